This design comes from an exercise in tuning for small area on the open sky130 flow, not from production work.
At most, simulation tests tie the RTL to the original design; equivalence was not proved.
The runs stand in the order in which they began. Some may have run side by side, so a run need not build on the results above it, and the first need not be the original design.
The series may have gaps, and a smaller design here may also do less where the tests do not look.
No functional check of the RTL was part of run 16.
Power figures rest on the tool's default switching activity, not on a simulated workload.

==> config.mk <==
export PLATFORM = sky130hd
export DESIGN_NAME = lottery
export DESIGN_NICKNAME = lottery
export VERILOG_FILES = /design/flow/design.v
export SDC_FILE = /design/flow/constraint.sdc
export NUM_CORES = 4
export LEC_CHECK = 0
export CAP_MARGIN = 20
export CORE_MARGIN = 2
export CORE_UTILIZATION = 40
export PLACE_DENSITY = 0.6
export SLEW_MARGIN = 20
==> constraint.sdc <==
create_clock -name core_clock -period 15.0 [get_ports {clk}]
set_input_delay 3.0000 -clock core_clock [delete_from_list [all_inputs] [get_ports {clk}]]
set_output_delay 3.0000 -clock core_clock [all_outputs]
set_load 0.01 [all_outputs]
==> design.v <==
module winning_number(
	input [4:0] W1, W2, W3, W4,  
	output SYSRDY  
);
	reg rdy;
	assign SYSRDY = rdy;
	always @ (W1 or W2 or W3 or W4) begin 
		if(W1 == 0 || W2 == 0 || W3 == 0 || W4 == 0 || W1 == W2 || W1 == W3 || W1 == W4 || W2 == W3 || W2 == W4 || W3 == W4)
			rdy = 0;
		else
			rdy = 1;
	end 
endmodule 
module bet(
	input clk,
	input [4:0] N_in, 
	input reset, scan, SYSRDY,
	output [4:0] B1, B2, B3, B4, 
	output RD_ERR, V, finish,
	output [1:0] number,
	output take,  
	output last   
);
	reg [4:0] b1, b2, b3, b4;
	reg [2:0] line;
	reg err, v, f;
	reg [1:0] n;
	assign B1 = b1;  
	assign B2 = b2;  
	assign B3 = b3;  
	assign B4 = b4;  
	assign RD_ERR = err;  
	assign V = v;  
	assign finish = f;  
	assign number = n;  
	wire rd = scan && SYSRDY && (N_in != 0) && (line != 0);
	assign take = rd && ((n == 0) ||
	                     (n == 1 && N_in != b1) ||
	                     (n == 2 && N_in != b1 && N_in != b2) ||
	                     (n == 3 && N_in != b1 && N_in != b2 && N_in != b3));
	assign last = take && (n == 3) && (line == 1) && !f;
	always @ (posedge clk or negedge reset) begin
		if(!reset) begin  
			err <= 0;
			b1 <= 0;
			b2 <= 0;
			b3 <= 0;
			b4 <= 0;
			line <= 0;
			n <= 0;
			v <= 0;
			f <= 0;
		end
		else if (scan && SYSRDY) begin  
			if(N_in == 0)  
				err <= 1;
			else if(line == 0) begin  
				if(N_in > 6)  
					err <= 1;
				else begin 
					line <= N_in[2:0];  
					n <= 0;  
					err <= 0;  
					v <= 1;  
					b1 <= 0;
					b2 <= 0;
					b3 <= 0;
					b4 <= 0;
				end
			end
			else begin
			if(n == 0) begin  
				b1 <= N_in;
				n <= 1;  
				v <= 0; 
			end
			else if(n == 1) begin  
				if(N_in == b1)  
					err <= 1;
				else begin  
					b2 <= N_in;
					n <= 2;  
					v <= 0; 
					err <= 0;
				end	
			end
			else if(n == 2) begin
				if(N_in == b1 || N_in == b2)  
					err <= 1;
				else begin
					b3 <= N_in;
					n <= 3;
					v <= 0; 
					err <= 0;
				end
			end 
			else begin  
				if(N_in == b1 || N_in == b2 || N_in == b3)  
					err <= 1;
				else begin
					b4 <= N_in;
					n <= 0;  
					line <= line - 1;  
					v <= 0; 
					err <= 0;
					if(line == 1)  
						f <= 1;
				end				
			end
			end
		end
	end 
	endmodule
module check_bet(
	input clk,
	input [4:0] W1, W2, W3, W4, N_in, 
	input take, reset, 
	input [1:0] number, 
	output [9:0] sum,  
	output [9:0] sum_next  
);
reg [2:0] h;  
reg [9:0] s;
assign sum = s;
wire hit = (N_in == W1 || N_in == W2 || N_in == W3 || N_in == W4);  
wire [2:0] h_next = (number == 0) ? {2'b0, hit} : h + {2'b0, hit};
reg [9:0] prize;
always @(*) begin
	case(h_next)
		0: prize = 0;  
		1: prize = 1;  
		2: prize = 5;  
		3: prize = 25;  
		4: prize = 125;  
		default: prize = 0;
	endcase
end
assign sum_next = (take && number == 3) ? s + prize : s;
always @ (posedge clk or negedge reset) begin  
	if(!reset) begin
		h <= 0;
		s <= 0;
	end
	else if(take) begin
		h <= h_next;
		s <= sum_next;
	end
end
endmodule
module cash(
	input clk,
	input [9:0] sum, 
	input reset, V, finish, last,
	output [2:0] Eur100, 
	output [3:0] Eur010, Eur001,
	output winner, not_a_win
);
	reg w, w_;
	reg [2:0] c;
	reg [3:0] d, u;
	reg [9:0] count, count_c, count_d;
	reg [2:0] c_n;
	reg [3:0] d_n, u_n;
	assign Eur100 = c;  
	assign Eur010 = d;  
	assign Eur001 = u;  
	assign winner = w;  
	assign not_a_win = w_;  
	always @(*) begin
		count = sum;
		count_c = count;
		count_d = 0;
		c_n = 0;
		d_n = 0;
		u_n = 0;
		if(count >= 700) begin
			count_c = count - 700;
			c_n = 7;
		end
		else if(count >= 600) begin
			count_c = count - 600;
			c_n = 6;
		end
		else if(count >= 500) begin
			count_c = count - 500;
			c_n = 5;
		end
		else if(count >= 400) begin
			count_c = count - 400;
			c_n = 4;
		end
		else if(count >= 300) begin
			count_c = count - 300;
			c_n = 3;
		end
		else if(count >= 200) begin
			count_c = count - 200;
			c_n = 2;
		end
		else if(count >= 100) begin
			count_c = count - 100;
			c_n = 1;
		end
		else begin
			c_n = 0;
			count_c = count;
		end
		if(count_c >= 90) begin
			count_d = count_c - 90;
			d_n = 9;
		end
		else if(count_c >= 80) begin
			count_d = count_c - 80;
			d_n = 8;
		end
		else if(count_c >= 70) begin
			count_d = count_c - 70;
			d_n = 7;
		end
		else if(count_c >= 60) begin
			count_d = count_c - 60;
			d_n = 6;
		end
		else if(count_c >= 50) begin
			count_d = count_c - 50;
			d_n = 5;
		end
		else if(count_c >= 40) begin
			count_d = count_c - 40;
			d_n = 4;
		end
		else if(count_c >= 30) begin
			count_d = count_c - 30;
			d_n = 3;
		end
		else if(count_c >= 20) begin
			count_d = count_c - 20;
			d_n = 2;
		end
		else if(count_c >= 10) begin
			count_d = count_c - 10;
			d_n = 1;
		end
		else begin
			count_d = count_c;
			d_n = 0;
		end
		u_n = count_d[3:0];
	end
	always @ (posedge clk or negedge reset) begin  
		if(!reset) begin
			c <= 3'b0;
			d <= 4'b0;
			u <= 4'b0;
			w <= 0;
			w_ <= 0;
		end
		else if(last && !finish) begin
			if(V) begin  
				w <= 0;
				w_ <= 0;
			end
			else if(sum == 0) begin  
				w <= 0;	
				w_ <= 1;
				c <= 3'b0;
				d <= 4'b0;
				u <= 4'b0;
			end
			else begin  
				w <= 1;
				w_ <= 0;
				c <= c_n;
				d <= d_n;
				u <= u_n;
			end
		end
	end
endmodule
module lottery(
	input clk,
	input [4:0] W1, W2, W3, W4, N_in, 
	input reset, scan,
	output SYSRDY, winner, not_a_win, RD_ERR, 
	output [2:0] Eur100, 
	output [3:0] Eur010, Eur001
);
	wire V, finish, take, last;
	wire [1:0] number;
	wire [9:0] sum, sum_next;
	wire [4:0] B1, B2, B3, B4;
	winning_number U1 (W1, W2, W3, W4, SYSRDY);
	bet U2 (clk, N_in, reset, scan, SYSRDY, B1, B2, B3, B4, RD_ERR, V, finish, number, take, last);
	check_bet U3 (clk, W1, W2, W3, W4, N_in, take, reset, number, sum, sum_next);
	cash U4 (clk, sum_next, reset, V, finish, last, Eur100, Eur010, Eur001, winner, not_a_win);
	endmodule
==> run.sh <==
#!/bin/bash
# synth_recipe.tcl (not shown) runs the flow's synth.tcl, then flattens the netlist and writes it again
# the make line also repeats each setting of config.mk as NAME=value (left out here)
make -C /OpenROAD-flow-scripts/flow DESIGN_CONFIG=/design/flow/config.mk WORK_HOME=/design/flow/orfs CLKGATE_MAP_FILE= SYNTH_SCRIPT=/design/flow/synth_recipe.tcl finish
==> run_results.csv, run 1 <==
group,metric,value,unit
timing,clock_skew,0.00893,ns
grt,gr-total-overflow,0,
synth,synth_cell_type_count,97,
synth,synth_commonest_cells,"nand2_1, dfrtp_1, xnor2_1, nor2_1, xor2_1",
clocking,clk_transition_reported_paths,0.07,ns
synth,synth_flop_cell,"dfrtp_1",
worst_setup_path,critical_path.max_fanout,13,
routing,top_layer_used,"met4",
worst_setup_path,worst-endpoint-required,15.18,ns
routing,routedWlPerCell,20.0,um
worst_setup_path,setup.worst_path.start_class,"primary input",
placed_design,hpwl,15.1,mm
clocking,postCtsHoldBufs,0,
placed_design,gp_congestion,0.960,
synth,syn_area_per_cell,8.04,um^2
synth,synthCells,791,
timing,relative_slew_margins,0.379,
floorplan,design.die.area,0.0169,mm^2
grt,number_of_antenna_violations_at_the_first_check_in_global_routing,0,
routing,met2RoutedLength,9.09,mm
clocking,numCtsBuffers,5,
synth,synth.most_common_cell,"nand2_1",
worst_setup_path,worstPathArrival,12.19,ns
final_layout,drive_above_1_share,0.0981,
synth,synth.yosys.seq_area_share,0.193,
clocking,tritoncts_num_sinks,49,
floorplan,die_h,130,um
routing,detailroute.wirelength.met3,1.45,mm
worst_setup_path,path_class,"primary input to flop",
worst_setup_path,cp-end-kind,"flop",
timing,final_min_period_over_clock_period,0.800,
synth,number_of_enable_type_register_cells_in_the_synthesized_netlist,0,
timing,finalHoldViolCount,0,
worst_setup_path,crit_path_max_incr_delay,0.82,ns
final_layout,fin_nets,849,
routing,drt_first_iter_violations,545,
final_layout,area_growth,9.03,%
grt,grt_start_max_net_pins,50,
clocking,clock_tree.root_cell,"clkbuf_16",
floorplan,design.portCount,43,
timing,timing.setup.tns,0,ns
grt,first_global_vias,6004,
final_layout,n_fill_cell,1533,
routing,detailroute.via_count,6183,
run,cap_violations,0,
grt,grtUsageTotal,0.238,
placed_design,io_buffer_count,42,
clocking,post_cts_buffers,0,
floorplan,placementRows,46,
clocking,insertion_delay,0.30,ns
synth,netlist_area,0.00636,mm^2
synth,synth.area.top_cells,"dfrtp_1, ha_1, xnor2_1, xor2_1, nand2_1",
timing,setup_repair_after_global_routing_missed_its_margin,"false",
timing,worst_slew_pin_slew,0.926,ns
synth,synth_fp_nets,856,
worst_setup_path,critical-path-slowest-cell,"clkdlybuf4s50_1",
timing,max_clock_freq,83.3,MHz
timing,finalWorstPathRequiredPeriod,12.01,ns
routing,post_drt_via_cell_ratio,6.18,
clocking,cts_tree,"done",
routing,detail_route.wirelength,20.0,mm
final_layout,sequential_cell_area,0.00123,mm^2
clocking,cts_htree_levels,2,
routing,route.antenna.remaining_nets,0,
routing,drt-met1-wl,8.95,mm
grt,grt_first_pass_wirelength,32.1,mm
synth,yosysTopAreaCell,"dfrtp_1",
clocking,postCtsResizedCells,0,
synth,postSynthRegisterBits,49,
outcome,outcome,"complete, no violations",
floorplan,core,0.0157,mm^2
routing,drtPass1Iterations,5,
final_layout,combined_area_of_the_multi_input_logic_cells,0.00470,mm^2
worst_setup_path,cpMostUsedCell,"ha_1",
synth,netlist.area_leader.share,0.193,
timing,final-max-slew-violation-count,0,
timing,timing.final.setup_violations,0,
floorplan,die_width,130,um
routing,drc_errors,0,
final_layout,n_antenna_cell,0,
clocking,clockBufferDepth,2,
synth,postSynth.asyncResetShare,1.00,
synth,yosys_warns,4,
floorplan,initial_utilization,0.405,
worst_hold_path,hold_path_class,"flop to flop",
==> logic make-up (layout without fill, tap and decap cells) <==
group | Yosys count | count (layout) | share of synthesized area
AND/OR/NAND/NOR | 279 | 279 | 0.235
XOR/XNOR | 89 | 89 | 0.124
multiplexers | 35 | 35 | 0.0608
buffers and inverters | 93 | 87 | 0.0693
flip-flops | 49 | 49 | 0.193
AO/OA/AOI/OAI | 209 | 209 | 0.246
adder cells (fa/ha/maj) | 37 | 37 | 0.0728
==> per-layer routing <==
metal,vias up,global-route usage
met5,-,0
met4,0,0.0715
met3,48,0.0312
met2,275,0.385
met1,2981,0.333
li1,2879,-
==> through the flow <==
step / area, um^2 / worst slack [ns] / std cells / util / hold WS (ns)
final: 6930 / 2.99 / 1001 / 0.441 / 0.463
after global routing: 6930 / 2.29 / 1001 / 0.441 / 0.493
after CTS: 6930 / 3.03 / 1001 / 0.441 / 0.466
after detailed placement: 6760 / 2.75 / 993 / 0.430 / 0.442
after global placement: 6760 / 2.87 / 993 / 0.430 / 0.441
after floorplan: 6360 / 4.98 / 791 / - / 0.421
==> cells in the final DEF, fill, tap and decap left out, types with 6 or more instances in the layout <==
master / count
a31oi_1: 14
or3_1: 7
nor4_1: 10
inv_1: 30
xor2_1: 39
a211oi_1: 8
or4_1: 7
a21o_1: 12
clkdlybuf4s50_1: 41
nor2_1: 44
mux2i_1: 10
and2_1: 12
dfrtp_1: 49
nand3_1: 37
xnor2_1: 49
o21a_1: 6
nand2_1: 72
nand2b_1: 8
ha_1: 37
and3_1: 8
mux2_2: 22
nor3_1: 31
a21oi_1: 34
o21ai_0: 38
o211ai_1: 9
==> worst paths after layout <==
kind                       cells past startpoint                   start                  end  slack [ns]
max reg2reg                                   26  U2.line[0]$_DFFE_PN0P_  U4.u[3]$_DFFE_PN0P_        6.73
min                                            1        U2.f$_DFFE_PN0P_     U2.f$_DFFE_PN0P_        0.46
max                                           37                 N_in[2]  U4.u[3]$_DFFE_PN0P_        2.99
min reg2reg                                    1        U2.f$_DFFE_PN0P_     U2.f$_DFFE_PN0P_        0.46
max in group asynchronous                      2                   reset  U4.u[0]$_DFFE_PN0P_       11.72
min in group asynchronous                      2                   reset  U3.s[8]$_DFFE_PN0N_        2.81
==> final cells by class <==
| class | instances | area share |
|---|---|---|
| multi-input combinational | 649 | 0.677 |
| clock buffer | 5 | 0.0180 |
| inverter | 33 | 0.0179 |
| tap | 216 | 0.0390 |
| timing repair buffer | 46 | 0.0642 |
| sequential | 49 | 0.177 |
| clock inverter | 3 | 0.00668 |
==> sequential cells by signal, summed over array words and instances (netlist names) <==
signal,cells
U2.v,1
U2.line,3
U2.b2,5
U3.h,3
U2.b3,5
U4.w,1
U2.b1,5
U2.err,1
U2.n,2
U4.u,4
U4.d,4
U2.f,1
U3.s,10
U4.w_,1
U4.c,3
==> critical path, delay by kind of cell <==
family | cells | cell delay (ns)
AO/OA/AOI/OAI | 14 | 3.57
XOR/XNOR | 3 | 0.69
adder cells (fa/ha/maj) | 6 | 1.39
buffers and inverters | 4 | 1.51
multiplexers | 1 | 0.39
AND/OR/NAND/NOR | 9 | 1.59
Power of run 1 is not shown: the default activity estimate is doubtful for this run.
==> inputs of run 2 (changes only) <==
==> design.v (replaced) <==
module lottery(
	input clk,
	input [4:0] W1, W2, W3, W4, N_in,
	input reset, scan,
	output SYSRDY, winner, not_a_win, RD_ERR,
	output [2:0] Eur100,
	output [3:0] Eur010, Eur001
);
	assign RD_ERR = err;
	assign SYSRDY = (W1 != 0) && (W2 != 0) && (W3 != 0) && (W4 != 0) &&
	                (W1 != W2) && (W1 != W3) && (W1 != W4) &&
	                (W2 != W3) && (W2 != W4) && (W3 != W4);
	reg [4:0] b1, b2, b3;    
	reg [2:0] line;          
	reg [1:0] n;             
	reg [1:0] h;             
	reg err, f;              
	reg [2:0] sh;            
	reg [3:0] st, su;        
	wire rd   = scan && SYSRDY && (N_in != 0);
	wire cnt  = rd && (line == 0);                     
	wire dup1 = (N_in == b1);
	wire dup2 = (N_in == b2);
	wire dup3 = (N_in == b3);
	wire dup  = (n[1] | n[0]) & dup1 | n[1] & dup2 | n[1] & n[0] & dup3;
	wire take = rd && (line != 0) && !dup;             
	wire hit  = (N_in == W1) || (N_in == W2) || (N_in == W3) || (N_in == W4);
	wire [2:0] hn = (n == 0) ? {2'b0, hit} : {1'b0, h} + {2'b0, hit};
	wire add  = take && (n == 3) && !f;                
	wire [3:0] ua = (hn == 0) ? 4'd0 : (hn == 1) ? 4'd1 : 4'd5;
	wire [4:0] us = su + ua;
	wire       uc = (us >= 10);
	wire [3:0] un = uc ? us - 10 : us[3:0];
	wire [4:0] ts = st + {hn >= 3, 1'b0} + uc;
	wire       tc = (ts >= 10);
	wire [3:0] tn = tc ? ts - 10 : ts[3:0];
	wire [2:0] hs = sh + hn[2] + tc;
	always @(posedge clk or negedge reset) begin
		if (!reset) begin
			line <= 0;
			n <= 0;
			err <= 0;
			f <= 0;
		end
		else if (scan && SYSRDY) begin
			if (N_in == 0)
				err <= 1;
			else if (line == 0) begin
				if (N_in > 6)
					err <= 1;
				else begin
					line <= N_in[2:0];
					err <= 0;
				end
			end
			else if (dup)
				err <= 1;
			else begin
				n <= n + 1;
				if (n != 0)
					err <= 0;
				if (n == 3) begin
					line <= line - 1;
					if (line == 1)
						f <= 1;
				end
			end
		end
	end
	always @(posedge clk) begin
		if (take) begin
			b1 <= N_in;
			b2 <= b1;
			b3 <= b2;
			h <= hn[1:0];
		end
	end
	always @(posedge clk) begin
		if (cnt && !f) begin
			sh <= 0;
			st <= 0;
			su <= 0;
		end
		else if (add) begin
			sh <= hs;
			st <= tn;
			su <= un;
		end
	end
	wire nz = (sh != 0) || (st != 0) || (su != 0);
	assign winner    = f & nz;
	assign not_a_win = f & !nz;
	assign Eur100 = f ? sh : 3'd0;
	assign Eur010 = f ? st : 4'd0;
	assign Eur001 = f ? su : 4'd0;
endmodule
==> run_results.csv, run 2 <==
group,metric,value,unit
outcome,outcome,"complete, no violations",
worst_hold_path,min_from,"b1[0]$_DFFE_PP_",
worst_setup_path,cpMostUsedCell,"ha_1",
timing,setup_repair_after_global_routing_missed_its_margin,"false",
run,cap_violations,0,
worst_setup_path,cp-end-kind,"flop",
power,peakVddDrop,75.7,uV
synth,syn_area_per_cell,9.40,um^2
timing,hold_slack,0.473,ns
routing,drt_first_iter_violations,50,
timing,final_min_period_over_clock_period,0.629,
synth,postSynthRegisterBits,35,
synth,yosysTopAreaCell,"edfxtp_1",
final_layout,final_common_cell,"clkdlybuf4s50_1",
power,pwr-share-seq,0.390,
placed_design,placement.cell_area,0.00324,mm^2
clocking,post_cts_buffers,0,
timing,max_clock_freq,106,MHz
synth,netlist.area_leader.share,0.177,
routing,routedWlPerCell,14.9,um
synth,postSynth.asyncResetShare,0.200,
synth,number_of_enable_type_register_cells_in_the_synthesized_netlist,17,
worst_setup_path,worstPathArrival,9.62,ns
worst_setup_path,path_class,"primary input to flop",
timing,clock_skew,0.00643,ns
power,sw_frac_of_total,0.351,
clocking,insertion_delay,0.28,ns
clocking,cts_tree,"done",
clocking,numCtsBuffers,5,
worst_setup_path,timing.rr.start,"h[0]$_DFFE_PP_",
placed_design,numPlacedInstances,416,
final_layout,area_growth,15.7,%
power,comb_power_share,0.412,
final_layout,fin_nets,372,
floorplan,design.die.area,0.00789,mm^2
floorplan,core,0.00687,mm^2
grt,grt_start_max_net_pins,18,
power,internal_power,227,uW
routing,route.antenna.remaining_nets,0,
floorplan,design.portCount,43,
grt,grtUsageTotal,0.172,
worst_setup_path,critical-path-slowest-cell,"clkdlybuf4s50_1",
worst_setup_path,timing.critical_path.from,"N_in[0]",
timing,timing.setup.tns,0,ns
power,power.clock.fraction,0.198,
routing,detail_route.wirelength,6.33,mm
final_layout,final_cell_area,0.00333,mm^2
timing,finalWorstPathRequiredPeriod,9.44,ns
placed_design,gp_congestion,0.835,
clocking,clockBufferDepth,2,
timing,timing.final.setup_violations,0,
synth,synth_commonest_cells,"xor2_1, xnor2_1, buf_2, edfxtp_1",
final_layout,instances_no_fill,424,
clocking,clock_tree.root_cell,"clkbuf_8",
power,power-per-cell-area,105,mW/mm^2
routing,drc_errors,0,
floorplan,initial_utilization,0.419,
synth,yosys_warns,1,
final_layout,drive_above_1_share,0.0579,
final_layout,n_antenna_cell,0,
clocking,tritoncts_num_sinks,35,
final_layout,most-common-layout-cells,"clkdlybuf4s50_1, xor2_1, xnor2_1",
timing,final-max-slew-violation-count,0,
floorplan,die_width,88.8,um
synth,netlist_area,0.00288,mm^2
synth,synth.most_common_cell,"xor2_1",
worst_hold_path,hold_path_class,"flop to flop",
synth,synth_fp_nets,351,
floorplan,die_h,88.8,um
routing,drtPass1Iterations,4,
worst_setup_path,crit_path_max_incr_delay,0.86,ns
floorplan,placementRows,30,
routing,detailroute.via_count,2223,
worst_setup_path,worst-endpoint-required,15.18,ns
grt,grt_first_pass_wirelength,10.6,mm
routing,post_drt_via_cell_ratio,5.24,
clocking,cts_htree_levels,2,
clocking,postCtsHoldBufs,0,
timing,finalHoldViolCount,0,
placed_design,io_buffer_count,42,
placed_design,hpwl,4.86,mm
power,switchingPower,123,uW
synth,synthCells,306,
clocking,clk_transition_reported_paths,0.07,ns
grt,gr-total-overflow,0,
power,p_leak,0.00128,uW
clocking,postCtsResizedCells,0,
synth,synth.yosys.seq_area_share,0.315,
timing,relative_slew_margins,0.546,
grt,number_of_antenna_violations_at_the_first_check_in_global_routing,0,
grt,first_global_vias,2176,
synth,synth_cell_type_count,55,
worst_setup_path,setup.worst_path.start_class,"primary input",
worst_setup_path,critical_path.max_fanout,11,
synth,synth_flop_cell,"edfxtp_1",
final_layout,biggestRegsByFlops,"b1 (5), b2 (5), b3 (5)",
timing,worst_slew_pin_slew,0.680,ns
synth,synth.area.top_cells,"edfxtp_1, xor2_1, xnor2_1, dfxtp_1, ha_1",
-- run 2: cell types whose count changed in the layout (fill, tap and decap cells not counted), moves of 20 or more --
cell     previous run  this run
a21oi_1            34         8
mux2_2             22         2
nand3_1            37        15
o21ai_0            38         3
nor2_1             44        14
ha_1               37        15
nand2_1            72         6
dfrtp_1            49         7
-- run 2: path summary, 6_finish.rpt --
| kind | to | slack (ns) | depth (start not counted) |
|---|---|---|---|
| setup / recovery | sh[1]$_SDFFE_PP0P_ | 5.56 | 30 |
| hold / removal | b2[0]$_DFFE_PP_ | 0.47 | 0 |
| setup reg to reg | sh[1]$_SDFFE_PP0P_ | 9.46 | 24 |
| hold reg to reg | b2[0]$_DFFE_PP_ | 0.47 | 0 |
| max in group asynchronous | n[1]$_DFFE_PN0P_ | 11.76 | 1 |
| min in group asynchronous | line[0]$_DFFE_PN0P_ | 2.98 | 1 |
-- run 2: final cells by class --
type / count / area [um^2]
Sequential cell: 35 / 906
Fill cell: 651 / 3540
Multi-Input combinational cell: 227 / 1730
Clock inverter: 1 / 5.00
Clock buffer: 7 / 86.3
Tap cell: 96 / 120
Inverter: 16 / 60.1
Timing Repair Buffer: 42 / 420
-- run 2: worst max-delay path: cells and delay by family --
family                     cells  cell delay, ns
AOI/OAI and AO/OA              4            0.86
and+or+nand+nor                8            1.48
adders and majority gates     10            2.53
buffers and inverters          5            1.16
xor gates and xnor gates       3            0.60
-- run 2: cells by family after synthesis --
family,Yosys count,share of synthesized area
AOI/OAI and AO/OA,44,0.115
xor gates and xnor gates,71,0.216
adders and majority gates,17,0.0792
buffers and inverters,44,0.0831
DFF,35,0.315
muxes,3,0.0113
and+or+nand+nor,92,0.181
-- run 2: routing by layer --
layer	track usage	share of wire	up-vias
met2	0.270	0.47	54
met1	0.247	0.49	1062
met3	0.0280	0.041	4
met5	0	0	-
li1	-	-	1103
met4	0.0468	0.0081	0
-- run 2: power groups by stage --
stage,registers [uW],clock network [uW],logic (uW)
global placement,138,0,142
detailed placement,139,0,144
CTS,137,71.6,145
global route,139,76.0,163
finish,137,69.5,144
floorplan,136,0,115
-- run 2: metrics by stage --
stage / power [uW] / worst slack [ns] / utilization
global placement: 280 / 5.40 / 0.471
CTS: 353 / 5.56 / 0.485
floorplan: 252 / 6.50 / -
finish: 350 / 5.56 / 0.485
detailed placement: 283 / 5.28 / 0.471
global route: 378 / 4.95 / 0.485
==> inputs of run 3 (changes only) <==
==> flow/run.sh (new file) <==
#!/bin/bash
# The standard layout, with the smallest buffer on every input and output port.
set -euo pipefail
bash standard.sh BUFFER_PORTS_ARGS="-buffer_cell sky130_fd_sc_hd__buf_1" finish > make_finish.log 2>&1
==> standard.sh (new file) <==
#!/bin/bash
# synth_recipe.tcl (not shown) runs the flow's synth.tcl, then flattens the netlist and writes it again
# the make line also repeats each setting of config.mk as NAME=value (left out here)
make -C /OpenROAD-flow-scripts/flow DESIGN_CONFIG=/design/flow/config.mk WORK_HOME=/design/flow/orfs CLKGATE_MAP_FILE= SYNTH_SCRIPT=/design/flow/synth_recipe.tcl "${@:-finish}"
--- a/config.mk
+++ b/config.mk
@@ -5,6 +5,7 @@
 export SDC_FILE = /design/flow/constraint.sdc
 export NUM_CORES = 4
 export LEC_CHECK = 0
+export ABC_AREA = 1
 export CAP_MARGIN = 20
 export CORE_MARGIN = 2
 export CORE_UTILIZATION = 40
removed: run.sh
==> run_results.csv, run 3 <==
group,metric,value,unit
final_layout,biggestRegsByFlops,"b1 (5), b2 (5), b3 (5)",
clocking,cts_htree_levels,2,
power,p_leak,0.00186,uW
timing,finalHoldViolCount,0,
routing,post_drt_via_cell_ratio,4.86,
clocking,post_cts_buffers,0,
timing,final_min_period_over_clock_period,0.547,
final_layout,n_antenna_cell,0,
power,design_power_total,488,uW
routing,drc_errors,0,
synth,synth.area.top_cells,"nand2_1, edfxtp_1, inv_1, dfxtp_1, nor2_1",
power,internal_power,277,uW
routing,detailroute.via_count,2967,
synth,synth_flop_cell,"edfxtp_1",
final_layout,final_cell_area,0.00344,mm^2
floorplan,design.die.area,0.00863,mm^2
final_layout,sequential_cell_area,906,um^2
timing,timing.setup.tns,0,ns
worst_setup_path,critical-path-slowest-cell,"fa_1",
worst_hold_path,min_delay_path_depth,0,
final_layout,area_growth,8.94,%
synth,postSynth.asyncResetShare,0.200,
synth,synth_cell_type_count,41,
clocking,tritoncts_num_sinks,35,
worst_setup_path,critical_path.max_fanout,11,
power,power.clock.fraction,0.179,
routing,drtPass1Iterations,5,
timing,clock_skew,0.0101,ns
timing,setup_repair_after_global_routing_missed_its_margin,"false",
timing,relative_slew_margins,0.542,
synth,yosysTopAreaCell,"nand2_1",
timing,worst_slew_pin_slew,0.686,ns
timing,final-max-slew-violation-count,0,
worst_setup_path,crit_path_max_incr_delay,0.40,ns
routing,drt_first_iter_violations,164,
worst_hold_path,hold_path_class,"flop to flop",
synth,synthCells,476,
worst_setup_path,path_buf_inv,5,
placed_design,numPlacedInstances,603,
routing,detail_route.wirelength,7.50,mm
power,power-per-cell-area,142,mW/mm^2
synth,synth_commonest_cells,"nand2_1, inv_1, nor2_1, nand3_1",
power,comb_power_share,0.545,
floorplan,placementRows,32,
final_layout,fin_nets,553,
worst_setup_path,setup.worst_path.start_class,"primary input",
synth,synth.yosys.seq_area_share,0.287,
clocking,postCtsHoldBufs,0,
worst_setup_path,cp-end-kind,"flop",
placed_design,gp_congestion,0.926,
floorplan,initial_utilization,0.411,
worst_setup_path,path_class,"primary input to flop",
placed_design,placement.cell_area,0.00333,mm^2
worst_setup_path,cpMostUsedCell,"ha_1",
final_layout,most-common-layout-cells,"nand2_1, inv_1, nor2_1",
synth,synth_fp_nets,521,
grt,grt_first_pass_wirelength,12.9,mm
power,sw_frac_of_total,0.432,
synth,syn_area_per_cell,6.64,um^2
synth,netlist.area_leader.share,0.172,
final_layout,final_common_cell,"nand2_1",
synth,number_of_enable_type_register_cells_in_the_synthesized_netlist,17,
timing,finalWorstPathRequiredPeriod,8.20,ns
routing,routedWlPerCell,12.3,um
worst_setup_path,worstPathArrival,8.43,ns
worst_setup_path,cp_num_cells,33,
floorplan,die_width,92.9,um
clocking,clock_tree.root_cell,"clkbuf_8",
final_layout,drive_above_1_share,0.0550,
clocking,clockBufferDepth,2,
timing,max_clock_freq,122,MHz
grt,gr-total-overflow,0,
placed_design,io_buffer_count,42,
final_layout,instances_no_fill,611,
grt,number_of_antenna_violations_at_the_first_check_in_global_routing,0,
power,switchingPower,211,uW
floorplan,die_h,92.9,um
worst_setup_path,cpLargestDelayFamily,"adder cells",
floorplan,core,0.00769,mm^2
timing,timing.final.setup_violations,0,
synth,netlist_area,0.00316,mm^2
final_layout,n_fill_cell,836,
final_layout,combined_area_of_the_multi_input_logic_cells,0.00183,mm^2
clocking,cts_tree,"done",
clocking,numCtsBuffers,5,
worst_setup_path,worst-r2r-cell-count,26,
clocking,insertion_delay,0.29,ns
clocking,clk_transition_reported_paths,0.08,ns
power,peakVddDrop,62.9,uV
grt,first_global_vias,2781,
timing,hold_slack,0.456,ns
outcome,outcome,"complete, no violations",
run,cap_violations,0,
clocking,postCtsResizedCells,0,
power,pwr-share-seq,0.277,
floorplan,design.portCount,43,
synth,postSynthRegisterBits,35,
synth,yosys_warns,1,
grt,grtUsageTotal,0.184,
synth,synth.most_common_cell,"nand2_1",
routing,route.antenna.remaining_nets,0,
worst_setup_path,worst-endpoint-required,15.22,ns
grt,grt_start_max_net_pins,20,
placed_design,hpwl,5.96,mm
[run 3: cell types whose count changed in the layout (fill, tap and decap cells not counted), sizes merged, moves of 16 or more]
cell           before  now
clkdlybuf4s50      42    0
buf                 0   42
xor2               37   14
nor2               15   62
inv                16   84
o21ai               3   19
xnor2              34   12
nand2               6  146
[run 3: path summary, 6_finish.rpt]
kind | slack (ns) | from | endpoint
max | 6.80 | N_in[0] | sh[2]$_SDFFE_PP0P_
min | 0.46 | b1[3]$_DFFE_PP_ | b2[3]$_DFFE_PP_
max reg2reg | 10.26 | h[0]$_DFFE_PP_ | sh[2]$_SDFFE_PP0P_
min reg2reg | 0.46 | b1[3]$_DFFE_PP_ | b2[3]$_DFFE_PP_
max in group asynchronous | 12.05 | reset | n[1]$_DFFE_PN0P_
min in group asynchronous | 2.63 | reset | line[2]$_DFFE_PN0P_
[run 3: per-layer routing]
metal | routed length (um) | track usage
met2 | 3220 | 0.290
met4 | 92 | 0.0441
met5 | 0 | 0
met1 | 3830 | 0.266
met3 | 359 | 0.0260
[run 3: through the flow]
stage | setup WS, ns | util
6_report | 6.80 | 0.448
5_1_grt | 6.17 | 0.448
4_1_cts | 6.79 | 0.448
3_5_place_dp | 6.52 | 0.433
3_3_place_gp | 6.81 | 0.433
2_1_floorplan | 7.38 | -
[run 3: area by class of cell]
| class | count | share of cell area |
|---|---|---|
| multi-input cells | 341 | 0.530 |
| flip-flops and latches | 35 | 0.263 |
| inverters | 83 | 0.0904 |
| repair buffers | 42 | 0.0458 |
| well taps | 102 | 0.0371 |
| clock buffers | 5 | 0.0200 |
| clock inverters | 3 | 0.0134 |
[run 3: power by group through the flow]
stage / clock [uW] / combinational (uW) / sequential (uW)
5_1_grt: 93.7 / 308 / 137
6_report: 87.1 / 266 / 135
3_5_place_dp: 0 / 262 / 137
3_3_place_gp: 0 / 256 / 137
2_1_floorplan: 0 / 211 / 134
4_1_cts: 89.8 / 265 / 135
[run 3: cell families (layout without fill, tap and decap cells)]
logic type / after synthesis / count (layout) / share of synthesized area
AND/OR/NAND/NOR: 257 / 257 / 0.354
buffers and inverters: 100 / 133 / 0.136
AO/OA/AOI/OAI: 40 / 40 / 0.0764
flip-flops: 35 / 35 / 0.287
XOR/XNOR: 26 / 26 / 0.0720
adder cells (fa/ha/maj): 17 / 17 / 0.0720
multiplexers: 1 / 1 / 0.00317
[run 3: worst register-to-register path: stages (launching register included)]
cell and delay [ns]:
edfxtp_1 0.38, ha_1 0.21, ha_1 0.27, nand2_1 0.10, nand4_1 0.11, ha_1 0.21, ha_1 0.20, xor2_1 0.20
inv_1 0.08, ha_1 0.21, o21ai_0 0.07, nand2_1 0.07, nand2_1 0.14, ha_1 0.20, inv_1 0.06, fa_1 0.40
xnor2_1 0.18, inv_1 0.08, ha_1 0.19, o21ai_0 0.11, nand2_1 0.11, nand2_1 0.11, fa_1 0.38, ha_1 0.20
xor2_1 0.13, nand4_1 0.11, a21oi_1 0.16
==> inputs of run 4 (changes only) <==
==> run.sh (new file) <==
#!/bin/bash
# synth_recipe.tcl (not shown) runs the flow's synth.tcl, then flattens the netlist and writes it again
# the make line also repeats each setting of config.mk as NAME=value (left out here)
make -C /OpenROAD-flow-scripts/flow DESIGN_CONFIG=/design/flow/config.mk WORK_HOME=/design/flow/orfs CLKGATE_MAP_FILE= SYNTH_SCRIPT=/design/flow/synth_recipe.tcl finish
removed: flow/run.sh
removed: standard.sh
==> run_results.csv, run 4 <==
group,metric,value,unit
synth,synth_commonest_cells,"nand2_1, inv_1, nor2_1, nand3_1",
grt,grt_start_max_net_pins,20,
timing,clock_skew,0.00375,ns
final_layout,final_cell_area,0.00368,mm^2
clocking,clk_transition_reported_paths,0.08,ns
synth,synth.most_common_cell,"nand2_1",
final_layout,final_common_cell,"nand2_1",
synth,synth_simple_gate_area_frac,0.354,
synth,number_of_enable_type_register_cells_in_the_synthesized_netlist,17,
placed_design,gp_congestion,0.929,
power,design_power_total,478,uW
timing,final_min_period_over_clock_period,0.566,
placed_design,placement.cell_area,0.00359,mm^2
final_layout,instances_no_fill,611,
floorplan,design.die.area,0.00863,mm^2
final_layout,area_growth,16.4,%
clocking,postCtsHoldBufs,0,
floorplan,initial_utilization,0.411,
synth,synth-adder-area-share,0.0720,
timing,finalHoldViolCount,0,
final_layout,n_antenna_cell,0,
synth,compound_cell_area_share_of_the_yosys_netlist,0.0764,
final_layout,fin_nets,553,
floorplan,placementRows,32,
synth,yosysTopAreaCell,"nand2_1",
placed_design,numPlacedInstances,603,
power,power-per-cell-area,130,mW/mm^2
synth,synth_cell_type_count,41,
grt,grtUsageTotal,0.196,
clocking,clockBufferDepth,2,
timing,setup_repair_after_global_routing_missed_its_margin,"false",
clocking,insertion_delay,0.29,ns
worst_setup_path,worstPathArrival,8.72,ns
worst_setup_path,critical-path-slowest-cell,"clkdlybuf4s50_1",
clocking,tritoncts_num_sinks,35,
final_layout,biggestRegsByFlops,"b1 (5), b2 (5), b3 (5)",
synth,synth.area.top_cells,"nand2_1, edfxtp_1, inv_1, dfxtp_1, nor2_1",
synth,synth_flop_cell,"edfxtp_1",
synth,synth_xor_xnor_area_share,0.0720,
clocking,cts_tree,"done",
power,p_leak,0.00197,uW
worst_setup_path,path_class,"primary input to flop",
grt,grt_first_pass_wirelength,13.5,mm
routing,routedWlPerCell,12.9,um
synth,netlist_area,0.00316,mm^2
placed_design,io_buffer_count,42,
worst_setup_path,cpMostUsedCell,"ha_1",
worst_hold_path,hold_path_class,"flop to flop",
synth,multiplexer_share_of_the_synthesized_area,0.00317,
timing,relative_slew_margins,0.537,
final_layout,finalCoreUtilization,0.479,
synth,netlist.area_leader.share,0.172,
floorplan,core,0.00769,mm^2
timing,max_clock_freq,118,MHz
synth,synth_fp_nets,521,
timing,timing.setup.tns,0,ns
grt,first_global_vias,2839,
routing,detail_route.wirelength,7.86,mm
clocking,postCtsResizedCells,0,
routing,post_drt_via_cell_ratio,4.92,
synth,postSynthRegisterBits,35,
synth,synthCells,476,
clocking,post_cts_buffers,0,
placed_design,hpwl,6.15,mm
worst_setup_path,cp-end-kind,"flop",
routing,drc_errors,0,
clocking,clock_tree.root_cell,"clkbuf_8",
timing,worst_slew_pin_slew,0.693,ns
synth,yosys_warns,1,
floorplan,design.portCount,43,
routing,route.antenna.remaining_nets,0,
routing,drtPass1Iterations,5,
synth,postSynth.asyncResetShare,0.200,
grt,gr-total-overflow,0,
worst_setup_path,critical_path.max_fanout,11,
clocking,numCtsBuffers,5,
routing,drt_first_iter_violations,185,
worst_setup_path,setup.worst_path.start_class,"primary input",
worst_setup_path,worst-endpoint-required,15.23,ns
final_layout,drive_above_1_share,0.0530,
outcome,outcome,"complete, no violations",
timing,timing.final.setup_violations,0,
run,cap_violations,0,
worst_setup_path,crit_path_max_incr_delay,0.70,ns
final_layout,most-common-layout-cells,"nand2_1, inv_1, nor2_1",
power,peakVddDrop,69.3,uV
timing,finalWorstPathRequiredPeriod,8.49,ns
synth,synth_top_family_by_area,"simple AND/OR/NAND/NOR gates",
floorplan,die_h,92.9,um
grt,number_of_antenna_violations_at_the_first_check_in_global_routing,0,
floorplan,die_width,92.9,um
clocking,cts_htree_levels,2,
timing,final-max-slew-violation-count,0,
routing,detailroute.via_count,3007,
synth,syn_area_per_cell,6.64,um^2
synth,synth.yosys.seq_area_share,0.287,
## run 4: changes by cell type in the layout (fill, tap and decap cells not counted)
cell | before | now
buf_1 | 42 | 0
clkdlybuf4s50_1 | 0 | 42
bufinv_16 | 1 | 0
clkinv_1 | 0 | 1
clkinv_4 | 0 | 1
inv_6 | 1 | 0
## run 4: through the flow
stage / worst slack, ns / hold slack, ns
detailed placement: 6.24 / 0.439
CTS: 6.54 / 0.454
global placement: 6.47 / 0.434
global route: 5.78 / 0.479
finish: 6.51 / 0.457
floorplan: 7.38 / 0.426
## run 4: routing by layer
| layer | vias up | GRT usage | part of all wire |
|---|---|---|---|
| met4 | 0 | 0.0466 | 0.015 |
| met1 | 1343 | 0.287 | 0.51 |
| met5 | - | 0 | 0 |
| met3 | 13 | 0.0334 | 0.063 |
| li1 | 1552 | - | - |
| met2 | 99 | 0.299 | 0.42 |
## run 4: final cells by class
cell class	instances	area, um^2
Clock buffer	5	68.8
Clock inverter	3	20.0
Sequential cell	35	906
Inverter	83	312
Timing Repair Buffer	42	420
Multi-Input combinational cell	341	1830
Tap cell	102	128
Fill cell	790	4010
## run 4: where the power goes
part	switching, uW	internal [uW]	total (uW)
Sequential	12.2	123	135
Combinational	163	109	273
Clock	37.4	32.4	69.8
Total	213	265	478
## run 4: worst max-delay path: cells and delay by family
family	cells	cell delay, ns
buffers and inverters	5	1.15
and+or+nand+nor	11	1.26
AOI/OAI and AO/OA	4	0.46
xor gates and xnor gates	3	0.50
adders and majority gates	10	2.36
## run 4: worst paths after layout
kind	start	end	slack (ns)	cells past startpoint
min reg2reg	b2[0]$_DFFE_PP_	b3[0]$_DFFE_PP_	0.46	0
max reg2reg	h[0]$_DFFE_PP_	sh[2]$_SDFFE_PP0P_	10.29	26
max	N_in[0]	sh[2]$_SDFFE_PP0P_	6.51	33
min in group asynchronous	reset	n[0]$_DFFE_PN0P_	2.99	1
max in group asynchronous	reset	err$_DFFE_PN0P_	11.74	1
min	b2[0]$_DFFE_PP_	b3[0]$_DFFE_PP_	0.46	0
## run 4: cell families after synthesis
kind of cell / after synthesis
compound gates: 40
fa+ha+maj: 17
buf+inv: 100
mux: 1
simple gates: 257
xor+xnor: 26
flops: 35
==> inputs of run 5 (changes only) <==
==> flow/run.sh (new file) <==
#!/bin/bash
# The standard layout, with the smallest buffer on every input and output port.
set -euo pipefail
bash standard.sh BUFFER_PORTS_ARGS="-buffer_cell sky130_fd_sc_hd__buf_1" finish > make_finish.log 2>&1
==> standard.sh (new file) <==
#!/bin/bash
# synth_recipe.tcl (not shown) runs the flow's synth.tcl, then flattens the netlist and writes it again
# the make line also repeats each setting of config.mk as NAME=value (left out here)
make -C /OpenROAD-flow-scripts/flow DESIGN_CONFIG=/design/flow/config.mk WORK_HOME=/design/flow/orfs CLKGATE_MAP_FILE= SYNTH_SCRIPT=/design/flow/synth_recipe.tcl "${@:-finish}"
--- a/config.mk
+++ b/config.mk
@@ -5,7 +5,6 @@
 export SDC_FILE = /design/flow/constraint.sdc
 export NUM_CORES = 4
 export LEC_CHECK = 0
-export ABC_AREA = 1
 export CAP_MARGIN = 20
 export CORE_MARGIN = 2
 export CORE_UTILIZATION = 40
removed: run.sh
==> run_results.csv, run 5 <==
group,metric,value,unit
outcome,outcome,"complete, no violations",
worst_setup_path,worstPathArrival,9.40,ns
grt,global_route.usage.met3,0.0280,
final_layout,final_common_cell,"buf_1",
routing,post_drt_via_cell_ratio,5.31,
placed_design,numPlacedInstances,416,
power,peakVddDrop,60.0,uV
synth,yosysTopAreaCell,"edfxtp_1",
placed_design,hpwl,4.85,mm
grt,busiest_layer,"met2",
worst_setup_path,critical_path.max_fanout,11,
routing,routedWlPerCell,15.1,um
synth,netlist.area_leader.share,0.177,
timing,post-route-worst-setup-slack,5.77,ns
synth,postSynth.asyncResetShare,0.200,
placed_design,io_buffer_count,42,
grt,gr-total-overflow,0,
grt,met2_global_route_usage,0.277,
floorplan,design.die.area,0.00789,mm^2
worst_setup_path,critical-path-slowest-cell,"buf_1",
timing,clock_skew,0.00652,ns
placed_design,preCtsSetupSlack,5.50,ns
clocking,postCtsHoldBufs,0,
timing,worst_slew_pin_slew,0.765,ns
clocking,postCtsResizedCells,0,
worst_hold_path,hold_path_class,"flop to flop",
final_layout,area_growth,6.61,%
worst_setup_path,crit_path_max_incr_delay,0.56,ns
floorplan,core,0.00687,mm^2
synth,netlist_area,0.00288,mm^2
synth,number_of_enable_type_register_cells_in_the_synthesized_netlist,17,
run,cap_violations,0,
timing,setup_repair_after_global_routing_missed_its_margin,"false",
routing,drtPass1Iterations,4,
synth,synth_cell_type_count,55,
synth,synth.area.top_cells,"edfxtp_1, xor2_1, xnor2_1, dfxtp_1, ha_1",
floorplan,placementRows,30,
routing,detail_route.wirelength,6.39,mm
synth,synth_commonest_cells,"xor2_1, xnor2_1, buf_2, edfxtp_1",
final_layout,biggestRegsByFlops,"b1 (5), b2 (5), b3 (5)",
grt,globalRouteMet1Util,0.244,
routing,drt_first_iter_violations,79,
synth,synth_flop_cell,"edfxtp_1",
clocking,insertion_delay,0.28,ns
synth,synthCells,306,
timing,timing.setup.tns,0,ns
synth,synth.most_common_cell,"xor2_1",
clocking,numCtsBuffers,5,
timing,final_min_period_over_clock_period,0.616,
grt,grt_start_max_net_pins,18,
clocking,cts_htree_levels,2,
grt,first_global_vias,2176,
final_layout,n_antenna_cell,0,
clocking,tritoncts_num_sinks,35,
timing,final-max-slew-violation-count,0,
clocking,clock_tree.root_cell,"clkbuf_8",
worst_setup_path,path_class,"primary input to flop",
worst_hold_path,min_delay_path_depth,0,
synth,synth.yosys.seq_area_share,0.315,
final_layout,instances_no_fill,424,
clocking,clk_transition_reported_paths,0.07,ns
final_layout,fin_nets,372,
synth,synth_fp_nets,351,
timing,relative_slew_margins,0.490,
synth,syn_area_per_cell,9.40,um^2
grt,grt_first_pass_wirelength,10.6,mm
power,p_leak,0.00117,uW
floorplan,design.portCount,43,
floorplan,initial_utilization,0.419,
clocking,post_cts_buffers,0,
grt,number_of_antenna_violations_at_the_first_check_in_global_routing,0,
power,power-per-cell-area,113,mW/mm^2
timing,finalHoldViolCount,0,
final_layout,drive_above_1_share,0.0579,
grt,grtUsageTotal,0.174,
worst_setup_path,cpMostUsedCell,"ha_1",
worst_setup_path,setup.worst_path.start_class,"primary input",
timing,max_clock_freq,108,MHz
floorplan,die_width,88.8,um
placed_design,gp_congestion,0.872,
floorplan,die_h,88.8,um
timing,finalWorstPathRequiredPeriod,9.23,ns
final_layout,most-common-layout-cells,"buf_1, xor2_1, xnor2_1",
worst_setup_path,worst-r2r-cell-count,24,
synth,postSynthRegisterBits,35,
clocking,clockBufferDepth,2,
routing,drc_errors,0,
routing,detailroute.via_count,2251,
worst_setup_path,cp-end-kind,"flop",
synth,yosys_warns,1,
clocking,cts_tree,"done",
routing,route.antenna.remaining_nets,0,
worst_setup_path,worst-endpoint-required,15.17,ns
timing,timing.final.setup_violations,0,
==> run 5: report_power, final <==
part	internal (uW)	switching (uW)	total (uW)	leakage [uW]
registers	125	12.1	137	0.000329
logic	58.9	80.0	139	0.000788
clock network	37.0	32.4	69.4	0.0000482
total	221	124	345	0.00117
==> run 5: cells by family (layout without fill, tap and decap cells) <==
family          after synthesis  count (layout)  synth area share
compound gates               44              44             0.115
buf+inv                      44              66            0.0831
mux                           3               3            0.0113
xor+xnor                     71              71             0.216
fa+ha+maj                    17              17            0.0792
simple gates                 92              92             0.181
flops                        35              35             0.315
==> run 5: worst max-delay path: cells and delay by family <==
kind                     cells  cell delay (ns)
AO/OA/AOI/OAI                4             0.88
XOR/XNOR                     3             0.63
adder cells (fa/ha/maj)     10             2.55
buffers and inverters        5             0.88
AND/OR/NAND/NOR              8             1.47
==> run 5: final timing paths <==
check	startpoint	to	slack (ns)
min in group asynchronous	reset	line[1]$_DFFE_PN0P_	2.63
worst min register to register	b2[4]$_DFFE_PP_	b3[4]$_DFFE_PP_	0.47
worst min-delay path	b2[4]$_DFFE_PP_	b3[4]$_DFFE_PP_	0.47
max in group asynchronous	reset	n[1]$_DFFE_PN0P_	12.06
worst max-delay path	N_in[1]	sh[1]$_SDFFE_PP0P_	5.77
worst max register to register	h[0]$_DFFE_PP_	sh[1]$_SDFFE_PP0P_	9.41
==> run 5: layout make-up <==
| cell class | instances | area [um^2] |
|---|---|---|
| Multi-Input combinational cell | 227 | 1730 |
| Clock inverter | 1 | 5.00 |
| Inverter | 16 | 60.1 |
| Sequential cell | 35 | 906 |
| Tap cell | 96 | 120 |
| Clock buffer | 7 | 86.3 |
| Timing Repair Buffer | 42 | 158 |
| Fill cell | 683 | 3800 |
==> run 5: metrics by stage <==
| step | total power, uW | hold WS (ns) | cell area (um^2) | utilization |
|---|---|---|---|---|
| 5_1_grt | 373 | 0.482 | 3070 | 0.446 |
| 3_3_place_gp | 273 | 0.450 | 2980 | 0.433 |
| 4_1_cts | 349 | 0.474 | 3070 | 0.446 |
| 2_1_floorplan | 252 | 0.447 | 2880 | - |
| 6_report | 345 | 0.470 | 3070 | 0.446 |
| 3_5_place_dp | 279 | 0.457 | 2980 | 0.433 |
==> run 5: layer usage <==
layer  up-vias  part of all wire  routed length [um]
li1       1107                 -                   -
met1      1092              0.47                3030
met2        43              0.47                2980
met3         9             0.045                 285
met4         0             0.015                  95
met5         -                 0                   0
==> inputs of run 6 (changes only) <==
--- a/design.v
+++ b/design.v
@@ -18,7 +18,6 @@
 	reg [2:0] sh;            
 	reg [3:0] st, su;        
 	wire rd   = scan && SYSRDY && (N_in != 0);
-	wire cnt  = rd && (line == 0);                     
 	wire dup1 = (N_in == b1);
 	wire dup2 = (N_in == b2);
 	wire dup3 = (N_in == b3);
@@ -27,14 +26,17 @@
 	wire hit  = (N_in == W1) || (N_in == W2) || (N_in == W3) || (N_in == W4);
 	wire [2:0] hn = (n == 0) ? {2'b0, hit} : {1'b0, h} + {2'b0, hit};
 	wire add  = take && (n == 3) && !f;                
-	wire [3:0] ua = (hn == 0) ? 4'd0 : (hn == 1) ? 4'd1 : 4'd5;
-	wire [4:0] us = su + ua;
+	wire p1   = add && (hn == 1);                      
+	wire p5   = add && (hn >= 2);                      
+	wire p20  = add && (hn >= 3);                      
+	wire p100 = add && hn[2];                          
+	wire [4:0] us = su + {1'b0, p5, 1'b0, p5 | p1};
 	wire       uc = (us >= 10);
 	wire [3:0] un = uc ? us - 10 : us[3:0];
-	wire [4:0] ts = st + {hn >= 3, 1'b0} + uc;
+	wire [4:0] ts = st + {p20, 1'b0} + uc;
 	wire       tc = (ts >= 10);
 	wire [3:0] tn = tc ? ts - 10 : ts[3:0];
-	wire [2:0] hs = sh + hn[2] + tc;
+	wire [2:0] hs = sh + p100 + tc;
 	always @(posedge clk or negedge reset) begin
 		if (!reset) begin
 			line <= 0;
@@ -75,13 +77,13 @@
 			h <= hn[1:0];
 		end
 	end
-	always @(posedge clk) begin
-		if (cnt && !f) begin
+	always @(posedge clk or negedge reset) begin
+		if (!reset) begin
 			sh <= 0;
 			st <= 0;
 			su <= 0;
 		end
-		else if (add) begin
+		else begin
 			sh <= hs;
 			st <= tn;
 			su <= un;
==> flow/run.sh (replaced) <==
#!/bin/bash
# The standard synthesis, its combinational logic mapped again for area by ABC
# (flip-flops untouched), then the standard layout with the smallest buffer on
# every input and output port. Each tool's output goes to a log file here.
set -euo pipefail
R=orfs/results/$FLOW_PLATFORM/lottery/base
export LIB=$FLOW_HOME/platforms/$FLOW_PLATFORM/lib/sky130_fd_sc_hd__tt_025C_1v80.lib
bash standard.sh synth > make_synth.log 2>&1
cp $R/1_2_yosys.v standard_synth.v
python3 flow/mkmodels.py $LIB models.v > mkmodels.log 2>&1
export ABC_DONT_USE="$(for c in $(sed -n '/^export DONT_USE_CELLS/,/^$/p' $FLOW_HOME/platforms/$FLOW_PLATFORM/config.mk | grep -o 'sky130_fd_sc_hd__[a-z0-9_]*'); do printf -- '-dont_use %s ' $c; done)"
NETLIST_IN=standard_synth.v NETLIST_OUT=resynth.v yosys -c flow/resynth.tcl > yosys_resynth.log 2>&1
cp resynth.v $R/1_2_yosys.v
rm -f $R/1_synth.odb $R/1_synth.sdc
bash standard.sh BUFFER_PORTS_ARGS="-buffer_cell sky130_fd_sc_hd__buf_1" finish > make_finish.log 2>&1
==> flow/mkmodels.py (new file) <==
# Write Verilog models of the combinational cells of a liberty file: mkmodels.py LIB OUT
import re, sys
txt = open(sys.argv[1]).read()
out = []
for c in re.split(r'\n\s*cell\s*\(', txt)[1:]:
    name = c.split(')')[0].strip().strip('"')
    if re.search(r'\b(ff|latch|statetable)\s*\(', c):
        continue
    pins = re.findall(r'pin\s*\(\s*"?(\w+)"?\s*\)\s*\{(.*?)\n\s{8}\}', c, re.S)
    ins, outs = [], []
    for p, body in pins:
        d = re.search(r'direction\s*:\s*"?(\w+)"?', body)
        if not d:
            continue
        if d.group(1) == 'input':
            ins.append(p)
        elif d.group(1) == 'output':
            f = re.search(r'function\s*:\s*"([^"]*)"', body)
            if not f:
                outs = None
                break
            outs.append((p, f.group(1)))
    if not outs:
        continue
    def conv(f):
        f = f.replace('!', '~').replace('*', '&').replace('+', '|')
        f = re.sub(r'(\w|\))\s+(?=[\w(~])', r'\1 & ', f)
        return f
    out.append('module %s(%s);' % (name, ', '.join(ins + [o for o, _ in outs])))
    for i in ins:
        out.append('  input %s;' % i)
    for o, f in outs:
        out.append('  output %s;' % o)
        out.append('  assign %s = %s;' % (o, conv(f)))
    out.append('endmodule')
open(sys.argv[2], 'w').write('\n'.join(out) + '\n')
==> flow/resynth.abc (new file) <==
strash
&get -n
&deepsyn -T 20
&put
dch -f
amap
topo
==> flow/resynth.tcl (new file) <==
# Re-map the combinational logic of the standard synthesis netlist for area.
# The flip-flops stay as they are (same instances, names and cell types): the
# cell library is read as black boxes, then the combinational cells are replaced
# by their logic functions (models.v), flattened and mapped again by ABC.
yosys read_liberty -lib $::env(LIB)
yosys read_verilog -overwrite models.v
yosys read_verilog $::env(NETLIST_IN)
yosys hierarchy -top $::env(FLOW_TOP)
yosys flatten
yosys techmap
yosys opt -purge
yosys abc -liberty $::env(LIB) {*}$::env(ABC_DONT_USE) -script flow/resynth.abc
yosys opt_clean -purge
yosys hilomap -singleton -hicell sky130_fd_sc_hd__conb_1 HI -locell sky130_fd_sc_hd__conb_1 LO
yosys splitnets
yosys opt_clean -purge
yosys hierarchy -top $::env(FLOW_TOP)
yosys stat -liberty $::env(LIB)
yosys write_verilog -noattr -nohex -nodec $::env(NETLIST_OUT)
==> run_results.csv, run 6 <==
group,metric,value,unit
grt,first_global_vias,2261,
floorplan,die_width,79.2,um
final_layout,biggestRegsByFlops,"b1 (5), b2 (5), b3 (5)",
synth,yosys_warns,1,
timing,setup_repair_after_global_routing_missed_its_margin,"false",
routing,drc_errors,0,
worst_setup_path,cp-end-kind,"flop",
timing,final_min_period_over_clock_period,0.568,
placed_design,hpwl,4.77,mm
final_layout,most-common-layout-cells,"nor2_1, clkinv_1, buf_1",
worst_setup_path,worst-endpoint-required,15.21,ns
timing,timing.final.setup_violations,0,
timing,clock_skew,0.0105,ns
final_layout,area_growth,15.3,%
floorplan,core,0.00547,mm^2
clocking,clockBufferDepth,2,
clocking,numCtsBuffers,5,
routing,post_drt_via_cell_ratio,6.00,
floorplan,design.portCount,43,
worst_hold_path,hold_path_class,"flop to flop",
floorplan,design.die.area,0.00627,mm^2
grt,gr-total-overflow,0,
synth,syn_area_per_cell,8.11,um^2
worst_setup_path,crit_path_max_incr_delay,0.73,ns
routing,routedWlPerCell,15.4,um
timing,max_clock_freq,117,MHz
power,p_leak,0.000869,uW
synth,synthCells,279,
clocking,postCtsResizedCells,0,
clocking,tritoncts_num_sinks,35,
worst_setup_path,timing.rr.end,"sh[2]$_DFF_PN0_",
clocking,clock_tree.root_cell,"clkbuf_8",
synth,netlist_area,0.00226,mm^2
routing,detailroute.via_count,2419,
floorplan,initial_utilization,0.413,
timing,worst_slew_pin_slew,0.909,ns
worst_setup_path,ff_to_ff_setup_slack,10.48,ns
worst_setup_path,setup.worst_path.start_class,"primary input",
worst_hold_path,min_from,"b2[2]$_DFFE_PN_",
final_layout,drive_above_1_share,0.0272,
timing,hold_slack,0.481,ns
worst_setup_path,critical-path-slowest-cell,"a2111oi_0",
worst_setup_path,path_class,"primary input to flop",
worst_hold_path,min_delay_path_depth,0,
worst_setup_path,worst-r2r-cell-count,28,
final_layout,fin_nets,358,
worst_setup_path,worstPathArrival,8.73,ns
placed_design,numPlacedInstances,395,
power,peakVddDrop,44.2,uV
routing,detail_route.wirelength,6.22,mm
clocking,postCtsHoldBufs,0,
clocking,insertion_delay,0.29,ns
final_layout,final_cell_area,0.00261,mm^2
clocking,clk_transition_reported_paths,0.07,ns
timing,relative_slew_margins,0.378,
final_layout,n_antenna_cell,0,
placed_design,placement.cell_area,0.00252,mm^2
worst_setup_path,timing.rr.start,"b3[4]$_DFFE_PN_",
clocking,post_cts_buffers,0,
grt,grt_first_pass_wirelength,10.7,mm
clocking,cts_htree_levels,2,
grt,number_of_antenna_violations_at_the_first_check_in_global_routing,0,
worst_setup_path,critical_path.max_fanout,7,
routing,drtPass1Iterations,5,
run,cap_violations,0,
worst_setup_path,cpMostUsedCell,"nor2_1",
grt,grtUsageTotal,0.215,
synth,synth_fp_nets,307,
outcome,outcome,"complete, no violations",
floorplan,placementRows,27,
power,power-per-cell-area,102,mW/mm^2
final_layout,instances_no_fill,403,
worst_hold_path,holdPathEnd,"b3[2]$_DFFE_PN_",
placed_design,io_buffer_count,42,
grt,grt_start_max_net_pins,19,
timing,finalHoldViolCount,0,
placed_design,gp_congestion,0.980,
floorplan,die_h,79.2,um
timing,finalWorstPathRequiredPeriod,8.52,ns
timing,timing.setup.tns,0,ns
timing,final-max-slew-violation-count,0,
final_layout,final_common_cell,"nor2_1",
routing,route.antenna.remaining_nets,0,
routing,drt_first_iter_violations,237,
clocking,cts_tree,"done",
final_layout,finalCoreUtilization,0.476,
run 6: through the flow:
stage,setup WS [ns],total power [uW]
after floorplan,6.20,177
after detailed placement,6.24,204
after global placement,6.55,203
final,6.48,267
after global routing,5.60,284
after CTS,6.51,268
run 6: worst max-delay path by stage:
stage                      endpoint   from  slack, ns  cells after the start
global placement    sh[2]$_DFF_PN0_  W4[0]       6.55                     30
global route        sh[2]$_DFF_PN0_  W4[0]       5.60                     30
finish              sh[2]$_DFF_PN0_  W4[0]       6.48                     30
floorplan           sh[2]$_DFF_PN0_  W4[2]       6.20                     29
CTS                 sh[2]$_DFF_PN0_  W4[0]       6.51                     30
detailed placement  sh[2]$_DFF_PN0_  W4[0]       6.24                     30
run 6: final cells by class:
cell class	count	area [um^2]
clock buffer	7	76.3
fill	545	2870
sequential	35	961
timing repair buffer	44	174
multi-input combinational	198	1130
clock inverter	1	5.00
inverter	46	173
tap	72	90.1
run 6: where the power goes:
part / total, uW / leakage, uW / internal [uW] / switching, uW
logic: 66.0 / 0.000454 / 23.2 / 42.8
registers: 136 / 0.000373 / 123 / 13.1
clock network: 64.9 / 0.0000422 / 32.5 / 32.4
run 6: per-layer routing:
metal | GRT usage | vias to the layer above | part of all wire
li1 | - | 1175 | -
met1 | 0.293 | 1100 | 0.45
met2 | 0.329 | 118 | 0.45
met3 | 0.0352 | 26 | 0.071
met4 | 0.107 | 0 | 0.030
met5 | 0 | - | 0
run 6: worst max-delay path: cells and delay by family:
kind / cells / cell delay, ns
compound gates: 8 / 2.07
buf+inv: 4 / 0.62
simple gates: 18 / 3.04
==> inputs of run 7 (changes only) <==
--- a/config.mk
+++ b/config.mk
@@ -8,5 +8,7 @@
 export CAP_MARGIN = 20
 export CORE_MARGIN = 2
 export CORE_UTILIZATION = 40
+export CTS_BUF_LIST = sky130_fd_sc_hd__clkbuf_4
+export CTS_CLUSTER_SIZE = 10
 export PLACE_DENSITY = 0.6
 export SLEW_MARGIN = 20
==> run_results.csv, run 7 <==
group,metric,value,unit
outcome,outcome,"complete, no violations",
floorplan,placementRows,27,
routing,drc_errors,0,
timing,max_clock_freq,118,MHz
worst_setup_path,cpMostUsedCell,"nor2_1",
clocking,clk_transition_reported_paths,0.11,ns
routing,detailroute.via_count,2422,
clocking,clockBufferDepth,2,
power,p_leak,0.000863,uW
worst_setup_path,critical-path-slowest-cell,"a2111oi_0",
timing,relative_slew_margins,0.392,
synth,yosys_warns,1,
grt,grtUsageTotal,0.214,
synth,synth_fp_nets,307,
placed_design,gp_congestion,0.980,
worst_setup_path,worst-endpoint-required,15.26,ns
worst_setup_path,worstPathArrival,8.75,ns
grt,grt_start_max_net_pins,19,
timing,finalHoldViolCount,0,
floorplan,initial_utilization,0.413,
clocking,postCtsHoldBufs,0,
worst_setup_path,setup.worst_path.start_class,"primary input",
grt,first_global_vias,2261,
floorplan,die_width,79.2,um
timing,timing.final.setup_violations,0,
final_layout,instances_no_fill,403,
power,power-per-cell-area,98.5,mW/mm^2
worst_setup_path,critical_path.max_fanout,6,
placed_design,placement.cell_area,0.00252,mm^2
final_layout,most-common-layout-cells,"nor2_1, clkinv_1, buf_1",
floorplan,die_h,79.2,um
placed_design,hpwl,4.77,mm
clocking,numCtsBuffers,5,
synth,netlist_area,0.00226,mm^2
placed_design,numPlacedInstances,395,
final_layout,final_common_cell,"nor2_1",
routing,drtPass1Iterations,5,
final_layout,n_antenna_cell,0,
synth,syn_area_per_cell,8.11,um^2
routing,route.antenna.remaining_nets,0,
worst_setup_path,cp-end-kind,"flop",
grt,number_of_antenna_violations_at_the_first_check_in_global_routing,0,
worst_hold_path,hold_path_class,"flop to flop",
floorplan,design.portCount,43,
final_layout,fin_nets,358,
routing,detail_route.wirelength,6.23,mm
timing,finalWorstPathRequiredPeriod,8.49,ns
final_layout,drive_above_1_share,0.0332,
timing,worst_slew_pin_slew,0.890,ns
timing,clock_skew,0.0140,ns
placed_design,io_buffer_count,42,
floorplan,design.die.area,0.00627,mm^2
timing,timing.setup.tns,0,ns
floorplan,core,0.00547,mm^2
final_layout,area_growth,14.2,%
clocking,tritoncts_num_sinks,35,
run,cap_violations,0,
grt,gr-total-overflow,0,
timing,hold_slack,0.486,ns
clocking,post_cts_buffers,0,
clocking,clock_tree.root_cell,"clkbuf_4",
routing,drt_first_iter_violations,197,
final_layout,finalCoreUtilization,0.472,
timing,final_min_period_over_clock_period,0.566,
clocking,insertion_delay,0.34,ns
timing,final-max-slew-violation-count,0,
clocking,cts_tree,"done",
synth,synthCells,279,
final_layout,n_fill_cell,546,
final_layout,biggestRegsByFlops,"b1 (5), b2 (5), b3 (5)",
routing,post_drt_via_cell_ratio,6.01,
worst_setup_path,crit_path_max_incr_delay,0.72,ns
grt,grt_first_pass_wirelength,10.7,mm
final_layout,final_cell_area,0.00258,mm^2
power,peakVddDrop,42.1,uV
clocking,cts_htree_levels,2,
timing,setup_repair_after_global_routing_missed_its_margin,"false",
worst_setup_path,path_class,"primary input to flop",
clocking,postCtsResizedCells,0,
routing,routedWlPerCell,15.5,um
## run 7: cell types whose count changed in the layout (fill, tap and decap cells not counted)
cell	delta
clkbuf_4	+7
clkbuf_1	-2
clkbuf_8	-5
## run 7: cell type report
type                            instances  area, um^2  share of cell area
Sequential cell                        35         961               0.372
Clock inverter                          1        5.00             0.00194
Multi-Input combinational cell        198        1130               0.437
Clock buffer                            7        52.6              0.0203
Inverter                               46         173              0.0668
Tap cell                               72        90.1              0.0349
Timing Repair Buffer                   44         174              0.0673
## run 7: final timing paths
| path | startpoint | to | slack, ns | cells after the start |
|---|---|---|---|---|
| setup / recovery | W1[2] | sh[2]$_DFF_PN0_ | 6.51 | 30 |
| hold / removal | b2[2]$_DFFE_PN_ | b3[2]$_DFFE_PN_ | 0.49 | 0 |
| setup reg to reg | b3[4]$_DFFE_PN_ | sh[2]$_DFF_PN0_ | 10.46 | 28 |
| hold reg to reg | b2[2]$_DFFE_PN_ | b3[2]$_DFFE_PN_ | 0.49 | 0 |
| max in group asynchronous | reset | line[0]$_DFFE_PN0P_ | 12.06 | 1 |
| min in group asynchronous | reset | su[3]$_DFF_PN0_ | 2.60 | 1 |
## run 7: layer usage
layer,track usage,vias up,share of wire
met5,0,-,0
met4,0.102,0,0.033
met3,0.0386,26,0.076
met2,0.329,120,0.44
met1,0.292,1098,0.45
li1,-,1178,-
## run 7: per-stage QoR
step	setup WS (ns)	power [uW]
detailed placement	6.24	204
floorplan	6.20	177
global route	5.66	271
global placement	6.55	203
finish	6.51	255
CTS	6.54	255
## run 7: critical path, delay by kind of cell
| kind | cells | cell delay (ns) |
|---|---|---|
| compound gates | 8 | 2.06 |
| buf+inv | 4 | 0.69 |
| simple gates | 18 | 2.97 |
## run 7: report_power, final
group          switching [uW]  internal [uW]  total [uW]  leakage (uW)
clock                    30.6           21.9        52.5     0.0000361
combinational            42.9           23.2        66.1      0.000454
sequential               13.2            123         136      0.000373
==> inputs of run 8 (changes only) <==
--- a/flow/run.sh
+++ b/flow/run.sh
@@ -12,4 +12,4 @@
 NETLIST_IN=standard_synth.v NETLIST_OUT=resynth.v yosys -c flow/resynth.tcl > yosys_resynth.log 2>&1
 cp resynth.v $R/1_2_yosys.v
 rm -f $R/1_synth.odb $R/1_synth.sdc
-bash standard.sh BUFFER_PORTS_ARGS="-buffer_cell sky130_fd_sc_hd__buf_1" finish > make_finish.log 2>&1
+bash standard.sh BUFFER_PORTS_ARGS="-buffer_cell sky130_fd_sc_hd__buf_1" CTS_ARGS="-sink_clustering_enable -repair_clock_nets -dont_use_dummy_load -buf_list sky130_fd_sc_hd__clkbuf_4 -sink_clustering_size 35 -sink_clustering_max_diameter 500" finish > make_finish.log 2>&1
--- a/config.mk
+++ b/config.mk
@@ -8,7 +8,5 @@
 export CAP_MARGIN = 20
 export CORE_MARGIN = 2
 export CORE_UTILIZATION = 40
-export CTS_BUF_LIST = sky130_fd_sc_hd__clkbuf_4
-export CTS_CLUSTER_SIZE = 10
 export PLACE_DENSITY = 0.6
 export SLEW_MARGIN = 20
==> run_results.csv, run 8 <==
group,metric,value,unit
clocking,tritoncts_num_sinks,35,
final_layout,combined_area_of_the_multi_input_logic_cells,0.00113,mm^2
floorplan,core,0.00547,mm^2
clocking,clockBufferDepth,2,
synth,synthCells,279,
routing,detailroute.via_count,2445,
clocking,post_cts_buffers,0,
run,cap_violations,0,
floorplan,die_h,79.2,um
routing,post_drt_via_cell_ratio,6.11,
final_layout,n_fill_cell,549,
synth,syn_area_per_cell,8.11,um^2
worst_setup_path,worst-endpoint-required,15.24,ns
timing,timing.setup.tns,0,ns
timing,worst_slew_pin_slew,0.883,ns
worst_setup_path,path_class,"primary input to flop",
placed_design,placement.cell_area,0.00252,mm^2
timing,final-max-slew-violation-count,0,
worst_setup_path,cp-end-kind,"flop",
floorplan,initial_utilization,0.413,
timing,finalHoldViolCount,0,
floorplan,design.die.area,0.00627,mm^2
clocking,cts_htree_levels,2,
grt,first_global_vias,2250,
clocking,postCtsResizedCells,0,
timing,finalWorstPathRequiredPeriod,8.47,ns
final_layout,sequential_cell_area,961,um^2
final_layout,biggestRegsByFlops,"b1 (5), b2 (5), b3 (5)",
worst_setup_path,cpMostUsedCell,"nor2_1",
routing,drtPass1Iterations,5,
grt,grt_first_pass_wirelength,10.7,mm
timing,clock_skew,0.0248,ns
routing,route.antenna.remaining_nets,0,
synth,synth_fp_nets,307,
timing,max_clock_freq,118,MHz
final_layout,most-common-layout-cells,"nor2_1, clkinv_1, buf_1",
timing,relative_slew_margins,0.396,
timing,setup_repair_after_global_routing_missed_its_margin,"false",
worst_hold_path,hold_path_class,"flop to flop",
clocking,numCtsBuffers,5,
floorplan,design.portCount,43,
placed_design,gp_congestion,0.980,
routing,routedWlPerCell,15.6,um
clocking,cts_tree,"done",
synth,yosys_warns,1,
clocking,clk_transition_reported_paths,0.10,ns
final_layout,n_antenna_cell,0,
worst_setup_path,critical-path-slowest-cell,"a2111oi_0",
worst_setup_path,crit_path_max_incr_delay,0.71,ns
placed_design,hpwl,4.77,mm
final_layout,drive_above_1_share,0.0244,
final_layout,area_growth,13.3,%
timing,final_min_period_over_clock_period,0.564,
final_layout,final_cell_area,0.00256,mm^2
power,power-per-cell-area,95.9,mW/mm^2
grt,gr-total-overflow,0,
routing,drt_first_iter_violations,201,
clocking,clock_tree.root_cell,"clkbuf_4",
power,p_leak,0.000850,uW
routing,detail_route.wirelength,6.24,mm
clocking,insertion_delay,0.34,ns
worst_setup_path,worstPathArrival,8.71,ns
power,peakVddDrop,42.0,uV
synth,netlist_area,0.00226,mm^2
worst_setup_path,ff_to_ff_setup_slack,10.46,ns
clocking,postCtsHoldBufs,0,
routing,drc_errors,0,
outcome,outcome,"complete, no violations",
grt,grt_start_max_net_pins,19,
floorplan,placementRows,27,
grt,grtUsageTotal,0.214,
final_layout,final_common_cell,"nor2_1",
grt,number_of_antenna_violations_at_the_first_check_in_global_routing,0,
timing,timing.final.setup_violations,0,
placed_design,io_buffer_count,42,
final_layout,fin_nets,358,
worst_setup_path,setup.worst_path.start_class,"primary input",
floorplan,die_width,79.2,um
worst_setup_path,critical_path.max_fanout,7,
run 8: stage by stage:
stage | utilization | setup WS, ns | cells | hold WS (ns) | power [uW]
3_3_place_gp | 0.461 | 6.55 | 395 | 0.452 | 203
3_5_place_dp | 0.461 | 6.24 | 395 | 0.466 | 204
6_report | 0.468 | 6.53 | 400 | 0.480 | 246
2_1_floorplan | - | 6.20 | 279 | 0.445 | 177
4_1_cts | 0.468 | 6.54 | 400 | 0.491 | 247
5_1_grt | 0.468 | 5.63 | 400 | 0.501 | 263
run 8: area by class of cell:
class,instances,area share
inverters,46,0.0674
repair buffers,44,0.0678
flip-flops and latches,35,0.375
well taps,72,0.0351
multi-input cells,198,0.440
clock buffers,5,0.0146
run 8: layer usage:
metal	part of all wire	up-vias	track usage
met2	0.45	125	0.329
met3	0.086	29	0.0386
met5	0	-	0
met4	0.030	0	0.102
met1	0.44	1112	0.293
li1	-	1179	-
run 8: worst max-delay path, delay by kind of cell:
family | cells | cell delay [ns]
simple gates | 18 | 3.02
compound gates | 8 | 2.06
buf+inv | 4 | 0.62
run 8: worst paths after layout:
kind                                 start                   to  cells after the start
setup / recovery                     W4[0]      sh[2]$_DFF_PN0_                     30
hold / removal             b2[2]$_DFFE_PN_      b3[2]$_DFFE_PN_                      0
setup reg to reg           b3[4]$_DFFE_PN_      sh[2]$_DFF_PN0_                     28
hold reg to reg            b2[2]$_DFFE_PN_      b3[2]$_DFFE_PN_                      0
max in group asynchronous            reset  line[0]$_DFFE_PN0P_                      1
min in group asynchronous            reset      su[3]$_DFF_PN0_                      1
run 8: power breakdown:
group	switching (uW)	internal (uW)
logic	42.8	23.2
clock network	28.3	15.7
registers	13.1	123
total	84.2	162
==> inputs of run 9 (changes only) <==
--- a/flow/run.sh
+++ b/flow/run.sh
@@ -12,4 +12,4 @@
 NETLIST_IN=standard_synth.v NETLIST_OUT=resynth.v yosys -c flow/resynth.tcl > yosys_resynth.log 2>&1
 cp resynth.v $R/1_2_yosys.v
 rm -f $R/1_synth.odb $R/1_synth.sdc
-bash standard.sh BUFFER_PORTS_ARGS="-buffer_cell sky130_fd_sc_hd__buf_1" CTS_ARGS="-sink_clustering_enable -repair_clock_nets -dont_use_dummy_load -buf_list sky130_fd_sc_hd__clkbuf_4 -sink_clustering_size 35 -sink_clustering_max_diameter 500" finish > make_finish.log 2>&1
+bash standard.sh BUFFER_PORTS_ARGS="-buffer_cell sky130_fd_sc_hd__buf_1" CTS_ARGS="-sink_clustering_enable -repair_clock_nets -dont_use_dummy_load -buf_list sky130_fd_sc_hd__clkbuf_8 -sink_clustering_size 35 -sink_clustering_max_diameter 500" finish > make_finish.log 2>&1
==> run_results.csv, run 9 <==
group,metric,value,unit
floorplan,design.die.area,0.00627,mm^2
timing,worst_slew_pin_slew,0.916,ns
routing,route.antenna.remaining_nets,0,
placed_design,io_buffer_count,42,
floorplan,core,0.00547,mm^2
clocking,cts_tree,"done",
synth,synth_fp_nets,307,
timing,timing.setup.tns,0,ns
routing,post_drt_via_cell_ratio,6.00,
final_layout,biggestRegsByFlops,"b1 (5), b2 (5), b3 (5)",
timing,finalHoldViolCount,0,
synth,synthCells,279,
worst_setup_path,critical-path-slowest-cell,"a2111oi_0",
timing,post-route-worst-setup-slack,6.45,ns
grt,gr-total-overflow,0,
worst_hold_path,min_delay_path_depth,0,
outcome,outcome,"complete, no violations",
worst_setup_path,path_buf_inv,4,
worst_hold_path,hold_path_class,"flop to flop",
worst_setup_path,critical_path.max_fanout,7,
clocking,clock_tree.root_cell,"clkbuf_8",
final_layout,fin_nets,358,
worst_setup_path,ff_to_ff_setup_slack,10.46,ns
worst_setup_path,worst-r2r-cell-count,28,
grt,first_global_vias,2255,
worst_setup_path,worstPathArrival,8.75,ns
floorplan,die_width,79.2,um
grt,number_of_antenna_violations_at_the_first_check_in_global_routing,0,
timing,final_min_period_over_clock_period,0.570,
timing,timing.final.setup_violations,0,
final_layout,final_common_cell,"nor2_1",
worst_hold_path,holdPathEnd,"b3[2]$_DFFE_PN_",
final_layout,instances_no_fill,400,
clocking,tritoncts_num_sinks,35,
timing,hold_slack,0.477,ns
routing,drt_first_iter_violations,221,
timing,relative_slew_margins,0.373,
clocking,insertion_delay,0.28,ns
worst_setup_path,worst-endpoint-required,15.20,ns
synth,yosys_warns,1,
power,power-per-cell-area,101,mW/mm^2
final_layout,most-common-layout-cells,"nor2_1, clkinv_1, buf_1",
grt,grt_first_pass_wirelength,10.6,mm
routing,detailroute.via_count,2399,
timing,setup_repair_after_global_routing_missed_its_margin,"false",
worst_setup_path,setup.worst_path.start_class,"primary input",
final_layout,drive_above_1_share,0.0244,
clocking,post_cts_buffers,0,
routing,routedWlPerCell,15.6,um
grt,grtUsageTotal,0.214,
clocking,postCtsResizedCells,0,
timing,final-max-slew-violation-count,0,
placed_design,preCtsSetupSlack,6.24,ns
worst_setup_path,timing.rr.start,"b3[4]$_DFFE_PN_",
final_layout,n_antenna_cell,0,
worst_setup_path,cp-end-kind,"flop",
clocking,clk_transition_reported_paths,0.07,ns
clocking,numCtsBuffers,5,
run,cap_violations,0,
routing,drc_errors,0,
routing,detail_route.wirelength,6.23,mm
worst_setup_path,timing.rr.end,"sh[2]$_DFF_PN0_",
grt,grt_start_max_net_pins,19,
worst_setup_path,cpMostUsedCell,"nor2_1",
placed_design,numPlacedInstances,395,
routing,drtPass1Iterations,6,
synth,netlist_area,0.00226,mm^2
worst_setup_path,cpLargestDelayFamily,"simple AND/OR/NAND/NOR gates",
clocking,cts_htree_levels,2,
floorplan,die_h,79.2,um
power,p_leak,0.000863,uW
timing,max_clock_freq,117,MHz
worst_hold_path,min_from,"b2[2]$_DFFE_PN_",
worst_setup_path,crit_path_max_incr_delay,0.74,ns
worst_setup_path,cp_num_cells,30,
final_layout,area_growth,14.7,%
floorplan,design.portCount,43,
floorplan,initial_utilization,0.413,
timing,clock_skew,0.0152,ns
placed_design,hpwl,4.77,mm
worst_setup_path,path_class,"primary input to flop",
floorplan,placementRows,27,
timing,finalWorstPathRequiredPeriod,8.55,ns
placed_design,gp_congestion,0.980,
power,peakVddDrop,44.1,uV
clocking,postCtsHoldBufs,0,
clocking,clockBufferDepth,2,
synth,syn_area_per_cell,8.11,um^2
[run 9: layer usage]
layer,vias up,share of wire,track usage
met4,0,0.031,0.107
met1,1079,0.44,0.293
met2,120,0.45,0.329
li1,1175,-,-
met5,-,0,0
met3,25,0.075,0.0352
[run 9: through the flow]
step / total power, uW / utilization / cell area (um^2)
after detailed placement: 204 / 0.461 / 2520
after global routing: 279 / 0.474 / 2590
final: 262 / 0.474 / 2590
after global placement: 203 / 0.461 / 2520
after floorplan: 177 / - / 2260
after CTS: 263 / 0.474 / 2590
[run 9: worst max-delay path by stage]
stage	slack, ns	from	end
after floorplan	6.20	W4[2]	sh[2]$_DFF_PN0_
after global placement	6.55	W4[0]	sh[2]$_DFF_PN0_
after detailed placement	6.24	W4[0]	sh[2]$_DFF_PN0_
after CTS	6.51	W4[0]	sh[2]$_DFF_PN0_
after global routing	5.58	W4[0]	sh[2]$_DFF_PN0_
final	6.45	W4[0]	sh[2]$_DFF_PN0_
[run 9: layout make-up]
cell class / count / area, um^2
Tap cell: 72 / 90.1
Sequential cell: 35 / 961
Multi-Input combinational cell: 198 / 1130
Fill cell: 544 / 2880
Inverter: 46 / 173
Timing Repair Buffer: 44 / 174
Clock buffer: 5 / 68.8
[run 9: power by group]
part	switching [uW]	internal (uW)	leakage (uW)	total [uW]
registers	13.1	123	0.000373	136
logic	42.7	23.2	0.000454	65.9
clock network	30.1	29.9	0.0000359	59.9
total	85.8	176	0.000863	262
==> inputs of run 10 (changes only) <==
--- a/design.v
+++ b/design.v
@@ -16,7 +16,9 @@
 	reg [1:0] h;             
 	reg err, f;              
 	reg [2:0] sh;            
-	reg [3:0] st, su;        
+	reg [3:0] st;            
+	reg [2:0] sq;            
+	reg sr;                  
 	wire rd   = scan && SYSRDY && (N_in != 0);
 	wire dup1 = (N_in == b1);
 	wire dup2 = (N_in == b2);
@@ -30,9 +32,10 @@
 	wire p5   = add && (hn >= 2);                      
 	wire p20  = add && (hn >= 3);                      
 	wire p100 = add && hn[2];                          
-	wire [4:0] us = su + {1'b0, p5, 1'b0, p5 | p1};
-	wire       uc = (us >= 10);
-	wire [3:0] un = uc ? us - 10 : us[3:0];
+	wire       qw = p1 & sq[2];                        
+	wire [2:0] qn = p1 ? {sq[1] & sq[0], sq[1] ^ sq[0], ~sq[0] & ~sq[2]} : sq;
+	wire       rt = p5 | qw;                           
+	wire       uc = sr & rt;                           
 	wire [4:0] ts = st + {p20, 1'b0} + uc;
 	wire       tc = (ts >= 10);
 	wire [3:0] tn = tc ? ts - 10 : ts[3:0];
@@ -77,19 +80,23 @@
 			h <= hn[1:0];
 		end
 	end
-	always @(posedge clk or negedge reset) begin
-		if (!reset) begin
+	wire clr = rd && (line == 0) && !f;
+	always @(posedge clk) begin
+		if (clr) begin
 			sh <= 0;
 			st <= 0;
-			su <= 0;
+			sq <= 0;
+			sr <= 0;
 		end
 		else begin
 			sh <= hs;
 			st <= tn;
-			su <= un;
+			sq <= qn;
+			sr <= sr ^ rt;
 		end
 	end
-	wire nz = (sh != 0) || (st != 0) || (su != 0);
+	wire [3:0] su = sq + (sr ? 4'd5 : 4'd0);
+	wire nz = (sh != 0) || (st != 0) || (sq != 0) || sr;
 	assign winner    = f & nz;
 	assign not_a_win = f & !nz;
 	assign Eur100 = f ? sh : 3'd0;
==> flow/run.sh (replaced) <==
#!/bin/bash
# The standard synthesis, its combinational logic mapped again for area by ABC
# (flip-flops untouched; four ABC runs with different seeds, the smallest kept),
# then the standard layout with the smallest buffer on every input and output
# port and a small clock tree. Each tool's output goes to a log file here.
set -euo pipefail
R=orfs/results/$FLOW_PLATFORM/lottery/base
export LIB=$FLOW_HOME/platforms/$FLOW_PLATFORM/lib/sky130_fd_sc_hd__tt_025C_1v80.lib
bash standard.sh synth > make_synth.log 2>&1
cp $R/1_2_yosys.v standard_synth.v
python3 flow/mkmodels.py $LIB models.v > mkmodels.log 2>&1
export ABC_DONT_USE="$(for c in $(sed -n '/^export DONT_USE_CELLS/,/^$/p' $FLOW_HOME/platforms/$FLOW_PLATFORM/config.mk | grep -o 'sky130_fd_sc_hd__[a-z0-9_]*'); do printf -- '-dont_use %s ' $c; done)"
for s in 1 2 3 4; do
  printf 'strash\n&get -n\n&deepsyn -T 20 -S %s\n&put\ndch -f\namap\ntopo\n' $s > resynth_$s.abc
  ABC_SCRIPT=resynth_$s.abc NETLIST_IN=standard_synth.v NETLIST_OUT=resynth_$s.v yosys -c flow/resynth.tcl > yosys_resynth_$s.log 2>&1 &
done
wait
best=$(for s in 1 2 3 4; do a=$(grep -o "Chip area for module '.lottery': [0-9.]*" yosys_resynth_$s.log | awk '{print $NF}'); [[ -n "$a" ]] && echo "$a $s"; done | sort -n | head -1 | awk '{print $2}')
echo "kept ABC run $best" > resynth_choice.log
grep "Chip area for module" yosys_resynth_*.log >> resynth_choice.log
cp resynth_$best.v $R/1_2_yosys.v
rm -f $R/1_synth.odb $R/1_synth.sdc
CTS="-sink_clustering_enable -repair_clock_nets -dont_use_dummy_load -buf_list sky130_fd_sc_hd__clkbuf_4 -sink_clustering_size 35 -sink_clustering_max_diameter 500"
bash standard.sh BUFFER_PORTS_ARGS="-buffer_cell sky130_fd_sc_hd__buf_1" CTS_ARGS="$CTS" finish > make_finish.log 2>&1
--- a/flow/resynth.tcl
+++ b/flow/resynth.tcl
@@ -9,7 +9,7 @@
 yosys flatten
 yosys techmap
 yosys opt -purge
-yosys abc -liberty $::env(LIB) {*}$::env(ABC_DONT_USE) -script flow/resynth.abc
+yosys abc -liberty $::env(LIB) {*}$::env(ABC_DONT_USE) -script $::env(ABC_SCRIPT)
 yosys opt_clean -purge
 yosys hilomap -singleton -hicell sky130_fd_sc_hd__conb_1 HI -locell sky130_fd_sc_hd__conb_1 LO
 yosys splitnets
--- a/config.mk
+++ b/config.mk
@@ -5,8 +5,8 @@
 export SDC_FILE = /design/flow/constraint.sdc
 export NUM_CORES = 4
 export LEC_CHECK = 0
-export CAP_MARGIN = 20
+export CAP_MARGIN = 0
 export CORE_MARGIN = 2
 export CORE_UTILIZATION = 40
 export PLACE_DENSITY = 0.6
-export SLEW_MARGIN = 20
+export SLEW_MARGIN = 0
removed: flow/resynth.abc
==> run_results.csv, run 10 <==
group,metric,value,unit
worst_setup_path,path_class,"primary input to output port",
final_layout,fin_nets,360,
timing,post-route-worst-setup-slack,6.68,ns
clocking,tritoncts_num_sinks,35,
floorplan,core,0.00547,mm^2
routing,routedWlPerCell,15.5,um
final_layout,area_growth,13.1,%
worst_setup_path,crit_path_cell_trace,"buf_1 > clkinv_1 > nand2_1 > nor4_1 > or4_1 > or4_1 > a2111oi_0 > buf_1",
clocking,numCtsBuffers,5,
timing,hold_slack,0.469,ns
synth,syn_area_per_cell,7.94,um^2
power,p_leak,0.000805,uW
timing,finalHoldViolCount,0,
routing,route.antenna.remaining_nets,0,
routing,detail_route.wirelength,6.23,mm
timing,timing.setup.tns,0,ns
final_layout,combined_area_of_the_multi_input_logic_cells,0.00117,mm^2
final_layout,final_common_cell,"nor2_1",
floorplan,die_width,78.8,um
timing,relative_slew_margins,0.331,
power,peakVddDrop,62.6,uV
routing,post_drt_via_cell_ratio,6.03,
timing,clock_skew,0.0125,ns
synth,synthCells,282,
final_layout,drive_above_1_share,0.0182,
worst_setup_path,path_buf_inv,3,
routing,drt_first_iter_violations,176,
timing,worst_slew_pin_slew,0.979,ns
clocking,postCtsHoldBufs,0,
final_layout,sequential_cell_area,906,um^2
grt,grt_first_pass_wirelength,10.6,mm
run,cap_violations,0,
floorplan,design.portCount,43,
synth,netlist_area,0.00224,mm^2
worst_hold_path,hold_path_class,"flop to flop",
clocking,clockBufferDepth,2,
synth,synth_fp_nets,310,
worst_setup_path,cpLargestDelayFamily,"simple AND/OR/NAND/NOR gates",
worst_setup_path,worstPathArrival,5.32,ns
outcome,outcome,"complete, no violations",
worst_setup_path,critical-path-slowest-cell,"a2111oi_0",
worst_setup_path,ff_to_ff_setup_slack,11.09,ns
timing,finalWorstPathRequiredPeriod,8.32,ns
timing,final_min_period_over_clock_period,0.554,
power,power-per-cell-area,96.5,mW/mm^2
worst_setup_path,crit_path_max_incr_delay,0.59,ns
floorplan,design.die.area,0.00621,mm^2
worst_hold_path,min_delay_path_depth,2,
grt,grtUsageTotal,0.214,
worst_setup_path,critical_path.max_fanout,7,
final_layout,most-common-layout-cells,"nor2_1, clkinv_1, buf_1",
final_layout,n_fill_cell,592,
routing,detailroute.via_count,2424,
clocking,clk_transition_reported_paths,0.09,ns
timing,timing.final.setup_violations,0,
placed_design,placement.cell_area,0.00249,mm^2
grt,gr-total-overflow,0,
floorplan,initial_utilization,0.409,
timing,max_clock_freq,120,MHz
worst_setup_path,worst-r2r-cell-count,24,
worst_setup_path,worst-endpoint-required,12.00,ns
worst_setup_path,setup.worst_path.start_class,"primary input",
floorplan,placementRows,27,
timing,final-max-slew-violation-count,0,
routing,drtPass1Iterations,6,
grt,first_global_vias,2283,
clocking,insertion_delay,0.33,ns
grt,grt_start_max_net_pins,20,
clocking,cts_tree,"done",
placed_design,hpwl,4.79,mm
placed_design,gp_congestion,0.918,
clocking,cts_htree_levels,2,
final_layout,biggestRegsByFlops,"b1 (5), b2 (5), b3 (5)",
placed_design,preCtsSetupSlack,6.70,ns
clocking,post_cts_buffers,0,
clocking,postCtsResizedCells,0,
placed_design,io_buffer_count,42,
final_layout,n_antenna_cell,0,
synth,yosys_warns,1,
worst_setup_path,cp-end-kind,"output port",
grt,number_of_antenna_violations_at_the_first_check_in_global_routing,0,
floorplan,die_h,78.8,um
final_layout,final_cell_area,0.00253,mm^2
worst_setup_path,cp_num_cells,8,
routing,drc_errors,0,
clocking,clock_tree.root_cell,"clkbuf_4",
timing,setup_repair_after_global_routing_missed_its_margin,"false",
## run 10: changes by cell type in the layout (fill, tap and decap cells not counted), sizes merged, moves of 2 or more
cell    change
dfxtp      +11
o22ai       -5
or3         +2
nor4        +2
a222oi      +3
a21oi       +2
a211oi      +3
or2         +2
a221oi      -2
clkinv      -3
o21ai       -4
dfrtp      -11
nand4       -2
## run 10: stage by stage
step,total power (uW),util,instances
after CTS,247,0.463,402
after floorplan,177,-,282
final,244,0.463,402
after global placement,202,0.456,397
after detailed placement,202,0.456,397
after global routing,262,0.463,402
## run 10: worst paths after layout
kind | startpoint | end
max reg2reg | b3[2]$_DFFE_PN_ | sh[2]$_SDFF_PP0_
min reg2reg | st[2]$_SDFF_PP0_ | st[3]$_SDFF_PP0_
min in group asynchronous | reset | err$_DFFE_PN0P_
max | W2[1] | SYSRDY
min | st[2]$_SDFF_PP0_ | st[3]$_SDFF_PP0_
max in group asynchronous | reset | n[0]$_DFFE_PN0P_
## run 10: cell type report
class,instances,area share
repair buffers,43,0.0652
flip-flops and latches,35,0.358
inverters,43,0.0637
multi-input cells,204,0.463
clock buffers,5,0.0148
well taps,72,0.0356
## run 10: worst reg2reg max path: cells and delay by family, from the launching register on
| kind | cells | cell delay (ns) |
|---|---|---|
| buffers and inverters | 3 | 0.46 |
| AND/OR/NAND/NOR | 12 | 1.83 |
| AO/OA/AOI/OAI | 9 | 1.15 |
| flip-flops | 1 | 0.40 |
## run 10: report_power, final
group          internal [uW]  leakage (uW)  switching (uW)
registers                123      0.000328            13.1
logic                   23.6      0.000454            40.7
clock network           15.7     0.0000230            28.6
## run 10: layer usage
| layer | up-vias | track usage | routed length (um) |
|---|---|---|---|
| met5 | - | 0 | 0 |
| li1 | 1190 | - | - |
| met1 | 1127 | 0.288 | 2910 |
| met4 | 0 | 0.0810 | 106 |
| met3 | 12 | 0.0398 | 375 |
| met2 | 95 | 0.342 | 2830 |
==> inputs of run 11 (changes only) <==
--- a/design.v
+++ b/design.v
@@ -81,18 +81,27 @@
 		end
 	end
 	wire clr = rd && (line == 0) && !f;
+	reg [2:0] shi, sqi;
+	reg [3:0] sti;
+	reg sri;
+	always @(*) begin
+		sh = ~shi;
+		st = ~sti;
+		sq = ~sqi;
+		sr = ~sri;
+	end
 	always @(posedge clk) begin
 		if (clr) begin
-			sh <= 0;
-			st <= 0;
-			sq <= 0;
-			sr <= 0;
+			shi <= 3'b111;
+			sti <= 4'b1111;
+			sqi <= 3'b111;
+			sri <= 1'b1;
 		end
 		else begin
-			sh <= hs;
-			st <= tn;
-			sq <= qn;
-			sr <= sr ^ rt;
+			shi <= ~hs;
+			sti <= ~tn;
+			sqi <= ~qn;
+			sri <= ~(sr ^ rt);
 		end
 	end
 	wire [3:0] su = sq + (sr ? 4'd5 : 4'd0);
--- a/config.mk
+++ b/config.mk
@@ -8,5 +8,6 @@
 export CAP_MARGIN = 0
 export CORE_MARGIN = 2
 export CORE_UTILIZATION = 40
+export GPL_TIMING_DRIVEN = 0
 export PLACE_DENSITY = 0.6
 export SLEW_MARGIN = 0
==> run_results.csv, run 11 <==
group,metric,value,unit
outcome,outcome,"complete, no violations",
placed_design,preCtsSetupSlack,5.81,ns
floorplan,die_h,78.5,um
timing,max_clock_freq,113,MHz
worst_hold_path,hold_path_class,"flop to flop",
routing,drc_errors,0,
grt,met2_global_route_usage,0.344,
synth,yosys_warns,1,
synth,synth_fp_nets,308,
power,power-per-cell-area,102,mW/mm^2
routing,drtPass1Iterations,5,
floorplan,initial_utilization,0.408,
worst_setup_path,timing.critical_path.from,"W2[0]",
clocking,postCtsHoldBufs,0,
placed_design,io_buffer_count,42,
placed_design,gp_congestion,0.950,
routing,post_drt_via_cell_ratio,6.15,
clocking,postCtsResizedCells,0,
timing,setup_repair_after_global_routing_missed_its_margin,"false",
routing,drt_first_iter_violations,211,
synth,netlist_area,0.00222,mm^2
worst_setup_path,worst-r2r-cell-count,20,
final_layout,n_antenna_cell,0,
grt,grtUsageTotal,0.218,
clocking,clock_tree.root_cell,"clkbuf_4",
grt,busiest_layer,"met2",
timing,post-route-worst-setup-slack,6.18,ns
floorplan,design.portCount,43,
clocking,clk_transition_reported_paths,0.11,ns
clocking,tritoncts_num_sinks,35,
clocking,numCtsBuffers,5,
floorplan,placementRows,27,
clocking,cts_htree_levels,2,
grt,globalRouteMet1Util,0.298,
timing,finalHoldViolCount,0,
grt,grt_start_max_net_pins,21,
timing,worst_slew_pin_slew,0.914,ns
timing,clock_skew,0.0363,ns
final_layout,sequential_cell_area,906,um^2
worst_setup_path,worstPathArrival,9.10,ns
final_layout,n_fill_cell,579,
synth,synthCells,280,
worst_setup_path,setup.worst_path.start_class,"primary input",
grt,global_route.usage.met3,0.0391,
final_layout,most-common-layout-cells,"nor2_1, buf_1, clkinv_1",
power,design_power_total,257,uW
grt,grt_first_pass_wirelength,10.9,mm
final_layout,combined_area_of_the_multi_input_logic_cells,0.00116,mm^2
worst_hold_path,min_from,"b2[4]$_DFFE_PN_",
power,peakVddDrop,43.7,uV
worst_setup_path,cp-end-kind,"flop",
grt,first_global_vias,2353,
timing,final-max-slew-violation-count,0,
timing,timing.final.setup_violations,0,
timing,relative_slew_margins,0.375,
routing,detail_route.wirelength,6.37,mm
synth,syn_area_per_cell,7.93,um^2
timing,final_min_period_over_clock_period,0.588,
routing,route.antenna.remaining_nets,0,
power,p_leak,0.000799,uW
final_layout,fin_nets,357,
grt,gr-total-overflow,0,
worst_setup_path,critical_path.max_fanout,20,
worst_setup_path,worst-endpoint-required,15.28,ns
run,cap_violations,0,
routing,routedWlPerCell,16.0,um
routing,detailroute.via_count,2452,
timing,finalWorstPathRequiredPeriod,8.82,ns
worst_setup_path,timing.rr.start,"n[0]$_DFFE_PN0P_",
worst_hold_path,min_delay_path_depth,0,
floorplan,core,0.00544,mm^2
final_layout,drive_above_1_share,0.0183,
timing,timing.setup.tns,0,ns
timing,hold_slack,0.463,ns
floorplan,design.die.area,0.00616,mm^2
floorplan,die_width,78.5,um
final_layout,biggestRegsByFlops,"b1 (5), b2 (5), b3 (5)",
clocking,post_cts_buffers,0,
clocking,cts_tree,"done",
final_layout,area_growth,13.0,%
grt,number_of_antenna_violations_at_the_first_check_in_global_routing,0,
clocking,insertion_delay,0.34,ns
worst_setup_path,path_class,"primary input to flop",
placed_design,hpwl,4.76,mm
clocking,clockBufferDepth,2,
==> run 11: path summary, 6_finish.rpt <==
path	end	slack (ns)
hold reg to reg	b3[4]$_DFFE_PN_	0.46
min in group asynchronous	n[0]$_DFFE_PN0P_	2.54
setup / recovery	shi[2]$_SDFF_PP1_	6.18
max in group asynchronous	line[0]$_DFFE_PN0P_	12.20
setup reg to reg	shi[2]$_SDFF_PP1_	10.47
hold / removal	b3[4]$_DFFE_PN_	0.46
==> run 11: power breakdown <==
part | leakage (uW) | internal [uW] | switching [uW]
logic | 0.000448 | 25.7 | 45.9
registers | 0.000328 | 125 | 16.0
clock network | 0.0000230 | 15.7 | 28.5
total | 0.000799 | 166 | 90.4
==> run 11: final cells by class <==
cell class | instances | area share
timing repair buffer | 42 | 0.0628
sequential | 35 | 0.361
clock buffer | 5 | 0.0150
multi-input combinational | 204 | 0.464
inverter | 41 | 0.0613
tap | 72 | 0.0359
==> run 11: metrics by stage <==
stage	util	cell area [um^2]	instances
after floorplan	-	2220	280
after global placement	0.454	2470	394
after detailed placement	0.454	2470	394
after CTS	0.461	2510	399
after global routing	0.461	2510	399
final	0.461	2510	399
==> run 11: metal layers <==
metal  up-vias  wire (um)
met5         -          0
met4         0        125
met3        14        380
met2        97       2860
met1      1152       3000
li1       1189          -
==> run 11: critical path, stage by stage <==
cell and delay (ns):
buf_1 0.23, clkinv_1 0.24, nand2_1 0.12, nor4_1 0.06
or4_1 0.47, or4_1 0.52, a2111oi_0 0.57, and2_0 0.32
o41ai_1 0.13, nor2_2 0.76, nand2_1 0.22, nor2_1 0.33
nand2_1 0.18, nor2_1 0.16, nand2_1 0.10, nor3_1 0.25
clkinv_1 0.14, o21ai_0 0.24, nand2_1 0.11, o22ai_1 0.22
o32ai_1 0.15, o21ai_0 0.22, or2_0 0.19, a21oi_1 0.08
o21ai_0 0.09
==> inputs of run 12 (changes only) <==
==> flow/run.sh (replaced) <==
#!/bin/bash
# The standard synthesis, its combinational logic mapped again for area by ABC
# (flip-flops untouched; sixteen ABC runs with different seeds, the smallest kept),
# then the standard layout with the smallest buffer on every input and output
# port and a small clock tree. Each tool's output goes to a log file here.
set -euo pipefail
R=orfs/results/$FLOW_PLATFORM/lottery/base
export LIB=$FLOW_HOME/platforms/$FLOW_PLATFORM/lib/sky130_fd_sc_hd__tt_025C_1v80.lib
bash standard.sh synth > make_synth.log 2>&1
cp $R/1_2_yosys.v standard_synth.v
python3 flow/mkmodels.py $LIB models.v > mkmodels.log 2>&1
export ABC_DONT_USE="$(for c in $(sed -n '/^export DONT_USE_CELLS/,/^$/p' $FLOW_HOME/platforms/$FLOW_PLATFORM/config.mk | grep -o 'sky130_fd_sc_hd__[a-z0-9_]*'); do printf -- '-dont_use %s ' $c; done)"
SEEDS="1 2 3 4 5 6 7 8 9 10 11 12 13 14 15 16"
for batch in "1 2 3 4" "5 6 7 8" "9 10 11 12" "13 14 15 16"; do
  for s in $batch; do
    printf 'strash\n&get -n\n&deepsyn -T 20 -S %s\n&put\ndch -f\namap\ntopo\n' $s > resynth_$s.abc
    ABC_SCRIPT=resynth_$s.abc NETLIST_IN=standard_synth.v NETLIST_OUT=resynth_$s.v yosys -c flow/resynth.tcl > yosys_resynth_$s.log 2>&1 &
  done
  wait
done
best=$(for s in $SEEDS; do a=$(grep -o "Chip area for module '.lottery': [0-9.]*" yosys_resynth_$s.log | awk '{print $NF}'); [[ -n "$a" ]] && echo "$a $s"; done | sort -n | head -1 | awk '{print $2}')
echo "kept ABC run $best" > resynth_choice.log
grep "Chip area for module" yosys_resynth_*.log >> resynth_choice.log
cp resynth_$best.v $R/1_2_yosys.v
rm -f $R/1_synth.odb $R/1_synth.sdc
CTS="-sink_clustering_enable -repair_clock_nets -dont_use_dummy_load -buf_list sky130_fd_sc_hd__clkbuf_4 -sink_clustering_size 35 -sink_clustering_max_diameter 500"
bash standard.sh BUFFER_PORTS_ARGS="-buffer_cell sky130_fd_sc_hd__buf_1" CTS_ARGS="$CTS" finish > make_finish.log 2>&1
==> run_results.csv, run 12 <==
group,metric,value,unit
floorplan,die_h,78.3,um
grt,number_of_antenna_violations_at_the_first_check_in_global_routing,0,
placed_design,io_buffer_count,42,
grt,grt_first_pass_wirelength,10.3,mm
timing,clock_skew,0.0121,ns
synth,syn_area_per_cell,8.06,um^2
routing,post_drt_via_cell_ratio,6.04,
final_layout,drive_above_1_share,0.0248,
floorplan,initial_utilization,0.409,
clocking,cts_tree,"done",
clocking,clockBufferDepth,2,
final_layout,n_fill_cell,600,
clocking,postCtsHoldBufs,0,
run,cap_violations,0,
timing,timing.setup.tns,0,ns
final_layout,final_common_cell,"nor2_1",
power,p_leak,0.000823,uW
placed_design,numPlacedInstances,390,
routing,route.antenna.remaining_nets,0,
timing,finalWorstPathRequiredPeriod,8.45,ns
placed_design,gp_congestion,0.936,
clocking,insertion_delay,0.34,ns
synth,yosys_warns,1,
final_layout,fin_nets,353,
grt,gr-total-overflow,0,
synth,netlist_area,0.00221,mm^2
final_layout,final_cell_area,0.00252,mm^2
routing,detailroute.via_count,2385,
final_layout,instances_no_fill,395,
outcome,outcome,"complete, no violations",
routing,detail_route.wirelength,5.99,mm
synth,synthCells,274,
floorplan,core,0.00541,mm^2
final_layout,biggestRegsByFlops,"b1 (5), b2 (5), b3 (5)",
floorplan,die_width,78.3,um
routing,drt_first_iter_violations,183,
timing,max_clock_freq,118,MHz
floorplan,design.portCount,43,
synth,synth_fp_nets,302,
timing,finalHoldViolCount,0,
grt,grtUsageTotal,0.208,
clocking,tritoncts_num_sinks,35,
clocking,clock_tree.root_cell,"clkbuf_4",
worst_setup_path,critical_path.max_fanout,9,
worst_setup_path,worstPathArrival,8.72,ns
worst_setup_path,cp-end-kind,"flop",
clocking,post_cts_buffers,0,
power,peakVddDrop,36.4,uV
worst_setup_path,setup.worst_path.start_class,"primary input",
routing,drc_errors,0,
grt,grt_start_max_net_pins,16,
timing,final-max-slew-violation-count,0,
clocking,cts_htree_levels,2,
clocking,clk_transition_reported_paths,0.10,ns
timing,worst_slew_pin_slew,1.09,ns
worst_hold_path,hold_path_class,"flop to flop",
timing,timing.final.setup_violations,0,
final_layout,n_antenna_cell,0,
routing,drtPass1Iterations,4,
power,power-per-cell-area,97.4,mW/mm^2
placed_design,hpwl,4.61,mm
final_layout,most-common-layout-cells,"nor2_1, buf_1, clkinv_1",
grt,first_global_vias,2185,
timing,relative_slew_margins,0.257,
floorplan,placementRows,27,
worst_setup_path,path_class,"primary input to flop",
routing,routedWlPerCell,15.2,um
worst_setup_path,worst-endpoint-required,15.27,ns
timing,setup_repair_after_global_routing_missed_its_margin,"false",
final_layout,area_growth,14.1,%
clocking,numCtsBuffers,5,
floorplan,design.die.area,0.00613,mm^2
timing,final_min_period_over_clock_period,0.563,
placed_design,placement.cell_area,0.00248,mm^2
clocking,postCtsResizedCells,0,
-- run 12: final cells by class --
type	count	area (um^2)	area share
tap	72	90.1	0.0358
timing repair buffer	44	176	0.0700
clock buffer	5	37.5	0.0149
inverter	37	139	0.0551
multi-input combinational	202	1170	0.464
sequential	35	906	0.360
-- run 12: worst paths after layout --
check	from	endpoint	slack [ns]	cells past startpoint
max in group asynchronous	reset	f$_DFFE_PN0P_	12.14	1
max	W2[0]	shi[2]$_SDFF_PP1_	6.55	27
min in group asynchronous	reset	n[0]$_DFFE_PN0P_	2.55	1
min reg2reg	b2[4]$_DFFE_PN_	b3[4]$_DFFE_PN_	0.48	0
max reg2reg	n[0]$_DFFE_PN0P_	shi[2]$_SDFF_PP1_	10.57	22
min	b2[4]$_DFFE_PN_	b3[4]$_DFFE_PN_	0.48	0
-- run 12: through the flow --
stage                     total power, uW  hold slack [ns]   util  setup slack [ns]
final                                 245            0.481  0.466              6.55
after global routing                  262            0.497  0.466              5.87
after CTS                             247            0.484  0.466              6.63
after detailed placement              203            0.458  0.459              6.31
after global placement                199            0.454  0.454              4.09
after floorplan                       176            0.445      -              5.74
-- run 12: metal layers --
layer,track usage,part of all wire,vias to the layer above
met2,0.324,0.45,108
li1,-,-,1176
met1,0.297,0.47,1090
met3,0.0333,0.070,11
met4,0.0649,0.016,0
met5,0,0,-
-- run 12: worst max-delay path, stage by stage --
cell	delay, ns
buf_1	0.33
clkinv_1	0.16
nand2_1	0.09
nor4_1	0.05
or4_1	0.53
or4_1	0.55
nor4_1	0.29
and2_0	0.26
o41ai_1	0.13
nor4_2	0.45
buf_4	0.28
nand2_1	0.10
nor2_1	0.26
nand2_1	0.15
nor2_1	0.17
nand2_1	0.11
nor2_1	0.14
clkinv_1	0.09
o21ai_0	0.21
o21ai_0	0.22
nor3_1	0.23
a31oi_1	0.08
a21o_1	0.22
o21ai_0	0.23
or2_0	0.21
a21oi_1	0.08
o21ai_0	0.09
-- run 12: where the power goes --
group,leakage (uW),total [uW],switching (uW),internal [uW]
registers,0.000327,136,13.9,122
logic,0.000473,64.4,40.1,24.3
clock network,0.0000230,44.7,29.0,15.7
total,0.000823,245,83.0,162
==> inputs of run 13 (changes only) <==
--- a/design.v
+++ b/design.v
@@ -36,9 +36,15 @@
 	wire [2:0] qn = p1 ? {sq[1] & sq[0], sq[1] ^ sq[0], ~sq[0] & ~sq[2]} : sq;
 	wire       rt = p5 | qw;                           
 	wire       uc = sr & rt;                           
-	wire [4:0] ts = st + {p20, 1'b0} + uc;
-	wire       tc = (ts >= 10);
-	wire [3:0] tn = tc ? ts - 10 : ts[3:0];
+	wire [2:0] k  = st[3:1];
+	wire       ke = uc & st[0];                        
+	wire       k1 = p20 ^ ke;                          
+	wire       k2 = p20 & ke;                          
+	wire [2:0] kp1 = {k[1] & k[0], k[1] ^ k[0], ~k[0] & ~k[2]};
+	wire [2:0] kp2 = {k[1] & ~k[0], ~k[1] & ~k[2], (k[0] & ~k[1]) | k[2]};
+	wire [2:0] kn = k2 ? kp2 : k1 ? kp1 : k;
+	wire       tc = k2 ? (k[2] | (k[1] & k[0])) : k1 & k[2];
+	wire [3:0] tn = {kn, st[0] ^ uc};
 	wire [2:0] hs = sh + p100 + tc;
 	always @(posedge clk or negedge reset) begin
 		if (!reset) begin
@@ -104,7 +110,7 @@
 			sri <= ~(sr ^ rt);
 		end
 	end
-	wire [3:0] su = sq + (sr ? 4'd5 : 4'd0);
+	wire [3:0] su = sr ? {sq[2] | (sq[1] & sq[0]), ~sq[2] & ~(sq[1] & sq[0]), sq[0] ^ sq[1], ~sq[0]} : {1'b0, sq};
 	wire nz = (sh != 0) || (st != 0) || (sq != 0) || sr;
 	assign winner    = f & nz;
 	assign not_a_win = f & !nz;
==> flow/run.sh (replaced) <==
#!/bin/bash
# The standard synthesis, its combinational logic mapped again for area by ABC
# (flip-flops untouched), then the standard layout with the smallest buffer on
# every input and output port and a small clock tree.
# ABC runs with sixteen seeds; the four smallest netlists are each taken through
# placement, clock tree and global routing in a trial folder (the repairs there
# can add buffers), and the one with the smallest cell area is laid out.
# Each tool's output goes to a log file here or in the trial folders.
set -euo pipefail
R=orfs/results/$FLOW_PLATFORM/lottery/base
export LIB=$FLOW_HOME/platforms/$FLOW_PLATFORM/lib/sky130_fd_sc_hd__tt_025C_1v80.lib
CTS="-sink_clustering_enable -repair_clock_nets -dont_use_dummy_load -buf_list sky130_fd_sc_hd__clkbuf_4 -sink_clustering_size 35 -sink_clustering_max_diameter 500"
BUFS="-buffer_cell sky130_fd_sc_hd__buf_1"

bash standard.sh synth > make_synth.log 2>&1
cp $R/1_2_yosys.v standard_synth.v
python3 flow/mkmodels.py $LIB models.v > mkmodels.log 2>&1
export ABC_DONT_USE="$(for c in $(sed -n '/^export DONT_USE_CELLS/,/^$/p' $FLOW_HOME/platforms/$FLOW_PLATFORM/config.mk | grep -o 'sky130_fd_sc_hd__[a-z0-9_]*'); do printf -- '-dont_use %s ' $c; done)"
for batch in "1 2 3 4" "5 6 7 8" "9 10 11 12" "13 14 15 16"; do
  for s in $batch; do
    printf 'strash\n&get -n\n&deepsyn -T 20 -S %s\n&put\ndch -f\namap\ntopo\n' $s > resynth_$s.abc
    ABC_SCRIPT=resynth_$s.abc NETLIST_IN=standard_synth.v NETLIST_OUT=resynth_$s.v yosys -c flow/resynth.tcl > yosys_resynth_$s.log 2>&1 &
  done
  wait || true
done
for s in $(seq 1 16); do
  a=$(grep -o "Chip area for module '.lottery': [0-9.]*" yosys_resynth_$s.log | awk '{print $NF}' || true)
  [[ -n "$a" && -s resynth_$s.v ]] && echo "$a $s"
done | sort -n -k1,1 -u | head -4 > resynth_top.txt

# trial layouts up to global routing, in folders of their own
for s in $(awk '{print $2}' resynth_top.txt); do
  (
    T=$PWD/trial_$s
    mkdir -p $T
    sed -e "s#WORK_HOME=[^ ]*#WORK_HOME=$T/orfs#" -e '/^if \[\[/,$d' standard.sh > $T/trial.sh
    TR=$T/orfs/results/$FLOW_PLATFORM/lottery/base
    bash $T/trial.sh synth > $T/make_synth.log 2>&1
    cp resynth_$s.v $TR/1_2_yosys.v
    rm -f $TR/1_synth.odb $TR/1_synth.sdc
    bash $T/trial.sh BUFFER_PORTS_ARGS="$BUFS" CTS_ARGS="$CTS" grt > $T/make_grt.log 2>&1
    printf 'read_db %s\nreport_design_area\n' $TR/5_1_grt.odb > $T/area.tcl
    openroad -no_init -exit $T/area.tcl > $T/area.log 2>&1
  ) &
done
wait || true
best=$(for s in $(awk '{print $2}' resynth_top.txt); do
  a=$(grep -o "Design area [0-9.]*" trial_$s/area.log | awk '{print $3}' || true)
  [[ -n "$a" ]] && echo "$a $s"
done | sort -n | head -1 | awk '{print $2}')
[[ -n "$best" ]] || best=$(head -1 resynth_top.txt | awk '{print $2}')
{ echo "kept ABC run $best"; cat resynth_top.txt; grep -H "Design area" trial_*/area.log || true; } > resynth_choice.log

cp resynth_$best.v $R/1_2_yosys.v
rm -f $R/1_synth.odb $R/1_synth.sdc
bash standard.sh BUFFER_PORTS_ARGS="$BUFS" CTS_ARGS="$CTS" finish > make_finish.log 2>&1
==> run_results.csv, run 13 <==
group,metric,value,unit
final_layout,instances_no_fill,389,
grt,grt_first_pass_wirelength,10.6,mm
final_layout,fin_nets,349,
timing,worst_slew_pin_slew,0.928,ns
worst_setup_path,cp_num_cells,8,
placed_design,hpwl,4.59,mm
worst_setup_path,critical_path.max_fanout,5,
clocking,tritoncts_num_sinks,35,
grt,grtUsageTotal,0.216,
worst_setup_path,worst-endpoint-required,12.00,ns
timing,final-max-slew-violation-count,0,
floorplan,core,0.00520,mm^2
grt,first_global_vias,2214,
final_layout,finalCoreUtilization,0.477,
placed_design,io_buffer_count,42,
worst_setup_path,critical-path-slowest-cell,"a2111oi_0",
final_layout,combined_area_of_the_multi_input_logic_cells,0.00115,mm^2
clocking,postCtsResizedCells,0,
clocking,cts_htree_levels,2,
worst_setup_path,cp-end-kind,"output port",
worst_setup_path,crit_path_cell_trace,"buf_1 > clkinv_1 > nand2_1 > nor4_1 > or4_1 > or4_1 > a2111oi_0 > buf_1",
floorplan,design.portCount,43,
floorplan,design.die.area,0.00610,mm^2
power,design_power_total,245,uW
clocking,cts_tree,"done",
worst_setup_path,cpLargestDelayFamily,"simple AND/OR/NAND/NOR gates",
final_layout,n_antenna_cell,0,
grt,busiest_layer,"met1",
routing,detail_route.wirelength,6.19,mm
worst_setup_path,crit_path_max_incr_delay,0.65,ns
synth,yosys_warns,1,
timing,setup_repair_after_global_routing_missed_its_margin,"false",
timing,max_clock_freq,117,MHz
floorplan,die_h,78.1,um
routing,post_drt_via_cell_ratio,6.10,
placed_design,gp_congestion,0.942,
synth,synth_fp_nets,300,
grt,global_route.usage.met3,0.0540,
final_layout,sequential_cell_area,906,um^2
power,peakVddDrop,90.9,uV
clocking,clk_transition_reported_paths,0.11,ns
routing,routedWlPerCell,15.9,um
routing,route.antenna.remaining_nets,0,
routing,drc_errors,0,
floorplan,placementRows,26,
final_layout,n_fill_cell,529,
power,p_leak,0.000806,uW
worst_setup_path,setup.worst_path.start_class,"primary input",
final_layout,drive_above_1_share,0.0188,
grt,grt_start_max_net_pins,20,
timing,timing.setup.tns,0,ns
run,cap_violations,0,
final_layout,area_growth,13.0,%
timing,final_min_period_over_clock_period,0.569,
grt,gr-total-overflow,0,
final_layout,most-common-layout-cells,"buf_1, nor2_1, clkinv_1, o22ai_1, nand2_1",
placed_design,numPlacedInstances,384,
timing,finalWorstPathRequiredPeriod,8.54,ns
routing,drt_first_iter_violations,201,
final_layout,final_common_cell,"buf_1",
timing,relative_slew_margins,0.366,
worst_hold_path,hold_path_class,"flop to flop",
clocking,postCtsHoldBufs,0,
routing,detailroute.via_count,2371,
clocking,clock_tree.root_cell,"clkbuf_4",
routing,drtPass1Iterations,4,
grt,number_of_antenna_violations_at_the_first_check_in_global_routing,0,
floorplan,initial_utilization,0.422,
clocking,post_cts_buffers,0,
timing,timing.final.setup_violations,0,
synth,synthCells,272,
grt,met2_global_route_usage,0.310,
worst_hold_path,min_delay_path_depth,0,
power,power-per-cell-area,98.6,mW/mm^2
worst_setup_path,worstPathArrival,5.54,ns
synth,syn_area_per_cell,8.08,um^2
worst_setup_path,path_buf_inv,3,
clocking,clockBufferDepth,2,
timing,clock_skew,0.0364,ns
worst_setup_path,worst-r2r-cell-count,20,
floorplan,die_width,78.1,um
worst_setup_path,path_class,"primary input to output port",
clocking,insertion_delay,0.33,ns
synth,netlist_area,0.00220,mm^2
clocking,numCtsBuffers,5,
outcome,outcome,"complete, no violations",
timing,finalHoldViolCount,0,
grt,globalRouteMet1Util,0.316,
==> run 13: cell count changes in the layout (fill, tap and decap cells not counted), moves of 3 or more <==
| cell | previous run | this run |
|---|---|---|
| o211ai_1 | 0 | 3 |
| nor4_1 | 7 | 10 |
| o21ai_0 | 12 | 8 |
| a221oi_1 | 8 | 4 |
| a2111oi_0 | 10 | 4 |
| o22ai_1 | 28 | 37 |
| nand3_1 | 4 | 1 |
| nor2_1 | 49 | 39 |
==> run 13: layout make-up <==
cell class	count	share of cell area
tap	70	0.0353
sequential	35	0.365
multi-input combinational	200	0.465
timing repair buffer	42	0.0635
inverter	37	0.0559
clock buffer	5	0.0151
==> run 13: routing by layer <==
metal | part of all wire | vias to the layer above
met5 | 0 | -
met4 | 0.019 | 0
met3 | 0.076 | 20
met2 | 0.43 | 120
met1 | 0.47 | 1072
li1 | - | 1159
==> run 13: worst paths after layout <==
path                       slack (ns)             from                 to
min                              0.44  b1[0]$_DFFE_PN_    b2[0]$_DFFE_PN_
min reg2reg                      0.44  b1[0]$_DFFE_PN_    b2[0]$_DFFE_PN_
max                              6.46            W1[4]             SYSRDY
max reg2reg                     10.51  b2[3]$_DFFE_PN_  shi[2]$_SDFF_PP1_
max in group asynchronous       12.15            reset   n[0]$_DFFE_PN0P_
min in group asynchronous        2.57            reset      f$_DFFE_PN0P_
==> run 13: report_power, final <==
group	internal [uW]	switching (uW)	leakage, uW
logic	24.2	42.1	0.000455
clock network	15.7	27.1	0.0000230
registers	123	12.8	0.000328
==> run 13: metrics by stage <==
| step | hold slack [ns] | worst slack [ns] | area [um^2] |
|---|---|---|---|
| finish | 0.439 | 6.46 | 2480 |
| global route | 0.449 | 5.88 | 2480 |
| CTS | 0.440 | 6.48 | 2480 |
| detailed placement | 0.464 | 6.18 | 2440 |
| global placement | 0.455 | 5.90 | 2440 |
| floorplan | 0.443 | 6.86 | 2200 |
==> inputs of run 14 (changes only) <==
--- a/design.v
+++ b/design.v
@@ -83,7 +83,7 @@
 			b1 <= N_in;
 			b2 <= b1;
 			b3 <= b2;
-			h <= hn[1:0];
+			h <= (n == 0) ? {1'b0, hit} : {h[1] | (h[0] & hit), h[0] ^ hit};
 		end
 	end
 	wire clr = rd && (line == 0) && !f;
--- a/config.mk
+++ b/config.mk
@@ -7,7 +7,7 @@
 export LEC_CHECK = 0
 export CAP_MARGIN = 0
 export CORE_MARGIN = 2
-export CORE_UTILIZATION = 40
+export CORE_UTILIZATION = 65
 export GPL_TIMING_DRIVEN = 0
-export PLACE_DENSITY = 0.6
+export PLACE_DENSITY = 0.8
 export SLEW_MARGIN = 0
==> run_results.csv, run 14 <==
group,metric,value,unit
timing,relative_slew_margins,0.342,
placed_design,io_buffer_count,42,
timing,max_clock_freq,118,MHz
clocking,postCtsResizedCells,0,
final_layout,drive_above_1_share,0.0193,
clocking,postCtsHoldBufs,0,
placed_design,placement.cell_area,0.00239,mm^2
final_layout,instances_no_fill,357,
synth,syn_area_per_cell,8.26,um^2
final_layout,combined_area_of_the_multi_input_logic_cells,0.00115,mm^2
worst_setup_path,critical-path-slowest-cell,"nor2_2",
floorplan,design.die.area,0.00383,mm^2
clocking,clock_tree.root_cell,"clkbuf_4",
floorplan,initial_utilization,0.664,
floorplan,die_width,61.9,um
synth,yosys_warns,1,
synth,netlist_area,0.00218,mm^2
floorplan,design.portCount,43,
worst_setup_path,cpLargestDelayFamily,"simple AND/OR/NAND/NOR gates",
timing,timing.setup.tns,0,ns
synth,synthCells,264,
run,cap_violations,0,
routing,routedWlPerCell,16.8,um
placed_design,preCtsSetupSlack,6.03,ns
timing,timing.final.setup_violations,0,
clocking,cts_htree_levels,2,
worst_setup_path,setup.worst_path.start_class,"primary input",
worst_hold_path,hold_path_class,"flop to flop",
routing,detail_route.wirelength,6.01,mm
timing,clock_skew,0.0309,ns
grt,grt_start_max_net_pins,20,
placed_design,hpwl,4.46,mm
power,peakVddDrop,43.5,uV
final_layout,final_cell_area,0.00244,mm^2
final_layout,fin_nets,341,
placed_design,numPlacedInstances,352,
worst_setup_path,crit_path_cell_trace,"buf_1 > clkinv_1 > nand2_1 > nor4_1 > or4_1 > or4_1 > nor4_1 > nand2_1 > nor2_2 > nand2_1 > nor2_1 > clkinv_1 > or3_1 > nor2b_1 > nand2_1 > o32ai_1 > and2_0 > nor2_1 > or2_0 > a21oi_1 > o21ai_0",
clocking,insertion_delay,0.34,ns
worst_setup_path,path_class,"primary input to flop",
floorplan,placementRows,21,
power,power-per-cell-area,101,mW/mm^2
clocking,post_cts_buffers,0,
timing,final-max-slew-violation-count,0,
final_layout,most-common-layout-cells,"buf_1, nor2_1, clkinv_1",
worst_setup_path,critical_path.max_fanout,19,
grt,grt_first_pass_wirelength,9.05,mm
routing,detailroute.via_count,2468,
worst_setup_path,cpMostUsedCell,"nand2_1",
synth,synth_fp_nets,292,
timing,finalWorstPathRequiredPeriod,8.44,ns
final_layout,area_growth,11.8,%
worst_setup_path,worst-endpoint-required,15.22,ns
outcome,outcome,"complete, no violations",
worst_setup_path,path_buf_inv,3,
clocking,cts_tree,"done",
final_layout,sequential_cell_area,906,um^2
routing,post_drt_via_cell_ratio,6.91,
clocking,clockBufferDepth,2,
worst_setup_path,worstPathArrival,8.67,ns
worst_setup_path,cp-end-kind,"flop",
worst_setup_path,crit_path_max_incr_delay,0.71,ns
grt,first_global_vias,1986,
final_layout,n_antenna_cell,0,
clocking,numCtsBuffers,5,
grt,gr-total-overflow,0,
grt,grtUsageTotal,0.323,
clocking,tritoncts_num_sinks,35,
routing,drt_first_iter_violations,300,
timing,post-route-worst-setup-slack,6.56,ns
final_layout,n_fill_cell,269,
placed_design,gp_congestion,1.07,
routing,route.antenna.remaining_nets,0,
grt,number_of_antenna_violations_at_the_first_check_in_global_routing,0,
timing,finalHoldViolCount,0,
power,p_leak,0.000767,uW
timing,setup_repair_after_global_routing_missed_its_margin,"false",
routing,drc_errors,0,
timing,worst_slew_pin_slew,0.984,ns
floorplan,core,0.00328,mm^2
routing,drtPass1Iterations,7,
final_layout,final_common_cell,"buf_1",
floorplan,die_h,61.9,um
power,design_power_total,245,uW
clocking,clk_transition_reported_paths,0.09,ns
timing,final_min_period_over_clock_period,0.563,
[run 14: layer usage]
| metal | global-route usage | wire length (um) | up-vias |
|---|---|---|---|
| li1 | - | - | 1142 |
| met1 | 0.430 | 2500 | 1119 |
| met2 | 0.498 | 2710 | 170 |
| met3 | 0.0725 | 561 | 37 |
| met4 | 0.158 | 233 | 0 |
| met5 | 0 | 0 | - |
[run 14: cell type report]
type,instances,area share
sequential,35,0.372
multi-input combinational,194,0.470
inverter,35,0.0539
timing repair buffer,42,0.0647
clock buffer,5,0.0154
tap,46,0.0236
[run 14: power by group]
group	leakage (uW)	internal [uW]	switching (uW)
combinational	0.000416	23.4	42.4
sequential	0.000328	123	12.8
clock	0.0000230	15.7	28.2
total	0.000767	162	83.4
[run 14: worst paths after layout]
check                                 from  slack, ns  cells after the start                 to
max                                  W3[3]       6.56                     21  shi[2]$_SDFF_PP1_
min in group asynchronous            reset       2.52                      1    err$_DFFE_PN0P_
max reg2reg                b3[1]$_DFFE_PN_      10.56                     19  shi[2]$_SDFF_PP1_
min reg2reg                b1[3]$_DFFE_PN_       0.47                      0    b2[3]$_DFFE_PN_
max in group asynchronous            reset      12.18                      1   n[0]$_DFFE_PN0P_
min                        b1[3]$_DFFE_PN_       0.47                      0    b2[3]$_DFFE_PN_
[run 14: through the flow]
step           hold slack [ns]   util
6_report                 0.471  0.742
5_1_grt                  0.493  0.742
4_1_cts                  0.468  0.741
3_5_place_dp             0.462  0.729
3_3_place_gp             0.455  0.729
2_1_floorplan            0.445      -
==> inputs of run 15 (changes only) <==
--- a/config.mk
+++ b/config.mk
@@ -7,7 +7,7 @@
 export LEC_CHECK = 0
 export CAP_MARGIN = 0
 export CORE_MARGIN = 2
-export CORE_UTILIZATION = 65
+export CORE_UTILIZATION = 40
 export GPL_TIMING_DRIVEN = 0
-export PLACE_DENSITY = 0.8
+export PLACE_DENSITY = 0.6
 export SLEW_MARGIN = 0
==> run_results.csv, run 15 <==
group,metric,value,unit
floorplan,design.die.area,0.00605,mm^2
worst_hold_path,min_delay_path_depth,1,
timing,setup_repair_after_global_routing_missed_its_margin,"false",
floorplan,die_h,77.8,um
final_layout,n_fill_cell,530,
final_layout,combined_area_of_the_multi_input_logic_cells,0.00113,mm^2
grt,grt_first_pass_wirelength,10.1,mm
clocking,insertion_delay,0.34,ns
placed_design,preCtsSetupSlack,6.57,ns
routing,drt_first_iter_violations,184,
worst_setup_path,timing.critical_path.from,"W3[1]",
timing,finalHoldViolCount,0,
worst_setup_path,worst-endpoint-required,12.00,ns
power,design_power_total,244,uW
routing,route.antenna.remaining_nets,0,
timing,final-max-slew-violation-count,0,
final_layout,drive_above_1_share,0.0194,
placed_design,gp_congestion,0.955,
timing,finalWorstPathRequiredPeriod,8.17,ns
floorplan,placementRows,26,
routing,drtPass1Iterations,4,
final_layout,n_antenna_cell,0,
worst_setup_path,worst-r2r-cell-count,18,
worst_setup_path,worstPathArrival,5.17,ns
clocking,clockBufferDepth,2,
worst_setup_path,setup.worst_path.start_class,"primary input",
clocking,postCtsHoldBufs,0,
floorplan,core,0.00517,mm^2
power,power-per-cell-area,99.1,mW/mm^2
worst_setup_path,timing.rr.end,"shi[2]$_SDFF_PP1_",
timing,worst_slew_pin_slew,1.09,ns
timing,timing.final.setup_violations,0,
clocking,tritoncts_num_sinks,35,
timing,post-route-worst-setup-slack,6.83,ns
power,p_leak,0.000757,uW
clocking,cts_htree_levels,2,
timing,final_min_period_over_clock_period,0.545,
grt,number_of_antenna_violations_at_the_first_check_in_global_routing,0,
worst_setup_path,cp-end-kind,"output port",
power,power.clock.fraction,0.178,
clocking,cts_tree,"done",
routing,drc_errors,0,
power,internal_power,162,uW
clocking,clk_transition_reported_paths,0.10,ns
synth,synth_fp_nets,291,
routing,met2RoutedLength,2.65,mm
worst_setup_path,critical-path-slowest-cell,"nor4b_1",
worst_setup_path,path_class,"primary input to output port",
synth,synthCells,263,
final_layout,fin_nets,340,
timing,timing.setup.tns,0,ns
timing,clock_skew,0.0341,ns
routing,drt-met1-wl,2.94,mm
floorplan,initial_utilization,0.421,
routing,detailroute.wirelength.met3,361,um
worst_setup_path,critical_path.max_fanout,7,
final_layout,sequential_cell_area,906,um^2
worst_setup_path,crit_path_cell_trace,"buf_1 > clkinv_1 > nand2_1 > nor4_1 > or4_1 > nor4_1 > nor4b_1 > buf_1",
final_layout,most-common-layout-cells,"buf_1, nor2_1, clkinv_1",
grt,grtUsageTotal,0.211,
power,sw_frac_of_total,0.336,
final_layout,final_common_cell,"buf_1",
synth,yosys_warns,1,
grt,first_global_vias,2129,
worst_setup_path,ff_to_ff_setup_slack,10.63,ns
clocking,postCtsResizedCells,0,
floorplan,design.portCount,43,
worst_hold_path,min_from,"line[2]$_DFFE_PN0P_",
clocking,numCtsBuffers,5,
placed_design,hpwl,4.54,mm
power,pwr-share-seq,0.549,
floorplan,die_width,77.8,um
worst_setup_path,timing.rr.start,"b2[4]$_DFFE_PN_",
timing,max_clock_freq,122,MHz
outcome,outcome,"complete, no violations",
power,peakVddDrop,48.7,uV
synth,syn_area_per_cell,8.28,um^2
routing,top_layer_used,"met4",
worst_hold_path,holdPathEnd,"f$_DFFE_PN0P_",
synth,netlist_area,0.00218,mm^2
routing,detailroute.via_count,2297,
run,cap_violations,0,
worst_setup_path,crit_path_max_incr_delay,0.60,ns
routing,routedWlPerCell,16.0,um
grt,gr-total-overflow,0,
grt,grt_start_max_net_pins,20,
power,switchingPower,82.0,uW
clocking,post_cts_buffers,0,
final_layout,area_growth,13.1,%
placed_design,io_buffer_count,42,
power,comb_power_share,0.273,
timing,relative_slew_margins,0.255,
clocking,clock_tree.root_cell,"clkbuf_4",
routing,post_drt_via_cell_ratio,6.04,
routing,detail_route.wirelength,6.09,mm
worst_hold_path,hold_path_class,"flop to flop",
==> run 15: worst max path at each step <==
stage	end	slack (ns)	cells past startpoint
2_1_floorplan	shi[2]$_SDFF_PP1_	7.43	20
3_3_place_gp	shi[2]$_SDFF_PP1_	6.12	21
3_5_place_dp	shi[2]$_SDFF_PP1_	6.57	21
4_1_cts	SYSRDY	6.82	8
5_1_grt	shi[2]$_SDFF_PP1_	6.31	22
6_report	SYSRDY	6.83	8
==> run 15: through the flow <==
| stage | area, um^2 | util | hold slack (ns) | instances |
|---|---|---|---|---|
| after floorplan | 2180 | - | 0.445 | 263 |
| after global placement | 2420 | 0.468 | 0.461 | 375 |
| after detailed placement | 2420 | 0.469 | 0.464 | 375 |
| after CTS | 2460 | 0.476 | 0.482 | 380 |
| after global routing | 2460 | 0.476 | 0.497 | 380 |
| final | 2460 | 0.476 | 0.483 | 380 |
==> run 15: power groups by stage <==
stage | registers, uW | clock network [uW] | logic (uW)
after floorplan | 134 | 0 | 44.1
after global placement | 136 | 0 | 65.0
after detailed placement | 136 | 0 | 65.8
after CTS | 134 | 45.0 | 66.0
after global routing | 137 | 49.8 | 75.0
final | 134 | 43.5 | 66.5
==> run 15: layer usage <==
layer	vias to the layer above	track usage
li1	1148	-
met1	1051	0.313
met2	85	0.299
met3	13	0.0384
met4	0	0.0821
met5	-	0
==> run 15: final cells by class <==
type | count | area share
multi-input combinational | 191 | 0.461
sequential | 35 | 0.368
timing repair buffer | 42 | 0.0640
inverter | 37 | 0.0564
tap | 70 | 0.0356
clock buffer | 5 | 0.0152
==> run 15: critical path, delay by kind of cell <==
family	cells	cell delay (ns)
and+or+nand+nor	5	1.50
buffers and inverters	3	0.66
==> inputs of run 16 (changes only) <==
--- a/design.v
+++ b/design.v
@@ -71,8 +71,8 @@
 				if (n != 0)
 					err <= 0;
 				if (n == 3) begin
-					line <= line - 1;
-					if (line == 1)
+					line <= {line[2] & (line[1] | line[0]), line[1] ~^ line[0], ~line[0]};
+					if (!line[2] && !line[1])
 						f <= 1;
 				end
 			end
==> run_results.csv, run 16 <==
group,metric,value,unit
outcome,outcome,"complete, no violations",
routing,route.antenna.remaining_nets,0,
final_layout,most-common-layout-cells,"clkinv_1, buf_1, nor2_1",
routing,routedWlPerCell,16.7,um
timing,timing.final.setup_violations,0,
floorplan,initial_utilization,0.422,
timing,setup_repair_after_global_routing_missed_its_margin,"false",
worst_setup_path,timing.rr.start,"n[0]$_DFFE_PN0P_",
synth,synthCells,267,
placed_design,gp_congestion,0.957,
timing,clock_skew,0.0259,ns
synth,synth_fp_nets,295,
clocking,postCtsResizedCells,0,
timing,relative_slew_margins,0.317,
worst_hold_path,hold_path_class,"flop to flop",
grt,met2_global_route_usage,0.366,
synth,netlist_area,0.00218,mm^2
timing,finalHoldViolCount,0,
grt,grtUsageTotal,0.225,
timing,post-route-worst-setup-slack,6.70,ns
clocking,tritoncts_num_sinks,35,
clocking,cts_tree,"done",
final_layout,final_common_cell,"clkinv_1",
power,p_leak,0.000761,uW
worst_setup_path,path_class,"primary input to flop",
run,cap_violations,0,
power,peakVddDrop,44.9,uV
worst_setup_path,worst-r2r-cell-count,19,
clocking,clockBufferDepth,2,
synth,syn_area_per_cell,8.18,um^2
floorplan,design.portCount,43,
worst_setup_path,worst-endpoint-required,15.24,ns
final_layout,area_growth,13.1,%
worst_setup_path,ff_to_ff_setup_slack,10.44,ns
final_layout,drive_above_1_share,0.0191,
timing,finalWorstPathRequiredPeriod,8.30,ns
synth,yosys_warns,1,
routing,drc_errors,0,
clocking,clk_transition_reported_paths,0.12,ns
worst_setup_path,cp-end-kind,"flop",
final_layout,n_fill_cell,539,
floorplan,die_h,77.9,um
power,design_power_total,245,uW
grt,grt_start_max_net_pins,20,
final_layout,n_antenna_cell,0,
timing,worst_slew_pin_slew,1.01,ns
grt,globalRouteMet1Util,0.284,
final_layout,fin_nets,344,
worst_setup_path,setup.worst_path.end,"shi[2]$_SDFF_PP1_",
clocking,postCtsHoldBufs,0,
clocking,numCtsBuffers,5,
final_layout,finalCoreUtilization,0.477,
power,power-per-cell-area,99.2,mW/mm^2
floorplan,design.die.area,0.00607,mm^2
floorplan,placementRows,26,
clocking,clock_tree.root_cell,"clkbuf_4",
placed_design,hpwl,4.83,mm
grt,grt_first_pass_wirelength,10.9,mm
worst_setup_path,worstPathArrival,8.54,ns
floorplan,core,0.00517,mm^2
worst_setup_path,critical_path.max_fanout,19,
routing,detailroute.via_count,2331,
clocking,insertion_delay,0.34,ns
routing,drtPass1Iterations,7,
timing,max_clock_freq,120,MHz
timing,final_min_period_over_clock_period,0.553,
worst_setup_path,timing.rr.end,"shi[2]$_SDFF_PP1_",
routing,drt_first_iter_violations,133,
grt,number_of_antenna_violations_at_the_first_check_in_global_routing,0,
routing,post_drt_via_cell_ratio,6.07,
grt,first_global_vias,2336,
clocking,cts_htree_levels,2,
timing,timing.setup.tns,0,ns
grt,busiest_layer,"met2",
clocking,post_cts_buffers,0,
grt,global_route.usage.met3,0.0430,
placed_design,io_buffer_count,42,
worst_setup_path,setup.worst_path.start_class,"primary input",
floorplan,die_width,77.9,um
timing,final-max-slew-violation-count,0,
placed_design,preCtsSetupSlack,6.56,ns
grt,gr-total-overflow,0,
routing,detail_route.wirelength,6.42,mm
timing,hold_slack,0.481,ns
worst_setup_path,timing.critical_path.from,"W4[4]",
==> run 16: final cells by class <==
| class | instances | area [um^2] | share of cell area |
|---|---|---|---|
| tap | 70 | 87.6 | 0.0355 |
| sequential | 35 | 906 | 0.367 |
| timing repair buffer | 42 | 158 | 0.0639 |
| multi-input combinational | 189 | 1120 | 0.453 |
| inverter | 43 | 161 | 0.0654 |
| clock buffer | 5 | 37.5 | 0.0152 |
==> run 16: worst min path at each step <==
stage	from	to	cells past startpoint
after global placement	b2[1]$_DFFE_PN_	b3[1]$_DFFE_PN_	0
after detailed placement	b1[1]$_DFFE_PN_	b2[1]$_DFFE_PN_	0
after CTS	b1[1]$_DFFE_PN_	b2[1]$_DFFE_PN_	0
after floorplan	b1[1]$_DFFE_PN_	b2[1]$_DFFE_PN_	0
after global routing	b2[3]$_DFFE_PN_	b3[3]$_DFFE_PN_	0
final	b1[1]$_DFFE_PN_	b2[1]$_DFFE_PN_	0
==> run 16: metal layers <==
metal | routed length [um] | up-vias | share of wire
met4 | 229 | 0 | 0.036
met2 | 2890 | 117 | 0.45
met3 | 423 | 24 | 0.066
met5 | 0 | - | 0
met1 | 2870 | 1038 | 0.45
li1 | - | 1152 | -
==> run 16: worst max-delay path: stages <==
cell	delay, ns
buf_1	0.28
clkinv_1	0.23
o22ai_1	0.17
a221oi_1	0.07
o221ai_1	0.10
a2111oi_0	0.11
a221o_1	0.31
nor4_1	0.78
nand2_1	0.20
nor2_2	0.76
nand2_1	0.21
nor2_1	0.23
clkinv_1	0.20
or3_1	0.39
or2_0	0.25
nor2_1	0.15
clkinv_1	0.11
nor2_1	0.15
a22oi_1	0.13
nor2_1	0.16
a21oi_1	0.07
or2_0	0.24
a21oi_1	0.15
o21ai_0	0.08
==> run 16: power breakdown <==
| part | leakage (uW) | internal (uW) | total [uW] | switching [uW] |
|---|---|---|---|---|
| clock network | 0.0000230 | 15.7 | 43.6 | 27.9 |
| logic | 0.000410 | 23.0 | 66.6 | 43.5 |
| registers | 0.000328 | 123 | 135 | 12.1 |
==> run 16: stage by stage <==
step | instance area (um^2) | std cells
2_1_floorplan | 2180 | 267
3_3_place_gp | 2430 | 379
3_5_place_dp | 2430 | 379
4_1_cts | 2470 | 384
5_1_grt | 2470 | 384
6_report | 2470 | 384
==> inputs of run 17 (changes only) <==
--- a/design.v
+++ b/design.v
@@ -71,8 +71,8 @@
 				if (n != 0)
 					err <= 0;
 				if (n == 3) begin
-					line <= {line[2] & (line[1] | line[0]), line[1] ~^ line[0], ~line[0]};
-					if (!line[2] && !line[1])
+					line <= line - 1;
+					if (line == 1)
 						f <= 1;
 				end
 			end
--- a/flow/run.sh
+++ b/flow/run.sh
@@ -2,7 +2,7 @@
 # The standard synthesis, its combinational logic mapped again for area by ABC
 # (flip-flops untouched), then the standard layout with the smallest buffer on
 # every input and output port and a small clock tree.
-# ABC runs with sixteen seeds; the four smallest netlists are each taken through
+# ABC runs with 32 seeds; the six smallest netlists are each taken through
 # placement, clock tree and global routing in a trial folder (the repairs there
 # can add buffers), and the one with the smallest cell area is laid out.
 # Each tool's output goes to a log file here or in the trial folders.
@@ -16,17 +16,17 @@
 cp $R/1_2_yosys.v standard_synth.v
 python3 flow/mkmodels.py $LIB models.v > mkmodels.log 2>&1
 export ABC_DONT_USE="$(for c in $(sed -n '/^export DONT_USE_CELLS/,/^$/p' $FLOW_HOME/platforms/$FLOW_PLATFORM/config.mk | grep -o 'sky130_fd_sc_hd__[a-z0-9_]*'); do printf -- '-dont_use %s ' $c; done)"
-for batch in "1 2 3 4" "5 6 7 8" "9 10 11 12" "13 14 15 16"; do
+for batch in "1 2 3 4" "5 6 7 8" "9 10 11 12" "13 14 15 16" "17 18 19 20" "21 22 23 24" "25 26 27 28" "29 30 31 32"; do
   for s in $batch; do
     printf 'strash\n&get -n\n&deepsyn -T 20 -S %s\n&put\ndch -f\namap\ntopo\n' $s > resynth_$s.abc
     ABC_SCRIPT=resynth_$s.abc NETLIST_IN=standard_synth.v NETLIST_OUT=resynth_$s.v yosys -c flow/resynth.tcl > yosys_resynth_$s.log 2>&1 &
   done
   wait || true
 done
-for s in $(seq 1 16); do
+for s in $(seq 1 32); do
   a=$(grep -o "Chip area for module '.lottery': [0-9.]*" yosys_resynth_$s.log | awk '{print $NF}' || true)
   [[ -n "$a" && -s resynth_$s.v ]] && echo "$a $s"
-done | sort -n -k1,1 -u | head -4 > resynth_top.txt
+done | sort -n -k1,1 -u | head -6 > resynth_top.txt
 
 # trial layouts up to global routing, in folders of their own
 for s in $(awk '{print $2}' resynth_top.txt); do
==> run_results.csv, run 17 <==
group,metric,value,unit
grt,met2_global_route_usage,0.299,
final_layout,sequential_cell_area,906,um^2
routing,drtPass1Iterations,4,
routing,detailroute.via_count,2297,
worst_setup_path,path_class,"primary input to output port",
power,switchingPower,82.0,uW
power,peakVddDrop,48.7,uV
grt,grt_first_pass_wirelength,10.1,mm
power,power.clock.fraction,0.178,
synth,syn_area_per_cell,8.28,um^2
grt,gr-total-overflow,0,
worst_setup_path,worstPathArrival,5.17,ns
timing,final-max-slew-violation-count,0,
routing,routedWlPerCell,16.0,um
placed_design,gp_congestion,0.955,
timing,final_min_period_over_clock_period,0.545,
clocking,insertion_delay,0.34,ns
power,internal_power,162,uW
final_layout,drive_above_1_share,0.0194,
grt,grtUsageTotal,0.211,
timing,worst_slew_pin_slew,1.09,ns
worst_hold_path,hold_path_class,"flop to flop",
placed_design,preCtsSetupSlack,6.57,ns
timing,relative_slew_margins,0.255,
routing,post_drt_via_cell_ratio,6.04,
worst_setup_path,cp-end-kind,"output port",
grt,global_route.usage.met3,0.0384,
grt,busiest_layer,"met1",
final_layout,most-common-layout-cells,"buf_1, nor2_1, clkinv_1",
final_layout,final_common_cell,"buf_1",
power,sw_frac_of_total,0.336,
floorplan,core,0.00517,mm^2
floorplan,design.portCount,43,
clocking,clockBufferDepth,2,
grt,first_global_vias,2129,
clocking,clk_transition_reported_paths,0.10,ns
power,comb_power_share,0.273,
synth,yosys_warns,1,
synth,synth_fp_nets,291,
final_layout,n_fill_cell,530,
final_layout,area_growth,13.1,%
synth,synthCells,263,
grt,globalRouteMet1Util,0.313,
timing,clock_skew,0.0341,ns
synth,netlist_area,0.00218,mm^2
clocking,cts_tree,"done",
worst_setup_path,critical-path-slowest-cell,"nor4b_1",
final_layout,final_cell_area,0.00246,mm^2
clocking,cts_htree_levels,2,
worst_setup_path,critical_path.max_fanout,7,
worst_setup_path,crit_path_cell_trace,"buf_1 > clkinv_1 > nand2_1 > nor4_1 > or4_1 > nor4_1 > nor4b_1 > buf_1",
clocking,postCtsHoldBufs,0,
power,pwr-share-seq,0.549,
placed_design,io_buffer_count,42,
timing,max_clock_freq,122,MHz
timing,finalWorstPathRequiredPeriod,8.17,ns
routing,drc_errors,0,
worst_setup_path,crit_path_max_incr_delay,0.60,ns
clocking,post_cts_buffers,0,
timing,timing.setup.tns,0,ns
final_layout,fin_nets,340,
routing,drt_first_iter_violations,184,
floorplan,initial_utilization,0.421,
run,cap_violations,0,
timing,setup_repair_after_global_routing_missed_its_margin,"false",
grt,number_of_antenna_violations_at_the_first_check_in_global_routing,0,
floorplan,design.die.area,0.00605,mm^2
timing,hold_slack,0.483,ns
clocking,numCtsBuffers,5,
timing,post-route-worst-setup-slack,6.83,ns
timing,timing.final.setup_violations,0,
power,power-per-cell-area,99.1,mW/mm^2
power,p_leak,0.000757,uW
outcome,outcome,"complete, no violations",
routing,detail_route.wirelength,6.09,mm
final_layout,n_antenna_cell,0,
floorplan,die_width,77.8,um
clocking,tritoncts_num_sinks,35,
worst_setup_path,setup.worst_path.start_class,"primary input",
worst_setup_path,worst-endpoint-required,12.00,ns
placed_design,placement.cell_area,0.00242,mm^2
routing,route.antenna.remaining_nets,0,
placed_design,hpwl,4.54,mm
grt,grt_start_max_net_pins,20,
final_layout,combined_area_of_the_multi_input_logic_cells,0.00113,mm^2
final_layout,finalCoreUtilization,0.476,
floorplan,die_h,77.8,um
clocking,clock_tree.root_cell,"clkbuf_4",
clocking,postCtsResizedCells,0,
timing,finalHoldViolCount,0,
floorplan,placementRows,26,
run 17: critical path, delay by kind of cell:
family | cells | cell delay, ns
buffers and inverters | 3 | 0.66
and+or+nand+nor | 5 | 1.50
run 17: path summary, 6_finish.rpt:
path	start	end	slack [ns]	cells after the start
max	W3[1]	SYSRDY	6.83	8
min	line[2]$_DFFE_PN0P_	f$_DFFE_PN0P_	0.48	1
max reg2reg	b2[4]$_DFFE_PN_	shi[2]$_SDFF_PP1_	10.63	18
min reg2reg	line[2]$_DFFE_PN0P_	f$_DFFE_PN0P_	0.48	1
max in group asynchronous	reset	n[1]$_DFFE_PN0P_	12.14	1
min in group asynchronous	reset	err$_DFFE_PN0P_	2.56	1
run 17: metrics by stage:
stage	instances	total power, uW
after floorplan	263	178
after global placement	375	201
after detailed placement	375	202
after CTS	380	245
after global routing	380	262
final	380	244
run 17: area by class of cell:
class / instances / share of cell area
well taps: 70 / 0.0356
flip-flops and latches: 35 / 0.368
repair buffers: 42 / 0.0640
clock buffers: 5 / 0.0152
inverters: 37 / 0.0564
multi-input cells: 191 / 0.461
run 17: power groups by stage:
stage | clock network, uW | logic, uW | registers [uW]
final | 43.5 | 66.5 | 134
after global routing | 49.8 | 75.0 | 137
after CTS | 45.0 | 66.0 | 134
after detailed placement | 0 | 65.8 | 136
after global placement | 0 | 65.0 | 136
after floorplan | 0 | 44.1 | 134
run 17: layer usage:
| metal | up-vias | share of wire | wire, um |
|---|---|---|---|
| li1 | 1148 | - | - |
| met1 | 1051 | 0.48 | 2940 |
| met2 | 85 | 0.44 | 2650 |
| met3 | 13 | 0.059 | 361 |
| met4 | 0 | 0.023 | 138 |
| met5 | - | 0 | 0 |

## separate check: timing with driven ports
No port has a modelled driver above. Below, the same layouts with a new extraction and two added sets of constraints. Step 1 (the two cells are an assumption about what drives the block):
set clk [get_ports {clk}]
set_driving_cell -lib_cell sky130_fd_sc_hd__clkbuf_16 $clk
set_driving_cell -lib_cell sky130_fd_sc_hd__buf_2 [delete_from_list [all_inputs] $clk]
Step 2 adds t to the input delays and takes it off the output delays; t is the mean of the earliest and latest rising clock arrival at the registers after step 1. Input paths then give back, and output paths get back, about the clock's delay inside the block. a / b / c = no drivers / after step 1 / after step 2; a / b = the first two.
| run | shift t [ns] | setup WS [ns] | worst setup path at the end |
|---|---|---|---|
| run 1 | 0.328 | 2.993 / 3.003 / 2.676 | input to register |
| run 2 | 0.307 | 5.559 / 5.563 / 5.255 | input to register |
| run 3 | 0.312 | 6.797 / 6.799 / 6.487 | input to register |
| run 4 | 0.319 | 6.511 / 6.517 / 6.198 | input to register |
| run 5 | 0.305 | 5.767 / 5.770 / 5.465 | input to register |
| run 6 | 0.312 | 6.478 / 6.484 / 6.172 | input to register |
| run 7 | 0.356 | 6.511 / 6.502 / 6.158 | input to register |
| run 8 | 0.349 | 6.534 / 6.519 / 6.188 | input to register |
| run 9 | 0.305 | 6.450 / 6.456 / 6.151 | input to register |
| run 10 | 0.351 | 6.684 / 6.662 / 6.662 | input to output |
| run 11 | 0.347 | 6.176 / 6.179 / 5.832 | input to register |
| run 12 | 0.356 | 6.548 / 6.553 / 6.197 | input to register |
| run 13 | 0.339 | 6.461 / 6.439 / 6.169 | input to register |
| run 14 | 0.353 | 6.558 / 6.537 / 6.202 | input to register |
| run 15 | 0.345 | 6.830 / 6.805 / 6.589 | input to register |
| run 16 | 0.353 | 6.698 / 6.699 / 6.346 | input to register |
| run 17 | 0.345 | 6.830 / 6.805 / 6.589 | input to register |
After both steps setup and hold are still met in every run listed. For run 14, which loses most, drivers alone change the setup slack by -0.021 ns; drivers and shift together by -0.356 ns.
